What follows belongs to an exercise in optimizing a design on an open flow for small area and a short achievable clock period; a production flow would make more cautious choices.
The RTL was checked by simulation tests, not by an equivalence proof against the original design.
Runs are listed by start time; runs that overlapped did not see each other's results, and the first one shown may already differ from the original design.
The series may have gaps, and a smaller design here may also do less where the tests do not look.
Power and IR drop assume default switching activity.

==> flow/design.v <==
module mux #(
    parameter WIDTH = 8,
    parameter SEL_WIDTH = 1
)(
    input  wire [WIDTH*(1<<SEL_WIDTH)-1:0] data_in_flat,
    input  wire [SEL_WIDTH-1:0] sel,
    output wire [WIDTH-1:0] data_out
);
    wire [WIDTH-1:0] data_in [0:(1<<SEL_WIDTH)-1];
    genvar i;
    generate
        for (i = 0; i < (1<<SEL_WIDTH); i = i + 1) begin : UNPACK
            assign data_in[i] = data_in_flat[WIDTH*i +: WIDTH];
        end
    endgenerate
    assign data_out = data_in[sel];
endmodule
module ffd #(
    parameter WIDTH = 8
)(
    input  wire clk,
    input  wire rst,
    input  wire [WIDTH-1:0] d,
    output reg  [WIDTH-1:0] q
);
always @(posedge clk) begin
    if (rst)
        q <= {WIDTH{1'b0}};
    else
        q <= d;
end
endmodule
module m16_bit(
    input wire [15:0] a,
    input wire [15:0] b,
    output wire [15:0] ADD_OUT
);
    wire signed [16:0] A,B,OUT;
    assign A = {a[15], a};
    assign B = {b[15], b};
    assign OUT = A + B;
    mux #(
        .WIDTH(16),
        .SEL_WIDTH(2)
    ) mux_inst (
        .data_in_flat({OUT[15:0],16'h8000,16'h7FFF,OUT[15:0]}),
        .sel({OUT[16],OUT[15]}),                     
        .data_out(ADD_OUT)
    );
endmodule
module mac (
    input  wire       CLKEXT,
    input  wire       RST_MAC,
    input  wire       EN_MAC,
    input  wire [7:0] a,
    input  wire [7:0] b,
    input  wire [7:0] BIAS_IN,
    output wire [15:0] result
);
    wire signed [15:0] out_mult, out_16bit, out_mux;
    wire signed [7:0] A, B;
    assign A = EN_MAC ? $signed(a) : 8'b0;
    assign B = EN_MAC ? $signed(b) : 8'b0;
    assign out_mult = A * B;
    m16_bit adder_inst (
        .a(out_mult),
        .b(result),
        .ADD_OUT(out_16bit)
    );
    mux #(
        .WIDTH(16),
        .SEL_WIDTH(1)
    ) mux_inst (
        .data_in_flat({{8'b0,BIAS_IN},out_16bit}),
        .sel(RST_MAC),
        .data_out(out_mux)
    );
    ffd #(16) ffd_inst (
        .clk(CLKEXT),
        .rst(RST_MAC),
        .d(out_mux),
        .q(result)
    );
endmodule
module input_buffer (
    input  wire       CLKEXT,
    input  wire       CLR_BUF_IN,
    input  wire       EN_BUF_IN,
    input  wire [7:0] DA,
    input  wire [7:0] DB,
    input  wire [7:0] DC,
    input  wire [7:0] DD,
    output wire [7:0] DA_OUT,
    output wire [7:0] DB_OUT,
    output wire [7:0] DC_OUT,
    output wire [7:0] DD_OUT
);
    wire [31:0] data_in;
    assign data_in = EN_BUF_IN ? {DA, DB, DC, DD} : 32'b0;
    ffd  #(
        .WIDTH(8)
    ) uut1 (
        .clk(CLKEXT),
        .rst(CLR_BUF_IN),
        .d(data_in[31:24]),
        .q(DA_OUT)
    );
    ffd #(
        .WIDTH(8)
    ) uut2 (
        .clk(CLKEXT),
        .rst(CLR_BUF_IN),
        .d(data_in[23:16]),
        .q(DB_OUT)
    );
    ffd #(
        .WIDTH(8)
    ) uut3 (
        .clk(CLKEXT),
        .rst(CLR_BUF_IN),
        .d(data_in[15:8]),
        .q(DC_OUT)
    );
    ffd #(
        .WIDTH(8)
    ) uut4 (
        .clk(CLKEXT),
        .rst(CLR_BUF_IN),
        .d(data_in[7:0]),
        .q(DD_OUT)
    );
endmodule
module PISO #(
    parameter WIDTH = 8,
    parameter NUM_TAPS = 4
)(
    input                             CLR_PISO_OUT,
    input                             CLKEXT,
    input                             SHIFT_OUT,
    input                             EN_PISO_OUT,
    input  [WIDTH*NUM_TAPS-1:0]       DATA_IN,
    output [WIDTH-1:0]                DATA_OUT
);
    reg [WIDTH-1:0] reg_data [0:NUM_TAPS-1];
    integer i;
    reg [WIDTH*NUM_TAPS-1:0]       DATA_TEST;
    assign DATA_OUT = reg_data[NUM_TAPS-1];
    always @(posedge CLKEXT) begin
        DATA_TEST <= DATA_IN;
        if(CLR_PISO_OUT) begin
            for(i=0; i<NUM_TAPS; i=i+1) begin
                reg_data[i] <= 0;
            end
        end else if (!SHIFT_OUT) begin
            for(i=0; i<NUM_TAPS; i=i+1) begin
                reg_data[i] <= DATA_TEST[WIDTH*i +: WIDTH];
            end
        end else if (EN_PISO_OUT) begin
            for(i=NUM_TAPS-1; i>0; i=i-1) begin
                reg_data[i] <= reg_data[i-1];
            end
        end
    end
endmodule
module reLU (
    input wire CLKEXT,
    input wire RST,
    input wire [15:0] DATA_IN,
    input wire EN_reLU,
    input wire BYPASS_reLU,
    output wire [15:0] reLU_OUT
);
    wire mux_sel;
    wire [15:0] data_in_ff,data_in_ff1;
    assign data_in_ff = EN_reLU ? data_in_ff1 : 16'b0; 
    assign mux_sel = DATA_IN[15] & ~BYPASS_reLU;  
    mux #(
        .WIDTH(16),
        .SEL_WIDTH(1)
    ) mux_reLu (
        .data_in_flat({16'b0,DATA_IN}),
        .sel(mux_sel),
        .data_out(data_in_ff1)
    );
    ffd #(16) ffd_reLU (
        .clk(CLKEXT),
        .rst(RST),
        .d(data_in_ff),
        .q(reLU_OUT)
    );
endmodule
module auto_comparator (
    input  wire        CLKEXT,
    input  wire        RST_COMP,
    input  wire        EN_COMP,
    input  wire        TRIG,
    input  wire [15:0] IN1,
    input  wire [15:0] IN2,
    output reg  [15:0] LARGEST,
    output reg  [7:0]  INDEX
);
    reg [7:0] next_idx;
    always @(posedge CLKEXT) begin
        if (RST_COMP) begin
            LARGEST  <= 16'h8000;
            INDEX    <= 0;
            next_idx <= 1;
        end else if (EN_COMP && TRIG) begin
            if ($signed(IN1) > $signed(LARGEST) && $signed(IN1) >= $signed(IN2)) begin
                LARGEST <= IN1;
                INDEX   <= next_idx;
            end else if ($signed(IN2) > $signed(LARGEST)) begin
                LARGEST <= IN2;
                INDEX   <= next_idx;
            end
            next_idx <= next_idx + 1;
        end
    end
endmodule
module fifo #(
    parameter DATA_WIDTH = 8,
    parameter DEPTH = 128
)(
    input  wire                  CLKEXT,
    input  wire                  RST,
    input  wire                  WR_EN,
    input  wire                  RD_EN,
    input  wire [DATA_WIDTH-1:0] DATA_IN,
    output reg  [DATA_WIDTH-1:0] DATA_OUT,
    output wire                  FULL,
    output wire                  EMPTY
);
    reg [DATA_WIDTH-1:0] mem [0:DEPTH-1];
    reg [$clog2(DEPTH)-1:0] wr_ptr, rd_ptr;
    reg [$clog2(DEPTH):0] fifo_count;
    assign FULL  = (fifo_count == DEPTH);
    assign EMPTY = (fifo_count == 0);
    always @(posedge CLKEXT) begin
        if (RST) begin
            wr_ptr <= 0;
            rd_ptr <= 0;
            fifo_count <= 0;
            DATA_OUT <= 0;
        end else begin
            if (WR_EN && !FULL) begin
                mem[wr_ptr] <= DATA_IN;
                wr_ptr <= wr_ptr + 1;
            end
            if (RD_EN && !EMPTY) begin
                DATA_OUT <= mem[rd_ptr];
                rd_ptr <= rd_ptr + 1;
            end
            case ({WR_EN && !FULL, RD_EN && !EMPTY})
                2'b10: fifo_count <= fifo_count + 1;
                2'b01: fifo_count <= fifo_count - 1;
                default: fifo_count <= fifo_count;
            endcase
        end
    end
endmodule
module ssfr (
    input  wire        CLKEXT,
    input  wire        RST,
    input  wire [7:0]  DA,
    input  wire [7:0]  DB,
    input  wire        EN_CONFIG,
    output wire [15:0] SSFR
);
    reg [15:0] ssfr_reg;
    assign SSFR = ssfr_reg; 
    always @(posedge CLKEXT) begin
        if (RST) begin
            ssfr_reg <= 16'b0010_0010_1000_0000;
        end else if (EN_CONFIG) begin
            ssfr_reg <= {DA, DB};
        end
    end
endmodule
module fsm (
    input  wire        CLKEXT,
    input  wire        RST,
    input  wire        EN_FSM,
    input  wire [7:0]  DB,
    input  wire [7:0]  DD,
    output wire [15:0] CON_SIG
);
    localparam IDLE       = 3'b000;
    localparam BIAS       = 3'b001;
    localparam ACC        = 3'b010;
    localparam LAST       = 3'b011;
    localparam WAIT       = 3'b100;
    localparam OUT_IDLE   = 3'b000;
    localparam OUT_S1     = 3'b001;
    localparam OUT_S2     = 3'b010;
    localparam OUT_S3     = 3'b011;
    localparam OUT_S4     = 3'b100;
    localparam OUT_S5     = 3'b101;
    reg OUT_DONE;
    reg ACC_FLAG;
    reg CTR_OUT;
    reg EN_BUF_IN;
    reg CLR_BUF_IN;
    reg EN_MAC;
    reg RST_MAC;
    reg EN_reLU;
    reg SHIFT_OUT;
    reg EN_PISO_OUT;
    reg CLR_PISO_OUT;
    reg WR_EN;
    reg [2:0] state_acc,state_out;
    reg [15:0] counter;
    assign CON_SIG[15]  = EN_BUF_IN;
    assign CON_SIG[14]  = CLR_BUF_IN;
    assign CON_SIG[13]  = EN_MAC;
    assign CON_SIG[12]  = RST_MAC;
    assign CON_SIG[11]  = EN_reLU;
    assign CON_SIG[10]  = SHIFT_OUT;
    assign CON_SIG[9]   = EN_PISO_OUT;
    assign CON_SIG[8]   = CLR_PISO_OUT;
    assign CON_SIG[7]   = WR_EN;
    assign CON_SIG[6:0] = 7'b0000000;  
    always @(posedge CLKEXT) begin : DOWNCOUNTER
        if (RST) begin
            counter <= {DB, DD};
            CTR_OUT <= 1'b0;
        end else begin
            counter <= counter - 1;
            if (counter == 16'b1) begin
                CTR_OUT <= 1'b1;
            end else if (counter == 16'b0) begin
                counter <= {DB, DD};
                CTR_OUT <= 1'b0;
            end else begin
                CTR_OUT <= 1'b0;
            end
        end
    end
    always @(posedge CLKEXT) begin : FSM_OUT
        if (RST) begin
            SHIFT_OUT   <= 1'b0;
            EN_PISO_OUT <= 1'b0;
            WR_EN       <= 1'b0;
            OUT_DONE    <= 1'b0;
            state_out   <= OUT_IDLE;
        end
        else begin
            case (state_out)
                OUT_IDLE: begin
                    SHIFT_OUT   <= 1'b1;
                    EN_PISO_OUT <= 1'b0;
                    WR_EN       <= 1'b0;
                    OUT_DONE    <= 1'b0;
                    if (EN_reLU) begin
                        state_out <= OUT_S1;
                    end
                    else begin
                        state_out <= OUT_IDLE;
                    end
                end
                OUT_S1: begin
                    SHIFT_OUT   <= 1'b0;
                    EN_PISO_OUT <= 1'b1;
                    WR_EN       <= 1'b0;
                    OUT_DONE    <= 1'b0;
                    state_out   <= OUT_S2;
                end
                OUT_S2: begin
                    SHIFT_OUT   <= 1'b1;
                    EN_PISO_OUT <= 1'b1;
                    WR_EN       <= 1'b1;
                    OUT_DONE    <= 1'b0;
                    state_out   <= OUT_S3;
                end
                OUT_S3: begin
                    SHIFT_OUT   <= 1'b1;
                    EN_PISO_OUT <= 1'b1;
                    WR_EN       <= 1'b1;
                    OUT_DONE    <= 1'b0;
                    state_out   <= OUT_S4;
                end
                OUT_S4: begin
                    SHIFT_OUT   <= 1'b1;
                    EN_PISO_OUT <= 1'b1;
                    WR_EN       <= 1'b1;
                    OUT_DONE    <= 1'b0;
                    state_out   <= OUT_S5;
                end
                OUT_S5: begin
                    SHIFT_OUT   <= 1'b1;
                    EN_PISO_OUT <= 1'b0;
                    WR_EN       <= 1'b1;
                    OUT_DONE    <= 1'b1;
                    state_out   <= OUT_IDLE;
                end
                default: begin
                    SHIFT_OUT   <= 1'b0;
                    EN_PISO_OUT <= 1'b0;
                    WR_EN       <= 1'b0;
                    OUT_DONE    <= 1'b0;
                    state_out   <= OUT_IDLE;
                end
            endcase
        end
    end
    always @(posedge CLKEXT) begin : FSM_ACC
        if (RST) begin
            EN_BUF_IN    <= 1'b0;
            CLR_BUF_IN   <= 1'b1;
            EN_MAC       <= 1'b0;
            RST_MAC      <= 1'b1;
            CLR_PISO_OUT <= 1'b1;
            EN_reLU      <= 1'b0;
            ACC_FLAG     <= 1'b0;
            state_acc    <= IDLE;
        end
        else begin
            case(state_acc)
                IDLE: begin
                    EN_BUF_IN    <= 1'b0;
                    CLR_BUF_IN   <= 1'b1;
                    EN_MAC       <= 1'b0;
                    RST_MAC      <= 1'b0;
                    CLR_PISO_OUT <= 1'b1;
                    EN_reLU      <= 1'b0;
                    ACC_FLAG     <= 1'b0;
                    if (EN_FSM) begin
                        state_acc <= BIAS;
                    end
                    else begin
                        state_acc <= IDLE;
                    end
                end
                BIAS: begin
                    EN_BUF_IN    <= 1'b0;
                    CLR_BUF_IN   <= 1'b1;
                    EN_MAC       <= 1'b1;
                    RST_MAC      <= 1'b1;
                    CLR_PISO_OUT <= 1'b0;
                    state_acc    <= ACC;
                    if (ACC_FLAG) begin
                        EN_reLU  <= 1'b1;
                    end
                    else begin
                        EN_reLU  <= 1'b0;
                    end
                end
                ACC: begin
                    EN_BUF_IN    <= 1'b1;
                    CLR_BUF_IN   <= 1'b0;
                    EN_MAC       <= 1'b1;
                    RST_MAC      <= 1'b0;
                    CLR_PISO_OUT <= 1'b0;
                    EN_reLU      <= 1'b0;
                    ACC_FLAG     <= 1'b1;
                    if      (!EN_FSM & CTR_OUT) begin
                        state_acc <= LAST;
                    end
                    else if (EN_FSM & CTR_OUT)begin
                        state_acc <= BIAS;
                    end
                    else begin
                        state_acc <= ACC;
                    end
                end
                LAST: begin
                    EN_BUF_IN    <= 1'b0;
                    CLR_BUF_IN   <= 1'b0;
                    EN_MAC       <= 1'b1;
                    RST_MAC      <= 1'b0;
                    CLR_PISO_OUT <= 1'b0;
                    EN_reLU      <= 1'b1;
                    state_acc    <= WAIT;
                end
                WAIT: begin
                    EN_BUF_IN    <= 1'b0;
                    CLR_BUF_IN   <= 1'b0;
                    EN_MAC       <= 1'b0;
                    RST_MAC      <= 1'b0;
                    CLR_PISO_OUT <= 1'b0;
                    EN_reLU      <= 1'b0;
                    if (OUT_DONE) begin
                        state_acc <= IDLE;
                    end
                    else begin
                        state_acc <= WAIT;
                    end
                end
                default: begin
                    EN_BUF_IN    <= 1'b0;
                    CLR_BUF_IN   <= 1'b1;
                    EN_MAC       <= 1'b0;
                    RST_MAC      <= 1'b1;
                    CLR_PISO_OUT <= 1'b1;
                    EN_reLU      <= 1'b0;
                    ACC_FLAG     <= 1'b0;
                    state_acc    <= IDLE;
                end
            endcase
        end
    end
endmodule
module npu_core (
    input  wire        CLKEXT,
    input  wire        RST,
    input  wire [7:0]  DA,
    input  wire [7:0]  DB,
    input  wire [7:0]  DC,
    input  wire [7:0]  DD,
    input  wire        RD_EN,
    input  wire [15:0] SSFR,
    input  wire [15:0] CON_SIG,
    input  wire        SHIFT_DEB,
    input  wire        EN_PISO_DEB,
    input  wire        CLR_PISO_DEB,
    output wire [7:0]  DATA_OUT,
    output wire        FULL,
    output wire        EMPTY
);
    wire [7:0] DA_OUT;
    wire [7:0] DB_OUT;
    wire [7:0] DC_OUT;
    wire [7:0] DD_OUT;
    wire EN_BUF_IN;
    wire CLR_BUF_IN;
    wire EN_MAC;
    wire RST_MAC;
    wire EN_reLU;
    wire SHIFT_OUT;
    wire EN_PISO_OUT;
    wire CLR_PISO_OUT;
    wire WR_EN;
    wire [2:0] SEL_OUT;
    wire       BYPASS_reLU1;
    wire       BYPASS_reLU2;
    wire       EN_COMP;
    wire       RST_COMP;
    wire       EN_FIFO;
    wire       RST_FIFO;
    wire [15:0] RESULT_MAC1;
    wire [15:0] RESULT_MAC2;
    wire [7:0] DATA_OUT_PISO_DEB;
    wire [15:0] reLU_OUT1;
    wire [15:0] reLU_OUT2;
    wire [7:0] DATA_OUT_PISO_OUT;
    wire [7:0] DATA_OUT_FIFO;
    wire [15:0] LARGEST;
    wire [7:0]  INDEX;
    wire CLR_PISO_OUT_RST;
    wire RST_COMP_RST;
    wire CLR_PISO_DEB_RST;
    wire RST_MAC_RST;
    wire CLR_BUF_IN_RST;
    wire WR_EN_FIFO;
    wire RD_EN_FIFO;
    assign EN_BUF_IN      = CON_SIG[15];
    assign CLR_BUF_IN     = CON_SIG[14];
    assign EN_MAC         = CON_SIG[13];
    assign RST_MAC        = CON_SIG[12];
    assign EN_reLU        = CON_SIG[11];
    assign SHIFT_OUT      = CON_SIG[10];
    assign EN_PISO_OUT    = CON_SIG[9];
    assign CLR_PISO_OUT   = CON_SIG[8];
    assign WR_EN          = CON_SIG[7];
    assign SEL_OUT        = SSFR[15:13];
    assign BYPASS_reLU1    = SSFR[12];
    assign BYPASS_reLU2    = SSFR[11];
    assign EN_COMP        = SSFR[10];
    assign RST_COMP       = SSFR[9];
    assign EN_FIFO        = SSFR[8];
    assign RST_FIFO       = SSFR[7];
    assign CLR_PISO_OUT_RST = CLR_PISO_OUT | RST;
    assign RST_COMP_RST     = RST_COMP     | RST;
    assign CLR_PISO_DEB_RST = CLR_PISO_DEB | RST;
    assign RST_MAC_RST      = RST_MAC      | RST;
    assign CLR_BUF_IN_RST   = CLR_BUF_IN   | RST;
    assign RD_EN_FIFO = RD_EN & !EMPTY;
    assign WR_EN_FIFO = WR_EN & !FULL;
    input_buffer  BUFFER (
            .CLKEXT(CLKEXT),
            .CLR_BUF_IN(CLR_BUF_IN_RST),
            .EN_BUF_IN(EN_BUF_IN),
            .DA(DA),
            .DB(DB),
            .DC(DC),
            .DD(DD),
            .DA_OUT(DA_OUT),
            .DB_OUT(DB_OUT),
            .DC_OUT(DC_OUT),
            .DD_OUT(DD_OUT)
    );
    mac MAC1 (
            .CLKEXT(CLKEXT),
            .RST_MAC(RST_MAC_RST),
            .EN_MAC(EN_MAC),
            .a(DA_OUT),
            .b(DB_OUT),
            .BIAS_IN(DA_OUT),
            .result(RESULT_MAC1)
        );
    mac MAC2 (
            .CLKEXT(CLKEXT),
            .RST_MAC(RST_MAC_RST),
            .EN_MAC(EN_MAC),
            .a(DC_OUT),
            .b(DD_OUT),
            .BIAS_IN(DC_OUT),
            .result(RESULT_MAC2)
        );
    PISO #(
            .WIDTH(8),
            .NUM_TAPS(12)
    ) PISO_DEB (
            .CLR_PISO_OUT(CLR_PISO_DEB_RST),
            .CLKEXT(CLKEXT),
            .SHIFT_OUT(SHIFT_DEB),
            .EN_PISO_OUT(EN_PISO_DEB),
            .DATA_IN({SSFR[15:8], SSFR[7:0], CON_SIG[15:8], CON_SIG[7:0], RESULT_MAC2[15:8], RESULT_MAC2[7:0], RESULT_MAC1[15:8], RESULT_MAC1[7:0], DD_OUT, DC_OUT, DB_OUT, DA_OUT}),
            .DATA_OUT(DATA_OUT_PISO_DEB)
        );
    reLU reLU1 (
            .CLKEXT(CLKEXT),
            .RST(RST),
            .DATA_IN(RESULT_MAC1),
            .EN_reLU(EN_reLU),
            .BYPASS_reLU(BYPASS_reLU1),
            .reLU_OUT(reLU_OUT1)
        );
    reLU reLU2 (
            .CLKEXT(CLKEXT),
            .RST(RST),
            .DATA_IN(RESULT_MAC2),
            .EN_reLU(EN_reLU),
            .BYPASS_reLU(BYPASS_reLU2),
            .reLU_OUT(reLU_OUT2)
        );
    auto_comparator COMP (
            .CLKEXT(CLKEXT),
            .RST_COMP(RST_COMP_RST),
            .EN_COMP(EN_COMP),
            .TRIG(EN_reLU),
            .IN1(reLU_OUT1),
            .IN2(reLU_OUT2),
            .LARGEST(LARGEST),
            .INDEX(INDEX)
        );
    PISO #(
            .WIDTH(8),
            .NUM_TAPS(4)
    ) PISO_OUT (
            .CLR_PISO_OUT(CLR_PISO_OUT_RST),
            .CLKEXT(CLKEXT),
            .SHIFT_OUT(SHIFT_OUT),
            .EN_PISO_OUT(EN_PISO_OUT),
            .DATA_IN({reLU_OUT2[15:8], reLU_OUT2[7:0], reLU_OUT1[15:8], reLU_OUT1[7:0]}),
            .DATA_OUT(DATA_OUT_PISO_OUT)
        );
    fifo #(
            .DATA_WIDTH(8),
            .DEPTH(128)
    ) FIFO_OUT (
            .CLKEXT(CLKEXT),
            .RST(RST),
            .WR_EN(WR_EN_FIFO),
            .RD_EN(RD_EN_FIFO),
            .DATA_IN(DATA_OUT_PISO_OUT),
            .DATA_OUT(DATA_OUT_FIFO),
            .FULL(FULL),
            .EMPTY(EMPTY)
        );
    mux #(
            .WIDTH(8),
            .SEL_WIDTH(3)
        ) mux_inst (
            .data_in_flat({8'b0,8'b0,DATA_OUT_PISO_DEB,LARGEST[7:0],LARGEST[15:8],INDEX,DATA_OUT_PISO_OUT,DATA_OUT_FIFO}),
            .sel(SEL_OUT),                     
            .data_out(DATA_OUT)
        );
endmodule
module npu_top(
    input  wire        CLKEXT,
    input  wire        RST_GLO,
    input  wire        EN_FSM,
    input  wire        EN_CONFIG,
    input  wire [7:0]  DA,
    input  wire [7:0]  DB,
    input  wire [7:0]  DC,
    input  wire [7:0]  DD,
    input  wire        RD_EN,
    input  wire        EN_PISO_DEB,
    input  wire        CLR_PISO_DEB,
    input  wire        SHIFT_DEB,
    input  wire        SEL_CON,
    output wire [7:0]  D_OUT,
    output wire        FULL,
    output wire        EMPTY
);
    wire [15:0] SSFR;
    wire [15:0] CON_SIG;
    wire [15:0] CON_SIG_FSM;
    ssfr ssfr_inst (
        .CLKEXT(CLKEXT),
        .RST(RST_GLO),
        .DA(DA),
        .DB(DB),
        .EN_CONFIG(EN_CONFIG),
        .SSFR(SSFR)
    );
    fsm fsm_inst (
        .CLKEXT(CLKEXT),
        .RST(RST_GLO),
        .EN_FSM(EN_FSM),
        .DB(DB),
        .DD(DD),
        .CON_SIG(CON_SIG_FSM)
    );
    mux #(
        .WIDTH(16),
        .SEL_WIDTH(1)
    ) mux_top (
        .data_in_flat({CON_SIG_FSM,{DC,CON_SIG_FSM[7],7'b0000000}}),
        .sel(SEL_CON),
        .data_out(CON_SIG)
    );
    npu_core npu_core_inst (
        .CLKEXT(CLKEXT),
        .RST(RST_GLO),
        .DA(DA),
        .DB(DB),
        .DC(DC),
        .DD(DD),
        .RD_EN(RD_EN),
        .SSFR(SSFR),
        .CON_SIG(CON_SIG),
        .SHIFT_DEB(SHIFT_DEB),
        .EN_PISO_DEB(EN_PISO_DEB),
        .CLR_PISO_DEB(CLR_PISO_DEB),
        .DATA_OUT(D_OUT),
        .FULL(FULL),
        .EMPTY(EMPTY)
    );
endmodule
==> flow/run.sh <==
#!/bin/bash
# synth_recipe.tcl (not shown) runs the flow's synth.tcl, then flattens the netlist and writes it again
# the make line also repeats each setting of config.mk as NAME=value (left out here)
make -C /OpenROAD-flow-scripts/flow DESIGN_CONFIG=/design/flow/config.mk WORK_HOME=/design/flow/orfs CLKGATE_MAP_FILE= SYNTH_SCRIPT=/design/flow/synth_recipe.tcl finish
==> flow/config.mk <==
export PLATFORM = sky130hd
export DESIGN_NAME = npu_top
export DESIGN_NICKNAME = npu_top
export VERILOG_FILES = /design/flow/design.v
export SDC_FILE = /design/flow/constraint.sdc
export NUM_CORES = 4
export LEC_CHECK = 0
export CAP_MARGIN = 20
export CORE_MARGIN = 2
export CORE_UTILIZATION = 40
export SLEW_MARGIN = 20
==> flow/constraint.sdc <==
create_clock -name core_clock -period 10.0 [get_ports {CLKEXT}]
set_input_delay 2.0000 -clock core_clock [delete_from_list [all_inputs] [get_ports {CLKEXT}]]
set_output_delay 2.0000 -clock core_clock [all_outputs]
set_load 0.01 [all_outputs]
==> results of run 1 <==
-- worst reg2reg max path: cells and delay by family (launching register included) --
family,cells,cell delay [ps]
XOR/XNOR,1,160
buffers and inverters,2,360
flip-flops,1,310
multiplexers,1,410
AND/OR/NAND/NOR,6,1370
adder cells (fa/ha/maj),7,3200
AO/OA/AOI/OAI,5,1350
-- routing by layer --
| metal | vias up | share of wire [%] | global-route usage (%) |
|---|---|---|---|
| met5 | - | 0 | 0 |
| met3 | 188 | 6.7 | 3.72 |
| met4 | 0 | 2.0 | 4.76 |
| met1 | 17395 | 45 | 26.7 |
| li1 | 15376 | - | - |
| met2 | 1043 | 46 | 28.6 |
-- logic make-up (layout without fill, tap and decap cells) --
logic type,count (synthesis),count (layout)
xor gates and xnor gates,69,69
adders and majority gates,297,297
DFF,1481,1481
muxes,422,422
AOI/OAI and AO/OA,498,498
and+or+nand+nor,857,857
buffers and inverters,444,597
other,0,4
-- layout make-up --
class / count / area (µm²) / area share [%]
sequential: 1481 / 39900 / 57.3
clock inverter: 79 / 825 / 1.18
tap: 2044 / 2560 / 3.67
inverter: 228 / 856 / 1.23
clock buffer: 198 / 4200 / 6.02
timing repair buffer: 92 / 870 / 1.25
antenna: 4 / 10.0 / 0.0144
multi-input combinational: 2143 / 20500 / 29.4
-- report_power, final --
part / internal (mW) / switching (mW) / total, mW / leakage, nW
clock network: 3.22 / 2.42 / 5.64 / 2.43
logic: 0.154 / 0.218 / 0.373 / 9.15
registers: 6.56 / 0.0630 / 6.62 / 13.5
total: 9.94 / 2.70 / 12.6 / 25.1
-- placed cells by master, fill, tap and decap left out, types with 9 or more instances in the layout --
| cell type | instances |
|---|---|
| nor4_1 | 12 |
| dfxtp_4 | 10 |
| nor2b_1 | 15 |
| and3_1 | 69 |
| mux2i_1 | 158 |
| clkbuf_16 | 157 |
| a2111oi_0 | 13 |
| edfxtp_1 | 1024 |
| nand4_1 | 17 |
| mux4_2 | 256 |
| o211ai_1 | 19 |
| a21oi_1 | 108 |
| o21ai_0 | 30 |
| a221oi_1 | 64 |
| clkbuf_8 | 11 |
| nor2_1 | 394 |
| clkinv_2 | 17 |
| and2_1 | 68 |
| xor2_1 | 27 |
| xnor2_1 | 42 |
| clkbuf_1 | 29 |
| nor3_1 | 35 |
| a21o_1 | 21 |
| ha_1 | 144 |
| buf_4 | 40 |
| inv_1 | 227 |
| clkdlybuf4s50_1 | 47 |
| a211oi_1 | 111 |
| o22ai_1 | 33 |
| nand2_1 | 116 |
| a22o_1 | 64 |
| bufinv_16 | 9 |
| nand2b_1 | 15 |
| dfxtp_1 | 447 |
| clkinv_1 | 27 |
| fa_1 | 153 |
| nand3_1 | 79 |
-- how the worst max path moves through the flow --
stage	slack, ps	from	endpoint
CTS	1410	SEL_CON	npu_core_inst.MAC1.ffd_inst.q[10]$_SDFF_PP0_
detailed placement	580	SEL_CON	npu_core_inst.MAC1.ffd_inst.q[10]$_SDFF_PP0_
floorplan	1300	SEL_CON	npu_core_inst.MAC2.ffd_inst.q[12]$_SDFF_PP0_
global placement	650	SEL_CON	npu_core_inst.MAC1.ffd_inst.q[14]$_SDFF_PP0_
global route	850	SEL_CON	npu_core_inst.MAC2.ffd_inst.q[14]$_SDFF_PP0_
finish	1310	SEL_CON	npu_core_inst.MAC1.ffd_inst.q[7]$_SDFF_PP0_
-- through the flow --
stage	setup slack [ps]	total power, mW
global placement	648	7.12
CTS	1410	12.7
global route	846	13.0
finish	1310	12.6
detailed placement	580	7.13
floorplan	1300	6.99
==> results.yml, run 1 <==
die:
  die_h_um: 398
  core_area_mm2: 0.154
  start_util_pct: 40.3
  dieArea_mm2: 0.158
  io_pins: 51
  fp.dieW_um: 398
  rows: 144
placement:
  post-dp-hpwl_um: 92300
  dp_cells: 5987
  place_congestion: 0.829
  dpl_cell_area_mm2: 0.0647
  portBuffers: 50
detailed_routing:
  dr_total_vias: 34002
  wl_um: 146000
  drtPass1Iterations: 6
  viasPerCell: 5.42
  drt_first_iter_violations: 2945
  drc: 0
  antenna_left: 0
  wl_per_cell_um: 23.3
clocking:
  clock_path_buffers: 3
  ctsHoldBuffers: 0
  clk_pin_slew_ps: 60
  cts_tree: "built"
  cts_setup_buffers: 0
  cts_root_buf: "clkbuf_16"
  cts_made_buffers: 153
  ctsHtreeMaxLevel: 4
  clock_sinks: 1481
  cts_resized: 0
  clock_latency_ps: 800
critical_path:
  cp_data_arrival_time_ps: 9400
  r2r-end: "npu_core_inst.MAC1.ffd_inst.q[7]$_SDFF_PP0_"
  regToRegStartpoint: "fsm_inst.EN_MAC$_SDFF_PP0_"
  required_ps: 10710
  cp-end-kind: "register"
  cpLargestDelayFamily: "adder cells"
  crit_top_cell: "fa_1"
  crit_buf_inv: 3
  start_kind: "input pin"
  max_stage_delay_ps: 590
  slowest_stage: "a2111oi_0"
  cp_cell_sequence: "clkdlybuf4s50_1 > mux2_2 > buf_4 > nand2_1 > or2_2 > fa_1 > fa_1 > inv_1 > fa_1 > fa_1 > fa_1 > ha_1 > a21o_1 > a2111oi_0 > nor3_1 > o31a_1 > o21ai_0 > nand2b_1 > xnor2_1 > ha_1 > nor2_1 > a21oi_1 > nor2_1"
  crit_type: "input pin to register"
  cp.depth: 23
  cp_max_fo: 23
  ff2ff_path_depth: 22
  r2r_slack_ps: 2750
final_layout:
  area_growth_syn_to_layout_pct: 12.3
  fin_nets: 4437
  design_area_mm2: 0.0697
  top_regs: "npu_core_inst.FIFO_OUT.mem x1024, npu_core_inst.PISO_DEB.reg_data x96, npu_core_inst.PISO_DEB.DATA_TEST x89"
  drive_above_1_share_pct: 13.4
  num-fill-cells: 13433
  fin_cells: 6269
  top_register: "npu_core_inst.FIFO_OUT.mem"
  fin_util_pct: 45.3
  largest_reg_flops: 1024
timing:
  slew_headroom_pct: 31.4
  fmax_mhz: 115
  max_slew.worst_pin.slew_ps: 1020
  fin_crit_ps: 8690
  setup_viol: 0
  rsz0062_at_grt: "false"
  finalSetupTns_ps: 0
  timing.hold.ws_ps: 351
  slew_viol_final: 0
  finalHoldViolations: 0
  skew_ps: 69.0
  finalCritPeriodShare_pct: 86.9
min_path:
  timing.hold.worst.class: "register to register"
  hold_path_end: "npu_core_inst.PISO_DEB.DATA_TEST[80]$_DFF_P_"
  holdCritStartpoint: "ssfr_inst.ssfr_reg[0]$_SDFFE_PP0P_"
  hold_path_depth: 0
job:
  cap_viol_max_count: 0
synth:
  synth_top_family_by_area: "multiplexers"
  ys_ff_latch: 1481
  synth.area.top_cells: "edfxtp_1 50%, dfxtp_1 15%, mux4_2 9.3%"
  syn_inst: 4068
  synth_ff_type: "edfxtp_1"
  synth_simple_gate_area_share_pct: 6.36
  async_flop_share_pct: 0
  synth_edf_count: 1024
  avgSynthCellArea_um2: 15.3
  syn_area_mm2: 0.0621
  synth_cell_types: 62
  synth_xor_area_share_pct: 0.973
  synthTopCellsByCount: "1,024 x edfxtp_1, 457 x dfxtp_1, 396 x nor2_1"
  synthMuxAreaShare_pct: 12.0
  synth_area_leader_cell: "edfxtp_1"
  ys_seq_area_share_pct: 64.3
  synth_fa_ha_area_share_pct: 7.83
  ys.warnings.count: 13
  syn_nets: 4406
  netlist.area_leader.share_pct: 49.5
  synthMostInstantiatedCell: "edfxtp_1"
  synth_compound_area_share_pct: 5.73
global_route:
  grt_max_degree: 124
  grt_pass1_wl_um: 219000
  antenna_found_initial: 4
  grt-ovfl-total: 0
  grt_use_total_pct: 18.5
  grt_pass1_vias: 34175
pwr:
  vdd_drop_max_v: 0.000141
  power.leakage_nw: 25.1
  p_per_area_mw_per_mm2: 181
run_status:
  status: "finished clean"
==> inputs of run 2 (changes only) <==
==> flow/design.v (replaced) <==
module npu_top(
    input  wire        CLKEXT,
    input  wire        RST_GLO,
    input  wire        EN_FSM,
    input  wire        EN_CONFIG,
    input  wire [7:0]  DA,
    input  wire [7:0]  DB,
    input  wire [7:0]  DC,
    input  wire [7:0]  DD,
    input  wire        RD_EN,
    input  wire        EN_PISO_DEB,
    input  wire        CLR_PISO_DEB,
    input  wire        SHIFT_DEB,
    input  wire        SEL_CON,
    output wire [7:0]  D_OUT,
    output wire        FULL,
    output wire        EMPTY
);
    wire RST = RST_GLO;
    reg [15:0] ssfr;
    always @(posedge CLKEXT)
        if (RST)            ssfr <= 16'h2280;
        else if (EN_CONFIG) ssfr <= {DA, DB};
    localparam IDLE = 3'd0, BIAS = 3'd1, ACC = 3'd2, LAST = 3'd3, WAIT = 3'd4;
    localparam O_IDLE = 3'd0, O_S1 = 3'd1, O_S2 = 3'd2, O_S3 = 3'd3, O_S4 = 3'd4, O_S5 = 3'd5;
    reg [15:0] counter;
    reg        ctr_out;
    reg [2:0]  state_acc, state_out;
    reg        out_done, acc_flag;
    reg        f_en_buf, f_clr_buf, f_en_mac, f_rst_mac, f_en_relu, f_clr_piso;
    reg        f_shift, f_en_piso, f_wr;
    always @(posedge CLKEXT) begin
        if (RST) begin
            counter <= {DB, DD};
            ctr_out <= 1'b0;
        end else begin
            ctr_out <= (counter == 16'd1);
            counter <= (counter == 16'd0) ? {DB, DD} : counter - 16'd1;
        end
    end
    always @(posedge CLKEXT) begin
        if (RST) begin
            f_shift <= 1'b0; f_en_piso <= 1'b0; f_wr <= 1'b0; out_done <= 1'b0;
            state_out <= O_IDLE;
        end else begin
            case (state_out)
                O_IDLE: begin
                    f_shift <= 1'b1; f_en_piso <= 1'b0; f_wr <= 1'b0; out_done <= 1'b0;
                    state_out <= f_en_relu ? O_S1 : O_IDLE;
                end
                O_S1: begin
                    f_shift <= 1'b0; f_en_piso <= 1'b1; f_wr <= 1'b0; out_done <= 1'b0;
                    state_out <= O_S2;
                end
                O_S2, O_S3, O_S4: begin
                    f_shift <= 1'b1; f_en_piso <= 1'b1; f_wr <= 1'b1; out_done <= 1'b0;
                    state_out <= state_out + 3'd1;
                end
                O_S5: begin
                    f_shift <= 1'b1; f_en_piso <= 1'b0; f_wr <= 1'b1; out_done <= 1'b1;
                    state_out <= O_IDLE;
                end
                default: begin
                    f_shift <= 1'b0; f_en_piso <= 1'b0; f_wr <= 1'b0; out_done <= 1'b0;
                    state_out <= O_IDLE;
                end
            endcase
        end
    end
    always @(posedge CLKEXT) begin
        if (RST) begin
            f_en_buf <= 1'b0; f_clr_buf <= 1'b1; f_en_mac <= 1'b0; f_rst_mac <= 1'b1;
            f_clr_piso <= 1'b1; f_en_relu <= 1'b0; acc_flag <= 1'b0;
            state_acc <= IDLE;
        end else begin
            case (state_acc)
                IDLE: begin
                    f_en_buf <= 1'b0; f_clr_buf <= 1'b1; f_en_mac <= 1'b0; f_rst_mac <= 1'b0;
                    f_clr_piso <= 1'b1; f_en_relu <= 1'b0; acc_flag <= 1'b0;
                    state_acc <= EN_FSM ? BIAS : IDLE;
                end
                BIAS: begin
                    f_en_buf <= 1'b0; f_clr_buf <= 1'b1; f_en_mac <= 1'b1; f_rst_mac <= 1'b1;
                    f_clr_piso <= 1'b0; f_en_relu <= acc_flag;
                    state_acc <= ACC;
                end
                ACC: begin
                    f_en_buf <= 1'b1; f_clr_buf <= 1'b0; f_en_mac <= 1'b1; f_rst_mac <= 1'b0;
                    f_clr_piso <= 1'b0; f_en_relu <= 1'b0; acc_flag <= 1'b1;
                    state_acc <= !ctr_out ? ACC : (EN_FSM ? BIAS : LAST);
                end
                LAST: begin
                    f_en_buf <= 1'b0; f_clr_buf <= 1'b0; f_en_mac <= 1'b1; f_rst_mac <= 1'b0;
                    f_clr_piso <= 1'b0; f_en_relu <= 1'b1;
                    state_acc <= WAIT;
                end
                WAIT: begin
                    f_en_buf <= 1'b0; f_clr_buf <= 1'b0; f_en_mac <= 1'b0; f_rst_mac <= 1'b0;
                    f_clr_piso <= 1'b0; f_en_relu <= 1'b0;
                    state_acc <= out_done ? IDLE : WAIT;
                end
                default: begin
                    f_en_buf <= 1'b0; f_clr_buf <= 1'b1; f_en_mac <= 1'b0; f_rst_mac <= 1'b1;
                    f_clr_piso <= 1'b1; f_en_relu <= 1'b0; acc_flag <= 1'b0;
                    state_acc <= IDLE;
                end
            endcase
        end
    end
    wire c_en_buf   = SEL_CON ? f_en_buf   : DC[7];
    wire c_clr_buf  = SEL_CON ? f_clr_buf  : DC[6];
    wire c_en_mac   = SEL_CON ? f_en_mac   : DC[5];
    wire c_rst_mac  = SEL_CON ? f_rst_mac  : DC[4];
    wire c_en_relu  = SEL_CON ? f_en_relu  : DC[3];
    wire c_shift    = SEL_CON ? f_shift    : DC[2];
    wire c_en_piso  = SEL_CON ? f_en_piso  : DC[1];
    wire c_clr_piso = SEL_CON ? f_clr_piso : DC[0];
    wire [8:0] con_hi = {c_en_buf, c_clr_buf, c_en_mac, c_rst_mac, c_en_relu,
                         c_shift, c_en_piso, c_clr_piso, f_wr};    
    reg [7:0] bA, bB, bC, bD;
    wire ld_buf = c_en_buf & ~c_clr_buf & ~RST;
    always @(posedge CLKEXT) begin
        bA <= ld_buf ? DA : 8'd0;
        bB <= ld_buf ? DB : 8'd0;
        bC <= ld_buf ? DC : 8'd0;
        bD <= ld_buf ? DD : 8'd0;
    end
    reg [15:0] dt_ssfr;
    reg [8:0]  dt_con;       
    reg [7:0]  dt_a, dt_b, dt_c, dt_d;
    reg        rst_d;
    always @(posedge CLKEXT) begin
        dt_ssfr <= ssfr;
        dt_con  <= con_hi;
        dt_a <= bA; dt_b <= bB; dt_c <= bC; dt_d <= bD;
        rst_d <= RST;
    end
    reg  signed [15:0] prod1, prod2;
    reg         [15:0] acc1_d, acc2_d;
    always @(posedge CLKEXT) begin
        prod1 <= $signed(bA) * $signed(bB);
        prod2 <= $signed(bC) * $signed(bD);
    end
    wire m_en  = dt_con[6];             
    wire m_clr = dt_con[5] | rst_d;     
    function [15:0] sat_add;
        input [15:0] a;
        input [15:0] b;
        reg   [16:0] s;
        begin
            s = {a[15], a} + {b[15], b};
            if (s[16] != s[15]) sat_add = s[16] ? 16'h8000 : 16'h7FFF;
            else                sat_add = s[15:0];
        end
    endfunction
    wire [15:0] acc1_now = m_clr ? 16'd0 : sat_add(acc1_d, m_en ? prod1 : 16'd0);
    wire [15:0] acc2_now = m_clr ? 16'd0 : sat_add(acc2_d, m_en ? prod2 : 16'd0);
    always @(posedge CLKEXT) begin
        acc1_d <= acc1_now;
        acc2_d <= acc2_now;
    end
    wire r_en = dt_con[4] & ~rst_d;     
    wire [15:0] relu1 = (r_en & ~(acc1_d[15] & ~dt_ssfr[12])) ? acc1_d : 16'd0;
    wire [15:0] relu2 = (r_en & ~(acc2_d[15] & ~dt_ssfr[11])) ? acc2_d : 16'd0;
    reg [15:0] largest;
    reg [7:0]  index, next_idx;
    wire c1 = ($signed(relu1) > $signed(largest)) && ($signed(relu1) >= $signed(relu2));
    wire c2 = $signed(relu2) > $signed(largest);
    reg [15:0] largest_n;
    reg [7:0]  index_n, next_idx_n;
    always @* begin
        largest_n = largest; index_n = index; next_idx_n = next_idx;
        if (RST | ssfr[9]) begin
            largest_n = 16'h8000; index_n = 8'd0; next_idx_n = 8'd1;
        end else if (ssfr[10] & c_en_relu) begin
            if (c1) begin largest_n = relu1; index_n = next_idx; end
            else if (c2) begin largest_n = relu2; index_n = next_idx; end
            next_idx_n = next_idx + 8'd1;
        end
    end
    always @(posedge CLKEXT) begin
        largest <= largest_n; index <= index_n; next_idx <= next_idx_n;
    end
    reg [31:0] dt_out;
    reg [7:0]  po [0:3];
    reg [7:0]  po3_n;
    wire po_clr = c_clr_piso | RST;
    always @(posedge CLKEXT) dt_out <= {relu2, relu1};
    always @* begin
        if (po_clr)        po3_n = 8'd0;
        else if (!c_shift) po3_n = dt_out[31:24];
        else if (c_en_piso) po3_n = po[2];
        else               po3_n = po[3];
    end
    integer i;
    always @(posedge CLKEXT) begin
        if (po_clr) begin
            for (i = 0; i < 4; i = i + 1) po[i] <= 8'd0;
        end else if (!c_shift) begin
            for (i = 0; i < 4; i = i + 1) po[i] <= dt_out[8*i +: 8];
        end else if (c_en_piso) begin
            for (i = 3; i > 0; i = i - 1) po[i] <= po[i-1];
        end
    end
    wire [95:0] deb_in = {dt_ssfr, dt_con, 7'd0, acc2_d, acc1_d, dt_d, dt_c, dt_b, dt_a};
    reg [7:0] pd [0:11];
    reg [7:0] pd11_n;
    wire pd_clr = CLR_PISO_DEB | RST;
    always @* begin
        if (pd_clr)           pd11_n = 8'd0;
        else if (!SHIFT_DEB)  pd11_n = deb_in[95:88];
        else if (EN_PISO_DEB) pd11_n = pd[10];
        else                  pd11_n = pd[11];
    end
    integer j;
    always @(posedge CLKEXT) begin
        if (pd_clr) begin
            for (j = 0; j < 12; j = j + 1) pd[j] <= 8'd0;
        end else if (!SHIFT_DEB) begin
            for (j = 0; j < 12; j = j + 1) pd[j] <= deb_in[8*j +: 8];
        end else if (EN_PISO_DEB) begin
            for (j = 11; j > 0; j = j - 1) pd[j] <= pd[j-1];
        end
    end
    reg [7:0] mem [0:127];
    reg [6:0] wr_ptr, rd_ptr;
    reg       full_r, empty_r;
    reg [7:0] rdata;
    wire wr = f_wr & ~full_r;
    wire rd = RD_EN & ~empty_r;
    wire [7:0] rdata_n = RST ? 8'd0 : (rd ? mem[rd_ptr] : rdata);
    always @(posedge CLKEXT) begin
        if (wr) mem[wr_ptr] <= po[3];
    end
    always @(posedge CLKEXT) begin
        rdata <= rdata_n;
        if (RST) begin
            wr_ptr <= 7'd0; rd_ptr <= 7'd0; full_r <= 1'b0; empty_r <= 1'b1;
        end else begin
            if (wr) wr_ptr <= wr_ptr + 7'd1;
            if (rd) rd_ptr <= rd_ptr + 7'd1;
            full_r  <= (full_r & ~rd) | (wr & ~rd & (wr_ptr + 7'd1 == rd_ptr));
            empty_r <= (empty_r & ~wr) | (rd & ~wr & (rd_ptr + 7'd1 == wr_ptr));
        end
    end
    wire [2:0] sel_n = RST ? 3'd1 : (EN_CONFIG ? DA[7:5] : ssfr[15:13]);
    reg  [7:0] dout_n;
    always @* begin
        case (sel_n)
            3'd0: dout_n = rdata_n;
            3'd1: dout_n = po3_n;
            3'd2: dout_n = index_n;
            3'd3: dout_n = largest_n[15:8];
            3'd4: dout_n = largest_n[7:0];
            3'd5: dout_n = pd11_n;
            default: dout_n = 8'd0;
        endcase
    end
    reg [7:0] dout;
    always @(posedge CLKEXT) dout <= dout_n;
    assign D_OUT = dout;
    assign FULL  = full_r;
    assign EMPTY = empty_r;
endmodule
==> results.yml, run 2 <==
synth:
  ys_ff_latch: 1459
  syn_area_mm2: 0.0629
  netlist.area_leader.share_pct: 48.9
  synthTopCellsByCount: "1,024 x edfxtp_1, 435 x dfxtp_1, 380 x nor2_1"
  ys.warnings.count: 3
  synth_edf_count: 1024
  syn_inst: 4338
  avgSynthCellArea_um2: 14.5
  syn_nets: 4633
  ys_seq_area_share_pct: 62.7
  synth.area.top_cells: "edfxtp_1 49%, dfxtp_1 14%, mux4_2 9.2%"
  synthMostInstantiatedCell: "edfxtp_1"
  async_flop_share_pct: 0
  synth_ff_type: "edfxtp_1"
  synth_area_leader_cell: "edfxtp_1"
  synth_cell_types: 83
die:
  io_pins: 51
  core_area_mm2: 0.156
  start_util_pct: 40.3
  die_h_um: 401
  dieArea_mm2: 0.161
  rows: 145
  fp.dieW_um: 401
final_layout:
  fin_nets: 4677
  drive_above_1_share_pct: 13.4
  top_register: "mem"
  fin_cells: 6571
  layout_commonest_cell: "edfxtp_1"
  top_regs: "mem x1024, pd x96"
  largest_reg_flops: 1024
  area_growth_syn_to_layout_pct: 12.3
  final_cell_mix: "1,024 x edfxtp_1, 422 x dfxtp_1, 380 x nor2_1"
pwr:
  power.leakage_nw: 24.4
  p_per_area_mw_per_mm2: 176
  finalPower_mw: 12.5
  vdd_drop_max_v: 0.000199
placement:
  dp_cells: 6281
  portBuffers: 50
  place_ws_ps: 4580
  post-dp-hpwl_um: 103000
  place_congestion: 0.892
global_route:
  grt_pass1_vias: 35993
  grt_max_degree: 134
  grt_use_total_pct: 19.3
  grt-ovfl-total: 0
  antenna_found_initial: 4
  grt_pass1_wl_um: 234000
timing:
  skew_ps: 70.3
  finalCritPeriodShare_pct: 51.5
  max_slew.worst_pin.slew_ps: 1110
  rsz0062_at_grt: "false"
  finalSetupTns_ps: 0
  fmax_mhz: 194
  slew_headroom_pct: 25.9
  finalHoldViolations: 0
  fin_crit_ps: 5150
  slew_viol_final: 0
  setup_viol: 0
  worst_slack_ps: 4850
clocking:
  cts_tree: "built"
  cts_resized: 0
  clock_sinks: 1459
  ctsHoldBuffers: 0
  clk_pin_slew_ps: 60
  ctsHtreeMaxLevel: 4
  clock_latency_ps: 800
  cts_root_buf: "clkbuf_16"
  clock_path_buffers: 3
  cts_setup_buffers: 0
  cts_made_buffers: 157
run_status:
  status: "finished clean"
detailed_routing:
  dr_total_vias: 36180
  viasPerCell: 5.51
  drt_first_iter_violations: 3809
  wl_um: 156000
  antenna_left: 0
  drtPass1Iterations: 5
  drc: 0
  wl_per_cell_um: 23.8
critical_path:
  cp_max_fo: 133
  cp_cell_sequence: "buf_12 > buf_4 > mux4_2 > a221oi_1 > o21ai_0 > a311oi_1 > a211oi_1 > o2bb2ai_1 > a311oi_1 > nand4_1"
  cp-end-kind: "register"
  crit_type: "register to register"
  max_stage_delay_ps: 810
  cp_data_arrival_time_ps: 5800
  crit_top_cell: "a311oi_1"
  slowest_stage: "dfxtp_4"
  required_ps: 10650
  start_kind: "register"
min_path:
  timing.hold.worst.class: "register to register"
job:
  cap_viol_max_count: 0
[run 2: changes by cell type in the layout (fill, tap and decap cells not counted), moves of 23 or more]
cell	change
nand2_1	+110
and2_1	+89
a22oi_1	+62
a221oi_1	-55
a22o_1	-45
and3_1	-43
fa_1	-41
mux2i_1	+39
a21oi_1	+25
dfxtp_1	-25
o21ai_0	+25
nand3_1	-23
[run 2: worst paths after layout]
path / slack, ps / endpoint / from / cells after the start
max: 4850 / dout[1]$_DFF_P_ / register / 10
min: 340 / dt_ssfr[11]$_DFF_P_ / ssfr[11]$_SDFFE_PP0P_ / 0
max reg2reg: 4850 / dout[1]$_DFF_P_ / register / 10
min reg2reg: 340 / dt_ssfr[11]$_DFF_P_ / ssfr[11]$_SDFFE_PP0P_ / 0
[run 2: per-layer routing]
layer	wire length (µm)	GRT usage [%]
met4	3510	5.04
met3	10700	3.81
met1	69800	27.8
met2	72300	29.9
met5	0	0
[run 2: final cells by class]
cell class	instances	area, µm²
fillers	13668	85500
clock buffers	208	4330
well taps	2058	2570
multi-input cells	2425	21700
clock inverters	80	807
repair buffers	98	880
inverters	241	905
flip-flops and latches	1459	39500
diodes	2	5.00
[run 2: worst max-delay path, delay by kind of cell (launching register included)]
family,cells,cell delay [ps]
AND/OR/NAND/NOR,1,150
flip-flops,1,810
AO/OA/AOI/OAI,6,1830
buffers and inverters,2,1430
multiplexers,1,590
[run 2: logic make-up (layout without fill, tap and decap cells)]
group | after synthesis | count (layout) | share of synthesized area [%]
other | 0 | 2 | 0
XOR/XNOR | 94 | 94 | 1.31
flip-flops | 1459 | 1459 | 62.7
multiplexers | 462 | 462 | 12.5
adder cells (fa/ha/maj) | 255 | 255 | 6.40
AO/OA/AOI/OAI | 581 | 581 | 6.36
buffers and inverters | 454 | 627 | 2.93
AND/OR/NAND/NOR | 1033 | 1033 | 7.85
[run 2: per-stage QoR]
| stage | utilization, % | area [µm²] | hold WS, ps |
|---|---|---|---|
| global placement | 41.9 | 65500 | 334 |
| CTS | 45.3 | 70700 | 344 |
| detailed placement | 42.0 | 65500 | 334 |
| finish | 45.3 | 70700 | 337 |
| global route | 45.3 | 70700 | 352 |
| floorplan | - | 62900 | 324 |
[run 2: power breakdown]
group / total (mW) / switching [mW] / leakage (nW) / internal (mW)
Combinational: 0.233 / 0.152 / 9.13 / 0.0813
Sequential: 6.52 / 0.0526 / 12.7 / 6.47
Clock: 5.72 / 2.43 / 2.51 / 3.28
==> inputs of run 3 (changes only) <==
--- a/flow/config.mk
+++ b/flow/config.mk
@@ -7,5 +7,5 @@
 export LEC_CHECK = 0
 export CAP_MARGIN = 20
 export CORE_MARGIN = 2
-export CORE_UTILIZATION = 40
+export CORE_UTILIZATION = 65
 export SLEW_MARGIN = 20
==> results.yml, run 3 <==
run_status:
  status: "finished clean"
critical_path:
  r2r_slack_ps: 5070
  required_ps: 10620
  r2r-end: "dout[3]$_DFF_P_"
  cp_max_fo: 19
  worstSetupEndpoint: "dout[4]$_DFF_P_"
  cp_data_arrival_time_ps: 5650
  cp-end-kind: "register"
  start_kind: "input pin"
  crit_type: "input pin to register"
  worstSetupStartpoint: "EN_CONFIG"
  ff2ff_path_depth: 11
synth:
  synth.area.top_cells: "edfxtp_1 49%, dfxtp_1 14%, mux4_2 9.2%"
  synthTopCellsByCount: "1,024 x edfxtp_1, 435 x dfxtp_1, 380 x nor2_1"
  syn_area_mm2: 0.0629
  ys.warnings.count: 3
  synth_compound_area_share_pct: 6.36
  async_flop_share_pct: 0
  synth_edf_count: 1024
  netlist.area_leader.share_pct: 48.9
  synth_simple_gate_area_share_pct: 7.85
  synth_xor_area_share_pct: 1.31
  syn_inst: 4338
  synthMuxAreaShare_pct: 12.5
  synth_cell_types: 83
  synth_top_family_by_area: "multiplexers"
  synth_area_leader_cell: "edfxtp_1"
  ys_seq_area_share_pct: 62.7
  ys_ff_latch: 1459
  syn_nets: 4633
  synthMostInstantiatedCell: "edfxtp_1"
  avgSynthCellArea_um2: 14.5
  synth_ff_type: "edfxtp_1"
  synth_fa_ha_area_share_pct: 6.40
detailed_routing:
  viasPerCell: 6.33
  wl_um: 153000
  dr_total_vias: 36469
  drtPass1Iterations: 6
  drt_first_iter_violations: 3792
  antenna_left: 0
  drc: 0
  wl_per_cell_um: 26.6
timing:
  rsz0062_at_grt: "false"
  slew_headroom_pct: 20.2
  fin_crit_ps: 5020
  finalSetupTns_ps: 0
  slew_viol_final: 0
  timing.hold.ws_ps: 348
  fmax_mhz: 199
  finalHoldViolations: 0
  skew_ps: 26.9
  finalCritPeriodShare_pct: 50.2
  setup_viol: 0
  max_slew.worst_pin.slew_ps: 1190
clocking:
  ctsHoldBuffers: 0
  clock_sinks: 1459
  cts_tree: "built"
  ctsHtreeMaxLevel: 4
  clock_path_buffers: 3
  clock_latency_ps: 770
  cts_resized: 0
  cts_setup_buffers: 0
  cts_root_buf: "clkbuf_16"
  cts_made_buffers: 146
  clk_pin_slew_ps: 60
global_route:
  grt-ovfl-total: 0
  grt_pass1_vias: 35639
  antenna_found_initial: 2
  grt_max_degree: 122
  grt_pass1_wl_um: 228000
  grt_use_total_pct: 31.4
placement:
  place_congestion: 0.964
  post-dp-hpwl_um: 100000
  portBuffers: 50
final_layout:
  final_cell_mix: "1,024 x edfxtp_1, 423 x dfxtp_1, 378 x nor2_1"
  top_register: "mem"
  top_regs: "mem x1024, pd x96"
  fin_nets: 4672
  largest_reg_flops: 1024
  fin_util_pct: 71.9
  layout_commonest_cell: "edfxtp_1"
  drive_above_1_share_pct: 12.9
  area_growth_syn_to_layout_pct: 9.99
die:
  io_pins: 51
  fp.dieW_um: 315
  core_area_mm2: 0.0963
  die_h_um: 315
  dieArea_mm2: 0.0993
  start_util_pct: 65.4
  rows: 114
pwr:
  p_per_area_mw_per_mm2: 173
  vdd_drop_max_v: 0.000192
  power.leakage_nw: 24.1
  finalPower_mw: 12.0
min_path:
  hold_path_depth: 0
  timing.hold.worst.class: "register to register"
job:
  cap_viol_max_count: 0
[run 3: cell counts after synthesis]
No cell type changed its count.
[run 3: logic make-up after synthesis]
family                   count (synthesis)
flip-flops                            1459
AND/OR/NAND/NOR                       1033
AO/OA/AOI/OAI                          581
multiplexers                           462
buffers and inverters                  454
adder cells (fa/ha/maj)                255
XOR/XNOR                                94
[run 3: final cells by class]
type | count | area, µm²
Sequential cell | 1459 | 39500
Clock inverter | 58 | 489
Tap cell | 1276 | 1600
Antenna cell | 3 | 7.51
Fill cell | 6352 | 27000
Timing Repair Buffer | 104 | 970
Inverter | 241 | 905
Multi-Input combinational cell | 2425 | 21700
Clock buffer | 199 | 4060
[run 3: metal layers]
metal,track usage (%),vias up,wire [µm]
met5,0,-,0
met4,11.0,0,5080
met3,4.47,301,10600
met2,50.1,1402,74100
met1,44.8,18471,63300
li1,-,16295,-
[run 3: worst min-delay path by stage]
stage                                     start                   to  slack (ps)
after floorplan           ssfr[13]$_SDFFE_PP1P_  dt_ssfr[13]$_DFF_P_         320
after global placement     ssfr[7]$_SDFFE_PP1P_   dt_ssfr[7]$_DFF_P_         330
after detailed placement   ssfr[7]$_SDFFE_PP1P_   dt_ssfr[7]$_DFF_P_         330
after CTS                  ssfr[7]$_SDFFE_PP1P_   dt_ssfr[7]$_DFF_P_         350
after global routing       ssfr[7]$_SDFFE_PP1P_   dt_ssfr[7]$_DFF_P_         360
final                      ssfr[7]$_SDFFE_PP1P_   dt_ssfr[7]$_DFF_P_         350
[run 3: critical path: stages]
cell             delay [ps]
clkdlybuf4s50_1        1190
nor2b_1                 120
a211oi_2                550
inv_1                   390
nand2_1                 180
nor2_1                  200
a222oi_1                420
nor2_1                   60
or4_1                   520
[run 3: through the flow]
stage          cells  setup WS [ps]  instance area [µm²]
6_report        5765           4980                69200
5_1_grt         5762           4720                69200
4_1_cts         5760           4920                69200
3_5_place_dp    5503           4120                64600
3_3_place_gp    5503           4200                64600
2_1_floorplan   4338           5650                62900
[run 3: power breakdown]
group          internal, mW  switching (mW)
registers              6.47          0.0483
clock network          2.97            2.26
logic                0.0823           0.156
==> inputs of run 4 (changes only) <==
--- a/flow/design.v
+++ b/flow/design.v
@@ -1,3 +1,232 @@
+module acc_step (
+    input  wire [15:0] acc,
+    input  wire [15:0] ps,
+    input  wire [15:0] pc,
+    input  wire        psg,
+    input  wire        clr,
+    output wire [15:0] nxt
+);
+    wire [15:0] t_s = acc ^ ps ^ pc;
+    wire [15:0] t_c = (acc & ps) | (pc & (acc ^ ps));
+    wire [15:0] sum;
+    add16 ADD (.x(t_s), .y({t_c[14:0], 1'b0}), .z(sum));
+    wire ovf = (acc[15] == psg) & (sum[15] != acc[15]);
+    assign nxt = clr ? 16'd0 : (ovf ? (acc[15] ? 16'h8000 : 16'h7FFF) : sum);
+endmodule
+module booth8_cs(input wire [7:0] a, input wire [7:0] b, output wire [15:0] s, output wire [15:0] c);
+    wire [8:0] b9 = {b, 1'b0};
+    wire one0 = b9[1] ^ b9[0];
+    wire two0 = (b9[2] & ~b9[1] & ~b9[0]) | (~b9[2] & b9[1] & b9[0]);
+    wire neg0 = b9[2] & ~(b9[1] & b9[0]);
+    wire m0_0 = ((one0 & a[0]) | (two0 & 1'b0)) ^ neg0;
+    wire m0_1 = ((one0 & a[1]) | (two0 & a[0])) ^ neg0;
+    wire m0_2 = ((one0 & a[2]) | (two0 & a[1])) ^ neg0;
+    wire m0_3 = ((one0 & a[3]) | (two0 & a[2])) ^ neg0;
+    wire m0_4 = ((one0 & a[4]) | (two0 & a[3])) ^ neg0;
+    wire m0_5 = ((one0 & a[5]) | (two0 & a[4])) ^ neg0;
+    wire m0_6 = ((one0 & a[6]) | (two0 & a[5])) ^ neg0;
+    wire m0_7 = ((one0 & a[7]) | (two0 & a[6])) ^ neg0;
+    wire m0_8 = ((one0 & a[7]) | (two0 & a[7])) ^ neg0;
+    wire m0_9 = ((one0 & a[7]) | (two0 & a[7])) ^ neg0;
+    wire ns0 = ~m0_9;
+    wire one1 = b9[3] ^ b9[2];
+    wire two1 = (b9[4] & ~b9[3] & ~b9[2]) | (~b9[4] & b9[3] & b9[2]);
+    wire neg1 = b9[4] & ~(b9[3] & b9[2]);
+    wire m1_0 = ((one1 & a[0]) | (two1 & 1'b0)) ^ neg1;
+    wire m1_1 = ((one1 & a[1]) | (two1 & a[0])) ^ neg1;
+    wire m1_2 = ((one1 & a[2]) | (two1 & a[1])) ^ neg1;
+    wire m1_3 = ((one1 & a[3]) | (two1 & a[2])) ^ neg1;
+    wire m1_4 = ((one1 & a[4]) | (two1 & a[3])) ^ neg1;
+    wire m1_5 = ((one1 & a[5]) | (two1 & a[4])) ^ neg1;
+    wire m1_6 = ((one1 & a[6]) | (two1 & a[5])) ^ neg1;
+    wire m1_7 = ((one1 & a[7]) | (two1 & a[6])) ^ neg1;
+    wire m1_8 = ((one1 & a[7]) | (two1 & a[7])) ^ neg1;
+    wire m1_9 = ((one1 & a[7]) | (two1 & a[7])) ^ neg1;
+    wire ns1 = ~m1_9;
+    wire one2 = b9[5] ^ b9[4];
+    wire two2 = (b9[6] & ~b9[5] & ~b9[4]) | (~b9[6] & b9[5] & b9[4]);
+    wire neg2 = b9[6] & ~(b9[5] & b9[4]);
+    wire m2_0 = ((one2 & a[0]) | (two2 & 1'b0)) ^ neg2;
+    wire m2_1 = ((one2 & a[1]) | (two2 & a[0])) ^ neg2;
+    wire m2_2 = ((one2 & a[2]) | (two2 & a[1])) ^ neg2;
+    wire m2_3 = ((one2 & a[3]) | (two2 & a[2])) ^ neg2;
+    wire m2_4 = ((one2 & a[4]) | (two2 & a[3])) ^ neg2;
+    wire m2_5 = ((one2 & a[5]) | (two2 & a[4])) ^ neg2;
+    wire m2_6 = ((one2 & a[6]) | (two2 & a[5])) ^ neg2;
+    wire m2_7 = ((one2 & a[7]) | (two2 & a[6])) ^ neg2;
+    wire m2_8 = ((one2 & a[7]) | (two2 & a[7])) ^ neg2;
+    wire m2_9 = ((one2 & a[7]) | (two2 & a[7])) ^ neg2;
+    wire ns2 = ~m2_9;
+    wire one3 = b9[7] ^ b9[6];
+    wire two3 = (b9[8] & ~b9[7] & ~b9[6]) | (~b9[8] & b9[7] & b9[6]);
+    wire neg3 = b9[8] & ~(b9[7] & b9[6]);
+    wire m3_0 = ((one3 & a[0]) | (two3 & 1'b0)) ^ neg3;
+    wire m3_1 = ((one3 & a[1]) | (two3 & a[0])) ^ neg3;
+    wire m3_2 = ((one3 & a[2]) | (two3 & a[1])) ^ neg3;
+    wire m3_3 = ((one3 & a[3]) | (two3 & a[2])) ^ neg3;
+    wire m3_4 = ((one3 & a[4]) | (two3 & a[3])) ^ neg3;
+    wire m3_5 = ((one3 & a[5]) | (two3 & a[4])) ^ neg3;
+    wire m3_6 = ((one3 & a[6]) | (two3 & a[5])) ^ neg3;
+    wire m3_7 = ((one3 & a[7]) | (two3 & a[6])) ^ neg3;
+    wire m3_8 = ((one3 & a[7]) | (two3 & a[7])) ^ neg3;
+    wire m3_9 = ((one3 & a[7]) | (two3 & a[7])) ^ neg3;
+    wire ns3 = ~m3_9;
+    wire ts1 = m0_6 ^ m1_4;
+    wire tc2 = m0_6 & m1_4;
+    wire ts3 = m0_7 ^ m1_5;
+    wire tc4 = m0_7 & m1_5;
+    wire ts5 = m0_8 ^ m1_6;
+    wire tc6 = m0_8 & m1_6;
+    wire ts7 = ns0 ^ m1_7 ^ m2_5;
+    wire tc8 = (ns0 & m1_7) | (m2_5 & (ns0 ^ m1_7));
+    wire ts9 = m1_8 ^ m2_6;
+    wire tc10 = m1_8 & m2_6;
+    wire ts11 = m0_4 ^ m1_2;
+    wire tc12 = m0_4 & m1_2;
+    wire ts13 = m0_5 ^ m1_3;
+    wire tc14 = m0_5 & m1_3;
+    wire ts15 = m2_2 ^ m3_0 ^ neg3;
+    wire tc16 = (m2_2 & m3_0) | (neg3 & (m2_2 ^ m3_0));
+    wire ts17 = m2_3 ^ m3_1 ^ tc2;
+    wire tc18 = (m2_3 & m3_1) | (tc2 & (m2_3 ^ m3_1));
+    wire ts19 = m2_4 ^ m3_2 ^ tc4;
+    wire tc20 = (m2_4 & m3_2) | (tc4 & (m2_4 ^ m3_2));
+    wire ts21 = m3_3 ^ 1'b1 ^ tc6;
+    wire tc22 = (m3_3 & 1'b1) | (tc6 & (m3_3 ^ 1'b1));
+    wire ts23 = m3_4 ^ 1'b1 ^ tc8;
+    wire tc24 = (m3_4 & 1'b1) | (tc8 & (m3_4 ^ 1'b1));
+    wire ts25 = ns1 ^ m2_7 ^ m3_5;
+    wire tc26 = (ns1 & m2_7) | (m3_5 & (ns1 ^ m2_7));
+    wire ts27 = m2_8 ^ m3_6;
+    wire tc28 = m2_8 & m3_6;
+    wire ts29 = m0_2 ^ m1_0;
+    wire tc30 = m0_2 & m1_0;
+    wire ts31 = m0_3 ^ m1_1;
+    wire tc32 = m0_3 & m1_1;
+    wire ts33 = m2_0 ^ neg2 ^ ts11;
+    wire tc34 = (m2_0 & neg2) | (ts11 & (m2_0 ^ neg2));
+    wire ts35 = m2_1 ^ tc12 ^ ts13;
+    wire tc36 = (m2_1 & tc12) | (ts13 & (m2_1 ^ tc12));
+    wire ts37 = ts1 ^ tc14 ^ ts15;
+    wire tc38 = (ts1 & tc14) | (ts15 & (ts1 ^ tc14));
+    wire ts39 = ts3 ^ tc16 ^ ts17;
+    wire tc40 = (ts3 & tc16) | (ts17 & (ts3 ^ tc16));
+    wire ts41 = ts5 ^ tc18 ^ ts19;
+    wire tc42 = (ts5 & tc18) | (ts19 & (ts5 ^ tc18));
+    wire ts43 = ts7 ^ tc20 ^ ts21;
+    wire tc44 = (ts7 & tc20) | (ts21 & (ts7 ^ tc20));
+    wire ts45 = ts9 ^ tc22 ^ ts23;
+    wire tc46 = (ts9 & tc22) | (ts23 & (ts9 ^ tc22));
+    wire ts47 = tc10 ^ tc24 ^ ts25;
+    wire tc48 = (tc10 & tc24) | (ts25 & (tc10 ^ tc24));
+    wire ts49 = 1'b1 ^ tc26 ^ ts27;
+    wire tc50 = (1'b1 & tc26) | (ts27 & (1'b1 ^ tc26));
+    wire ts51 = ns2 ^ m3_7 ^ tc28;
+    wire tc52 = (ns2 & m3_7) | (tc28 & (ns2 ^ m3_7));
+    wire ts53 = m3_8 ^ 1'b1;
+    wire tc54 = m3_8 & 1'b1;
+    assign s[0] = m0_0;
+    assign c[0] = neg0;
+    assign s[1] = m0_1;
+    assign c[1] = 1'b0;
+    assign s[2] = neg1;
+    assign c[2] = ts29;
+    assign s[3] = tc30;
+    assign c[3] = ts31;
+    assign s[4] = tc32;
+    assign c[4] = ts33;
+    assign s[5] = tc34;
+    assign c[5] = ts35;
+    assign s[6] = tc36;
+    assign c[6] = ts37;
+    assign s[7] = tc38;
+    assign c[7] = ts39;
+    assign s[8] = tc40;
+    assign c[8] = ts41;
+    assign s[9] = tc42;
+    assign c[9] = ts43;
+    assign s[10] = tc44;
+    assign c[10] = ts45;
+    assign s[11] = tc46;
+    assign c[11] = ts47;
+    assign s[12] = tc48;
+    assign c[12] = ts49;
+    assign s[13] = tc50;
+    assign c[13] = ts51;
+    assign s[14] = tc52;
+    assign c[14] = ts53;
+    assign s[15] = ns3;
+    assign c[15] = tc54;
+endmodule
+module add16(input wire [15:0] x, input wire [15:0] y, output wire [15:0] z);
+    wire [15:0] g0 = x & y;
+    wire [15:0] p0 = x ^ y;
+    wire g1_1 = g0[1] | (p0[1] & g0[0]);
+    wire g1_3 = g0[3] | (p0[3] & g0[2]);
+    wire p1_3 = p0[3] & p0[2];
+    wire g1_5 = g0[5] | (p0[5] & g0[4]);
+    wire p1_5 = p0[5] & p0[4];
+    wire g1_7 = g0[7] | (p0[7] & g0[6]);
+    wire p1_7 = p0[7] & p0[6];
+    wire g1_9 = g0[9] | (p0[9] & g0[8]);
+    wire p1_9 = p0[9] & p0[8];
+    wire g1_11 = g0[11] | (p0[11] & g0[10]);
+    wire p1_11 = p0[11] & p0[10];
+    wire g1_13 = g0[13] | (p0[13] & g0[12]);
+    wire p1_13 = p0[13] & p0[12];
+    wire g1_15 = g0[15] | (p0[15] & g0[14]);
+    wire p1_15 = p0[15] & p0[14];
+    wire g2_2 = g0[2] | (p0[2] & g1_1);
+    wire g2_3 = g1_3 | (p1_3 & g1_1);
+    wire g2_6 = g0[6] | (p0[6] & g1_5);
+    wire p2_6 = p0[6] & p1_5;
+    wire g2_7 = g1_7 | (p1_7 & g1_5);
+    wire p2_7 = p1_7 & p1_5;
+    wire g2_10 = g0[10] | (p0[10] & g1_9);
+    wire p2_10 = p0[10] & p1_9;
+    wire g2_11 = g1_11 | (p1_11 & g1_9);
+    wire p2_11 = p1_11 & p1_9;
+    wire g2_14 = g0[14] | (p0[14] & g1_13);
+    wire p2_14 = p0[14] & p1_13;
+    wire g2_15 = g1_15 | (p1_15 & g1_13);
+    wire p2_15 = p1_15 & p1_13;
+    wire g3_4 = g0[4] | (p0[4] & g2_3);
+    wire g3_5 = g1_5 | (p1_5 & g2_3);
+    wire g3_6 = g2_6 | (p2_6 & g2_3);
+    wire g3_7 = g2_7 | (p2_7 & g2_3);
+    wire g3_12 = g0[12] | (p0[12] & g2_11);
+    wire p3_12 = p0[12] & p2_11;
+    wire g3_13 = g1_13 | (p1_13 & g2_11);
+    wire p3_13 = p1_13 & p2_11;
+    wire g3_14 = g2_14 | (p2_14 & g2_11);
+    wire p3_14 = p2_14 & p2_11;
+    wire g3_15 = g2_15 | (p2_15 & g2_11);
+    wire p3_15 = p2_15 & p2_11;
+    wire g4_8 = g0[8] | (p0[8] & g3_7);
+    wire g4_9 = g1_9 | (p1_9 & g3_7);
+    wire g4_10 = g2_10 | (p2_10 & g3_7);
+    wire g4_11 = g2_11 | (p2_11 & g3_7);
+    wire g4_12 = g3_12 | (p3_12 & g3_7);
+    wire g4_13 = g3_13 | (p3_13 & g3_7);
+    wire g4_14 = g3_14 | (p3_14 & g3_7);
+    wire g4_15 = g3_15 | (p3_15 & g3_7);
+    assign z[0] = p0[0];
+    assign z[1] = p0[1] ^ g0[0];
+    assign z[2] = p0[2] ^ g1_1;
+    assign z[3] = p0[3] ^ g2_2;
+    assign z[4] = p0[4] ^ g2_3;
+    assign z[5] = p0[5] ^ g3_4;
+    assign z[6] = p0[6] ^ g3_5;
+    assign z[7] = p0[7] ^ g3_6;
+    assign z[8] = p0[8] ^ g3_7;
+    assign z[9] = p0[9] ^ g4_8;
+    assign z[10] = p0[10] ^ g4_9;
+    assign z[11] = p0[11] ^ g4_10;
+    assign z[12] = p0[12] ^ g4_11;
+    assign z[13] = p0[13] ^ g4_12;
+    assign z[14] = p0[14] ^ g4_13;
+    assign z[15] = p0[15] ^ g4_14;
+endmodule
 module npu_top(
     input  wire        CLKEXT,
     input  wire        RST_GLO,
@@ -135,37 +364,46 @@
         dt_a <= bA; dt_b <= bB; dt_c <= bC; dt_d <= bD;
         rst_d <= RST;
     end
-    reg  signed [15:0] prod1, prod2;
-    reg         [15:0] acc1_d, acc2_d;
+    wire [15:0] s1, c1w, s2, c2w;
+    booth8_cs MUL1 (.a(bA), .b(bB), .s(s1), .c(c1w));
+    booth8_cs MUL2 (.a(bC), .b(bD), .s(s2), .c(c2w));
+    wire sg1 = (bA[7] ^ bB[7]) & (|bA) & (|bB);
+    wire sg2 = (bC[7] ^ bD[7]) & (|bC) & (|bD);
+    reg [15:0] ps1, pc1, ps2, pc2;
+    reg        psg1, psg2;
+    reg [15:0] acc1_d, acc2_d;
     always @(posedge CLKEXT) begin
-        prod1 <= $signed(bA) * $signed(bB);
-        prod2 <= $signed(bC) * $signed(bD);
+        ps1 <= c_en_mac ? s1 : 16'd0;
+        pc1 <= c_en_mac ? c1w : 16'd0;
+        ps2 <= c_en_mac ? s2 : 16'd0;
+        pc2 <= c_en_mac ? c2w : 16'd0;
+        psg1 <= c_en_mac & sg1;
+        psg2 <= c_en_mac & sg2;
     end
-    wire m_en  = dt_con[6];             
     wire m_clr = dt_con[5] | rst_d;     
-    function [15:0] sat_add;
-        input [15:0] a;
-        input [15:0] b;
-        reg   [16:0] s;
-        begin
-            s = {a[15], a} + {b[15], b};
-            if (s[16] != s[15]) sat_add = s[16] ? 16'h8000 : 16'h7FFF;
-            else                sat_add = s[15:0];
-        end
-    endfunction
-    wire [15:0] acc1_now = m_clr ? 16'd0 : sat_add(acc1_d, m_en ? prod1 : 16'd0);
-    wire [15:0] acc2_now = m_clr ? 16'd0 : sat_add(acc2_d, m_en ? prod2 : 16'd0);
+    wire [15:0] acc1_now, acc2_now;
+    acc_step ACC1 (.acc(acc1_d), .ps(ps1), .pc(pc1), .psg(psg1), .clr(m_clr), .nxt(acc1_now));
+    acc_step ACC2 (.acc(acc2_d), .ps(ps2), .pc(pc2), .psg(psg2), .clr(m_clr), .nxt(acc2_now));
     always @(posedge CLKEXT) begin
         acc1_d <= acc1_now;
         acc2_d <= acc2_now;
     end
     wire r_en = dt_con[4] & ~rst_d;     
-    wire [15:0] relu1 = (r_en & ~(acc1_d[15] & ~dt_ssfr[12])) ? acc1_d : 16'd0;
-    wire [15:0] relu2 = (r_en & ~(acc2_d[15] & ~dt_ssfr[11])) ? acc2_d : 16'd0;
     reg [15:0] largest;
     reg [7:0]  index, next_idx;
-    wire c1 = ($signed(relu1) > $signed(largest)) && ($signed(relu1) >= $signed(relu2));
-    wire c2 = $signed(relu2) > $signed(largest);
+    wire g1 = r_en & ~(acc1_d[15] & ~dt_ssfr[12]);
+    wire g2 = r_en & ~(acc2_d[15] & ~dt_ssfr[11]);
+    wire [15:0] relu1 = g1 ? acc1_d : 16'd0;
+    wire [15:0] relu2 = g2 ? acc2_d : 16'd0;
+    wire a1_gt_l  = $signed(acc1_d) > $signed(largest);
+    wire a2_gt_l  = $signed(acc2_d) > $signed(largest);
+    wire a1_ge_a2 = $signed(acc1_d) >= $signed(acc2_d);
+    wire r1_gt_l  = g1 ? a1_gt_l : largest[15];
+    wire r2_gt_l  = g2 ? a2_gt_l : largest[15];
+    wire r1_ge_r2 = g1 ? (g2 ? a1_ge_a2 : ~acc1_d[15])
+                       : (g2 ? (acc2_d[15] | (acc2_d == 16'd0)) : 1'b1);
+    wire c1 = r1_gt_l & r1_ge_r2;
+    wire c2 = r2_gt_l;
     reg [15:0] largest_n;
     reg [7:0]  index_n, next_idx_n;
     always @* begin
--- a/flow/config.mk
+++ b/flow/config.mk
@@ -8,4 +8,5 @@
 export CAP_MARGIN = 20
 export CORE_MARGIN = 2
 export CORE_UTILIZATION = 65
+export SETUP_SLACK_MARGIN = 5
 export SLEW_MARGIN = 20
==> results.yml, run 4 <==
synth:
  syn_inst: 4285
  ys.warnings.count: 3
  synth_edf_count: 1024
  synth.area.top_cells: "edfxtp_1 50%, dfxtp_1 15%, mux4_2 7.5%"
  ys_ff_latch: 1489
  synthTopCellsByCount: "1,024 x edfxtp_1, 465 x dfxtp_1, 409 x nor2_1"
  ys_seq_area_share_pct: 64.7
  avgSynthCellArea_um2: 14.4
  synthMostInstantiatedCell: "edfxtp_1"
  synth_ff_type: "edfxtp_1"
  synth_area_leader_cell: "edfxtp_1"
  syn_nets: 4503
  async_flop_share_pct: 0
  netlist.area_leader.share_pct: 49.7
  syn_area_mm2: 0.0619
  synth_cell_types: 77
job:
  cap_viol_max_count: 0
die:
  die_h_um: 313
  start_util_pct: 65.4
  fp.dieW_um: 313
  core_area_mm2: 0.0947
  io_pins: 51
  dieArea_mm2: 0.0977
  rows: 113
pwr:
  vdd_drop_max_v: 0.000169
  p_per_area_mw_per_mm2: 187
  power.leakage_nw: 23.3
run_status:
  status: "finished clean"
timing:
  slew_viol_final: 0
  fin_crit_ps: 4670
  finalHoldViolations: 0
  finalSetupTns_ps: 0
  setup_viol: 0
  rsz0062_at_grt: "false"
  worst_slack_ps: 5330
  fmax_mhz: 214
  max_slew.worst_pin.slew_ps: 1290
  slew_headroom_pct: 14.0
  finalCritPeriodShare_pct: 46.7
  skew_ps: 21.9
detailed_routing:
  viasPerCell: 6.53
  drtPass1Iterations: 6
  drc: 0
  drt_first_iter_violations: 5171
  dr_total_vias: 37142
  wl_um: 162000
  antenna_left: 0
  wl_per_cell_um: 28.4
critical_path:
  cp-end-kind: "register"
  required_ps: 10630
  regToRegStartpoint: "acc1_d[2]$_SDFF_PP0_"
  start_kind: "input pin"
  r2r-end: "acc1_d[12]$_SDFF_PP0_"
  ff2ff_path_depth: 11
  cp_max_fo: 27
  cp_data_arrival_time_ps: 5300
  crit_type: "input pin to register"
  r2r_slack_ps: 5380
clocking:
  clk_pin_slew_ps: 60
  cts_made_buffers: 148
  cts_tree: "built"
  ctsHtreeMaxLevel: 4
  clock_latency_ps: 760
  cts_resized: 0
  clock_path_buffers: 3
  ctsHoldBuffers: 0
  clock_sinks: 1489
  cts_setup_buffers: 0
  cts_root_buf: "clkbuf_16"
final_layout:
  drive_above_1_share_pct: 12.6
  area.sequential_mm2: 0.0401
  design_area_mm2: 0.0683
  largest_reg_flops: 1024
  fin_util_pct: 72.1
  layout_commonest_cell: "edfxtp_1"
  top_register: "mem"
  fin_nets: 4514
  num-fill-cells: 6191
  area_growth_syn_to_layout_pct: 10.3
  multiInputGateArea_mm2: 0.0203
  top_regs: "mem x1024, pd x96"
  final_cell_mix: "1,024 x edfxtp_1, 452 x dfxtp_1, 407 x nor2_1"
placement:
  place_ws_ps: 4650
  place_congestion: 0.917
  post-dp-hpwl_um: 106000
  dpl_cell_area_mm2: 0.0635
  portBuffers: 50
global_route:
  grt_pass1_wl_um: 236000
  grt-ovfl-total: 0
  grt_pass1_vias: 35242
  grt_use_total_pct: 33.2
  antenna_found_initial: 5
  grt_max_degree: 105
min_path:
  hold_path_end: "dt_ssfr[1]$_DFF_P_"
  hold_path_depth: 0
  holdCritStartpoint: "ssfr[1]$_SDFFE_PP0P_"
  timing.hold.worst.class: "register to register"
[run 4: cell families after synthesis]
logic type | count (synthesis) | synth area share [%]
xor gates and xnor gates | 138 | 1.95
AOI/OAI and AO/OA | 628 | 6.93
adders and majority gates | 177 | 4.28
buffers and inverters | 368 | 2.60
and+or+nand+nor | 999 | 7.47
DFF | 1489 | 64.7
muxes | 486 | 12.1
[run 4: critical path, stage by stage]
cell and delay, ps:
clkdlybuf4s50_1 830, mux2_2 380, and2_1 690, nand2_1 790, a32oi_1 470, nand4_1 120
[run 4: area by class of cell]
class	count	area share, %
diodes	4	0.0147
flip-flops and latches	1489	58.7
clock buffers	207	6.11
repair buffers	121	1.57
inverters	108	0.594
multi-input cells	2428	29.8
well taps	1265	2.32
clock inverters	65	0.885
[run 4: worst max-delay path by stage]
stage	from	end	slack, ps
after global placement	EN_CONFIG	dout[5]$_SDFF_PN0_	4540
after detailed placement	SEL_CON	dout[3]$_SDFF_PN0_	4650
after floorplan	SEL_CON	dout[4]$_SDFF_PN0_	5770
final	SEL_CON	dout[3]$_SDFF_PN0_	5330
after global routing	register	dout[7]$_SDFF_PN0_	5090
after CTS	register	dout[7]$_SDFF_PN0_	5320
[run 4: stage by stage]
stage | hold WS (ps) | cells | power (mW)
floorplan | 324 | 4285 | 7.19
global placement | 337 | 5410 | 7.39
detailed placement | 340 | 5411 | 7.41
CTS | 342 | 5683 | 12.8
global route | 363 | 5683 | 13.1
finish | 343 | 5687 | 12.8
[run 4: layer usage]
metal | GRT usage [%] | up-vias | wire (µm)
li1 | - | 16201 | -
met1 | 52.6 | 18812 | 70600
met2 | 47.5 | 1876 | 70600
met3 | 7.26 | 251 | 17100
met4 | 7.96 | 2 | 3410
met5 | 0 | - | 13
[run 4: power breakdown]
part / internal (mW) / total, mW / switching (mW)
logic: 0.218 / 0.558 / 0.339
clock network: 3.15 / 5.46 / 2.31
registers: 6.61 / 6.74 / 0.123
total: 9.99 / 12.8 / 2.77
==> inputs of run 5 (changes only) <==
--- a/flow/config.mk
+++ b/flow/config.mk
@@ -8,5 +8,4 @@
 export CAP_MARGIN = 20
 export CORE_MARGIN = 2
 export CORE_UTILIZATION = 65
-export SETUP_SLACK_MARGIN = 5
 export SLEW_MARGIN = 20
==> results.yml, run 5 <==
run_status:
  status: "finished clean"
clocking:
  cts_setup_buffers: 0
  clk_pin_slew_ps: 60
  cts_made_buffers: 148
  ctsHoldBuffers: 0
  ctsHtreeMaxLevel: 4
  clock_path_buffers: 3
  clock_latency_ps: 760
  cts_resized: 0
  clock_sinks: 1489
  cts_tree: "built"
  cts_root_buf: "clkbuf_16"
synth:
  netlist.area_leader.share_pct: 49.7
  synth_edf_count: 1024
  ys_seq_area_share_pct: 64.7
  syn_nets: 4503
  synth_cell_types: 77
  synthTopCellsByCount: "1,024 x edfxtp_1, 465 x dfxtp_1, 409 x nor2_1"
  avgSynthCellArea_um2: 14.4
  synth_ff_type: "edfxtp_1"
  synth_area_leader_cell: "edfxtp_1"
  ys.warnings.count: 3
  syn_inst: 4285
  ys_ff_latch: 1489
  synth.area.top_cells: "edfxtp_1 50%, dfxtp_1 15%, mux4_2 7.5%"
  async_flop_share_pct: 0
  syn_area_mm2: 0.0619
  synthMostInstantiatedCell: "edfxtp_1"
detailed_routing:
  antenna_left: 0
  wl_um: 162000
  drt_first_iter_violations: 5171
  drc: 0
  wl_per_cell_um: 28.4
  dr_total_vias: 37142
  drtPass1Iterations: 6
  viasPerCell: 6.53
critical_path:
  cp_max_fo: 27
  required_ps: 10630
  start_kind: "input pin"
  crit_type: "input pin to register"
  cp-end-kind: "register"
  cp_data_arrival_time_ps: 5300
timing:
  rsz0062_at_grt: "false"
  finalHoldViolations: 0
  finalSetupTns_ps: 0
  slew_viol_final: 0
  finalCritPeriodShare_pct: 46.7
  fmax_mhz: 214
  fin_crit_ps: 4670
  skew_ps: 21.9
  setup_viol: 0
  max_slew.worst_pin.slew_ps: 1290
  slew_headroom_pct: 14.0
global_route:
  grt_max_degree: 105
  grt_pass1_vias: 35242
  grt_pass1_wl_um: 236000
  grt_use_total_pct: 33.2
  antenna_found_initial: 5
  grt-ovfl-total: 0
final_layout:
  top_register: "mem"
  layout_commonest_cell: "edfxtp_1"
  fin_util_pct: 72.1
  top_regs: "mem x1024, pd x96"
  num-fill-cells: 6191
  area_growth_syn_to_layout_pct: 10.3
  fin_nets: 4514
  final_cell_mix: "1,024 x edfxtp_1, 452 x dfxtp_1, 407 x nor2_1"
  largest_reg_flops: 1024
  drive_above_1_share_pct: 12.6
pwr:
  power.leakage_nw: 23.3
  vdd_drop_max_v: 0.000169
  finalPower_mw: 12.8
  p_per_area_mw_per_mm2: 187
min_path:
  timing.hold.worst.class: "register to register"
die:
  fp.dieW_um: 313
  rows: 113
  io_pins: 51
  start_util_pct: 65.4
  die_h_um: 313
  core_area_mm2: 0.0947
  dieArea_mm2: 0.0977
placement:
  post-dp-hpwl_um: 106000
  place_congestion: 0.917
  portBuffers: 50
job:
  cap_viol_max_count: 0
-- run 5: cell counts in the layout (fill, tap and decap cells not counted) --
No cell type changed its count.
-- run 5: logic make-up (layout without fill, tap and decap cells) --
kind of cell,Yosys count,in the layout,synth area share [%]
flip-flops,1489,1489,64.7
other,0,4,0
adder cells (fa/ha/maj),177,177,4.28
buffers and inverters,368,501,2.60
AO/OA/AOI/OAI,628,628,6.93
XOR/XNOR,138,138,1.95
multiplexers,486,486,12.1
AND/OR/NAND/NOR,999,999,7.47
-- run 5: area by class of cell --
cell class | count | area (µm²) | area share (%)
clock inverter | 65 | 604 | 0.885
antenna | 4 | 10.0 | 0.0147
multi-input combinational | 2428 | 20300 | 29.8
inverter | 108 | 405 | 0.594
tap | 1265 | 1580 | 2.32
clock buffer | 207 | 4170 | 6.11
timing repair buffer | 121 | 1070 | 1.57
sequential | 1489 | 40100 | 58.7
-- run 5: routing by layer --
metal	GRT usage, %	vias up	wire [µm]
met1	52.6	18812	70600
met5	0	-	13
met4	7.96	2	3410
met2	47.5	1876	70600
met3	7.26	251	17100
li1	-	16201	-
-- run 5: worst paths after layout --
path / slack, ps / depth (start not counted) / start / to
hold reg to reg: 340 / 0 / ssfr[1]$_SDFFE_PP0P_ / dt_ssfr[1]$_DFF_P_
setup / recovery: 5330 / 6 / SEL_CON / dout[3]$_SDFF_PN0_
hold / removal: 340 / 0 / ssfr[1]$_SDFFE_PP0P_ / dt_ssfr[1]$_DFF_P_
setup reg to reg: 5380 / 11 / acc1_d[2]$_SDFF_PP0_ / acc1_d[12]$_SDFF_PP0_
-- run 5: stage by stage --
stage               std cells  hold WS [ps]  worst slack, ps  instance area, µm²
CTS                      5683           342             5320               68300
global route             5683           363             5090               68300
floorplan                4285           324             5770               61900
global placement         5410           337             4540               63500
finish                   5687           343             5330               68300
detailed placement       5411           340             4650               63500
-- run 5: power breakdown --
group          switching, mW  internal, mW  total [mW]  leakage (nW)
Combinational          0.339         0.218       0.558          7.73
Clock                   2.31          3.15        5.46          2.34
Sequential             0.123          6.61        6.74          13.2
-- run 5: worst max-delay path: stages --
cell and delay (ps):
clkdlybuf4s50_1 830, mux2_2 380, and2_1 690, nand2_1 790, a32oi_1 470, nand4_1 120
==> inputs of run 6 (changes only) <==
--- a/flow/design.v
+++ b/flow/design.v
@@ -6,10 +6,7 @@
     input  wire        clr,
     output wire [15:0] nxt
 );
-    wire [15:0] t_s = acc ^ ps ^ pc;
-    wire [15:0] t_c = (acc & ps) | (pc & (acc ^ ps));
-    wire [15:0] sum;
-    add16 ADD (.x(t_s), .y({t_c[14:0], 1'b0}), .z(sum));
+    wire [15:0] sum = acc + ps + pc;
     wire ovf = (acc[15] == psg) & (sum[15] != acc[15]);
     assign nxt = clr ? 16'd0 : (ovf ? (acc[15] ? 16'h8000 : 16'h7FFF) : sum);
 endmodule
@@ -461,24 +458,27 @@
         end
     end
     reg [7:0] mem [0:127];
-    reg [6:0] wr_ptr, rd_ptr;
+    reg [6:0] wr_ptr, rp1;
     reg       full_r, empty_r;
-    reg [7:0] rdata;
+    reg [7:0] rdata, head;
     wire wr = f_wr & ~full_r;
     wire rd = RD_EN & ~empty_r;
-    wire [7:0] rdata_n = RST ? 8'd0 : (rd ? mem[rd_ptr] : rdata);
+    wire one_left = (rp1 == wr_ptr);            
+    wire [7:0] rdata_n = RST ? 8'd0 : (rd ? head : rdata);
     always @(posedge CLKEXT) begin
         if (wr) mem[wr_ptr] <= po[3];
     end
     always @(posedge CLKEXT) begin
         rdata <= rdata_n;
+        if (rd) head <= (wr & one_left) ? po[3] : mem[rp1];
+        else if (wr & empty_r) head <= po[3];
         if (RST) begin
-            wr_ptr <= 7'd0; rd_ptr <= 7'd0; full_r <= 1'b0; empty_r <= 1'b1;
+            wr_ptr <= 7'd0; rp1 <= 7'd1; full_r <= 1'b0; empty_r <= 1'b1;
         end else begin
             if (wr) wr_ptr <= wr_ptr + 7'd1;
-            if (rd) rd_ptr <= rd_ptr + 7'd1;
-            full_r  <= (full_r & ~rd) | (wr & ~rd & (wr_ptr + 7'd1 == rd_ptr));
-            empty_r <= (empty_r & ~wr) | (rd & ~wr & (rd_ptr + 7'd1 == wr_ptr));
+            if (rd) rp1 <= rp1 + 7'd1;
+            full_r  <= (full_r & ~rd) | (wr & ~rd & (wr_ptr + 7'd2 == rp1));
+            empty_r <= (empty_r & ~wr) | (rd & ~wr & one_left);
         end
     end
     wire [2:0] sel_n = RST ? 3'd1 : (EN_CONFIG ? DA[7:5] : ssfr[15:13]);
==> flow/flow/run.sh (new file) <==
#!/bin/bash
set -euo pipefail
bash standard.sh SETUP_SLACK_MARGIN=7 finish > standard_flow.log 2>&1
==> flow/standard.sh (new file) <==
#!/bin/bash
# synth_recipe.tcl (not shown) runs the flow's synth.tcl, then flattens the netlist and writes it again
# the make line also repeats each setting of config.mk as NAME=value (left out here)
make -C /OpenROAD-flow-scripts/flow DESIGN_CONFIG=/design/flow/config.mk WORK_HOME=/design/flow/orfs CLKGATE_MAP_FILE= SYNTH_SCRIPT=/design/flow/synth_recipe.tcl "${@:-finish}"
removed: flow/run.sh
==> results.yml, run 6 <==
run_status:
  status: "finished clean"
detailed_routing:
  wl_um: 169000
  drtPass1Iterations: 6
  wl_met1_um: 63100
  highest_layer: "met5"
  dr_wl_met2_um: 82100
  viasPerCell: 6.65
  wl_met3_um: 16300
  dr_total_vias: 36584
  antenna_left: 0
  drc: 0
  wl_per_cell_um: 30.7
  drt_first_iter_violations: 4739
min_path:
  timing.hold.worst.class: "register to register"
  hold_path_depth: 0
  hold_path_end: "dt_ssfr[5]$_DFF_P_"
  holdCritStartpoint: "ssfr[5]$_SDFFE_PP0P_"
placement:
  portBuffers: 50
  place_congestion: 0.911
  post-dp-hpwl_um: 96500
  dpl_cell_area_mm2: 0.0635
die:
  io_pins: 51
  dieArea_mm2: 0.0972
  rows: 112
  start_util_pct: 65.8
  core_area_mm2: 0.0936
  fp.dieW_um: 312
  die_h_um: 312
synth:
  netlist.area_leader.share_pct: 50.3
  syn_inst: 3943
  syn_area_mm2: 0.0616
  synth_cell_types: 68
  avgSynthCellArea_um2: 15.6
  syn_nets: 4160
  synth_edf_count: 1032
  synth.area.top_cells: "edfxtp_1 50%, dfxtp_1 15%, mux4_2 12%"
  synth_area_leader_cell: "edfxtp_1"
  synthMostInstantiatedCell: "edfxtp_1"
  ys_seq_area_share_pct: 65.4
  synthTopCellsByCount: "1,032 x edfxtp_1, 465 x dfxtp_1, 402 x nor2_1"
  ys_ff_latch: 1497
  ys.warnings.count: 3
  synth_ff_type: "edfxtp_1"
  async_flop_share_pct: 0
critical_path:
  r2r-end: "dout[0]$_SDFF_PN0_"
  r2r_slack_ps: 6740
  cp_cell_sequence: "inv_1 > ha_1 > nand4_1 > a2111oi_2 > nor4b_2 > mux2_4 > and4_4 > nor2_4 > mux2_4 > a2111o_1"
  cp_max_fo: 5
  crit_type: "register to register"
  ff2ff_path_depth: 10
  regToRegStartpoint: "acc2_d[14]$_SDFF_PP0_"
  cp-end-kind: "register"
  slowest_stage: "a2111oi_2"
  start_kind: "register"
  max_stage_delay_ps: 420
  required_ps: 10630
  crit_top_cell: "mux2_4"
  cp_data_arrival_time_ps: 3880
clocking:
  clock_sinks: 1497
  cts_root_buf: "clkbuf_16"
  cts_made_buffers: 148
  clock_path_buffers: 3
  ctsHoldBuffers: 0
  clock_latency_ps: 770
  ctsHtreeMaxLevel: 4
  cts_tree: "built"
  clk_pin_slew_ps: 60
global_route:
  grt_pass1_vias: 37233
  antenna_found_initial: 9
  grt_max_degree: 117
  grt-ovfl-total: 0
  grt_use_total_pct: 35.2
  grt_pass1_wl_um: 249000
timing:
  slew_viol_final: 0
  fmax_mhz: 307
  max_slew.worst_pin.slew_ps: 1070
  finalCritPeriodShare_pct: 32.6
  setup_viol: 0
  slew_headroom_pct: 28.6
  finalHoldViolations: 0
  skew_ps: 39.4
  rsz0062_at_grt: "true"
  finalSetupTns_ps: 0
  fin_crit_ps: 3260
final_layout:
  top_register: "mem"
  design_area_mm2: 0.0719
  final_cell_mix: "1,032 x edfxtp_1, 404 x dfxtp_1, 336 x mux4_2"
  area_growth_syn_to_layout_pct: 16.7
  layout_commonest_cell: "edfxtp_1"
  num-fill-cells: 5381
  largest_reg_flops: 1024
  fin_nets: 4340
  top_regs: "mem x1024, pd x96"
  drive_above_1_share_pct: 26.9
pwr:
  p_per_area_mw_per_mm2: 187
  vdd_drop_max_v: 0.000225
  power.leakage_nw: 24.4
job:
  cap_viol_max_count: 0
==> run 6: cell count changes after synthesis, sizes merged, moves of 19 or more <==
cell	delta
a22oi	-54
nor3	-44
o22ai	-20
mux2i	-90
mux2	-19
mux4	+130
nand2	-70
nand3	-19
==> run 6: cell families after synthesis <==
kind of cell / after synthesis / share of synthesized area (%)
flip-flops: 1497 / 65.4
buffers and inverters: 333 / 2.18
XOR/XNOR: 133 / 1.89
AND/OR/NAND/NOR: 818 / 6.08
AO/OA/AOI/OAI: 479 / 5.09
adder cells (fa/ha/maj): 176 / 4.23
multiplexers: 507 / 15.1
==> run 6: worst max path at each step <==
stage	startpoint	to	slack (ps)
2_1_floorplan	SEL_CON	dout[6]$_SDFF_PN0_	6200
3_3_place_gp	SEL_CON	dout[7]$_SDFF_PN0_	4740
3_5_place_dp	SEL_CON	dout[7]$_SDFF_PN0_	4710
4_1_cts	dout[3]$_SDFF_PN0_	D_OUT[3]	6730
5_1_grt	acc2_d[14]$_SDFF_PP0_	dout[0]$_SDFF_PN0_	6740
6_report	acc2_d[14]$_SDFF_PP0_	dout[0]$_SDFF_PN0_	6740
==> run 6: layout make-up <==
class                      count  area [µm²]  share of cell area, %
clock inverter                72         727                   1.01
clock buffer                 197        4170                   5.80
antenna                        2        5.00                0.00696
inverter                     101         393                  0.547
tap                         1254        1570                   2.18
timing repair buffer         253        3170                   4.42
sequential                  1497       40500                   56.3
multi-input combinational   2122       21400                   29.7
==> run 6: timing repair <==
action | CTS | global route
setup buffers | 112 | 29
endpoints found under the hold margin | 0 | 0
cloned | 38 | 1
pin swaps | 49 | 24
resized for setup | 434 | 72
endpoints found under the setup margin | 1351 | 311
==> run 6: per-layer routing <==
metal / GRT usage (%) / up-vias
met5: 0 / -
met4: 14.0 / 6
met3: 7.41 / 399
met2: 56.4 / 2104
met1: 47.8 / 18652
li1: - / 15423
==> run 6: worst max-delay path: cells and delay by family, from the launching register on <==
family / cells / cell delay [ps]
AOI/OAI and AO/OA: 2 / 800
adders and majority gates: 1 / 330
buffers and inverters: 1 / 150
DFF: 1 / 410
muxes: 2 / 710
and+or+nand+nor: 4 / 720
==> run 6: through the flow <==
stage	worst slack [ps]	std cells	utilization [%]	hold WS [ps]	total power, mW
CTS	6730	5466	76.2	353	13.4
finish	6740	5498	76.8	350	13.5
global placement	4740	5047	67.8	341	7.68
detailed placement	4710	5047	67.8	333	7.71
floorplan	6200	3943	-	324	7.41
global route	6740	5496	76.8	357	13.8
==> run 6: report_power, final <==
group	switching [mW]	internal, mW
combinational	0.574	0.401
clock	2.40	3.25
sequential	0.158	6.68
total	3.13	10.3
==> inputs of run 7 (changes only) <==
--- a/flow/design.v
+++ b/flow/design.v
@@ -438,46 +438,55 @@
         end
     end
     wire [95:0] deb_in = {dt_ssfr, dt_con, 7'd0, acc2_d, acc1_d, dt_d, dt_c, dt_b, dt_a};
-    reg [7:0] pd [0:11];
-    reg [7:0] pd11_n;
-    wire pd_clr = CLR_PISO_DEB | RST;
-    always @* begin
-        if (pd_clr)           pd11_n = 8'd0;
-        else if (!SHIFT_DEB)  pd11_n = deb_in[95:88];
-        else if (EN_PISO_DEB) pd11_n = pd[10];
-        else                  pd11_n = pd[11];
-    end
+    reg  [7:0] pd [0:11];
+    wire pd_clr   = CLR_PISO_DEB | RST;
+    wire pd_load  = ~pd_clr & ~SHIFT_DEB;
+    wire pd_shift = ~pd_clr & SHIFT_DEB & EN_PISO_DEB;
+    wire pd_hold  = ~pd_clr & SHIFT_DEB & ~EN_PISO_DEB;
+    reg  [7:0] pd_n [0:11];
     integer j;
-    always @(posedge CLKEXT) begin
-        if (pd_clr) begin
-            for (j = 0; j < 12; j = j + 1) pd[j] <= 8'd0;
-        end else if (!SHIFT_DEB) begin
-            for (j = 0; j < 12; j = j + 1) pd[j] <= deb_in[8*j +: 8];
-        end else if (EN_PISO_DEB) begin
-            for (j = 11; j > 0; j = j - 1) pd[j] <= pd[j-1];
-        end
+    always @* begin
+        pd_n[0] = ({8{pd_load}} & deb_in[7:0]) | ({8{pd_shift | pd_hold}} & pd[0]);
+        for (j = 1; j < 12; j = j + 1)
+            pd_n[j] = ({8{pd_load}} & deb_in[8*j +: 8]) | ({8{pd_shift}} & pd[j-1])
+                    | ({8{pd_hold}} & pd[j]);
     end
+    wire [7:0] pd11_n = pd_n[11];
+    always @(posedge CLKEXT)
+        for (j = 0; j < 12; j = j + 1) pd[j] <= pd_n[j];
     reg [7:0] mem [0:127];
-    reg [6:0] wr_ptr, rp1;
+    reg [6:0] ra;                               
     reg       full_r, empty_r;
     reg [7:0] rdata, head;
     wire wr = f_wr & ~full_r;
     wire rd = RD_EN & ~empty_r;
-    wire one_left = (rp1 == wr_ptr);            
+    wire one_left = (ra == 7'd127);             
     wire [7:0] rdata_n = RST ? 8'd0 : (rd ? head : rdata);
+    wire [7:0]  rsel_lo = 8'd1 << ra[2:0];
+    wire [15:0] rsel_hi = 16'd1 << ra[6:3];
+    reg  [7:0]  mem_ra;
+    integer k;
+    always @* begin
+        mem_ra = 8'd0;
+        for (k = 0; k < 128; k = k + 1)
+            mem_ra = mem_ra | ({8{rsel_lo[k % 8] & rsel_hi[k / 8]}} & mem[k]);
+    end
     always @(posedge CLKEXT) begin
-        if (wr) mem[wr_ptr] <= po[3];
+        if (wr) begin
+            mem[0] <= po[3];
+            for (k = 1; k < 128; k = k + 1) mem[k] <= mem[k-1];
+        end
     end
     always @(posedge CLKEXT) begin
         rdata <= rdata_n;
-        if (rd) head <= (wr & one_left) ? po[3] : mem[rp1];
+        if (rd) head <= (wr & one_left) ? po[3] : mem_ra;
         else if (wr & empty_r) head <= po[3];
         if (RST) begin
-            wr_ptr <= 7'd0; rp1 <= 7'd1; full_r <= 1'b0; empty_r <= 1'b1;
+            ra <= 7'd126; full_r <= 1'b0; empty_r <= 1'b1;
         end else begin
-            if (wr) wr_ptr <= wr_ptr + 7'd1;
-            if (rd) rp1 <= rp1 + 7'd1;
-            full_r  <= (full_r & ~rd) | (wr & ~rd & (wr_ptr + 7'd2 == rp1));
+            if (wr & ~rd) ra <= ra + 7'd1;
+            else if (rd & ~wr) ra <= ra - 7'd1;
+            full_r  <= (full_r & ~rd) | (wr & ~rd & (ra == 7'd125));
             empty_r <= (empty_r & ~wr) | (rd & ~wr & one_left);
         end
     end
==> flow/flow/run.sh (replaced) <==
#!/bin/bash
set -euo pipefail
bash standard.sh SETUP_SLACK_MARGIN=6.75 finish > standard_flow.log 2>&1
--- a/flow/config.mk
+++ b/flow/config.mk
@@ -7,5 +7,7 @@
 export LEC_CHECK = 0
 export CAP_MARGIN = 20
 export CORE_MARGIN = 2
-export CORE_UTILIZATION = 65
+export CORE_UTILIZATION = 60
+export CTS_CLUSTER_DIAMETER = 60
+export CTS_CLUSTER_SIZE = 30
 export SLEW_MARGIN = 20
==> results.yml, run 7 <==
clocking:
  cts_root_buf: "clkbuf_16"
  cts_tree: "built"
  clock_path_buffers: 3
  clk_pin_slew_ps: 80
  ctsHtreeMaxLevel: 3
  clock_sinks: 1483
  cts_made_buffers: 105
  clock_latency_ps: 760
critical_path:
  r2r_slack_ps: 6590
  cp_data_arrival_time_ps: 3900
  start_kind: "register"
  required_ps: 10490
  crit_type: "register to register"
  cp-end-kind: "register"
  cp_max_fo: 14
synth:
  avgSynthCellArea_um2: 13.9
  ys.warnings.count: 5
  synth_xor_area_share_pct: 1.82
  synthMostInstantiatedCell: "edfxtp_1"
  netlist.area_leader.share_pct: 53.3
  ys_ff_latch: 1483
  synth_fa_ha_area_share_pct: 4.58
  synth_compound_area_share_pct: 12.6
  async_flop_share_pct: 0
  synth_top_family_by_area: "compound AO/OA/AOI/OAI gates"
  synth_simple_gate_area_share_pct: 7.92
  synthMuxAreaShare_pct: 2.62
  syn_area_mm2: 0.0582
  syn_nets: 4393
  synthTopCellsByCount: "1,032 x edfxtp_1, 451 x dfxtp_1, 295 x nor2_1"
  synth_ff_type: "edfxtp_1"
  synth_edf_count: 1032
  synth.area.top_cells: "edfxtp_1 53%, dfxtp_1 16%, a22oi_1 3.7%"
  syn_inst: 4173
  synth_cell_types: 79
  ys_seq_area_share_pct: 68.8
  synth_area_leader_cell: "edfxtp_1"
die:
  dieArea_mm2: 0.0995
  core_area_mm2: 0.0964
  die_h_um: 315
  rows: 114
  io_pins: 51
  start_util_pct: 60.4
  fp.dieW_um: 315
final_layout:
  top_regs: "mem x1024, pd x96"
  largest_reg_flops: 1024
  fin_util_pct: 70.7
  layout_commonest_cell: "edfxtp_1"
  drive_above_1_share_pct: 18.3
  design_area_mm2: 0.0682
  fin_nets: 4710
  area_growth_syn_to_layout_pct: 17.2
  fin_cells: 5882
  top_register: "mem"
  final_cell_mix: "1,032 x edfxtp_1, 409 x dfxtp_1, 280 x a22oi_1"
global_route:
  grt_max_degree: 107
  grt-ovfl-total: 0
  antenna_found_initial: 17
  grt_pass1_wl_um: 311000
  grt_pass1_vias: 38835
  grt_use_total_pct: 45.9
pwr:
  finalPower_mw: 12.0
  power_frac_comb_pct: 4.9
  vdd_drop_max_v: 0.000172
  share_clk_of_total_power_pct: 40.0
  swShare_pct: 25.0
  internal_power_mw: 9.01
  seqPwrFrac_pct: 55.1
  p_per_area_mw_per_mm2: 176
  power.leakage_nw: 23.5
  p_sw_mw: 3.00
timing:
  finalCritPeriodShare_pct: 34.1
  slew_viol_final: 0
  setup_viol: 0
  fin_crit_ps: 3410
  finalSetupTns_ps: 0
  slew_headroom_pct: 18.7
  fmax_mhz: 293
  skew_ps: 49.0
  rsz0062_at_grt: "true"
  max_slew.worst_pin.slew_ps: 1220
  finalHoldViolations: 0
detailed_routing:
  dr_total_vias: 42319
  wl_per_cell_um: 39.0
  antenna_left: 0
  wl_um: 229000
  drt_first_iter_violations: 8169
  viasPerCell: 7.19
  drtPass1Iterations: 9
  drc: 0
job:
  cap_viol_max_count: 0
placement:
  post-dp-hpwl_um: 158000
  dpl_cell_area_mm2: 0.0614
  portBuffers: 50
  place_congestion: 1.09
  dp_cells: 5515
min_path:
  timing.hold.worst.class: "register to register"
run_status:
  status: "finished clean"
run 7: changes by cell type in the layout (fill, tap and decap cells not counted), moves of 50 or more:
| cell | previous run | this run |
|---|---|---|
| a211oi_2 | 81 | 7 |
| buf_4 | 123 | 248 |
| nand2_1 | 126 | 229 |
| clkbuf_16 | 156 | 106 |
| nor2_1 | 324 | 184 |
| o21ai_0 | 42 | 122 |
| a221oi_1 | 0 | 125 |
| nand4_1 | 23 | 82 |
| a22o_1 | 3 | 142 |
| a22oi_1 | 45 | 280 |
| mux4_2 | 336 | 0 |
run 7: power groups by stage:
stage	clock [mW]	sequential (mW)	combinational, mW
2_1_floorplan	0	6.73	0.316
3_3_place_gp	0	6.76	0.453
3_5_place_dp	0	6.76	0.459
4_1_cts	4.80	6.62	0.520
5_1_grt	5.02	6.62	0.631
6_report	4.81	6.62	0.587
run 7: layer usage:
metal  vias to the layer above  routed length, µm  GRT usage [%]
li1                      16844                  -              -
met1                     20528              72800           54.3
met2                      3790              98700           68.0
met3                      1139              32900           17.1
met4                        18              24700           35.9
met5                         -                265           1.66
run 7: area by class of cell:
| class | count | area (µm²) |
|---|---|---|
| tap | 1276 | 1600 |
| timing repair buffer | 356 | 3330 |
| multi-input combinational | 2439 | 18800 |
| clock inverter | 86 | 1200 |
| fill | 6632 | 28200 |
| sequential | 1483 | 40100 |
| inverter | 105 | 435 |
| antenna | 26 | 65.1 |
| clock buffer | 111 | 2680 |
run 7: cells by family after synthesis:
logic type	after synthesis
flops	1483
compound gates	1016
simple gates	964
buf+inv	258
fa+ha+maj	180
mux	151
xor+xnor	121
run 7: worst max-delay path, stage by stage (launching register included):
cell and delay (ps):
dfxtp_4 530, nor2b_4 490, nand3_2 450, nor2_4 780
a22o_1 270, a221oi_1 70, nand4_1 140, nor4_2 60
a31oi_1 350
run 7: stage by stage:
step / hold slack [ps] / setup WS [ps]
final: 353 / 6590
after detailed placement: 332 / 4630
after floorplan: 324 / -8140
after global placement: 330 / 4620
after global routing: 357 / 6570
after CTS: 356 / 6610
run 7: final timing paths:
kind,startpoint,endpoint,depth (start not counted)
hold / removal,ssfr[5]$_SDFFE_PP0P_,dt_ssfr[5]$_DFF_P_,0
setup / recovery,ra[5]$_SDFFE_PP1P_,head[3]$_DFFE_PP_,8
setup reg to reg,ra[5]$_SDFFE_PP1P_,head[3]$_DFFE_PP_,8
hold reg to reg,ssfr[5]$_SDFFE_PP0P_,dt_ssfr[5]$_DFF_P_,0
run 7: what timing repair did:
item,4_1_cts,5_1_grt
resized for setup,321,159
buffers inserted,60,70
endpoints found under the hold margin,0,0
gates cloned,12,2
pin swaps,31,56
hold buffers,0,0
endpoints found under the setup margin,552,432
==> inputs of run 8 (changes only) <==
--- a/flow/design.v
+++ b/flow/design.v
@@ -455,38 +455,26 @@
     always @(posedge CLKEXT)
         for (j = 0; j < 12; j = j + 1) pd[j] <= pd_n[j];
     reg [7:0] mem [0:127];
-    reg [6:0] ra;                               
+    reg [6:0] wr_ptr, rp1;
     reg       full_r, empty_r;
     reg [7:0] rdata, head;
     wire wr = f_wr & ~full_r;
     wire rd = RD_EN & ~empty_r;
-    wire one_left = (ra == 7'd127);             
+    wire one_left = (rp1 == wr_ptr);            
     wire [7:0] rdata_n = RST ? 8'd0 : (rd ? head : rdata);
-    wire [7:0]  rsel_lo = 8'd1 << ra[2:0];
-    wire [15:0] rsel_hi = 16'd1 << ra[6:3];
-    reg  [7:0]  mem_ra;
-    integer k;
-    always @* begin
-        mem_ra = 8'd0;
-        for (k = 0; k < 128; k = k + 1)
-            mem_ra = mem_ra | ({8{rsel_lo[k % 8] & rsel_hi[k / 8]}} & mem[k]);
-    end
     always @(posedge CLKEXT) begin
-        if (wr) begin
-            mem[0] <= po[3];
-            for (k = 1; k < 128; k = k + 1) mem[k] <= mem[k-1];
-        end
+        if (wr) mem[wr_ptr] <= po[3];
     end
     always @(posedge CLKEXT) begin
         rdata <= rdata_n;
-        if (rd) head <= (wr & one_left) ? po[3] : mem_ra;
+        if (rd) head <= (wr & one_left) ? po[3] : mem[rp1];
         else if (wr & empty_r) head <= po[3];
         if (RST) begin
-            ra <= 7'd126; full_r <= 1'b0; empty_r <= 1'b1;
+            wr_ptr <= 7'd0; rp1 <= 7'd1; full_r <= 1'b0; empty_r <= 1'b1;
         end else begin
-            if (wr & ~rd) ra <= ra + 7'd1;
-            else if (rd & ~wr) ra <= ra - 7'd1;
-            full_r  <= (full_r & ~rd) | (wr & ~rd & (ra == 7'd125));
+            if (wr) wr_ptr <= wr_ptr + 7'd1;
+            if (rd) rp1 <= rp1 + 7'd1;
+            full_r  <= (full_r & ~rd) | (wr & ~rd & (wr_ptr + 7'd2 == rp1));
             empty_r <= (empty_r & ~wr) | (rd & ~wr & one_left);
         end
     end
--- a/flow/config.mk
+++ b/flow/config.mk
@@ -7,7 +7,7 @@
 export LEC_CHECK = 0
 export CAP_MARGIN = 20
 export CORE_MARGIN = 2
-export CORE_UTILIZATION = 60
+export CORE_UTILIZATION = 65
 export CTS_CLUSTER_DIAMETER = 60
 export CTS_CLUSTER_SIZE = 30
 export SLEW_MARGIN = 20
==> results.yml, run 8 <==
synth:
  synth_cell_types: 71
  synthMostInstantiatedCell: "edfxtp_1"
  synth_xor_area_share_pct: 1.92
  synth.area.top_cells: "edfxtp_1 50%, dfxtp_1 15%, mux4_2 12%"
  avgSynthCellArea_um2: 15.6
  synthMuxAreaShare_pct: 15.0
  syn_inst: 3952
  synth_ff_type: "edfxtp_1"
  syn_nets: 4169
  synth_simple_gate_area_share_pct: 6.33
  synth_top_family_by_area: "multiplexers"
  syn_area_mm2: 0.0615
  async_flop_share_pct: 0
  synth_compound_area_share_pct: 4.98
  ys_seq_area_share_pct: 65.5
  synth_area_leader_cell: "edfxtp_1"
  ys.warnings.count: 4
  synth_fa_ha_area_share_pct: 4.24
  ys_ff_latch: 1497
  netlist.area_leader.share_pct: 50.4
  synth_edf_count: 1032
  synthTopCellsByCount: "1,032 x edfxtp_1, 465 x dfxtp_1, 336 x mux4_2"
clocking:
  cts_tree: "built"
  clock_latency_ps: 720
  clk_pin_slew_ps: 100
  clock_path_buffers: 3
  ctsHtreeMaxLevel: 3
  ctsHoldBuffers: 0
  cts_made_buffers: 99
  cts_root_buf: "clkbuf_16"
  clock_sinks: 1497
final_layout:
  top_register: "mem"
  layout_commonest_cell: "edfxtp_1"
  drive_above_1_share_pct: 21.8
  top_regs: "mem x1024, pd x96"
  largest_reg_flops: 1024
  n_antenna_cell: 0
  final_cell_mix: "1,032 x edfxtp_1, 397 x dfxtp_1, 336 x mux4_2"
  area_growth_syn_to_layout_pct: 12.4
  fin_nets: 4246
timing:
  finalSetupTns_ps: 0
  fin_crit_ps: 3250
  fmax_mhz: 308
  slew_headroom_pct: 25.1
  finalCritPeriodShare_pct: 32.5
  setup_viol: 0
  timing.hold.ws_ps: 356
  slew_viol_final: 0
  rsz0062_at_grt: "true"
  skew_ps: 57.6
  finalHoldViolations: 0
  max_slew.worst_pin.slew_ps: 1120
pwr:
  swShare_pct: 24.8
  internal_power_mw: 9.03
  power.leakage_nw: 23.3
  vdd_drop_max_v: 0.000220
  power_frac_comb_pct: 5.5
  p_sw_mw: 2.98
  p_per_area_mw_per_mm2: 174
  seqPwrFrac_pct: 56.3
  share_clk_of_total_power_pct: 38.2
die:
  core_area_mm2: 0.0935
  die_h_um: 312
  fp.dieW_um: 312
  dieArea_mm2: 0.0971
  rows: 112
  start_util_pct: 65.8
  io_pins: 51
placement:
  place_congestion: 0.911
  post-dp-hpwl_um: 94600
  portBuffers: 50
critical_path:
  cp_cell_sequence: "ha_1 > ha_4 > fa_2 > a211oi_4 > o21ai_2 > nand2_2 > o2111ai_2 > a2111o_1 > o211a_4 > or3_4 > buf_12 > a21oi_1"
  cp-end-kind: "register"
  start_kind: "register"
  required_ps: 10630
  cp_data_arrival_time_ps: 3880
  slowest_stage: "dfxtp_4"
  max_stage_delay_ps: 470
  crit_type: "register to register"
  cp_max_fo: 7
global_route:
  grt_max_degree: 108
  antenna_found_initial: 2
  met3_usage_pct: 5.54
  grt_pass1_vias: 35277
  grt_pass1_wl_um: 229000
  grt_use_total_pct: 31.9
  grt-ovfl-total: 0
  grt_busiest_layer: "met2"
  use_met2_pct: 52.6
  met1_usage_pct: 42.5
detailed_routing:
  wl_per_cell_um: 28.9
  drtPass1Iterations: 5
  wl_um: 155000
  drc: 0
  drt_first_iter_violations: 3989
  dr_total_vias: 35138
  antenna_left: 0
  viasPerCell: 6.55
run_status:
  status: "finished clean"
job:
  cap_viol_max_count: 0
min_path:
  timing.hold.worst.class: "register to register"
## run 8: changes by cell type in the layout (fill, tap and decap cells not counted), sizes merged, moves of 14 or more
cell / delta
a21oi: -17
a221oi: -126
a22o: -119
a22oi: -228
buf: -159
dfxtp: +14
diode: -26
mux4: +336
nand3: -33
nand4: -66
nor4: -19
o21ai: -14
## run 8: cell families (layout without fill, tap and decap cells)
group | after synthesis | after routing
AND/OR/NAND/NOR | 846 | 851
adder cells (fa/ha/maj) | 176 | 176
XOR/XNOR | 135 | 135
buffers and inverters | 323 | 480
flip-flops | 1497 | 1497
multiplexers | 498 | 498
AO/OA/AOI/OAI | 477 | 477
## run 8: power groups by stage
stage / Sequential [mW] / Combinational [mW] / Clock (mW)
3_5_place_dp: 6.91 / 0.492 / 0
5_1_grt: 6.76 / 0.710 / 4.85
6_report: 6.76 / 0.658 / 4.59
2_1_floorplan: 6.84 / 0.356 / 0
4_1_cts: 6.76 / 0.591 / 4.64
3_3_place_gp: 6.90 / 0.472 / 0
## run 8: final timing paths
kind / from / end / slack (ps) / depth (start not counted)
setup reg to reg: acc2_d[1]$_SDFF_PP0_ / acc2_d[1]$_SDFF_PP0_ / 6750 / 12
hold / removal: ssfr[3]$_SDFFE_PP0P_ / dt_ssfr[3]$_DFF_P_ / 360 / 0
setup / recovery: acc2_d[1]$_SDFF_PP0_ / acc2_d[1]$_SDFF_PP0_ / 6750 / 12
hold reg to reg: ssfr[3]$_SDFFE_PP0P_ / dt_ssfr[3]$_DFF_P_ / 360 / 0
## run 8: layer usage
metal / up-vias / part of all wire (%)
met5: - / 0.0084
met4: 2 / 4.8
met3: 374 / 7.8
met2: 1633 / 50
met1: 17960 / 38
li1: 15169 / -
## run 8: through the flow
step / utilization, % / setup WS, ps / cell area, µm² / power [mW] / std cells
after floorplan: - / 6250 / 61700 / 7.20 / 3952
after global placement: 67.6 / 4910 / 63200 / 7.38 / 5067
after detailed placement: 67.6 / 4840 / 63200 / 7.40 / 5067
after CTS: 73.1 / 6700 / 68300 / 12.0 / 5332
after global routing: 73.9 / 6630 / 69100 / 12.3 / 5368
final: 73.9 / 6750 / 69100 / 12.0 / 5368
## run 8: critical path, delay by kind of cell, from the launching register on
| kind | cells | cell delay, ps |
|---|---|---|
| AO/OA/AOI/OAI | 6 | 1200 |
| adder cells (fa/ha/maj) | 3 | 850 |
| buffers and inverters | 1 | 150 |
| flip-flops | 1 | 470 |
| AND/OR/NAND/NOR | 2 | 510 |
## run 8: timing repair
item                                    CTS  global route
setup buffers                            65            27
endpoints found under the setup margin  306           138
gates resized for setup                 252            94
pin swaps                                29            39
gates cloned                             14             7
## run 8: final cells by class
class	count	area, µm²
Tap cell	1254	1570
Multi-Input combinational cell	2137	20700
Clock buffer	103	2540
Timing Repair Buffer	200	2280
Sequential cell	1497	40500
Fill cell	5721	24400
Clock inverter	83	1150
Inverter	94	359
==> inputs of run 9 (changes only) <==
--- a/flow/design.v
+++ b/flow/design.v
@@ -455,26 +455,57 @@
     always @(posedge CLKEXT)
         for (j = 0; j < 12; j = j + 1) pd[j] <= pd_n[j];
     reg [7:0] mem [0:127];
-    reg [6:0] wr_ptr, rp1;
+    reg [6:0] ra;                               
     reg       full_r, empty_r;
     reg [7:0] rdata, head;
     wire wr = f_wr & ~full_r;
     wire rd = RD_EN & ~empty_r;
-    wire one_left = (rp1 == wr_ptr);            
+    wire one_left = (ra == 7'd127);             
     wire [7:0] rdata_n = RST ? 8'd0 : (rd ? head : rdata);
+    reg [7:0] t1 [0:31];
+    reg [7:0] t2 [0:7];
+    reg [7:0] t3 [0:1];
+    integer k;
+    always @* begin
+        for (k = 0; k < 32; k = k + 1)
+            case (ra[1:0])
+                2'd0: t1[k] = mem[4*k];
+                2'd1: t1[k] = mem[4*k+1];
+                2'd2: t1[k] = mem[4*k+2];
+                default: t1[k] = mem[4*k+3];
+            endcase
+        for (k = 0; k < 8; k = k + 1)
+            case (ra[3:2])
+                2'd0: t2[k] = t1[4*k];
+                2'd1: t2[k] = t1[4*k+1];
+                2'd2: t2[k] = t1[4*k+2];
+                default: t2[k] = t1[4*k+3];
+            endcase
+        for (k = 0; k < 2; k = k + 1)
+            case (ra[5:4])
+                2'd0: t3[k] = t2[4*k];
+                2'd1: t3[k] = t2[4*k+1];
+                2'd2: t3[k] = t2[4*k+2];
+                default: t3[k] = t2[4*k+3];
+            endcase
+    end
+    wire [7:0] mem_ra = ra[6] ? t3[1] : t3[0];
     always @(posedge CLKEXT) begin
-        if (wr) mem[wr_ptr] <= po[3];
+        if (wr) begin
+            mem[0] <= po[3];
+            for (k = 1; k < 128; k = k + 1) mem[k] <= mem[k-1];
+        end
     end
     always @(posedge CLKEXT) begin
         rdata <= rdata_n;
-        if (rd) head <= (wr & one_left) ? po[3] : mem[rp1];
+        if (rd) head <= (wr & one_left) ? po[3] : mem_ra;
         else if (wr & empty_r) head <= po[3];
         if (RST) begin
-            wr_ptr <= 7'd0; rp1 <= 7'd1; full_r <= 1'b0; empty_r <= 1'b1;
+            ra <= 7'd126; full_r <= 1'b0; empty_r <= 1'b1;
         end else begin
-            if (wr) wr_ptr <= wr_ptr + 7'd1;
-            if (rd) rp1 <= rp1 + 7'd1;
-            full_r  <= (full_r & ~rd) | (wr & ~rd & (wr_ptr + 7'd2 == rp1));
+            if (wr & ~rd) ra <= ra + 7'd1;
+            else if (rd & ~wr) ra <= ra - 7'd1;
+            full_r  <= (full_r & ~rd) | (wr & ~rd & (ra == 7'd125));
             empty_r <= (empty_r & ~wr) | (rd & ~wr & one_left);
         end
     end
==> results.yml, run 9 <==
run_status:
  status: "finished clean"
timing:
  slew_viol_final: 0
  skew_ps: 33.0
  rsz0062_at_grt: "true"
  timing.hold.ws_ps: 358
  slew_headroom_pct: 41.4
  fmax_mhz: 299
  finalCritPeriodShare_pct: 33.4
  finalHoldViolations: 0
  setup_viol: 0
  finalSetupTns_ps: 0
  fin_crit_ps: 3340
  max_slew.worst_pin.slew_ps: 874
clocking:
  clock_latency_ps: 710
  clock_sinks: 1483
  clock_path_buffers: 3
  cts_root_buf: "clkbuf_16"
  cts_tree: "built"
  clk_pin_slew_ps: 90
  cts_made_buffers: 94
  ctsHoldBuffers: 0
  ctsHtreeMaxLevel: 3
critical_path:
  crit_buf_inv: 2
  start_kind: "input pin"
  r2r_slack_ps: 6720
  cp-end-kind: "register"
  ff2ff_path_depth: 12
  r2r-end: "dout[5]$_SDFF_PN0_"
  crit_top_cell: "a21oi_2"
  cp_data_arrival_time_ps: 3930
  required_ps: 10590
  regToRegStartpoint: "largest[5]$_DFF_P_"
  cpLargestDelayFamily: "simple AND/OR/NAND/NOR gates"
  cp_max_fo: 4
  cp_cell_sequence: "buf_6 > nand2b_4 > ha_4 > inv_6 > fa_2 > a21oi_2 > nor2_1 > nor2_2 > o21bai_1 > a21oi_2 > xnor2_2 > nor3_1 > or3b_4"
  slowest_stage: "or3b_4"
  crit_type: "input pin to register"
  max_stage_delay_ps: 400
placement:
  place_congestion: 0.897
  portBuffers: 50
  post-dp-hpwl_um: 77200
  dpl_cell_area_mm2: 0.0620
final_layout:
  top_regs: "mem x1024, pd x96"
  fin_nets: 4115
  area_growth_syn_to_layout_pct: 11.9
  design_area_mm2: 0.0676
  num-fill-cells: 5690
  final_cell_mix: "1,032 x edfxtp_1, 399 x dfxtp_1, 309 x mux4_2"
  largest_reg_flops: 1024
  drive_above_1_share_pct: 20.3
  layout_commonest_cell: "edfxtp_1"
  top_register: "mem"
detailed_routing:
  drtPass1Iterations: 5
  viasPerCell: 6.34
  drt_first_iter_violations: 3335
  wl_um: 130000
  dr_total_vias: 33077
  antenna_left: 0
  wl_per_cell_um: 24.9
  drc: 0
min_path:
  timing.hold.worst.class: "register to register"
  holdCritStartpoint: "ssfr[5]$_SDFFE_PP0P_"
  hold_path_depth: 0
  hold_path_end: "dt_ssfr[5]$_DFF_P_"
synth:
  ys_ff_latch: 1483
  synth_ff_type: "edfxtp_1"
  synth_cell_types: 72
  synth_edf_count: 1032
  avgSynthCellArea_um2: 15.8
  ys.warnings.count: 8
  synthMostInstantiatedCell: "edfxtp_1"
  async_flop_share_pct: 0
  synthTopCellsByCount: "1,032 x edfxtp_1, 451 x dfxtp_1, 309 x mux4_2"
  netlist.area_leader.share_pct: 51.3
  syn_area_mm2: 0.0604
  synth.area.top_cells: "edfxtp_1 51%, dfxtp_1 15%, mux4_2 12%"
  syn_inst: 3820
  syn_nets: 4040
  synth_area_leader_cell: "edfxtp_1"
  ys_seq_area_share_pct: 66.2
die:
  core_area_mm2: 0.0919
  dieArea_mm2: 0.0954
  die_h_um: 309
  io_pins: 51
  start_util_pct: 65.7
  fp.dieW_um: 309
  rows: 111
job:
  cap_viol_max_count: 0
global_route:
  grt_use_total_pct: 27.2
  grt_max_degree: 226
  grt_pass1_vias: 32971
  grt_pass1_wl_um: 198000
  antenna_found_initial: 0
  grt-ovfl-total: 0
pwr:
  finalPower_mw: 11.5
  power.leakage_nw: 23.2
  p_per_area_mw_per_mm2: 170
  vdd_drop_max_v: 0.000138
[run 9: cell types whose count changed after synthesis, moves of 16 or more]
| cell | previous run | this run |
|---|---|---|
| clkbuf_1 | 170 | 142 |
| mux4_2 | 336 | 309 |
| nand3_1 | 45 | 21 |
| nand2_1 | 241 | 258 |
| nor2_1 | 300 | 175 |
| mux2i_1 | 157 | 191 |
| o21ai_0 | 121 | 153 |
| a21oi_1 | 140 | 156 |
| buf_2 | 8 | 29 |
[run 9: cells by family after synthesis]
kind of cell,share of synthesized area [%]
xor+xnor,1.71
mux,14.9
compound gates,5.33
fa+ha+maj,4.39
flops,66.2
simple gates,5.29
buf+inv,2.14
[run 9: area by class of cell]
class | count | area [µm²] | share of cell area, %
Clock inverter | 72 | 960 | 1.42
Clock buffer | 102 | 2470 | 3.65
Multi-Input combinational cell | 2026 | 19800 | 29.3
Timing Repair inverter | 3 | 22.5 | 0.0333
Inverter | 104 | 414 | 0.613
Antenna cell | 3 | 7.51 | 0.0111
Sequential cell | 1483 | 40100 | 59.4
Tap cell | 1243 | 1560 | 2.30
Timing Repair Buffer | 183 | 2200 | 3.25
[run 9: how the worst max path moves through the flow]
stage / depth (start not counted) / slack [ps] / to / startpoint
finish: 13 / 6660 / ra[6]$_SDFFE_PP1P_ / RD_EN
global route: 13 / 6590 / ra[6]$_SDFFE_PP1P_ / RD_EN
CTS: 7 / 6680 / head[0]$_DFFE_PP_ / ra[1]$_SDFFE_PP1P_
detailed placement: 10 / 4860 / dout[5]$_SDFF_PN0_ / RST_GLO
global placement: 13 / 4910 / ra[6]$_SDFFE_PP1P_ / RD_EN
floorplan: 13 / -8160 / ra[6]$_SDFFE_PP1P_ / full_r$_SDFF_PP0_
[run 9: what timing repair did]
item	CTS	global route
gates resized for setup	240	86
setup endpoints to repair	872	500
setup buffers	45	38
pin swaps	27	28
gates cloned	15	8
[run 9: per-stage QoR]
stage / setup WS [ps] / utilization [%] / cells
after global placement: 4910 / 67.5 / 4935
final: 6660 / 73.5 / 5219
after detailed placement: 4860 / 67.5 / 4935
after global routing: 6590 / 73.5 / 5216
after floorplan: -8160 / - / 3820
after CTS: 6680 / 72.7 / 5169
[run 9: power by group]
| part | internal [mW] | leakage [nW] | switching (mW) | total [mW] |
|---|---|---|---|---|
| logic | 0.243 | 8.57 | 0.313 | 0.557 |
| clock network | 2.03 | 1.64 | 2.29 | 4.32 |
| registers | 6.55 | 13.0 | 0.0952 | 6.64 |
| total | 8.82 | 23.2 | 2.70 | 11.5 |
[run 9: metal layers]
| layer | global-route usage (%) | wire length, µm |
|---|---|---|
| met5 | 0 | 0 |
| met4 | 8.22 | 3810 |
| met3 | 3.85 | 7980 |
| met2 | 42.6 | 61400 |
| met1 | 40.4 | 56600 |
==> inputs of run 10 (changes only) <==
==> flow/design.v: back to that of run 8 <==
--- a/flow/config.mk
+++ b/flow/config.mk
@@ -5,9 +5,9 @@
 export SDC_FILE = /design/flow/constraint.sdc
 export NUM_CORES = 4
 export LEC_CHECK = 0
-export CAP_MARGIN = 20
+export CAP_MARGIN = 10
 export CORE_MARGIN = 2
 export CORE_UTILIZATION = 65
 export CTS_CLUSTER_DIAMETER = 60
 export CTS_CLUSTER_SIZE = 30
-export SLEW_MARGIN = 20
+export SLEW_MARGIN = 10
==> results.yml, run 10 <==
clocking:
  cts_tree: "built"
  clock_latency_ps: 720
  cts_root_buf: "clkbuf_16"
  clock_sinks: 1497
  clk_pin_slew_ps: 100
  cts_made_buffers: 99
  clock_path_buffers: 3
  ctsHtreeMaxLevel: 3
synth:
  synthTopCellsByCount: "1,032 x edfxtp_1, 465 x dfxtp_1, 336 x mux4_2"
  ys_seq_area_share_pct: 65.5
  netlist.area_leader.share_pct: 50.4
  ys.warnings.count: 4
  synth_cell_types: 71
  ys_ff_latch: 1497
  synth.area.top_cells: "edfxtp_1 50%, dfxtp_1 15%, mux4_2 12%"
  synth_ff_type: "edfxtp_1"
  syn_nets: 4169
  synth_area_leader_cell: "edfxtp_1"
  syn_area_mm2: 0.0615
  avgSynthCellArea_um2: 15.6
  async_flop_share_pct: 0
  synth_edf_count: 1032
  syn_inst: 3952
  synthMostInstantiatedCell: "edfxtp_1"
die:
  die_h_um: 312
  core_area_mm2: 0.0935
  rows: 112
  fp.dieW_um: 312
  dieArea_mm2: 0.0971
  start_util_pct: 65.8
  io_pins: 51
timing:
  rsz0062_at_grt: "true"
  fmax_mhz: 307
  slew_headroom_pct: 20.8
  skew_ps: 58.6
  finalCritPeriodShare_pct: 32.6
  slew_viol_final: 0
  setup_viol: 0
  max_slew.worst_pin.slew_ps: 1190
  finalHoldViolations: 0
  fin_crit_ps: 3260
  worst_slack_ps: 6740
  finalSetupTns_ps: 0
detailed_routing:
  wl_per_cell_um: 29.0
  wl_um: 155000
  drt_first_iter_violations: 4026
  drtPass1Iterations: 7
  viasPerCell: 6.56
  antenna_left: 0
  drc: 0
  dr_total_vias: 35218
placement:
  post-dp-hpwl_um: 94600
  place_congestion: 0.911
  place_ws_ps: 4840
  portBuffers: 50
final_layout:
  final_cell_mix: "1,032 x edfxtp_1, 397 x dfxtp_1, 336 x mux4_2"
  num-fill-cells: 5712
  top_register: "mem"
  area_growth_syn_to_layout_pct: 12.3
  largest_reg_flops: 1024
  fin_nets: 4244
  drive_above_1_share_pct: 21.7
  top_regs: "mem x1024, pd x96"
  layout_commonest_cell: "edfxtp_1"
global_route:
  grt_pass1_wl_um: 229000
  grt_use_total_pct: 31.9
  grt_pass1_vias: 35277
  grt-ovfl-total: 0
  antenna_found_initial: 2
  grt_max_degree: 108
min_path:
  timing.hold.worst.class: "register to register"
  hold_path_depth: 0
pwr:
  p_per_area_mw_per_mm2: 174
  vdd_drop_max_v: 0.000220
  power.leakage_nw: 23.3
critical_path:
  cp-end-kind: "register"
  ff2ff_path_depth: 15
  cp_data_arrival_time_ps: 3840
  cp_max_fo: 7
  crit_type: "register to register"
  required_ps: 10580
  start_kind: "register"
job:
  cap_viol_max_count: 0
run_status:
  status: "finished clean"
-- run 10: per-layer routing --
layer / up-vias / GRT usage [%] / part of all wire [%] / wire length [µm]
met1: 18033 / 42.5 / 38 / 59200
li1: 15172 / - / - / -
met3: 368 / 5.54 / 7.7 / 11900
met5: - / 0 / 0.0084 / 13
met4: 2 / 13.5 / 4.5 / 6990
met2: 1643 / 52.6 / 50 / 77300
-- run 10: what timing repair did --
action                     4_1_cts  5_1_grt
pin swaps                       29       39
cloned                          14        7
buffers inserted                65       27
hold buffers                     0        0
gates resized for setup        252       94
setup endpoints to repair      306      138
-- run 10: final cells by class --
type                    count  area [µm²]  area share (%)
diodes                      1        2.50         0.00362
clock buffers             103        2540            3.69
clock inverters            83        1150            1.67
inverters                  94         359           0.520
multi-input cells        2137       20700            30.0
flip-flops and latches   1497       40500            58.7
well taps                1254        1570            2.27
repair buffers            198        2230            3.24
-- run 10: per-stage QoR --
step | cell area [µm²] | util [%] | cells | hold WS [ps] | total power, mW
after global routing | 69000 | 73.9 | 5366 | 359 | 12.3
after floorplan | 61700 | - | 3952 | 324 | 7.20
after CTS | 68300 | 73.1 | 5332 | 355 | 12.0
after detailed placement | 63200 | 67.6 | 5067 | 337 | 7.40
final | 69000 | 73.9 | 5367 | 356 | 12.0
after global placement | 63200 | 67.6 | 5067 | 332 | 7.38
-- run 10: logic make-up after synthesis --
kind of cell | count (synthesis) | synth area share [%]
AO/OA/AOI/OAI | 477 | 4.98
XOR/XNOR | 135 | 1.92
adder cells (fa/ha/maj) | 176 | 4.24
flip-flops | 1497 | 65.5
buffers and inverters | 323 | 2.02
multiplexers | 498 | 15.0
AND/OR/NAND/NOR | 846 | 6.33
-- run 10: where the power goes --
part | switching [mW] | total [mW] | leakage [nW] | internal, mW
Sequential | 0.119 | 6.76 | 13.0 | 6.64
Clock | 2.48 | 4.59 | 1.79 | 2.11
Combinational | 0.379 | 0.658 | 8.50 | 0.279
-- run 10: worst paths after layout --
check                                     startpoint             endpoint  slack [ps]
worst max register to register  acc2_d[4]$_SDFF_PP0_  largest[11]$_DFF_P_        6740
worst min register to register  ssfr[3]$_SDFFE_PP0P_   dt_ssfr[3]$_DFF_P_         360
worst min-delay path            ssfr[3]$_SDFFE_PP0P_   dt_ssfr[3]$_DFF_P_         360
worst max-delay path            acc2_d[4]$_SDFF_PP0_  largest[11]$_DFF_P_        6740
-- run 10: critical path: stages, from the launching register on --
cell,delay (ps)
dfxtp_4,380
buf_8,130
inv_2,70
ha_1,290
and4_1,210
nand4_1,130
o21ai_1,100
or4_1,480
o211ai_1,200
buf_4,170
nor2_2,60
buf_6,160
buf_12,140
a22oi_1,320
a2bb2oi_1,220
nor2_1,70
==> inputs of run 11 (changes only) <==
--- a/flow/design.v
+++ b/flow/design.v
@@ -455,26 +455,62 @@
     always @(posedge CLKEXT)
         for (j = 0; j < 12; j = j + 1) pd[j] <= pd_n[j];
     reg [7:0] mem [0:127];
-    reg [6:0] wr_ptr, rp1;
+    reg [6:0] ra;                               
+    reg [6:0] ra_p, ra_m;                       
     reg       full_r, empty_r;
     reg [7:0] rdata, head;
     wire wr = f_wr & ~full_r;
     wire rd = RD_EN & ~empty_r;
-    wire one_left = (rp1 == wr_ptr);            
+    wire one_left = (ra == 7'd127);             
     wire [7:0] rdata_n = RST ? 8'd0 : (rd ? head : rdata);
+    reg [7:0] t1 [0:31];
+    reg [7:0] t2 [0:7];
+    reg [7:0] t3 [0:1];
+    integer k;
+    always @* begin
+        for (k = 0; k < 32; k = k + 1)
+            case (ra[1:0])
+                2'd0: t1[k] = mem[4*k];
+                2'd1: t1[k] = mem[4*k+1];
+                2'd2: t1[k] = mem[4*k+2];
+                default: t1[k] = mem[4*k+3];
+            endcase
+        for (k = 0; k < 8; k = k + 1)
+            case (ra[3:2])
+                2'd0: t2[k] = t1[4*k];
+                2'd1: t2[k] = t1[4*k+1];
+                2'd2: t2[k] = t1[4*k+2];
+                default: t2[k] = t1[4*k+3];
+            endcase
+        for (k = 0; k < 2; k = k + 1)
+            case (ra[5:4])
+                2'd0: t3[k] = t2[4*k];
+                2'd1: t3[k] = t2[4*k+1];
+                2'd2: t3[k] = t2[4*k+2];
+                default: t3[k] = t2[4*k+3];
+            endcase
+    end
+    wire [7:0] mem_ra = ra[6] ? t3[1] : t3[0];
     always @(posedge CLKEXT) begin
-        if (wr) mem[wr_ptr] <= po[3];
+        if (wr) begin
+            mem[0] <= po[3];
+            for (k = 1; k < 128; k = k + 1) mem[k] <= mem[k-1];
+        end
     end
     always @(posedge CLKEXT) begin
         rdata <= rdata_n;
-        if (rd) head <= (wr & one_left) ? po[3] : mem[rp1];
+        if (rd) head <= (wr & one_left) ? po[3] : mem_ra;
         else if (wr & empty_r) head <= po[3];
         if (RST) begin
-            wr_ptr <= 7'd0; rp1 <= 7'd1; full_r <= 1'b0; empty_r <= 1'b1;
+            ra <= 7'd126; ra_p <= 7'd127; ra_m <= 7'd125;
+            full_r <= 1'b0; empty_r <= 1'b1;
         end else begin
-            if (wr) wr_ptr <= wr_ptr + 7'd1;
-            if (rd) rp1 <= rp1 + 7'd1;
-            full_r  <= (full_r & ~rd) | (wr & ~rd & (wr_ptr + 7'd2 == rp1));
+            if (wr & ~rd) begin
+                ra <= ra_p; ra_p <= ra_p + 7'd1; ra_m <= ra;
+            end else if (rd & ~wr) begin
+                ra <= ra_m; ra_p <= ra; ra_m <= ra_m - 7'd1;
+            end
+            full_r  <= (full_r & ~rd) | (wr & ~rd & (ra_p == 7'd126));
             empty_r <= (empty_r & ~wr) | (rd & ~wr & one_left);
         end
     end
--- a/flow/config.mk
+++ b/flow/config.mk
@@ -5,9 +5,9 @@
 export SDC_FILE = /design/flow/constraint.sdc
 export NUM_CORES = 4
 export LEC_CHECK = 0
-export CAP_MARGIN = 10
+export CAP_MARGIN = 20
 export CORE_MARGIN = 2
 export CORE_UTILIZATION = 65
 export CTS_CLUSTER_DIAMETER = 60
 export CTS_CLUSTER_SIZE = 30
-export SLEW_MARGIN = 10
+export SLEW_MARGIN = 20
==> results.yml, run 11 <==
run_status:
  status: "finished clean"
global_route:
  antenna_found_initial: 8
  grt_max_degree: 221
  grt_use_total_pct: 28.5
  grt-ovfl-total: 0
  grt_pass1_vias: 34838
  grt_pass1_wl_um: 212000
detailed_routing:
  wl_met3_um: 11100
  drc: 0
  wl_met1_um: 58900
  antenna_left: 0
  wl_per_cell_um: 25.7
  highest_layer: "met5"
  dr_total_vias: 34673
  dr_wl_met2_um: 64600
  drtPass1Iterations: 6
  wl_um: 138000
  drt_first_iter_violations: 4255
  viasPerCell: 6.46
synth:
  ys_ff_latch: 1497
  ys_seq_area_share_pct: 66.0
  syn_nets: 4155
  synth_ff_type: "edfxtp_1"
  ys.warnings.count: 8
  netlist.area_leader.share_pct: 50.7
  syn_inst: 3938
  async_flop_share_pct: 0
  avgSynthCellArea_um2: 15.5
  synthTopCellsByCount: "1,032 x edfxtp_1, 465 x dfxtp_1, 301 x mux4_2"
  synth.area.top_cells: "edfxtp_1 51%, dfxtp_1 15%, mux4_2 11%"
  synth_area_leader_cell: "edfxtp_1"
  synth_edf_count: 1032
  syn_area_mm2: 0.0611
  synth_cell_types: 69
  synthMostInstantiatedCell: "edfxtp_1"
die:
  rows: 112
  dieArea_mm2: 0.0965
  start_util_pct: 65.6
  fp.dieW_um: 311
  core_area_mm2: 0.0932
  io_pins: 51
  die_h_um: 311
clocking:
  clock_path_buffers: 3
  clock_sinks: 1497
  cts_made_buffers: 99
  cts_root_buf: "clkbuf_16"
  clk_pin_slew_ps: 100
  clock_latency_ps: 720
  cts_tree: "built"
  ctsHtreeMaxLevel: 3
critical_path:
  cp_max_fo: 8
  required_ps: 10570
  ff2ff_path_depth: 11
  start_kind: "input pin"
  crit_top_cell: "buf_4"
  slowest_stage: "or4_1"
  r2r-end: "dout[5]$_SDFF_PN0_"
  r2r_slack_ps: 6680
  cpLargestDelayFamily: "simple AND/OR/NAND/NOR gates"
  crit_type: "input pin to register"
  cp_data_arrival_time_ps: 3900
  cp.depth: 10
  regToRegStartpoint: "acc1_d[5]$_SDFF_PP0_"
  cp_cell_sequence: "buf_4 > buf_12 > a211oi_4 > inv_1 > nor4_2 > buf_4 > and2_4 > a222oi_1 > nand4_1 > or4_1"
  crit_buf_inv: 4
  max_stage_delay_ps: 430
  cp-end-kind: "register"
placement:
  place_congestion: 0.928
  post-dp-hpwl_um: 81400
  portBuffers: 50
timing:
  slew_viol_final: 0
  finalSetupTns_ps: 0
  max_slew.worst_pin.slew_ps: 953
  rsz0062_at_grt: "true"
  finalHoldViolations: 0
  skew_ps: 36.6
  slew_headroom_pct: 36.5
  finalCritPeriodShare_pct: 33.3
  setup_viol: 0
  fin_crit_ps: 3330
  fmax_mhz: 300
final_layout:
  drive_above_1_share_pct: 20.4
  multiInputGateArea_mm2: 0.0201
  layout_commonest_cell: "edfxtp_1"
  fin_util_pct: 74.1
  largest_reg_flops: 1024
  top_register: "mem"
  area.sequential_mm2: 0.0404
  num-fill-cells: 5637
  final_cell_mix: "1,032 x edfxtp_1, 408 x dfxtp_1, 301 x mux4_2"
  top_regs: "mem x1024, pd x96"
  area_growth_syn_to_layout_pct: 13.0
  fin_nets: 4247
  n_antenna_cell: 0
pwr:
  vdd_drop_max_v: 0.000188
  power.leakage_nw: 23.9
  p_per_area_mw_per_mm2: 176
job:
  cap_viol_max_count: 0
min_path:
  holdCritStartpoint: "ssfr[4]$_SDFFE_PP0P_"
  hold_path_depth: 0
  hold_path_end: "dt_ssfr[4]$_DFF_P_"
  timing.hold.worst.class: "register to register"
## run 11: layout make-up
| cell class | instances | area share [%] |
|---|---|---|
| Clock inverter | 82 | 2.03 |
| Timing Repair Buffer | 212 | 3.71 |
| Sequential cell | 1497 | 58.6 |
| Multi-Input combinational cell | 2114 | 29.1 |
| Clock buffer | 103 | 3.66 |
| Tap cell | 1254 | 2.27 |
| Timing Repair inverter | 2 | 0.0181 |
| Inverter | 104 | 0.589 |
## run 11: per-layer routing
layer	up-vias	global-route usage [%]
met1	17739	43.6
met3	240	5.09
met4	8	7.22
li1	15227	-
met2	1459	43.2
met5	-	0
## run 11: logic make-up after synthesis
kind of cell	after synthesis	share of synthesized area, %
flops	1497	66.0
simple gates	753	5.80
mux	500	14.4
compound gates	563	5.75
fa+ha+maj	176	4.27
buf+inv	331	2.17
xor+xnor	118	1.69
## run 11: power by group
group	switching, mW	total (mW)	internal [mW]
combinational	0.351	0.633	0.283
sequential	0.115	6.73	6.61
clock	2.53	4.76	2.23
total	3.00	12.1	9.12
## run 11: worst max path at each step
stage | from | endpoint
finish | RST_GLO | dout[5]$_SDFF_PN0_
global route | acc2_d[8]$_SDFF_PP0_ | dout[5]$_SDFF_PN0_
CTS | EN_CONFIG | dout[5]$_SDFF_PN0_
detailed placement | SEL_CON | dout[7]$_SDFF_PN0_
global placement | SEL_CON | dout[7]$_SDFF_PN0_
floorplan | full_r$_SDFF_PP0_ | ra_p[5]$_SDFFE_PP1P_
## run 11: per-stage QoR
step                      power [mW]  std cells  hold WS (ps)  area [µm²]  setup WS (ps)
after global placement          7.33       5059           342       62700           4460
after detailed placement        7.35       5059           343       62700           4400
after floorplan                 7.16       3938           324       61200          -7120
final                           12.1       5368           329       69000           6670
after CTS                       12.1       5332           337       68400           6690
after global routing            12.5       5368           346       69000           6610
## run 11: timing repair
item	CTS	global route
endpoints found under the hold margin	0	0
gates cloned	19	4
pin swaps	30	32
gates resized for setup	272	77
endpoints found under the setup margin	751	495
hold buffers	0	0
setup buffers	69	31
==> inputs of run 12 (changes only) <==
==> flow/design.v: back to that of run 8 <==
--- a/flow/config.mk
+++ b/flow/config.mk
@@ -8,6 +8,6 @@
 export CAP_MARGIN = 20
 export CORE_MARGIN = 2
 export CORE_UTILIZATION = 65
-export CTS_CLUSTER_DIAMETER = 60
-export CTS_CLUSTER_SIZE = 30
+export CTS_CLUSTER_DIAMETER = 50
+export CTS_CLUSTER_SIZE = 24
 export SLEW_MARGIN = 20
==> results.yml, run 12 <==
detailed_routing:
  dr_total_vias: 35849
  wl_per_cell_um: 29.4
  drtPass1Iterations: 6
  wl_met1_um: 59000
  viasPerCell: 6.59
  antenna_left: 0
  wl_met3_um: 13600
  drt_first_iter_violations: 4037
  dr_wl_met2_um: 79800
  drc: 0
  wl_um: 160000
  highest_layer: "met5"
synth:
  ys_ff_latch: 1497
  synth.area.top_cells: "edfxtp_1 50%, dfxtp_1 15%, mux4_2 12%"
  synthMostInstantiatedCell: "edfxtp_1"
  synthTopCellsByCount: "1,032 x edfxtp_1, 465 x dfxtp_1, 336 x mux4_2"
  synth_cell_types: 71
  syn_area_mm2: 0.0615
  synth_ff_type: "edfxtp_1"
  synth_edf_count: 1032
  synth_area_leader_cell: "edfxtp_1"
  netlist.area_leader.share_pct: 50.4
  syn_nets: 4169
  async_flop_share_pct: 0
  syn_inst: 3952
  ys_seq_area_share_pct: 65.5
  avgSynthCellArea_um2: 15.6
  ys.warnings.count: 4
critical_path:
  cp_max_fo: 5
  cp_data_arrival_time_ps: 3920
  slowest_stage: "or3_4"
  crit_top_cell: "fa_2"
  required_ps: 10660
  cpLargestDelayFamily: "compound AO/OA/AOI/OAI gates"
  start_kind: "register"
  crit_buf_inv: 3
  cp-end-kind: "register"
  max_stage_delay_ps: 430
  crit_type: "register to register"
  cp_cell_sequence: "clkinvlp_4 > fa_2 > inv_2 > ha_4 > fa_2 > a211oi_4 > o21ai_2 > nand2_2 > o2111ai_2 > a2111o_1 > o211a_4 > or3_4 > buf_12 > a21oi_1"
placement:
  post-dp-hpwl_um: 94600
  portBuffers: 50
  place_ws_ps: 4840
  dpl_cell_area_mm2: 0.0632
  place_congestion: 0.911
  dp_cells: 5067
clocking:
  clk_pin_slew_ps: 70
  ctsHtreeMaxLevel: 4
  clock_latency_ps: 770
  clock_sinks: 1497
  ctsHoldBuffers: 0
  clock_path_buffers: 3
  cts_made_buffers: 132
  cts_tree: "built"
  cts_root_buf: "clkbuf_16"
timing:
  worst_slack_ps: 6740
  fin_crit_ps: 3260
  max_slew.worst_pin.slew_ps: 1110
  slew_headroom_pct: 25.7
  rsz0062_at_grt: "true"
  timing.hold.ws_ps: 344
  fmax_mhz: 307
  skew_ps: 34.0
  slew_viol_final: 0
  finalCritPeriodShare_pct: 32.6
  finalSetupTns_ps: 0
  finalHoldViolations: 0
  setup_viol: 0
die:
  die_h_um: 312
  dieArea_mm2: 0.0971
  rows: 112
  fp.dieW_um: 312
  core_area_mm2: 0.0935
  io_pins: 51
  start_util_pct: 65.8
pwr:
  power.leakage_nw: 23.7
  finalPower_mw: 12.7
  p_per_area_mw_per_mm2: 182
  vdd_drop_max_v: 0.000159
global_route:
  grt_max_degree: 108
  grt_use_total_pct: 33.0
  antenna_found_initial: 4
  grt_pass1_wl_um: 235000
  grt_pass1_vias: 36031
  grt-ovfl-total: 0
final_layout:
  top_regs: "mem x1024, pd x96"
  drive_above_1_share_pct: 22.7
  fin_util_pct: 75.0
  final_cell_mix: "1,032 x edfxtp_1, 398 x dfxtp_1, 336 x mux4_2"
  largest_reg_flops: 1024
  design_area_mm2: 0.0701
  top_register: "mem"
  area_growth_syn_to_layout_pct: 14.0
  layout_commonest_cell: "edfxtp_1"
  fin_cells: 5440
  fin_nets: 4292
run_status:
  status: "finished clean"
job:
  cap_viol_max_count: 0
min_path:
  timing.hold.worst.class: "register to register"
run 12: cell count changes in the layout (fill, tap and decap cells not counted), moves of 13 or more:
cell / delta
o22ai_1: -13
o31ai_1: -27
o21ai_0: -41
nor2_1: +94
and2_1: +15
ha_1: -13
mux2i_1: -34
clkbuf_16: +39
inv_12: -17
xnor2_1: +14
mux4_2: +35
dfxtp_4: +16
run 12: kinds of logic after synthesis:
family	Yosys count	synth area share, %
compound gates	477	4.98
xor+xnor	135	1.92
fa+ha+maj	176	4.24
buf+inv	323	2.02
flops	1497	65.5
mux	498	15.0
simple gates	846	6.33
run 12: worst register-to-register path, delay by kind of cell, from the launching register on:
family,cells,cell delay [ps]
AOI/OAI and AO/OA,6,1180
adders and majority gates,3,750
and+or+nand+nor,2,530
DFF,1,380
buffers and inverters,3,350
run 12: final cells by class:
class                      instances  area [µm²]
clock buffer                     148        3490
timing repair buffer             214        2360
multi-input combinational       2136       20700
sequential                      1497       40500
clock inverter                    95        1070
fill                            5571       23400
tap                             1254        1570
antenna                            2        5.00
inverter                          94         362
run 12: path summary, 6_finish.rpt:
kind	cells after the start	to	slack, ps	startpoint
setup / recovery	14	acc2_d[4]$_SDFF_PP0_	6740	acc2_d[0]$_SDFF_PP0_
hold / removal	0	dt_ssfr[14]$_DFF_P_	340	ssfr[14]$_SDFFE_PP0P_
setup reg to reg	14	acc2_d[4]$_SDFF_PP0_	6740	acc2_d[0]$_SDFF_PP0_
hold reg to reg	0	dt_ssfr[14]$_DFF_P_	340	ssfr[14]$_SDFFE_PP0P_
run 12: report_power, final:
part | leakage [nW] | internal [mW] | total [mW] | switching (mW)
clock network | 2.19 | 2.86 | 5.32 | 2.46
registers | 13.0 | 6.64 | 6.76 | 0.120
logic | 8.56 | 0.287 | 0.670 | 0.383
run 12: per-layer routing:
layer  vias to the layer above  GRT usage (%)
li1                      15281              -
met1                     18330           43.2
met2                      1818           53.8
met3                       416           6.42
met4                         4           15.5
met5                         -              0
run 12: repair_timing:
item	4_1_cts	5_1_grt
endpoints found under the hold margin	0	0
gates resized for setup	256	97
cloned	14	6
pin swaps	36	45
setup buffers	73	35
endpoints found under the setup margin	300	117
==> inputs of run 13 (changes only) <==
--- a/flow/design.v
+++ b/flow/design.v
@@ -478,21 +478,31 @@
             empty_r <= (empty_r & ~wr) | (rd & ~wr & one_left);
         end
     end
-    wire [2:0] sel_n = RST ? 3'd1 : (EN_CONFIG ? DA[7:5] : ssfr[15:13]);
-    reg  [7:0] dout_n;
+    wire [7:0]  rdata_s = rd ? head : rdata;
+    wire [7:0]  po3_f   = f_clr_piso ? 8'd0 : (!f_shift ? dt_out[31:24] : (f_en_piso ? po[2] : po[3]));
+    wire [7:0]  po3_m   = DC[0] ? 8'd0 : (!DC[2] ? dt_out[31:24] : (DC[1] ? po[2] : po[3]));
+    wire [7:0]  po3_s   = SEL_CON ? po3_f : po3_m;
+    wire        trig_s  = ssfr[10] & c_en_relu;
+    wire [15:0] l_upd   = c1 ? relu1 : (c2 ? relu2 : largest);
+    wire [7:0]  i_upd   = (c1 | c2) ? next_idx : index;
+    wire [15:0] l_s     = ssfr[9] ? 16'h8000 : (trig_s ? l_upd : largest);
+    wire [7:0]  i_s     = ssfr[9] ? 8'd0 : (trig_s ? i_upd : index);
+    wire [7:0]  pd11_s  = CLR_PISO_DEB ? 8'd0 : (!SHIFT_DEB ? dt_ssfr[15:8] : (EN_PISO_DEB ? pd[10] : pd[11]));
+    wire [2:0]  sel_s   = EN_CONFIG ? DA[7:5] : ssfr[15:13];
+    reg  [7:0]  dout_s;
     always @* begin
-        case (sel_n)
-            3'd0: dout_n = rdata_n;
-            3'd1: dout_n = po3_n;
-            3'd2: dout_n = index_n;
-            3'd3: dout_n = largest_n[15:8];
-            3'd4: dout_n = largest_n[7:0];
-            3'd5: dout_n = pd11_n;
-            default: dout_n = 8'd0;
+        case (sel_s)
+            3'd0: dout_s = rdata_s;
+            3'd1: dout_s = po3_s;
+            3'd2: dout_s = i_s;
+            3'd3: dout_s = l_s[15:8];
+            3'd4: dout_s = l_s[7:0];
+            3'd5: dout_s = pd11_s;
+            default: dout_s = 8'd0;
         endcase
     end
     reg [7:0] dout;
-    always @(posedge CLKEXT) dout <= dout_n;
+    always @(posedge CLKEXT) dout <= RST ? 8'd0 : dout_s;
     assign D_OUT = dout;
     assign FULL  = full_r;
     assign EMPTY = empty_r;
--- a/flow/config.mk
+++ b/flow/config.mk
@@ -8,6 +8,6 @@
 export CAP_MARGIN = 20
 export CORE_MARGIN = 2
 export CORE_UTILIZATION = 65
-export CTS_CLUSTER_DIAMETER = 50
-export CTS_CLUSTER_SIZE = 24
+export CTS_CLUSTER_DIAMETER = 60
+export CTS_CLUSTER_SIZE = 30
 export SLEW_MARGIN = 20
==> results.yml, run 13 <==
critical_path:
  r2r-end: "acc2_d[6]$_SDFF_PP0_"
  regToRegStartpoint: "pc2[2]$_SDFF_PN0_"
  crit_type: "register to register"
  max_stage_delay_ps: 520
  start_kind: "register"
  cpLargestDelayFamily: "compound AO/OA/AOI/OAI gates"
  cp_max_fo: 7
  crit_buf_inv: 2
  ff2ff_path_depth: 13
  cp-end-kind: "register"
  cp_cell_sequence: "fa_1 > fa_2 > a21oi_2 > o21bai_2 > a2111o_1 > nand4_1 > nand4_1 > a2111oi_4 > nor3_4 > o21ai_4 > buf_6 > buf_12 > o21ai_0"
  slowest_stage: "fa_1"
  cp_data_arrival_time_ps: 4070
  required_ps: 10600
  r2r_slack_ps: 6530
  crit_top_cell: "nand4_1"
synth:
  syn_nets: 4205
  ys_seq_area_share_pct: 65.1
  avgSynthCellArea_um2: 15.5
  synthMostInstantiatedCell: "edfxtp_1"
  ys.warnings.count: 4
  syn_area_mm2: 0.0619
  netlist.area_leader.share_pct: 50.1
  synth_cell_types: 78
  synth_ff_type: "edfxtp_1"
  synth_edf_count: 1032
  synth.area.top_cells: "edfxtp_1 50%, dfxtp_1 15%, mux4_2 12%"
  syn_inst: 3987
  ys_ff_latch: 1497
  async_flop_share_pct: 0
  synth_area_leader_cell: "edfxtp_1"
  synthTopCellsByCount: "1,032 x edfxtp_1, 465 x dfxtp_1, 431 x nor2_1"
clocking:
  clock_sinks: 1497
  cts_root_buf: "clkbuf_16"
  cts_made_buffers: 101
  clock_latency_ps: 740
  ctsHtreeMaxLevel: 3
  clock_path_buffers: 3
  cts_tree: "built"
  clk_pin_slew_ps: 110
placement:
  place_ws_ps: 5050
  dp_cells: 5104
  portBuffers: 50
  place_congestion: 0.942
  post-dp-hpwl_um: 97800
global_route:
  grt_pass1_vias: 35745
  grt_pass1_wl_um: 237000
  grt-ovfl-total: 0
  antenna_found_initial: 4
  grt_max_degree: 114
  grt_use_total_pct: 33.2
die:
  core_area_mm2: 0.0947
  rows: 113
  fp.dieW_um: 313
  start_util_pct: 65.3
  die_h_um: 313
  io_pins: 51
  dieArea_mm2: 0.0977
final_layout:
  fin_nets: 4293
  largest_reg_flops: 1024
  drive_above_1_share_pct: 22.3
  final_cell_mix: "1,032 x edfxtp_1, 428 x nor2_1, 397 x dfxtp_1"
  top_register: "mem"
  fin_cells: 5430
  area_growth_syn_to_layout_pct: 12.9
  layout_commonest_cell: "edfxtp_1"
  fin_util_pct: 73.8
  top_regs: "mem x1024, pd x96"
timing:
  fin_crit_ps: 3470
  finalCritPeriodShare_pct: 34.7
  fmax_mhz: 288
  finalHoldViolations: 0
  setup_viol: 0
  skew_ps: 33.0
  max_slew.worst_pin.slew_ps: 1230
  rsz0062_at_grt: "true"
  slew_headroom_pct: 17.7
  slew_viol_final: 0
  finalSetupTns_ps: 0
  worst_slack_ps: 6530
min_path:
  timing.hold.worst.class: "register to register"
  hold_path_end: "dt_ssfr[4]$_DFF_P_"
  holdCritStartpoint: "ssfr[4]$_SDFFE_PP0P_"
  hold_path_depth: 0
pwr:
  vdd_drop_max_v: 0.000204
  power.leakage_nw: 23.8
  p_per_area_mw_per_mm2: 178
detailed_routing:
  drt_first_iter_violations: 4460
  viasPerCell: 6.65
  wl_um: 164000
  drtPass1Iterations: 6
  drc: 0
  wl_per_cell_um: 30.1
  antenna_left: 0
  dr_total_vias: 36097
job:
  cap_viol_max_count: 0
run_status:
  status: "finished clean"
-- run 13: changes by cell type after synthesis, moves of 13 or more --
cell	change
inv_1	+17
nand2_1	-138
o21ai_0	-49
buf_1	+17
nand3_1	-13
a22o_1	-19
a211oi_1	+77
a21oi_1	-16
nor2_1	+131
-- run 13: layout make-up --
cell class / count / area [µm²]
flip-flops and latches: 1497 / 40500
fillers: 5684 / 24800
multi-input cells: 2149 / 21100
clock buffers: 105 / 2570
repair buffers: 212 / 2330
well taps: 1265 / 1580
clock inverters: 85 / 1280
inverters: 111 / 435
repair inverters: 3 / 22.5
diodes: 3 / 7.51
-- run 13: what timing repair did --
action	4_1_cts	5_1_grt
buffers inserted	60	52
setup endpoints to repair	216	176
cloned	14	6
resized for setup	242	144
pin swaps	47	58
hold buffers	0	0
-- run 13: metrics by stage --
step	total power, mW	hold slack (ps)	area [µm²]
finish	12.4	359	69900
global route	12.7	365	69900
CTS	12.3	357	68800
detailed placement	7.60	334	63500
global placement	7.57	338	63500
floorplan	7.33	324	62100
-- run 13: layer usage --
metal,global-route usage [%],vias to the layer above,share of wire (%)
li1,-,15411,-
met1,44.3,18436,37
met3,5.57,406,8.2
met2,54.9,1842,50
met4,14.2,2,4.7
met5,0,-,0.0079
-- run 13: report_power, final --
part	switching, mW	internal (mW)	leakage, nW
logic	0.509	0.370	8.67
registers	0.148	6.65	13.3
clock network	2.56	2.17	1.84
-- run 13: logic make-up (layout without fill, tap and decap cells) --
logic type	Yosys count	after routing	synth area share [%]
AOI/OAI and AO/OA	478	480	5.16
buffers and inverters	346	516	2.12
other	0	3	0
DFF	1497	1497	65.1
xor gates and xnor gates	135	135	1.91
and+or+nand+nor	841	844	6.36
adders and majority gates	177	177	4.23
muxes	513	513	15.1
-- run 13: worst max path at each step --
stage,start,endpoint,slack [ps],depth (start not counted)
2_1_floorplan,SEL_CON,dout[1]$_SDFF_PP0_,6130,9
3_3_place_gp,SEL_CON,dout[6]$_SDFF_PP0_,5070,9
3_5_place_dp,SEL_CON,dout[6]$_SDFF_PP0_,5050,9
4_1_cts,SEL_CON,dout[5]$_SDFF_PP0_,6550,10
5_1_grt,pc2[2]$_SDFF_PN0_,acc2_d[6]$_SDFF_PP0_,6320,13
6_report,pc2[2]$_SDFF_PN0_,acc2_d[6]$_SDFF_PP0_,6530,13
==> inputs of run 14 (changes only) <==
--- a/flow/config.mk
+++ b/flow/config.mk
@@ -7,7 +7,7 @@
 export LEC_CHECK = 0
 export CAP_MARGIN = 20
 export CORE_MARGIN = 2
-export CORE_UTILIZATION = 65
+export CORE_UTILIZATION = 68
 export CTS_CLUSTER_DIAMETER = 60
 export CTS_CLUSTER_SIZE = 30
 export SLEW_MARGIN = 20
==> results.yml, run 14 <==
placement:
  post-dp-hpwl_um: 102000
  place_congestion: 0.992
  portBuffers: 50
  place_ws_ps: 5080
clocking:
  clock_sinks: 1497
  ctsHtreeMaxLevel: 3
  clock_latency_ps: 760
  ctsHoldBuffers: 0
  cts_tree: "built"
  clk_pin_slew_ps: 100
  cts_root_buf: "clkbuf_16"
  clock_path_buffers: 3
  cts_made_buffers: 97
critical_path:
  cp-end-kind: "register"
  r2r_slack_ps: 6490
  worstSetupStartpoint: "acc2_d[4]$_SDFF_PP0_"
  start_kind: "register"
  regToRegStartpoint: "acc2_d[4]$_SDFF_PP0_"
  r2r-end: "acc2_d[13]$_SDFF_PP0_"
  required_ps: 10600
  ff2ff_path_depth: 14
  cp_data_arrival_time_ps: 4110
  cp_max_fo: 7
  crit_type: "register to register"
timing:
  rsz0062_at_grt: "true"
  setup_viol: 0
  fmax_mhz: 285
  finalHoldViolations: 0
  skew_ps: 43.0
  max_slew.worst_pin.slew_ps: 1160
  slew_headroom_pct: 22.5
  finalCritPeriodShare_pct: 35.1
  worst_slack_ps: 6490
  fin_crit_ps: 3510
  slew_viol_final: 0
  finalSetupTns_ps: 0
synth:
  synth_compound_area_share_pct: 5.16
  synthMostInstantiatedCell: "edfxtp_1"
  synth_area_leader_cell: "edfxtp_1"
  synth_edf_count: 1032
  syn_area_mm2: 0.0619
  async_flop_share_pct: 0
  avgSynthCellArea_um2: 15.5
  synth_top_family_by_area: "multiplexers"
  synth_cell_types: 78
  synth_fa_ha_area_share_pct: 4.23
  synth.area.top_cells: "edfxtp_1 50%, dfxtp_1 15%, mux4_2 12%"
  synth_ff_type: "edfxtp_1"
  netlist.area_leader.share_pct: 50.1
  syn_inst: 3987
  syn_nets: 4205
  ys_ff_latch: 1497
  synthMuxAreaShare_pct: 15.1
  synthTopCellsByCount: "1,032 x edfxtp_1, 465 x dfxtp_1, 431 x nor2_1"
  synth_xor_area_share_pct: 1.91
  ys.warnings.count: 4
  synth_simple_gate_area_share_pct: 6.36
  ys_seq_area_share_pct: 65.1
detailed_routing:
  drtPass1Iterations: 6
  drt_first_iter_violations: 5723
  antenna_left: 0
  dr_total_vias: 37724
  wl_um: 184000
  drc: 0
  wl_per_cell_um: 34.5
  viasPerCell: 7.08
die:
  rows: 110
  fp.dieW_um: 306
  start_util_pct: 68.7
  core_area_mm2: 0.0901
  dieArea_mm2: 0.0935
  io_pins: 51
  die_h_um: 306
final_layout:
  multiInputGateArea_mm2: 0.0211
  area.sequential_mm2: 0.0405
  drive_above_1_share_pct: 22.0
  top_register: "mem"
  area_growth_syn_to_layout_pct: 12.6
  fin_nets: 4287
  final_cell_mix: "1,032 x edfxtp_1, 427 x nor2_1, 403 x dfxtp_1"
  num-fill-cells: 4767
  layout_commonest_cell: "edfxtp_1"
  largest_reg_flops: 1024
  top_regs: "mem x1024, pd x96"
global_route:
  grt_max_degree: 119
  grt-ovfl-total: 0
  antenna_found_initial: 8
  grt_pass1_vias: 37521
  grt_pass1_wl_um: 264000
  grt_use_total_pct: 39.4
pwr:
  p_per_area_mw_per_mm2: 180
  p_sw_mw: 3.40
  vdd_drop_max_v: 0.000245
  share_clk_of_total_power_pct: 38.7
  power.leakage_nw: 23.8
  seqPwrFrac_pct: 54.0
  swShare_pct: 27.1
  power_frac_comb_pct: 7.3
  internal_power_mw: 9.16
job:
  cap_viol_max_count: 0
run_status:
  status: "finished clean"
min_path:
  timing.hold.worst.class: "register to register"
  hold_path_depth: 0
  hold_path_end: "dt_ssfr[6]$_DFF_P_"
  holdCritStartpoint: "ssfr[6]$_SDFFE_PP0P_"
[run 14: cells by family after synthesis]
| group | Yosys count |
|---|---|
| XOR/XNOR | 135 |
| flip-flops | 1497 |
| buffers and inverters | 346 |
| AND/OR/NAND/NOR | 841 |
| adder cells (fa/ha/maj) | 177 |
| AO/OA/AOI/OAI | 478 |
| multiplexers | 513 |
[run 14: per-layer routing]
layer	wire length, µm	part of all wire, %	track usage (%)	up-vias
met2	89100	48	63.9	2840
li1	-	-	-	15369
met1	63500	35	50.8	18830
met3	18700	10	7.44	677
met4	12400	6.8	22.0	8
met5	52	0.028	0	-
[run 14: worst max-delay path, cell delays in order, from the launching register on]
cell and delay, ps:
dfxtp_1 350, buf_6 190, fa_1 450, ha_1 310, inv_2 90, o21bai_2 80, a2111o_1 440, nand4_1 150
nand4_1 200, a2111oi_4 450, nor3_4 130, o21ai_4 210, buf_6 130, buf_12 120, o31ai_4 60
[run 14: layout make-up]
| type | count | area share [%] |
|---|---|---|
| Sequential cell | 1497 | 58.1 |
| Multi-Input combinational cell | 2150 | 30.3 |
| Clock buffer | 100 | 3.53 |
| Timing Repair Buffer | 211 | 3.36 |
| Tap cell | 1176 | 2.11 |
| Clock inverter | 82 | 2.00 |
| Inverter | 111 | 0.618 |
| Antenna cell | 4 | 0.0144 |
| Timing Repair inverter | 1 | 0.0108 |
[run 14: through the flow]
stage                     cell area [µm²]  hold slack (ps)  utilization, %  cells  power, mW
after floorplan                     62100              324               -   3987       7.33
after global placement              63500              338            70.4   5026       7.59
after detailed placement            63500              337            70.4   5026       7.62
after CTS                           68800              339            76.4   5283       12.4
after global routing                69700              341            77.3   5328       12.8
final                               69700              336            77.3   5332       12.6
[run 14: power groups by stage]
stage	Clock (mW)	Sequential, mW	Combinational, mW
6_report	4.86	6.79	0.912
2_1_floorplan	0	6.86	0.468
5_1_grt	5.04	6.79	0.975
4_1_cts	4.84	6.78	0.795
3_5_place_dp	0	6.93	0.695
3_3_place_gp	0	6.93	0.668
[run 14: how the worst max path moves through the flow]
stage                                  endpoint  slack (ps)  depth (start not counted)
after floorplan              dout[1]$_SDFF_PP0_        6130                          9
after global placement       dout[6]$_SDFF_PP0_        5150                          9
after detailed placement     dout[6]$_SDFF_PP0_        5080                          9
after CTS                    dout[1]$_SDFF_PP0_        6540                          9
after global routing      acc2_d[12]$_SDFF_PP0_        6370                         13
final                     acc2_d[13]$_SDFF_PP0_        6490                         14
[run 14: timing repair]
| action | CTS | global route |
|---|---|---|
| pin swaps | 43 | 54 |
| cloned | 14 | 5 |
| setup endpoints to repair | 254 | 168 |
| resized for setup | 251 | 119 |
| buffers inserted | 61 | 35 |
==> inputs of run 15 (changes only) <==
--- a/flow/design.v
+++ b/flow/design.v
@@ -478,31 +478,21 @@
             empty_r <= (empty_r & ~wr) | (rd & ~wr & one_left);
         end
     end
-    wire [7:0]  rdata_s = rd ? head : rdata;
-    wire [7:0]  po3_f   = f_clr_piso ? 8'd0 : (!f_shift ? dt_out[31:24] : (f_en_piso ? po[2] : po[3]));
-    wire [7:0]  po3_m   = DC[0] ? 8'd0 : (!DC[2] ? dt_out[31:24] : (DC[1] ? po[2] : po[3]));
-    wire [7:0]  po3_s   = SEL_CON ? po3_f : po3_m;
-    wire        trig_s  = ssfr[10] & c_en_relu;
-    wire [15:0] l_upd   = c1 ? relu1 : (c2 ? relu2 : largest);
-    wire [7:0]  i_upd   = (c1 | c2) ? next_idx : index;
-    wire [15:0] l_s     = ssfr[9] ? 16'h8000 : (trig_s ? l_upd : largest);
-    wire [7:0]  i_s     = ssfr[9] ? 8'd0 : (trig_s ? i_upd : index);
-    wire [7:0]  pd11_s  = CLR_PISO_DEB ? 8'd0 : (!SHIFT_DEB ? dt_ssfr[15:8] : (EN_PISO_DEB ? pd[10] : pd[11]));
-    wire [2:0]  sel_s   = EN_CONFIG ? DA[7:5] : ssfr[15:13];
-    reg  [7:0]  dout_s;
+    wire [2:0] sel_n = RST ? 3'd1 : (EN_CONFIG ? DA[7:5] : ssfr[15:13]);
+    reg  [7:0] dout_n;
     always @* begin
-        case (sel_s)
-            3'd0: dout_s = rdata_s;
-            3'd1: dout_s = po3_s;
-            3'd2: dout_s = i_s;
-            3'd3: dout_s = l_s[15:8];
-            3'd4: dout_s = l_s[7:0];
-            3'd5: dout_s = pd11_s;
-            default: dout_s = 8'd0;
+        case (sel_n)
+            3'd0: dout_n = rdata_n;
+            3'd1: dout_n = po3_n;
+            3'd2: dout_n = index_n;
+            3'd3: dout_n = largest_n[15:8];
+            3'd4: dout_n = largest_n[7:0];
+            3'd5: dout_n = pd11_n;
+            default: dout_n = 8'd0;
         endcase
     end
     reg [7:0] dout;
-    always @(posedge CLKEXT) dout <= RST ? 8'd0 : dout_s;
+    always @(posedge CLKEXT) dout <= dout_n;
     assign D_OUT = dout;
     assign FULL  = full_r;
     assign EMPTY = empty_r;
--- a/flow/config.mk
+++ b/flow/config.mk
@@ -5,9 +5,10 @@
 export SDC_FILE = /design/flow/constraint.sdc
 export NUM_CORES = 4
 export LEC_CHECK = 0
+export ABC_AREA = 1
 export CAP_MARGIN = 20
 export CORE_MARGIN = 2
-export CORE_UTILIZATION = 68
+export CORE_UTILIZATION = 65
 export CTS_CLUSTER_DIAMETER = 60
 export CTS_CLUSTER_SIZE = 30
 export SLEW_MARGIN = 20
==> results.yml, run 15 <==
final_layout:
  fin_nets: 6114
  final_cell_mix: "1,032 x edfxtp_1, 917 x nor2_1, 818 x nand2_1"
  num-fill-cells: 6946
  layout_commonest_cell: "edfxtp_1"
  top_regs: "mem x1024, pd x96"
  area_growth_syn_to_layout_pct: 10.7
  top_register: "mem"
  design_area_mm2: 0.0695
  drive_above_1_share_pct: 7.77
  largest_reg_flops: 1024
  fin_util_pct: 72.2
  fin_cells: 7274
timing:
  slew_viol_final: 0
  max_slew.worst_pin.slew_ps: 1080
  setup_viol: 0
  finalHoldViolations: 0
  worst_slack_ps: 6670
  finalCritPeriodShare_pct: 33.3
  slew_headroom_pct: 27.4
  fmax_mhz: 301
  skew_ps: 59.7
  fin_crit_ps: 3330
  finalSetupTns_ps: 0
  timing.hold.ws_ps: 354
  rsz0062_at_grt: "true"
synth:
  ys_seq_area_share_pct: 64.1
  synthMostInstantiatedCell: "edfxtp_1"
  avgSynthCellArea_um2: 10.6
  ys.warnings.count: 4
  netlist.area_leader.share_pct: 49.3
  ys_ff_latch: 1497
  synth_area_leader_cell: "edfxtp_1"
  synth_ff_type: "edfxtp_1"
  syn_nets: 6165
  synthTopCellsByCount: "1,032 x edfxtp_1, 937 x nor2_1, 827 x nand2_1"
  synth.area.top_cells: "edfxtp_1 49%, dfxtp_1 15%, nor2_1 5.6%"
  syn_area_mm2: 0.0628
  async_flop_share_pct: 0
  syn_inst: 5948
  synth_cell_types: 53
  synth_edf_count: 1032
clocking:
  clock_path_buffers: 3
  clock_sinks: 1497
  ctsHtreeMaxLevel: 3
  cts_made_buffers: 110
  clock_latency_ps: 750
  ctsHoldBuffers: 0
  clk_pin_slew_ps: 110
  cts_root_buf: "clkbuf_16"
  cts_tree: "built"
placement:
  place_ws_ps: 4480
  portBuffers: 50
  dp_cells: 7000
  place_congestion: 0.924
  post-dp-hpwl_um: 104000
  dpl_cell_area_mm2: 0.0640
global_route:
  grt_max_degree: 121
  grt_pass1_vias: 41359
  grt_use_total_pct: 34.6
  antenna_found_initial: 5
  grt_pass1_wl_um: 257000
  grt-ovfl-total: 0
detailed_routing:
  dr_total_vias: 44862
  viasPerCell: 6.17
  drtPass1Iterations: 8
  wl_per_cell_um: 23.9
  wl_um: 174000
  antenna_left: 0
  drc: 0
  drt_first_iter_violations: 5872
pwr:
  power.leakage_nw: 25.7
  p_per_area_mw_per_mm2: 182
  vdd_drop_max_v: 0.000207
  finalPower_mw: 12.6
die:
  core_area_mm2: 0.0963
  dieArea_mm2: 0.0992
  rows: 114
  die_h_um: 315
  start_util_pct: 65.3
  fp.dieW_um: 315
  io_pins: 51
min_path:
  timing.hold.worst.class: "register to register"
  hold_path_end: "dt_ssfr[2]$_DFF_P_"
  hold_path_depth: 0
  holdCritStartpoint: "ssfr[2]$_SDFFE_PP0P_"
job:
  cap_viol_max_count: 0
critical_path:
  r2r_slack_ps: 6700
  cp_cell_sequence: "buf_4 > buf_6"
  cp_data_arrival_time_ps: 1330
  cp-end-kind: "output port"
  cp_max_fo: 2
  ff2ff_path_depth: 7
  max_stage_delay_ps: 330
  cpLargestDelayFamily: "flip-flops"
  required_ps: 8000
  crit_type: "register to output port"
  start_kind: "register"
  r2r-end: "mem[73][0]$_DFFE_PP_"
  crit_buf_inv: 2
  regToRegStartpoint: "full_r$_SDFF_PP0_"
  slowest_stage: "dfxtp_2"
run_status:
  status: "finished clean"
-- run 15: worst max-delay path by stage --
stage / start / to / cells after the start
2_1_floorplan: SEL_CON / dout[7]$_SDFF_PN0_ / 13
3_3_place_gp: SEL_CON / dout[3]$_SDFF_PN0_ / 10
3_5_place_dp: SEL_CON / dout[3]$_SDFF_PN0_ / 10
4_1_cts: empty_r$_SDFF_PP1_ / EMPTY / 1
5_1_grt: full_r$_SDFF_PP0_ / mem[73][6]$_DFFE_PP_ / 7
6_report: full_r$_SDFF_PP0_ / FULL / 2
-- run 15: kinds of logic (layout without fill, tap and decap cells) --
kind of cell | Yosys count | count (layout) | synth area share [%]
buffers and inverters | 712 | 754 | 4.80
adders and majority gates | 176 | 176 | 4.15
AOI/OAI and AO/OA | 1370 | 1372 | 12.1
xor gates and xnor gates | 111 | 111 | 1.55
muxes | 2 | 2 | 0.0358
other | 0 | 3 | 0
and+or+nand+nor | 2080 | 2083 | 13.2
DFF | 1497 | 1497 | 64.1
-- run 15: area by class of cell --
class,count,area (µm²),area share [%]
flip-flops and latches,1497,40400,58.0
repair inverters,7,51.3,0.0738
multi-input cells,3744,19900,28.7
well taps,1276,1600,2.30
diodes,3,7.51,0.0108
repair buffers,147,1640,2.36
inverters,390,1560,2.25
clock inverters,93,1540,2.22
clock buffers,117,2830,4.07
-- run 15: routing by layer --
layer / up-vias / share of wire, % / track usage, %
met5: - / 0.016 / 0
met4: 4 / 3.5 / 11.6
met3: 353 / 10 / 6.07
met2: 2341 / 46 / 53.7
met1: 21572 / 40 / 49.8
li1: 20592 / - / -
-- run 15: report_power, final --
| part | leakage [nW] | internal, mW | switching (mW) | total, mW |
|---|---|---|---|---|
| clock | 2.09 | 2.45 | 2.67 | 5.12 |
| combinational | 9.33 | 0.250 | 0.462 | 0.712 |
| sequential | 14.3 | 6.66 | 0.134 | 6.79 |
| total | 25.7 | 9.35 | 3.27 | 12.6 |
-- run 15: timing repair --
action | 4_1_cts | 5_1_grt
gates cloned | 13 | 4
pin swaps | 8 | 11
resized for setup | 156 | 59
setup buffers | 23 | 21
setup endpoints to repair | 275 | 310
==> inputs of run 16 (changes only) <==
==> flow/flow/run.sh (replaced) <==
#!/bin/bash
set -euo pipefail
bash standard.sh SETUP_SLACK_MARGIN=6.85 finish > standard_flow.log 2>&1
==> results.yml, run 16 <==
run_status:
  status: "finished clean"
placement:
  dp_cells: 6997
  place_congestion: 0.984
  post-dp-hpwl_um: 106000
  place_ws_ps: 4900
  portBuffers: 50
critical_path:
  slowest_stage: "nor2_2"
  crit_buf_inv: 2
  start_kind: "register"
  cpLargestDelayFamily: "simple AND/OR/NAND/NOR gates"
  cp-end-kind: "register"
  required_ps: 10380
  cp_cell_sequence: "inv_1 > nor2_1 > inv_1 > nor2_1 > nand2_2 > nor2_2"
  cp_max_fo: 16
  cp_data_arrival_time_ps: 3670
  max_stage_delay_ps: 750
  crit_type: "register to register"
synth:
  async_flop_share_pct: 0
  ys_ff_latch: 1497
  synth_cell_types: 53
  synth_ff_type: "edfxtp_1"
  synthTopCellsByCount: "1,032 x edfxtp_1, 937 x nor2_1, 827 x nand2_1"
  synthMostInstantiatedCell: "edfxtp_1"
  ys.warnings.count: 4
  synth_edf_count: 1032
  syn_inst: 5948
  synth.area.top_cells: "edfxtp_1 49%, dfxtp_1 15%, nor2_1 5.6%"
  avgSynthCellArea_um2: 10.6
  synth_area_leader_cell: "edfxtp_1"
  netlist.area_leader.share_pct: 49.3
  syn_area_mm2: 0.0628
  syn_nets: 6165
  ys_seq_area_share_pct: 64.1
timing:
  finalCritPeriodShare_pct: 32.9
  skew_ps: 50.3
  slew_viol_final: 0
  timing.hold.ws_ps: 352
  setup_viol: 0
  fin_crit_ps: 3290
  fmax_mhz: 304
  slew_headroom_pct: 20.6
  finalHoldViolations: 0
  finalSetupTns_ps: 0
  max_slew.worst_pin.slew_ps: 1190
  rsz0062_at_grt: "true"
  worst_slack_ps: 6710
final_layout:
  top_register: "mem"
  largest_reg_flops: 1024
  drive_above_1_share_pct: 10.2
  fin_nets: 6136
  area_growth_syn_to_layout_pct: 11.4
  layout_commonest_cell: "edfxtp_1"
  final_cell_mix: "1,032 x edfxtp_1, 827 x nor2_1, 813 x nand2_1"
  top_regs: "mem x1024, pd x96"
  fin_cells: 7286
job:
  cap_viol_max_count: 0
clocking:
  clock_latency_ps: 760
  clock_path_buffers: 3
  cts_root_buf: "clkbuf_16"
  cts_tree: "built"
  clock_sinks: 1497
  cts_made_buffers: 101
  ctsHtreeMaxLevel: 3
  clk_pin_slew_ps: 100
detailed_routing:
  wl_per_cell_um: 24.7
  drc: 0
  drt_first_iter_violations: 5911
  dr_total_vias: 45571
  viasPerCell: 6.25
  drtPass1Iterations: 6
  wl_um: 180000
  antenna_left: 0
min_path:
  timing.hold.worst.class: "register to register"
die:
  core_area_mm2: 0.0963
  fp.dieW_um: 315
  io_pins: 51
  rows: 114
  die_h_um: 315
  start_util_pct: 65.3
  dieArea_mm2: 0.0992
pwr:
  power.leakage_nw: 25.8
  vdd_drop_max_v: 0.000214
  finalPower_mw: 12.2
  p_per_area_mw_per_mm2: 175
global_route:
  grt-ovfl-total: 0
  grt_pass1_wl_um: 263000
  grt_use_total_pct: 35.6
  antenna_found_initial: 2
  grt_pass1_vias: 42080
  grt_max_degree: 105
==> run 16: cell counts after synthesis <==
Identical to the previous run, type by type.
==> run 16: worst register-to-register path: stages, from the launching register on <==
cell     delay [ps]
dfxtp_1         530
inv_1            70
nor2_1          320
inv_1           220
nor2_1          330
nand2_2         690
nor2_2          810
==> run 16: logic make-up (layout without fill, tap and decap cells) <==
logic type | after synthesis | in the layout | synth area share, %
buf+inv | 712 | 768 | 4.80
mux | 2 | 2 | 0.0358
other cells | 0 | 3 | 0
flops | 1497 | 1497 | 64.1
compound gates | 1370 | 1370 | 12.1
simple gates | 2080 | 2083 | 13.2
xor+xnor | 111 | 111 | 1.55
fa+ha+maj | 176 | 176 | 4.15
==> run 16: what timing repair did <==
action                     4_1_cts  5_1_grt
resized for setup              274      141
setup buffers                   32       36
hold buffers                     0        0
gates cloned                    21        6
pin swaps                       15       35
setup endpoints to repair      963      915
==> run 16: through the flow <==
stage | util (%) | cell area (µm²)
floorplan | - | 63000
global placement | 66.5 | 64000
detailed placement | 66.5 | 64000
CTS | 71.7 | 69100
global route | 72.7 | 70000
finish | 72.7 | 70000
==> run 16: where the power goes <==
group / internal [mW] / leakage, nW / switching (mW)
sequential: 6.66 / 14.3 / 0.150
clock: 2.13 / 1.81 / 2.53
combinational: 0.274 / 9.65 / 0.481
==> run 16: final cells by class <==
class / count / area, µm²
flip-flops and latches: 1497 / 40400
fillers: 6772 / 26300
multi-input cells: 3742 / 20400
clock buffers: 106 / 2580
repair buffers: 177 / 2200
well taps: 1276 / 1600
inverters: 390 / 1580
clock inverters: 85 / 1170
repair inverters: 10 / 68.8
diodes: 3 / 7.51
==> run 16: per-layer routing <==
layer  global-route usage [%]  vias up  share of wire, %
met1                     50.2    21997                39
met2                     55.5     2469                46
met4                     15.7        2               4.6
met3                     5.23      446               9.4
li1                         -    20657                 -
met5                        0        -            0.0072
==> run 16: path summary, 6_finish.rpt <==
kind | slack, ps | cells after the start | startpoint | end
max | 6710 | 6 | f_wr$_SDFF_PP0_ | mem[78][5]$_DFFE_PP_
min | 350 | 0 | ssfr[1]$_SDFFE_PP0P_ | dt_ssfr[1]$_DFF_P_
max reg2reg | 6710 | 6 | f_wr$_SDFF_PP0_ | mem[78][5]$_DFFE_PP_
min reg2reg | 350 | 0 | ssfr[1]$_SDFFE_PP0P_ | dt_ssfr[1]$_DFF_P_

## static timing again, ports no longer ideal
How much do the figures lean on ideal ports? The routed layouts below were timed once more, with nothing changed but the port constraints. Step 1 sets driving cells, clkbuf_16 on the clock port and buf_2 on the other inputs (assumed; they add their load-dependent delay and slew). Step 2 times the ports against the registers' clock, not the clock port: input delays grow and output delays shrink by t, the midpoint of the rising clock arrivals with the driver on. Slacks: ideal ports / drivers / drivers and shift; pairs: ideal ports / drivers.
run | t (ns) | slack for setup (ns) | worst setup path at the end
run 1 | 0.831 | 1.306 / 1.353 / 0.522 | input to register
run 2 | 0.847 | 4.853 / 4.853 / 4.410 | input to register
run 3 | 0.824 | 4.975 / 4.947 / 4.124 | input to register
run 4 | 0.825 | 5.332 / 5.374 / 4.549 | input to register
run 5 | 0.825 | 5.332 / 5.374 / 4.549 | input to register
run 6 | 0.833 | 6.745 / 6.688 / 5.995 | input to register
run 7 | 0.807 | 6.590 / 6.590 / 5.879 | input to register
run 8 | 0.772 | 6.748 / 6.721 / 6.020 | input to register
run 9 | 0.762 | 6.659 / 6.696 / 5.933 | input to register
run 10 | 0.772 | 6.739 / 6.721 / 5.988 | input to register
run 11 | 0.768 | 6.668 / 6.681 / 5.939 | input to register
run 12 | 0.824 | 6.742 / 6.678 / 5.901 | input to register
run 13 | 0.798 | 6.526 / 6.526 / 5.778 | input to register
run 14 | 0.819 | 6.494 / 6.494 / 5.706 | input to register
run 15 | 0.795 | 6.674 / 6.600 / 5.994 | input to register
run 16 | 0.801 | 6.712 / 6.677 / 6.002 | input to register
After both steps every run listed still meets setup and hold. The setup slack of run 3, which loses most, moves by -0.028 ns with the drivers and by -0.851 ns with both steps.
